From an optimization exercise on the open Yosys and OpenROAD flow, aimed at small area; shortcuts taken in it are not production practice.
Where RTL was checked, it was by simulation tests only, not by an equivalence proof against the original.
The runs stand in the order in which they began. Some may have run side by side, so a run need not build on the results above it, and the first need not be the original design.
Not every run is shown, and edits may drop behaviour that the tests do not exercise.
No functional check of the RTL was part of runs 6 to 11, 14 and 15. No driver is modelled on the clock port, so clocking that relies on it looks cheaper here than on a real chip.

==> design/flow/design.v <==
module fix2float #(
    parameter INT_BITS  = 4,     
    parameter FRAC_BITS = 30     
) (
    input  wire [INT_BITS+FRAC_BITS:0] fixed_i,
    output reg  [31:0] float_o
);
    parameter TOTAL_BITS = INT_BITS + FRAC_BITS + 1;     
    reg                  sign;       
    reg [7:0]            exp;        
    reg [22:0]           mant;       
    reg [TOTAL_BITS-2:0] abs_fixed;  
    reg [TOTAL_BITS-2:0] norm_mant;  
    integer lead_zero;  
    integer i;
    integer msb;        
    always @(*) begin
        i         = 0;
        abs_fixed = 0;
        lead_zero = 0;
        msb       = 0;
        exp       = 8'd0;
        norm_mant = 0;
        mant      = 23'd0;
        sign = fixed_i[TOTAL_BITS-1];      
        if (fixed_i[TOTAL_BITS-2:0] == 0) begin
            float_o = {sign, 31'b0};   
        end else begin
            abs_fixed = sign ? -fixed_i[TOTAL_BITS-2:0] : fixed_i[TOTAL_BITS-2:0];   
            for (i = 1; i <= TOTAL_BITS-2; i = i + 1) begin
                if (abs_fixed[i] == 1'b1)
                    msb = i;
            end
            lead_zero = (msb != 0) ? TOTAL_BITS-2 - msb : 0;
            exp = 127 + msb - FRAC_BITS;     
            norm_mant = abs_fixed << (lead_zero + 1'b1);     
            mant = norm_mant[TOTAL_BITS-2:TOTAL_BITS-24];    
            float_o = {sign, exp, mant};  
        end
    end
endmodule
`timescale 1ns/1ps
module cic_filter (
    input                       clk         , 
    input                       rstn        , 
    input       signed [4:0]    dat_in      ,
    output  reg signed [34:0]   dat_out     ,
    output  reg                 clk_vld_out            
);
reg     signed  [34:0]  section_out1    ; 
reg     signed  [34:0]  section_out2    ;
reg     signed  [34:0]  section_out3    ;
reg     signed  [34:0]  section_out4    ;
reg     signed  [34:0]  section_out5    ;
reg     signed  [34:0]  section_out5_r  ;
reg     signed  [34:0]  section_out5_2r ;
reg     signed  [34:0]  section_out6_r  ;
reg     signed  [34:0]  section_out7_r  ;
reg     signed  [34:0]  section_out8_r  ;
reg     signed  [34:0]  section_out9_r  ;
wire    signed  [34:0]  section_out6    ;
wire    signed  [34:0]  section_out7    ;
wire    signed  [34:0]  section_out8    ;
wire    signed  [34:0]  section_out9    ;
wire    signed  [34:0]  section_out10   ;
reg     [5:0]   cur_cnt         ;
wire            phase_1         ;
always @(posedge clk or negedge rstn)
begin
    if (!rstn)
    begin
        section_out1 <= 35'd0;
        section_out2 <= 35'd0;
        section_out3 <= 35'd0;
        section_out4 <= 35'd0;
        section_out5 <= 35'd0;
    end
    else
    begin
        section_out1 <= dat_in       + section_out1;
        section_out2 <= section_out1 + section_out2;
        section_out3 <= section_out2 + section_out3;
        section_out4 <= section_out3 + section_out4;
        section_out5 <= section_out4 + section_out5;
    end
end
always @(posedge clk or negedge rstn)
begin
    if (!rstn)
        cur_cnt <= 6'd0;
    else 
        cur_cnt <= cur_cnt + 6'd1;
end
assign  phase_1 = (cur_cnt == 6'd1);
assign section_out6  = section_out5_r - section_out5_2r;
assign section_out7  = section_out6   - section_out6_r ;
assign section_out8  = section_out7   - section_out7_r ;
assign section_out9  = section_out8   - section_out8_r ;
assign section_out10 = section_out9   - section_out9_r ;
always @(posedge clk or negedge rstn)
begin
    if (!rstn)
    begin
        section_out5_r  <= 35'd0;
        section_out5_2r <= 35'd0;
        section_out6_r  <= 35'd0;
        section_out7_r  <= 35'd0;
        section_out8_r  <= 35'd0;
        section_out9_r  <= 35'd0;
    end
    else if (phase_1)
    begin
        section_out5_r  <= section_out5;
        section_out5_2r <= section_out5_r;
        section_out6_r  <= section_out6;
        section_out7_r  <= section_out7;
        section_out8_r  <= section_out8;
        section_out9_r  <= section_out9;
    end
end 
always @(posedge clk or negedge rstn)
begin
    if (!rstn)
        dat_out <= 35'd0;
    else if (phase_1)
        dat_out <= section_out10;
end 
always @(posedge clk or negedge rstn)
begin
    if (!rstn)
        clk_vld_out <= 1'b0;
    else
        clk_vld_out <= phase_1;
end 
endmodule  
`timescale 1ns/1ps
module cic_comp_filter (
    input                       clk         ,
    input                       rstn        ,
    input                       clk_vld_in  ,
    input       signed  [34:0]  dat_in      ,
    output  reg                 clk_vld_out ,
    output  reg signed  [34:0]  dat_out
);
    reg     signed  [34:0]      dat_r[13:0]    ;
    wire    signed  [64:0]      dat2[7:0]      ;
    wire    signed  [64:0]      dat3           ;
    wire    signed  [34:0]      dat4           ;
    reg                         cnt            ;
    wire                        clk_vld_out_pre;
    always @(posedge clk or negedge rstn) begin
        if (!rstn) begin
            dat_r[0]    <= 35'd0;
            dat_r[1]    <= 35'd0;
            dat_r[2]    <= 35'd0;
            dat_r[3]    <= 35'd0;
            dat_r[4]    <= 35'd0;
            dat_r[5]    <= 35'd0;
            dat_r[6]    <= 35'd0;
            dat_r[7]    <= 35'd0;
            dat_r[8]    <= 35'd0;
            dat_r[9]    <= 35'd0;
            dat_r[10]   <= 35'd0;
            dat_r[11]   <= 35'd0;
            dat_r[12]   <= 35'd0;
            dat_r[13]   <= 35'd0;
        end
        else if (clk_vld_in) begin
            dat_r[0]    <= dat_in   ;
            dat_r[1]    <= dat_r[0] ;
            dat_r[2]    <= dat_r[1] ;
            dat_r[3]    <= dat_r[2] ;
            dat_r[4]    <= dat_r[3] ;
            dat_r[5]    <= dat_r[4] ;
            dat_r[6]    <= dat_r[5] ;
            dat_r[7]    <= dat_r[6] ;
            dat_r[8]    <= dat_r[7] ;
            dat_r[9]    <= dat_r[8] ;
            dat_r[10]   <= dat_r[9] ;
            dat_r[11]   <= dat_r[10];
            dat_r[12]   <= dat_r[11];
            dat_r[13]   <= dat_r[12];
        end
    end
    always @(posedge clk or negedge rstn) begin
        if (!rstn)
            cnt <= 1'b0;
        else if (clk_vld_in)
            cnt <= ~cnt;
    end
    assign clk_vld_out_pre = clk_vld_in & cnt;
    wire signed [34:0] x[0:7];
    assign x[0] = dat_in   + dat_r[13];
    assign x[1] = dat_r[0] + dat_r[12];
    assign x[2] = dat_r[1] + dat_r[11];
    assign x[3] = dat_r[2] + dat_r[10];
    assign x[4] = dat_r[3] + dat_r[9];
    assign x[5] = dat_r[4] + dat_r[8];
    assign x[6] = dat_r[5] + dat_r[7];
    assign x[7] = dat_r[6];
    assign dat2[0] = {{8{x[0][34]}}, x[0], 22'b0}
                   + {{9{x[0][34]}}, x[0], 21'b0}
                   + {{13{x[0][34]}}, x[0], 17'b0}
                   - {{19{x[0][34]}}, x[0], 11'b0}
                   + {{21{x[0][34]}}, x[0], 9'b0}
                   + {{25{x[0][34]}}, x[0], 5'b0}
                   + {{29{x[0][34]}}, x[0], 1'b0};
    assign dat2[1] = {{10{x[1][34]}}, x[1], 20'b0}
                   + {{15{x[1][34]}}, x[1], 15'b0}
                   + {{18{x[1][34]}}, x[1], 12'b0}
                   + {{19{x[1][34]}}, x[1], 11'b0}
                   + {{21{x[1][34]}}, x[1], 9'b0}
                   + {{22{x[1][34]}}, x[1], 8'b0}
                   + {{24{x[1][34]}}, x[1], 6'b0}
                   - {{27{x[1][34]}}, x[1], 3'b0}
                   + {{29{x[1][34]}}, x[1], 1'b0};
    assign dat2[2] = {{5{x[2][34]}}, x[2], 25'b0}
                   + {{10{x[2][34]}}, x[2], 20'b0}
                   + {{13{x[2][34]}}, x[2], 17'b0}
                   + {{14{x[2][34]}}, x[2], 16'b0}
                   + {{17{x[2][34]}}, x[2], 13'b0}
                   + {{18{x[2][34]}}, x[2], 12'b0}
                   - {{21{x[2][34]}}, x[2], 9'b0}
                   + {{23{x[2][34]}}, x[2], 7'b0}
                   + {{29{x[2][34]}}, x[2], 1'b0};
    assign dat2[3] = {{7{x[3][34]}}, x[3], 23'b0}
                   + {{12{x[3][34]}}, x[3], 18'b0}
                   - {{16{x[3][34]}}, x[3], 14'b0}
                   + {{17{x[3][34]}}, x[3], 13'b0}
                   - {{20{x[3][34]}}, x[3], 10'b0}
                   + {{22{x[3][34]}}, x[3], 8'b0}
                   + {{26{x[3][34]}}, x[3], 4'b0}
                   + {{29{x[3][34]}}, x[3], 1'b0}
                   + {x[3]};
    assign dat2[4] = {{4{x[4][34]}}, x[4], 26'b0}
                   + {{5{x[4][34]}}, x[4], 25'b0}
                   + {{6{x[4][34]}}, x[4], 24'b0}
                   - {{10{x[4][34]}}, x[4], 20'b0}
                   + {{13{x[4][34]}}, x[4], 17'b0}
                   + {{17{x[4][34]}}, x[4], 13'b0}
                   + {{19{x[4][34]}}, x[4], 11'b0}
                   + {{21{x[4][34]}}, x[4], 9'b0}
                   - {{24{x[4][34]}}, x[4], 6'b0}
                   + {{29{x[4][34]}}, x[4], 1'b0}
                   + {x[4]};
    assign dat2[5] = {{5{x[5][34]}}, x[5], 25'b0}
                   + {{6{x[5][34]}}, x[5], 24'b0}
                   + {{9{x[5][34]}}, x[5], 21'b0}
                   + {{11{x[5][34]}}, x[5], 19'b0}
                   + {{12{x[5][34]}}, x[5], 18'b0}
                   + {{20{x[5][34]}}, x[5], 10'b0}
                   + {{23{x[5][34]}}, x[5], 7'b0}
                   + {{25{x[5][34]}}, x[5], 5'b0}
                   + {{26{x[5][34]}}, x[5], 4'b0}
                   + {x[5]};
    assign dat2[6] = {{2{x[6][34]}}, x[6], 28'b0}
                   + {{4{x[6][34]}}, x[6], 26'b0}
                   + {{6{x[6][34]}}, x[6], 24'b0}
                   + {{8{x[6][34]}}, x[6], 22'b0}
                   - {{12{x[6][34]}}, x[6], 18'b0}
                   + {{13{x[6][34]}}, x[6], 17'b0}
                   - {{16{x[6][34]}}, x[6], 14'b0}
                   + {{18{x[6][34]}}, x[6], 12'b0}
                   + {{19{x[6][34]}}, x[6], 11'b0}
                   + {{20{x[6][34]}}, x[6], 10'b0}
                   - {{23{x[6][34]}}, x[6], 7'b0}
                   + {{24{x[6][34]}}, x[6], 6'b0}
                   - {{29{x[6][34]}}, x[6], 1'b0};
    assign dat2[7] = {{1{x[7][34]}}, x[7], 29'b0}
                   + {{4{x[7][34]}}, x[7], 26'b0}
                   + {{6{x[7][34]}}, x[7], 24'b0}
                   + {{7{x[7][34]}}, x[7], 23'b0}
                   - {{10{x[7][34]}}, x[7], 20'b0}
                   + {{14{x[7][34]}}, x[7], 16'b0}
                   - {{17{x[7][34]}}, x[7], 13'b0}
                   + {{20{x[7][34]}}, x[7], 10'b0}
                   + {{25{x[7][34]}}, x[7], 5'b0}
                   + {{26{x[7][34]}}, x[7], 4'b0}
                   - {{29{x[7][34]}}, x[7], 1'b0};
    assign dat3 = - dat2[0]
                  - dat2[1]
                  + dat2[2]
                  + dat2[3]
                  - dat2[4]
                  - dat2[5]
                  + dat2[6]
                  + dat2[7];
    assign dat4 = dat3 >>> 30;
    always @(posedge clk or negedge rstn) begin
        if (!rstn)
            dat_out <= 35'd0;
        else if (clk_vld_out_pre)
            dat_out <= dat4;
    end
    always @(posedge clk or negedge rstn) begin
        if (!rstn)
            clk_vld_out <= 1'b0;
        else
            clk_vld_out <= clk_vld_out_pre;
    end
endmodule
`timescale 1ns/1ps
module hb1_filter (
    input                       clk         ,
    input                       rstn        ,
    input                       clk_vld_in  ,
    input       signed  [34:0]  dat_in      ,
    output  reg                 clk_vld_out ,
    output  reg signed  [34:0]  dat_out
);
    reg     signed  [34:0]      dat0_r[3:0]     ;
    reg     signed  [34:0]      dat1_r[1:0]     ;
    wire    signed  [64:0]      dat2[2:0]       ;
    wire    signed  [64:0]      dat3            ;
    wire    signed  [34:0]      dat4            ;
    reg                         cnt             ;
    wire                        clk_vld_out_0   ;
    wire                        clk_vld_out_1   ;
    always @(posedge clk or negedge rstn) begin
        if (!rstn)
        begin
            dat1_r[0]    <= 35'd0;
            dat1_r[1]    <= 35'd0;
        end
        else if (clk_vld_out_1)
        begin
            dat1_r[0]    <= dat_in      ;
            dat1_r[1]    <= dat1_r[0]   ;
        end
    end
    always @(posedge clk or negedge rstn) begin
        if (!rstn)
        begin
            dat0_r[0]    <= 35'd0;
            dat0_r[1]    <= 35'd0;
            dat0_r[2]    <= 35'd0;
            dat0_r[3]    <= 35'd0;
        end
        else if (clk_vld_out_0)
        begin
            dat0_r[0]    <= dat_in      ;
            dat0_r[1]    <= dat0_r[0]   ;
            dat0_r[2]    <= dat0_r[1]   ;
            dat0_r[3]    <= dat0_r[2]   ;
        end
    end
    always @(posedge clk or negedge rstn) begin
        if (!rstn)
            cnt <= 1'b0;
        else if (clk_vld_in)
            cnt <= ~cnt;
    end
    assign clk_vld_out_0 = clk_vld_in & (~cnt);
    assign clk_vld_out_1 = clk_vld_in & cnt;
    wire signed [34:0] x[0:2];
    assign x[0] = dat0_r[0] + dat0_r[3];
    assign x[1] = dat0_r[1] + dat0_r[2];
    assign x[2] = dat1_r[1];
    assign dat2[0] = {{5{x[0][34]}}, x[0], 25'b0}
                   + {{6{x[0][34]}}, x[0], 24'b0}
                   + {{8{x[0][34]}}, x[0], 22'b0}
                   - {{12{x[0][34]}}, x[0], 18'b0}
                   + {{14{x[0][34]}}, x[0], 16'b0}
                   + {{16{x[0][34]}}, x[0], 14'b0}
                   + {{17{x[0][34]}}, x[0], 13'b0}
                   + {{19{x[0][34]}}, x[0], 11'b0}
                   + {{20{x[0][34]}}, x[0], 10'b0}
                   + {{22{x[0][34]}}, x[0], 8'b0}
                   + {{25{x[0][34]}}, x[0], 5'b0}
                   + {{26{x[0][34]}}, x[0], 4'b0}
                   + {{29{x[0][34]}}, x[0], 1'b0};
    assign dat2[1] = {{2{x[1][34]}}, x[1], 28'b0}
                   + {{5{x[1][34]}}, x[1], 25'b0}
                   + {{6{x[1][34]}}, x[1], 24'b0}
                   - {{9{x[1][34]}}, x[1], 21'b0}
                   + {{13{x[1][34]}}, x[1], 17'b0}
                   + {{16{x[1][34]}}, x[1], 14'b0}
                   + {{23{x[1][34]}}, x[1], 7'b0}
                   + {{27{x[1][34]}}, x[1], 3'b0}
                   + {{28{x[1][34]}}, x[1], 2'b0};
    assign dat2[2] = {{1{x[2][34]}}, x[2], 29'b0};
    assign dat3 = -dat2[0] +dat2[1] +dat2[2];
    assign dat4 = dat3 >>> 30;
    always @(posedge clk or negedge rstn) begin
        if (!rstn)
            dat_out <= 35'd0;
        else if (clk_vld_out_1)
            dat_out <= dat4;
    end
    always @(posedge clk or negedge rstn) begin
        if (!rstn)
            clk_vld_out <= 1'b0;
        else
            clk_vld_out <= clk_vld_out_1;
    end
endmodule
`timescale 1ns/1ps
module hb2_filter (
    input                       clk         ,
    input                       rstn        ,
    input                       clk_vld_in  ,
    input       signed  [34:0]  dat_in      ,
    output  reg                 clk_vld_out ,
    output  reg signed  [34:0]  dat_out
);
    reg     signed  [34:0]      dat0_r[37:0]    ;
    reg     signed  [34:0]      dat1_r[18:0]    ;
    wire    signed  [64:0]      dat2[19:0]      ;
    wire    signed  [64:0]      dat3            ;
    wire    signed  [34:0]      dat4            ;
    reg                         cnt             ;
    wire                        clk_vld_out_0   ;
    wire                        clk_vld_out_1   ;
    genvar                      ii              ;
    always @(posedge clk or negedge rstn) begin
        if (!rstn)
            dat1_r[0]    <= 35'd0;
        else if (clk_vld_out_1)
            dat1_r[0]    <= dat_in;
    end
    generate
    for (ii=1;ii<=18;ii=ii+1)
    always @(posedge clk or negedge rstn) begin
        if (!rstn)
            dat1_r[ii]  <= 35'd0;
        else if (clk_vld_out_1)
            dat1_r[ii]  <= dat1_r[ii-1];
    end
    endgenerate
    always @(posedge clk or negedge rstn) begin
        if (!rstn)
            dat0_r[0]    <= 35'd0;
        else if (clk_vld_out_0)
            dat0_r[0]    <= dat_in;
    end
    generate
    for (ii=1;ii<=37;ii=ii+1)
    always @(posedge clk or negedge rstn) begin
        if (!rstn)
            dat0_r[ii]  <= 35'd0;
        else if (clk_vld_out_0)
            dat0_r[ii]  <= dat0_r[ii-1];
    end
    endgenerate
    always @(posedge clk or negedge rstn) begin
        if (!rstn)
            cnt <= 1'b0;
        else if (clk_vld_in)
            cnt <= ~cnt;
    end
    assign clk_vld_out_0 = clk_vld_in & (~cnt);
    assign clk_vld_out_1 = clk_vld_in & cnt;
    wire signed [34:0] x[0:19];
    assign x[0]  =  dat0_r[0]  + dat0_r[37];
    assign x[1]  =  dat0_r[1]  + dat0_r[36];
    assign x[2]  =  dat0_r[2]  + dat0_r[35];
    assign x[3]  =  dat0_r[3]  + dat0_r[34];
    assign x[4]  =  dat0_r[4]  + dat0_r[33];
    assign x[5]  =  dat0_r[5]  + dat0_r[32];
    assign x[6]  =  dat0_r[6]  + dat0_r[31];
    assign x[7]  =  dat0_r[7]  + dat0_r[30];
    assign x[8]  =  dat0_r[8]  + dat0_r[29];
    assign x[9]  =  dat0_r[9]  + dat0_r[28];
    assign x[10] =  dat0_r[10] + dat0_r[27];
    assign x[11] =  dat0_r[11] + dat0_r[26];
    assign x[12] =  dat0_r[12] + dat0_r[25];
    assign x[13] =  dat0_r[13] + dat0_r[24];
    assign x[14] =  dat0_r[14] + dat0_r[23];
    assign x[15] =  dat0_r[15] + dat0_r[22];
    assign x[16] =  dat0_r[16] + dat0_r[21];
    assign x[17] =  dat0_r[17] + dat0_r[20];
    assign x[18] =  dat0_r[18] + dat0_r[19];
    assign x[19] =  dat1_r[18];
    assign dat2[0] = {{18{x[0][34]}}, x[0], 12'b0}
                   - {{22{x[0][34]}}, x[0], 8'b0}
                   + {{25{x[0][34]}}, x[0], 5'b0}
                   - {{29{x[0][34]}}, x[0], 1'b0};
    assign dat2[1] = {{16{x[1][34]}}, x[1], 14'b0}
                   - {{23{x[1][34]}}, x[1], 7'b0}
                   + {{25{x[1][34]}}, x[1], 5'b0}
                   + {{26{x[1][34]}}, x[1], 4'b0}
                   + {x[1]};
    assign dat2[2] = {{15{x[2][34]}}, x[2], 15'b0}
                   + {{16{x[2][34]}}, x[2], 14'b0}
                   - {{20{x[2][34]}}, x[2], 10'b0}
                   + {{22{x[2][34]}}, x[2], 8'b0}
                   + {{23{x[2][34]}}, x[2], 7'b0}
                   + {{25{x[2][34]}}, x[2], 5'b0}
                   + {{27{x[2][34]}}, x[2], 3'b0}
                   + {x[2]};
    assign dat2[3] = {{13{x[3][34]}}, x[3], 17'b0}
                   - {{16{x[3][34]}}, x[3], 14'b0}
                   + {{18{x[3][34]}}, x[3], 12'b0}
                   + {{21{x[3][34]}}, x[3], 9'b0}
                   - {{24{x[3][34]}}, x[3], 6'b0}
                   + {{26{x[3][34]}}, x[3], 4'b0}
                   + {{27{x[3][34]}}, x[3], 3'b0}
                   + {{29{x[3][34]}}, x[3], 1'b0}
                   + {x[3]};
    assign dat2[4] = {{12{x[4][34]}}, x[4], 18'b0}
                   - {{17{x[4][34]}}, x[4], 13'b0}
                   + {{18{x[4][34]}}, x[4], 12'b0}
                   - {{22{x[4][34]}}, x[4], 8'b0}
                   + {{25{x[4][34]}}, x[4], 5'b0}
                   - {{28{x[4][34]}}, x[4], 2'b0};
    assign dat2[5] = {{11{x[5][34]}}, x[5], 19'b0}
                   - {{15{x[5][34]}}, x[5], 15'b0}
                   + {{16{x[5][34]}}, x[5], 14'b0}
                   - {{21{x[5][34]}}, x[5], 9'b0}
                   + {{25{x[5][34]}}, x[5], 5'b0}
                   + {{28{x[5][34]}}, x[5], 2'b0}
                   + {x[5]};
    assign dat2[6] = {{10{x[6][34]}}, x[6], 20'b0}
                   - {{13{x[6][34]}}, x[6], 17'b0}
                   + {{17{x[6][34]}}, x[6], 13'b0}
                   + {{19{x[6][34]}}, x[6], 11'b0}
                   + {{22{x[6][34]}}, x[6], 8'b0}
                   + {{23{x[6][34]}}, x[6], 7'b0}
                   + {{29{x[6][34]}}, x[6], 1'b0}
                   + {x[6]};
    assign dat2[7] = {{10{x[7][34]}}, x[7], 20'b0}
                   + {{11{x[7][34]}}, x[7], 19'b0}
                   + {{16{x[7][34]}}, x[7], 14'b0}
                   + {{17{x[7][34]}}, x[7], 13'b0}
                   + {{19{x[7][34]}}, x[7], 11'b0}
                   + {{22{x[7][34]}}, x[7], 8'b0}
                   + {{25{x[7][34]}}, x[7], 5'b0}
                   + {{26{x[7][34]}}, x[7], 4'b0}
                   + {{27{x[7][34]}}, x[7], 3'b0}
                   - {x[7]};
    assign dat2[8] = {{9{x[8][34]}}, x[8], 21'b0}
                   + {{11{x[8][34]}}, x[8], 19'b0}
                   + {{18{x[8][34]}}, x[8], 12'b0}
                   - {{22{x[8][34]}}, x[8], 8'b0}
                   + {{25{x[8][34]}}, x[8], 5'b0}
                   + {{27{x[8][34]}}, x[8], 3'b0}
                   + {x[8]};
    assign dat2[9] = {{8{x[9][34]}}, x[9], 22'b0}
                   - {{14{x[9][34]}}, x[9], 16'b0}
                   + {{18{x[9][34]}}, x[9], 12'b0}
                   + {{19{x[9][34]}}, x[9], 11'b0}
                   + {{24{x[9][34]}}, x[9], 6'b0}
                   + {{26{x[9][34]}}, x[9], 4'b0}
                   + {{27{x[9][34]}}, x[9], 3'b0}
                   + {x[9]};
    assign dat2[10] = {{8{x[10][34]}}, x[10], 22'b0}
                    + {{9{x[10][34]}}, x[10], 21'b0}
                    + {{19{x[10][34]}}, x[10], 11'b0}
                    + {{20{x[10][34]}}, x[10], 10'b0}
                    + {{27{x[10][34]}}, x[10], 3'b0}
                    - {x[10]};
    assign dat2[11] = {{7{x[11][34]}}, x[11], 23'b0}
                    + {{10{x[11][34]}}, x[11], 20'b0}
                    - {{13{x[11][34]}}, x[11], 17'b0}
                    + {{16{x[11][34]}}, x[11], 14'b0}
                    - {{20{x[11][34]}}, x[11], 10'b0}
                    + {{23{x[11][34]}}, x[11], 7'b0}
                    + {{24{x[11][34]}}, x[11], 6'b0}
                    + {{26{x[11][34]}}, x[11], 4'b0}
                    + {{27{x[11][34]}}, x[11], 3'b0}
                    + {{29{x[11][34]}}, x[11], 1'b0};
    assign dat2[12] = {{7{x[12][34]}}, x[12], 23'b0}
                    + {{8{x[12][34]}}, x[12], 22'b0}
                    + {{10{x[12][34]}}, x[12], 20'b0}
                    - {{13{x[12][34]}}, x[12], 17'b0}
                    + {{16{x[12][34]}}, x[12], 14'b0}
                    + {{18{x[12][34]}}, x[12], 12'b0}
                    + {{19{x[12][34]}}, x[12], 11'b0}
                    + {{25{x[12][34]}}, x[12], 5'b0}
                    + {{27{x[12][34]}}, x[12], 3'b0}
                    + {x[12]};
    assign dat2[13] = {{6{x[13][34]}}, x[13], 24'b0}
                    + {{9{x[13][34]}}, x[13], 21'b0}
                    + {{11{x[13][34]}}, x[13], 19'b0}
                    - {{15{x[13][34]}}, x[13], 15'b0}
                    + {{17{x[13][34]}}, x[13], 13'b0}
                    + {{19{x[13][34]}}, x[13], 11'b0}
                    + {{20{x[13][34]}}, x[13], 10'b0}
                    + {{22{x[13][34]}}, x[13], 8'b0}
                    + {{23{x[13][34]}}, x[13], 7'b0}
                    - {{26{x[13][34]}}, x[13], 4'b0}
                    + {{28{x[13][34]}}, x[13], 2'b0};
    assign dat2[14] = {{6{x[14][34]}}, x[14], 24'b0}
                    + {{7{x[14][34]}}, x[14], 23'b0}
                    + {{9{x[14][34]}}, x[14], 21'b0}
                    + {{11{x[14][34]}}, x[14], 19'b0}
                    - {{14{x[14][34]}}, x[14], 16'b0}
                    + {{16{x[14][34]}}, x[14], 14'b0}
                    + {{18{x[14][34]}}, x[14], 12'b0}
                    - {{23{x[14][34]}}, x[14], 7'b0};
    assign dat2[15] = {{5{x[15][34]}}, x[15], 25'b0}
                    + {{8{x[15][34]}}, x[15], 22'b0}
                    + {{9{x[15][34]}}, x[15], 21'b0}
                    + {{11{x[15][34]}}, x[15], 19'b0}
                    + {{15{x[15][34]}}, x[15], 15'b0}
                    + {{16{x[15][34]}}, x[15], 14'b0}
                    - {{21{x[15][34]}}, x[15], 9'b0}
                    + {{27{x[15][34]}}, x[15], 3'b0}
                    + {{29{x[15][34]}}, x[15], 1'b0}
                    + {x[15]};
    assign dat2[16] = {{4{x[16][34]}}, x[16], 26'b0}
                    - {{7{x[16][34]}}, x[16], 23'b0}
                    + {{9{x[16][34]}}, x[16], 21'b0}
                    + {{10{x[16][34]}}, x[16], 20'b0}
                    + {{12{x[16][34]}}, x[16], 18'b0}
                    - {{15{x[16][34]}}, x[16], 15'b0}
                    + {{20{x[16][34]}}, x[16], 10'b0}
                    + {{22{x[16][34]}}, x[16], 8'b0}
                    + {{24{x[16][34]}}, x[16], 6'b0};
    assign dat2[17] = {{4{x[17][34]}}, x[17], 26'b0}
                    + {{5{x[17][34]}}, x[17], 25'b0}
                    + {{7{x[17][34]}}, x[17], 23'b0}
                    + {{10{x[17][34]}}, x[17], 20'b0}
                    - {{14{x[17][34]}}, x[17], 16'b0}
                    + {{15{x[17][34]}}, x[17], 15'b0}
                    - {{18{x[17][34]}}, x[17], 12'b0}
                    + {{20{x[17][34]}}, x[17], 10'b0}
                    + {{21{x[17][34]}}, x[17], 9'b0}
                    + {{23{x[17][34]}}, x[17], 7'b0}
                    + {{25{x[17][34]}}, x[17], 5'b0}
                    + {{26{x[17][34]}}, x[17], 4'b0}
                    + {{28{x[17][34]}}, x[17], 2'b0}
                    + {x[17]};
    assign dat2[18] = {{2{x[18][34]}}, x[18], 28'b0}
                    + {{4{x[18][34]}}, x[18], 26'b0}
                    + {{8{x[18][34]}}, x[18], 22'b0}
                    + {{11{x[18][34]}}, x[18], 19'b0}
                    + {{13{x[18][34]}}, x[18], 17'b0}
                    + {{14{x[18][34]}}, x[18], 16'b0}
                    + {{16{x[18][34]}}, x[18], 14'b0}
                    + {{20{x[18][34]}}, x[18], 10'b0}
                    + {{23{x[18][34]}}, x[18], 7'b0}
                    - {{27{x[18][34]}}, x[18], 3'b0}
                    + {{29{x[18][34]}}, x[18], 1'b0}
                    + {x[18]};
    assign dat2[19] = {{1{x[19][34]}}, x[19], 29'b0};
    assign dat3 = dat2[0]
                - dat2[1]
                + dat2[2]
                - dat2[3]
                + dat2[4]
                - dat2[5]
                + dat2[6]
                - dat2[7]
                + dat2[8]
                - dat2[9]
                + dat2[10]
                - dat2[11]
                + dat2[12]
                - dat2[13]
                + dat2[14]
                - dat2[15]
                + dat2[16]
                - dat2[17]
                + dat2[18]
                + dat2[19];
    assign dat4 = dat3 >>> 30;
    always @(posedge clk or negedge rstn) begin
        if (!rstn)
            dat_out <= 35'd0;
        else if (clk_vld_out_1)
            dat_out <= dat4;
    end
    always @(posedge clk or negedge rstn) begin
        if (!rstn)
            clk_vld_out <= 1'b0;
        else
            clk_vld_out <= clk_vld_out_1;
    end
endmodule
`timescale 1ns/1ps
module adc_top (
    input  wire                clk,
    input  wire                rstn,
    input  wire signed [4:0]   dat_in,
    output wire                clk_vld_out,
    output wire signed [31:0]  dat_out
);
    wire signed [34:0] cic_dat_out;
    wire signed        cic_clk_vld_out;
    cic_filter u_cic_filter (
        .clk         ( clk             ),
        .rstn        ( rstn            ),
        .dat_in      ( dat_in          ),
        .dat_out     ( cic_dat_out     ),
        .clk_vld_out ( cic_clk_vld_out )
    );
    wire signed        comp_clk_vld_out;
    wire signed [34:0] comp_dat_out;
    cic_comp_filter u_cic_comp_filter (
        .clk         ( clk              ) ,
        .rstn        ( rstn             ) ,
        .clk_vld_in  ( cic_clk_vld_out  ) ,
        .dat_in      ( cic_dat_out      ) ,
        .clk_vld_out ( comp_clk_vld_out ) ,
        .dat_out     ( comp_dat_out     )
    );
    wire                 hb1_clk_vld_out;
    wire signed  [34:0]  hb1_dat_out;
    hb1_filter u_hb1_filter (
        .clk         ( clk              ) ,
        .rstn        ( rstn             ) ,
        .clk_vld_in  ( comp_clk_vld_out ) ,
        .dat_in      ( comp_dat_out     ) ,
        .clk_vld_out ( hb1_clk_vld_out  ) ,
        .dat_out     ( hb1_dat_out      )
    );
    wire signed  [34:0]  hb2_dat_out;
    hb2_filter u_hb2_filter (
        .clk         ( clk             ) ,
        .rstn        ( rstn            ) ,
        .clk_vld_in  ( hb1_clk_vld_out ) ,
        .dat_in      ( hb1_dat_out     ) ,
        .clk_vld_out ( clk_vld_out     ) ,
        .dat_out     ( hb2_dat_out     )
    );
    fix2float u_fix2float (
    .fixed_i ( hb2_dat_out ),
    .float_o ( dat_out     )
);
endmodule
==> design/flow/run.sh <==
#!/bin/bash
# synth_recipe.tcl (not shown) runs the flow's synth.tcl, then flattens the netlist and writes it again
# the make line also repeats each setting of config.mk as NAME=value (left out here)
make -C /OpenROAD-flow-scripts/flow DESIGN_CONFIG=/design/flow/config.mk WORK_HOME=/design/flow/orfs CLKGATE_MAP_FILE= SYNTH_SCRIPT=/design/flow/synth_recipe.tcl finish
==> design/flow/config.mk <==
export PLATFORM = sky130hd
export DESIGN_NAME = adc_top
export DESIGN_NICKNAME = adc_top
export VERILOG_FILES = /design/flow/design.v
export SDC_FILE = /design/flow/constraint.sdc
export NUM_CORES = 8
export LEC_CHECK = 0
export CAP_MARGIN = 20
export CORE_MARGIN = 2
export CORE_UTILIZATION = 40
export SLEW_MARGIN = 20
==> design/flow/constraint.sdc <==
create_clock -name core_clock -period 30.0 [get_ports {clk}]
set_input_delay 6.0000 -clock core_clock [delete_from_list [all_inputs] [get_ports {clk}]]
set_output_delay 6.0000 -clock core_clock [all_outputs]
set_load 0.01 [all_outputs]
==> flow_metrics.tcl, run 1 <==
set metrics [dict create \
    outcome "timing/DRC/antenna clean" \
    final_net_count 60500 \
    syn_avg_cell_area_um2 9.92 \
    synth_nets 59700 \
    cts.path.max_buffers 5 \
    core_area_um2 1150000 \
    row_count 394 \
    slowest_stage "a2111oi_1" \
    numPortBuffers 39 \
    die_area_um2 1160000 \
    drv_slew 0 \
    required_ns 30.95 \
    final-hold-violation-count 0 \
    hp-class "reg -> reg" \
    yosys_most_used_dff "dfrtp_1" \
    vias 329000 \
    path_max_fanout 6 \
    cp-start-kind "flip-flop" \
    ys.warnings.count 10 \
    layout_min_cycle_time_ns 20.80 \
    cts_made_buffers 399 \
    avgRoutedWirePerCell_um 28.1 \
    postCtsHoldBufs 0 \
    h-tree-depth 5 \
    max_cap_viol_count 0 \
    area_delta_synth_final_pct 8.97 \
    drt-initial-drc-count 34100 \
    drc_errors 0 \
    clock-sinks 3233 \
    cp_common_cell "fa_1" \
    cts-resized-gates 0 \
    period_share_pct 69.3 \
    antenna_found_initial 80 \
    finalSetupViolCount 0 \
    yosys.area.top_type "fa_1" \
    grt_first_pass_wirelength_mm 2530 \
    yosysSeqAreaShare_pct 17.5 \
    synth-edff-count 0 \
    dr.pass1.iters 7 \
    fmaxAchievable_mhz 48.1 \
    postRouteAntennaNets 0 \
    slew-limit-headroom_pct 13.1 \
    synthTopCellsByArea "fa_1 40%, dfrtp_1 18%, ha_1 11%, inv_1 8.8%, nand2_1 6.2%" \
    initial_core_util_pct 40.1 \
    ys_ff_latch 3233 \
    avgViaCountPerCell 5.24 \
    cts-root-buf "clkbuf_16" \
    path_clk_slew_ns 0.06 \
    cp-end-kind "flip-flop" \
    hpwl_mm 1500 \
    gr-total-overflow 0 \
    skew_ns 0.129 \
    grt_pass1_vias 338000 \
    cts_tree "done" \
    tightest_slew_ns 1.30 \
    routed_wl_mm 1760 \
    layout-drive-gt1-share_pct 5.89 \
    crit_type "reg -> reg" \
    dieHeight_mm 1.08 \
    insertion_delay_ns 1.16 \
    async_flop_share_pct 100 \
    synth_cells 46500 \
    cts_setup_buffers 0 \
    crit_arrival_ns 21.75 \
    post_synth_num_cell_types 114 \
    gp_congestion 1.03 \
    ios 40 \
    synth_top_area_share_pct 39.8 \
    grt_setup_unrepaired "no" \
    crit_path_max_incr_delay_ns 0.89 \
    grt_max_degree 237 \
    grt.total_usage_pct 30.7 \
    fin_tns_setup_ns 0 \
    chipWidth_mm 1.08 \
    syn_area_um2 461000 \
]
[worst max-delay path: cells and delay by family, from the launching register on]
kind            cells  cell delay [ns]
compound gates     29             8.49
xor+xnor            3             0.77
fa+ha+maj          18             8.33
buf+inv             4             0.59
flops               1             0.42
simple gates       13             2.05
[worst paths after layout]
check                                                       startpoint                                          to  slack (ns)  cells after the start
worst max-delay path            u_hb2_filter.dat0_r[35][1]$_DFFE_PN0P_        u_hb2_filter.dat_out[33]$_DFFE_PN0P_        9.20                     67
worst min-delay path             u_hb2_filter.dat1_r[2][9]$_DFFE_PN0P_       u_hb2_filter.dat1_r[3][9]$_DFFE_PN0P_        0.38                      2
worst max register to register  u_hb2_filter.dat0_r[35][1]$_DFFE_PN0P_        u_hb2_filter.dat_out[33]$_DFFE_PN0P_        9.20                     67
worst min register to register   u_hb2_filter.dat1_r[2][9]$_DFFE_PN0P_       u_hb2_filter.dat1_r[3][9]$_DFFE_PN0P_        0.38                      2
max in group asynchronous                                         rstn  u_cic_comp_filter.dat_r[6][10]$_DFFE_PN0P_       19.75                      7
min in group asynchronous                                         rstn        u_hb2_filter.dat_out[33]$_DFFE_PN0P_        4.81                      1
[registers in the layout, indices dropped and copies added, names as in the netlist, 70 cells and up]
signal / count
u_hb1_filter.dat0_r: 140
u_hb1_filter.dat1_r: 70
u_cic_comp_filter.dat_r: 490
u_hb2_filter.dat1_r: 665
u_hb2_filter.dat0_r: 1330
[layer usage]
layer | up-vias | share of wire, % | global-route usage, %
met5 | - | 0.013 | 0
met1 | 170000 | 43 | 43.6
met3 | 2275 | 11 | 9.56
li1 | 143000 | - | -
met2 | 13500 | 41 | 43.9
met4 | 20 | 4.8 | 11.3
[through the flow]
stage	setup slack (ns)	util [%]	instances	cell area [um^2]	hold WS (ns)
after floorplan	12.88	-	46500	461000	0.437
after global placement	9.03	42.5	62100	489000	0.446
after detailed placement	9.48	42.5	62100	489000	0.448
after CTS	9.47	43.7	62800	502000	0.369
after global routing	8.33	43.7	62800	503000	0.413
final	9.20	43.7	62900	503000	0.379
[synthesized netlist by cell type, types with 29 or more instances]
cell	number
dfrtp_1	3233
ha_1	4049
nor2b_1	258
a21boi_0	72
a41o_1	29
inv_1	10800
o2111ai_1	49
and3_1	171
nor2_1	1037
or2_2	120
a31oi_1	164
o21ai_0	1170
nor3_1	333
a211o_1	51
xor2_1	760
o21a_1	285
a21oi_1	1445
xnor2_1	1447
nand4_1	88
o31ai_1	83
a41oi_1	36
nand3_1	314
or3_1	113
o31a_1	41
o22ai_1	34
a31o_2	32
nand2_1	7588
and2_1	94
a21o_1	752
clkbuf_1	671
a211oi_1	122
a2111oi_0	33
o21bai_1	314
mux2_2	539
mux2i_1	48
nor4_1	41
o41ai_1	37
fa_1	9178
nand2b_1	319
o211ai_1	79
[cells in the final DEF, fill, tap and decap left out, types with 330 or more instances in the layout]
cell type | Yosys | routed
nand2_1 | 7588 | 7584
a21oi_1 | 1445 | 1440
clkbuf_16 | 0 | 400
o21ai_0 | 1170 | 1165
dfrtp_1 | 3233 | 3224
mux2_2 | 539 | 539
ha_1 | 4049 | 4049
a21o_1 | 752 | 752
inv_1 | 10800 | 10800
nor2_1 | 1037 | 1028
fa_1 | 9178 | 9178
nor3_1 | 333 | 330
buf_4 | 4 | 1013
xor2_1 | 760 | 684
xnor2_1 | 1447 | 1255
[cell families after synthesis]
family | after synthesis | share of synthesized area, %
AOI/OAI and AO/OA | 5100 | 7.03
xor gates and xnor gates | 2212 | 4.21
adders and majority gates | 13200 | 50.8
buffers and inverters | 11500 | 9.38
DFF | 3233 | 17.5
muxes | 590 | 1.43
and+or+nand+nor | 10600 | 9.59
[cell type report]
class | instances | area, um^2
clock buffer | 545 | 11400
sequential | 3233 | 80900
multi-input combinational | 31800 | 340000
fill | 112000 | 648000
antenna | 44 | 110
clock inverter | 177 | 2330
tap | 15200 | 19100
timing repair buffer | 1075 | 8470
inverter | 10800 | 40500
Power of run 1 is not shown: the default activity estimate is doubtful for this run.
==> run 2: changes to the inputs <==
==> design/flow/design.v (replaced) <==
`timescale 1ns/1ps
module fix2float (
    input               clk,
    input       [5:0]   ph,
    input               start,
    input               din,
    input               sign,
    output      [31:0]  float_o
);
    reg        rd;
    reg        any;
    reg [22:0] sr;
    reg [22:0] mant;
    reg [7:0]  expo;
    reg        sg;
    wire act  = start && (ph != 6'd0);
    wire st   = start && (ph == 6'd1);
    wire anye = st ? 1'b0 : any;
    wire ab   = rd ^ (sign & anye);
    always @(posedge clk) begin
        rd  <= din;
        any <= anye | rd;
        sr  <= {act & ab, sr[22:1]};
        if (st) begin
            mant <= 23'd0;
            expo <= 8'd0;
            sg   <= sign;
        end
        if (act && ab) begin
            mant <= sr;
            expo <= 8'd96 + {2'd0, ph};
        end
    end
    assign float_o = {sg, expo, mant};
endmodule
`timescale 1ns/1ps
module cic_filter (
    input                   clk,
    input                   rstn,
    input  signed [4:0]     dat_in,
    input         [5:0]     ph,
    input                   cap,
    input                   rend,
    input                   pass,
    input                   clr,
    output                  y
);
    reg signed [34:0] s1, s2, s3, s4, a5;
    reg        [34:0] c;         
    reg        [4:0]  chi;       
    reg               rep;       
    wire [34:0] n1, n2, n3, n4, n5;
    rca #(35) r1 (.a(s1), .b({{30{dat_in[4]}}, dat_in}), .ci(1'b0), .s(n1));
    rca #(35) r2 (.a(s2), .b(s1), .ci(1'b0), .s(n2));
    rca #(35) r3 (.a(s3), .b(s2), .ci(1'b0), .s(n3));
    rca #(35) r4 (.a(s4), .b(s3), .ci(1'b0), .s(n4));
    rca #(35) r5 (.a(a5 & {35{~cap}}), .b(s4), .ci(1'b0), .s(n5));
    always @(posedge clk or negedge rstn) begin
        if (!rstn) begin
            s1 <= 35'd0; s2 <= 35'd0; s3 <= 35'd0; s4 <= 35'd0; a5 <= 35'd0;
        end else begin
            s1 <= n1; s2 <= n2; s3 <= n3; s4 <= n4; a5 <= n5;
        end
    end
    always @(posedge clk) begin
        if (cap) begin
            c   <= a5;
            chi <= c[34:30];
        end
        if (rend)
            rep <= 1'b0;
        else if (cap)
            rep <= 1'b1;
    end
    wire d0 = (rep && ph >= 6'd30) ? chi[ph - 6'd30] : c[ph];
    reg  [34:0] l1, l2, l3, l4;
    reg  [3:0]  bc;
    wire        first = (ph == 6'd0);
    wire [3:0]  cin = first ? 4'b1111 : bc;
    wire        a1 = d0;
    wire        p1 = l1[0], p2 = l2[0], p3 = l3[0], p4 = l4[0];
    wire        d1 = a1 ^ ~p1 ^ cin[0];
    wire        d2 = d1 ^ ~p2 ^ cin[1];
    wire        d3 = d2 ^ ~p3 ^ cin[2];
    wire        d4 = d3 ^ ~p4 ^ cin[3];
    always @(posedge clk) begin
        bc[0] <= (a1 & ~p1) | (a1 & cin[0]) | (~p1 & cin[0]);
        bc[1] <= (d1 & ~p2) | (d1 & cin[1]) | (~p2 & cin[1]);
        bc[2] <= (d2 & ~p3) | (d2 & cin[2]) | (~p3 & cin[2]);
        bc[3] <= (d3 & ~p4) | (d3 & cin[3]) | (~p4 & cin[3]);
        l1 <= {~clr & (pass ? a1 : p1), l1[34:1]};
        l2 <= {~clr & (pass ? d1 : p2), l2[34:1]};
        l3 <= {~clr & (pass ? d2 : p3), l3[34:1]};
        l4 <= {~clr & (pass ? d3 : p4), l4[34:1]};
    end
    assign y = d4;
endmodule
`timescale 1ns/1ps
module cic_comp_filter (
    input               clk,
    input       [5:0]   ph,
    input               clr,
    input               pB,
    input               pA,
    input               pQ,
    input               ystr,
    input       [13:0]  cl,
    input       [2:0]   hl_e,
    input       [1:0]   hl_o,
    output              str
);
    wire sgn = (ph == 6'd34);
    wire rb  = (ph == 6'd0);
    reg a1, b1, a2, b2, a3, b3, a4, b4;
    always @* begin
        a1 = 1'b0; b1 = 1'b0; a2 = 1'b0; b2 = 1'b0;
        a3 = 1'b0; b3 = 1'b0; a4 = 1'b0; b4 = 1'b0;
        if (pB) begin
            a1 = ystr;   b1 = cl[13];
            a2 = cl[0];  b2 = cl[12];
            a3 = cl[1];  b3 = cl[11];
            a4 = cl[2];  b4 = cl[10];
        end
        if (pA) begin
            a1 = cl[4];  b1 = cl[10];
            a2 = cl[5];  b2 = cl[9];
            a3 = cl[6];  b3 = cl[8];
            a4 = cl[7];
        end
        if (pQ) begin
            a1 = str;     b1 = hl_e[2];
            a2 = hl_e[0]; b2 = hl_e[1];
            a3 = hl_o[1];
        end
    end
    reg  [3:0] cy;
    wire [3:0] ci = rb ? 4'd0 : cy;
    wire s1 = a1 ^ b1 ^ ci[0];
    wire s2 = a2 ^ b2 ^ ci[1];
    wire s3 = a3 ^ b3 ^ ci[2];
    wire s4 = a4 ^ b4 ^ ci[3];
    always @(posedge clk) begin
        cy[0] <= (a1 & b1) | (a1 & ci[0]) | (b1 & ci[0]);
        cy[1] <= (a2 & b2) | (a2 & ci[1]) | (b2 & ci[1]);
        cy[2] <= (a3 & b3) | (a3 & ci[2]) | (b3 & ci[2]);
        cy[3] <= (a4 & b4) | (a4 & ci[3]) | (b4 & ci[3]);
    end
    reg [32:0] x12;
    always @* begin
        x12 = 33'd0;
        if (pB) begin
            case ({sgn, s1, s2})
                3'b000: x12 = 33'sd0;
                3'b001: x12 = -33'sd1088314;
                3'b010: x12 = -33'sd6421026;
                3'b011: x12 = -33'sd7509340;
                3'b100: x12 = 33'sd0;
                3'b101: x12 = 33'sd1088314;
                3'b110: x12 = 33'sd6421026;
                3'b111: x12 = 33'sd7509340;
            endcase
        end
        if (pA) begin
            case ({sgn, s1, s2})
                3'b000: x12 = 33'sd0;
                3'b001: x12 = -33'sd53216433;
                3'b010: x12 = -33'sd116533699;
                3'b011: x12 = -33'sd169750132;
                3'b100: x12 = 33'sd0;
                3'b101: x12 = 33'sd53216431;
                3'b110: x12 = 33'sd116533697;
                3'b111: x12 = 33'sd169750128;
            endcase
        end
        if (pQ) begin
            case ({sgn, s1, s2})
                3'b000: x12 = 33'sd0;
                3'b001: x12 = 33'sd316817548;
                3'b010: x12 = -33'sd54357298;
                3'b011: x12 = 33'sd262460250;
                3'b100: x12 = 33'sd0;
                3'b101: x12 = -33'sd316817548;
                3'b110: x12 = 33'sd54357298;
                3'b111: x12 = -33'sd262460250;
            endcase
        end
    end
    reg [32:0] x34;
    always @* begin
        x34 = 33'd0;
        if (pB) begin
            case ({sgn, s3, s4})
                3'b000: x34 = 33'sd0;
                3'b001: x34 = 33'sd8641811;
                3'b010: x34 = 33'sd34811522;
                3'b011: x34 = 33'sd43453333;
                3'b100: x34 = 33'sd0;
                3'b101: x34 = -33'sd8641809;
                3'b110: x34 = -33'sd34811522;
                3'b111: x34 = -33'sd43453331;
            endcase
        end
        if (pA) begin
            case ({sgn, s3, s4})
                3'b000: x34 = 33'sd0;
                3'b001: x34 = 33'sd628155438;
                3'b010: x34 = 33'sd356375486;
                3'b011: x34 = 33'sd984530924;
                3'b100: x34 = 33'sd0;
                3'b101: x34 = -33'sd628155438;
                3'b110: x34 = -33'sd356375486;
                3'b111: x34 = -33'sd984530924;
            endcase
        end
        if (pQ) begin
            case ({sgn, s3, s4})
                3'b000: x34 = 33'sd0;
                3'b001: x34 = 33'sd0;
                3'b010: x34 = 33'sd536870912;
                3'b011: x34 = 33'sd536870912;
                3'b100: x34 = 33'sd0;
                3'b101: x34 = 33'sd0;
                3'b110: x34 = -33'sd536870912;
                3'b111: x34 = -33'sd536870912;
            endcase
        end
    end
    wire first = pB | pQ;
    reg  signed [31:0] acc;
    reg         [34:0] lr;
    reg         [29:0] hr;
    reg         [4:0]  dly;
    reg                pfirst;
    wire               lb = ~first & lr[0];
    wire        [32:0] ae = rb ? 33'd0 : {acc[31], acc};
    wire        [32:0] sum;
    wire [32:0] cs_s, cs_k;
    csa #(33) c0 (.a(ae), .b(x12), .c(x34), .s(cs_s), .k(cs_k));
    rca #(33) ra (.a(cs_s), .b(cs_k), .ci(lb), .s(sum));
    wire        [29:0] hn;
    rca #(30) rh (.a(hr & {30{~pfirst}}), .b(acc[29:0]), .ci(1'b0), .s(hn));
    always @(posedge clk) begin
        acc <= sum[32:1];
        lr  <= {sum[0], lr[34:1]};
        dly <= {sum[0], dly[4:1]};
        if (rb)
            hr <= hn;
        if (sgn)
            pfirst <= first;
    end
    assign str = (ph < 6'd5) ? dly[0] : hr[ph - 6'd5];
endmodule
`timescale 1ns/1ps
module hb1_filter (
    input           clk,
    input           clr,
    input           ystr,
    input           shift_c,
    input           str,
    input           shift_e,
    input           shift_o,
    output [13:0]   cl,
    output [2:0]    hl_e,
    output [1:0]    hl_o
);
    wire [13:0] lco;
    genvar g_lc;
    generate for (g_lc = 0; g_lc < 14; g_lc = g_lc + 1) begin : gl_lc
        reg [34:0] r;
        wire nb;
        if (g_lc == 0) begin : h
            assign nb = shift_c ? ystr : r[0];
        end else begin : t
            assign nb = shift_c ? lco[g_lc-1] : r[0];
        end
        always @(posedge clk)
            r <= {~clr & nb, r[34:1]};
        assign lco[g_lc] = r[0];
    end endgenerate
    wire [2:0] leo;
    genvar g_le;
    generate for (g_le = 0; g_le < 3; g_le = g_le + 1) begin : gl_le
        reg [34:0] r;
        wire nb;
        if (g_le == 0) begin : h
            assign nb = shift_e ? str : r[0];
        end else begin : t
            assign nb = shift_e ? leo[g_le-1] : r[0];
        end
        always @(posedge clk)
            r <= {~clr & nb, r[34:1]};
        assign leo[g_le] = r[0];
    end endgenerate
    wire [1:0] loo;
    genvar g_lo;
    generate for (g_lo = 0; g_lo < 2; g_lo = g_lo + 1) begin : gl_lo
        reg [34:0] r;
        wire nb;
        if (g_lo == 0) begin : h
            assign nb = shift_o ? str : r[0];
        end else begin : t
            assign nb = shift_o ? loo[g_lo-1] : r[0];
        end
        always @(posedge clk)
            r <= {~clr & nb, r[34:1]};
        assign loo[g_lo] = r[0];
    end endgenerate
    assign cl   = lco;
    assign hl_e = leo;
    assign hl_o = loo;
endmodule
`timescale 1ns/1ps
module hb2_filter (
    input           clk,
    input           rstn,
    input   [5:0]   ph,
    input           clr,
    input           v_evt,
    input           w_evt,
    input           din,
    output          str,
    output          sign
);
    wire sgn = (ph == 6'd34);
    wire rb  = (ph == 6'd0);
    wire [36:0] leo;
    genvar g_le;
    generate for (g_le = 0; g_le < 37; g_le = g_le + 1) begin : gl_le
        reg [34:0] r;
        wire nb;
        if (g_le == 0) begin : h
            assign nb = v_evt ? din : r[0];
        end else begin : t
            assign nb = v_evt ? leo[g_le-1] : r[0];
        end
        always @(posedge clk)
            r <= {~clr & nb, r[34:1]};
        assign leo[g_le] = r[0];
    end endgenerate
    wire [17:0] loo;
    genvar g_lo;
    generate for (g_lo = 0; g_lo < 18; g_lo = g_lo + 1) begin : gl_lo
        reg [34:0] r;
        wire nb;
        if (g_lo == 0) begin : h
            assign nb = w_evt ? din : r[0];
        end else begin : t
            assign nb = w_evt ? loo[g_lo-1] : r[0];
        end
        always @(posedge clk)
            r <= {~clr & nb, r[34:1]};
        assign loo[g_lo] = r[0];
    end endgenerate
    reg [3:0] p;
    reg       f;
    wire go = ~clr & (((p != 4'd6) && (p != 4'd9)) || ((p == 4'd6) && w_evt) || ((p == 4'd9) && v_evt));
    always @(posedge clk or negedge rstn) begin
        if (!rstn) begin
            p <= 4'd7;
            f <= 1'b1;
        end else if (sgn && go) begin
            p <= (p == 4'd9) ? 4'd0 : p + 4'd1;
            f <= (p == 4'd9);
        end
    end
    reg a1, b1, a2, b2;
    always @* begin
        a1 = 1'b0; b1 = 1'b0; a2 = 1'b0; b2 = 1'b0;
        if (go) begin
            case (p)
                4'd9: begin a1 = din; b1 = leo[36]; end
                default: begin a1 = leo[p]; b1 = leo[35 - p]; end
            endcase
            case (p)
                4'd6: begin a2 = loo[17]; b2 = 1'b0; end
                4'd7: begin a2 = leo[15]; b2 = leo[20]; end
                4'd8: begin a2 = leo[16]; b2 = leo[19]; end
                4'd9: begin a2 = leo[17]; b2 = leo[18]; end
                default: begin a2 = leo[9 + p]; b2 = leo[26 - p]; end
            endcase
        end
    end
    reg  [1:0] cy;
    wire [1:0] ci = rb ? 2'd0 : cy;
    wire s1 = a1 ^ b1 ^ ci[0];
    wire s2 = a2 ^ b2 ^ ci[1];
    always @(posedge clk) begin
        cy[0] <= (a1 & b1) | (a1 & ci[0]) | (b1 & ci[0]);
        cy[1] <= (a2 & b2) | (a2 & ci[1]) | (b2 & ci[1]);
    end
    reg [31:0] k1;
    always @* begin
        k1 = 32'sd0;
        if (go)
        case (p)
            4'd0: k1 = sgn ? 32'sd16303 : -32'sd16305;
            4'd1: k1 = sgn ? -32'sd48551 : 32'sd48553;
            4'd2: k1 = sgn ? 32'sd119257 : -32'sd119259;
            4'd3: k1 = sgn ? -32'sd257820 : 32'sd257820;
            4'd4: k1 = sgn ? 32'sd507427 : -32'sd507429;
            4'd5: k1 = sgn ? -32'sd928129 : 32'sd928131;
            4'd6: k1 = sgn ? 32'sd1599801 : -32'sd1599799;
            4'd7: k1 = sgn ? -32'sd2625319 : 32'sd2625321;
            4'd8: k1 = sgn ? 32'sd4134999 : -32'sd4135001;
            4'd9: k1 = sgn ? -32'sd3870 : 32'sd3870;
            default: k1 = 32'sd0;
        endcase
    end
    wire [31:0] x1 = s1 ? k1 : 32'd0;
    reg [31:0] k2;
    always @* begin
        k2 = 32'sd0;
        if (go)
        case (p)
            4'd0: k2 = sgn ? -32'sd6294537 : 32'sd6294535;
            4'd1: k2 = sgn ? 32'sd9321690 : -32'sd9321690;
            4'd2: k2 = sgn ? -32'sd13522983 : 32'sd13522985;
            4'd3: k2 = sgn ? 32'sd19377524 : -32'sd19377524;
            4'd4: k2 = sgn ? -32'sd27742080 : 32'sd27742080;
            4'd5: k2 = sgn ? 32'sd40418825 : -32'sd40418827;
            4'd6: k2 = sgn ? -32'sd536870912 : 32'sd536870912;
            4'd7: k2 = sgn ? -32'sd62096704 : 32'sd62096704;
            4'd8: k2 = sgn ? 32'sd110065331 : -32'sd110065333;
            4'd9: k2 = sgn ? -32'sd340477049 : 32'sd340477051;
            default: k2 = 32'sd0;
        endcase
    end
    wire [31:0] x2 = s2 ? k2 : 32'd0;
    wire first = go & f;
    reg  signed [30:0] acc;
    reg         [34:0] lr;
    reg         [29:0] hr;
    reg         [4:0]  dly;
    reg                pfirst;
    wire               lb = ~first & lr[0];
    wire        [31:0] ae = rb ? 32'd0 : {acc[30], acc};
    wire        [31:0] sum;
    wire [31:0] ta_s, ta_k;
    csa #(32) c0 (.a(ae), .b(x1), .c(x2), .s(ta_s), .k(ta_k));
    rca #(32) ra (.a(ta_s), .b(ta_k), .ci(lb), .s(sum));
    wire        [29:0] hn;
    rca #(30) rh (.a(hr & {30{~pfirst}}), .b(acc[29:0]), .ci(1'b0), .s(hn));
    always @(posedge clk) begin
        acc <= sum[31:1];
        lr  <= {sum[0], lr[34:1]};
        dly <= {sum[0], dly[4:1]};
        if (rb)
            hr <= hn;
        if (sgn)
            pfirst <= first;
    end
    assign str  = (ph < 6'd5) ? dly[0] : hr[ph - 6'd5];
    assign sign = hr[29];
endmodule
`timescale 1ns/1ps
module adc_top (
    input  wire                clk,
    input  wire                rstn,
    input  wire signed [4:0]   dat_in,
    output wire                clk_vld_out,
    output wire signed [31:0]  dat_out
);
    reg  [8:0] cnt;       
    reg  [5:0] ph;        
    reg        clr;       
    reg        vld;
    always @(posedge clk or negedge rstn) begin
        if (!rstn) begin
            cnt <= 9'd0;
            ph  <= 6'd0;
            clr <= 1'b1;
            vld <= 1'b0;
        end else begin
            cnt <= cnt + 9'd1;
            ph  <= (ph == 6'd34) ? 6'd0 : ph + 6'd1;
            if (ph == 6'd34)
                clr <= 1'b0;
            vld <= (cnt == 9'd452);
        end
    end
    wire rend = (ph == 6'd34);         
    wire cap  = (cnt[5:0] == 6'd1);    
    reg       cpend;
    reg [2:0] ckk;
    reg       e0v, e1v, e2v, e3v, e4v;
    reg [2:0] e0k, e1k, e2k, e3k, e4k;
    always @(posedge clk or negedge rstn) begin
        if (!rstn) begin
            cpend <= 1'b0; ckk <= 3'd0;
            e0v <= 1'b0; e1v <= 1'b0; e2v <= 1'b0; e3v <= 1'b0; e4v <= 1'b0;
            e0k <= 3'd0; e1k <= 3'd0; e2k <= 3'd0; e3k <= 3'd0; e4k <= 3'd0;
        end else if (rend) begin
            e0v <= cpend | cap;
            e0k <= cap ? cnt[8:6] : ckk;
            cpend <= 1'b0;
            e1v <= e0v; e1k <= e0k;
            e2v <= e1v; e2k <= e1k;
            e3v <= e2v; e3k <= e2k;
            e4v <= e3v; e4k <= e3k;
        end else if (cap) begin
            cpend <= 1'b1;
            ckk   <= cnt[8:6];
        end
    end
    wire ystr;                  
    wire e1str;                 
    wire e2str;                 
    wire e2sign;
    cic_filter u_cic (
        .clk(clk), .rstn(rstn), .dat_in(dat_in), .ph(ph), .cap(cap),
        .rend(rend), .pass(e0v), .clr(clr), .y(ystr)
    );
    wire [13:0] cl;             
    wire [2:0]  hl_e;           
    wire [1:0]  hl_o;           
    cic_comp_filter u_comp (
        .clk(clk), .ph(ph), .clr(clr),
        .pB(e0v & ~e0k[0]), .pA(e1v & ~e1k[0]), .pQ(e2v & (e2k[1:0] == 2'd0)),
        .ystr(ystr), .cl(cl), .hl_e(hl_e), .hl_o(hl_o), .str(e1str)
    );
    hb1_filter u_hb1 (
        .clk(clk), .clr(clr), .ystr(ystr), .shift_c(e0v),
        .str(e1str), .shift_e(e2v & (e2k[1:0] == 2'd0)), .shift_o(e2v & (e2k[1:0] == 2'd2)),
        .cl(cl), .hl_e(hl_e), .hl_o(hl_o)
    );
    hb2_filter u_hb2 (
        .clk(clk), .rstn(rstn), .ph(ph), .clr(clr),
        .v_evt(e3v & (e3k == 3'd0)), .w_evt(e3v & (e3k == 3'd4)),
        .din(e1str), .str(e2str), .sign(e2sign)
    );
    fix2float u_fix2float (
        .clk(clk), .ph(ph), .start(e4v & (e4k == 3'd0)),
        .din(e2str), .sign(e2sign), .float_o(dat_out)
    );
    assign clk_vld_out = vld;
endmodule
module rca #(parameter W = 35) (
    input  [W-1:0] a,
    input  [W-1:0] b,
    input          ci,
    output [W-1:0] s
);
    wire [W:0] c;
    assign c[0] = ci;
    genvar i;
    generate for (i = 0; i < W; i = i + 1) begin : g
        assign s[i]   = a[i] ^ b[i] ^ c[i];
        assign c[i+1] = (a[i] & b[i]) | (a[i] & c[i]) | (b[i] & c[i]);
    end endgenerate
endmodule
module csa #(parameter W = 35) (
    input  [W-1:0] a,
    input  [W-1:0] b,
    input  [W-1:0] c,
    output [W-1:0] s,
    output [W-1:0] k
);
    assign s = a ^ b ^ c;
    assign k = {(a[W-2:0] & b[W-2:0]) | (a[W-2:0] & c[W-2:0]) | (b[W-2:0] & c[W-2:0]), 1'b0};
endmodule
==> run 2 against run 1 <==
  * Register-to-register slack improved by 1.4 ns
  * Design area fell by 81%
  * Synthesized cell count fell by 89%
==> flow_metrics.tcl, run 2 <==
set metrics [dict create \
    synthTopCellsByCount "2899 x dfxtp_1, 355 x fa_1, 272 x nand2_1" \
    multi_input_area_um2 14400 \
    clock-sinks 3253 \
    path_clk_slew_ns 0.06 \
    gr-total-overflow 0 \
    grt_max_degree 110 \
    cts_made_buffers 318 \
    postRouteAntennaNets 0 \
    cts-root-buf "clkbuf_16" \
    yosysSeqAreaShare_pct 81.4 \
    syn_avg_cell_area_um2 16.5 \
    final_net_count 5689 \
    outcome "timing/DRC/antenna clean" \
    grt_setup_unrepaired "no" \
    synth-edff-count 133 \
    slowest_stage "fa_1" \
    ys.warnings.count 6 \
    postCtsHoldBufs 0 \
    reg2reg_to "u_comp.acc[30]$_DFF_P_" \
    tightest_slew_ns 1.01 \
    top_register "u_hb2.gl_le.r" \
    grt_pass1_vias 35400 \
    final_common_cell "dfxtp_1" \
    grt_first_pass_wirelength_mm 195 \
    initial_core_util_pct 40.2 \
    most-common-layout-cells "2899 x dfxtp_1, 355 x fa_1, 334 x clkbuf_16, 272 x nand2_1, 216 x dfrtp_1" \
    post_synth_num_cell_types 70 \
    ys_ff_latch 3253 \
    layout_min_cycle_time_ns 20.02 \
    h-tree-depth 5 \
    synth_cells 5018 \
    fin_tns_setup_ns 0 \
    gp_congestion 0.833 \
    drt-initial-drc-count 1826 \
    antenna_found_initial 7 \
    reg_top3 "u_hb2.gl_le.r x1295, u_hb2.gl_lo.r x630, u_hb1.gl_lc.r x490" \
    seqCellArea_um2 67600 \
    period_share_pct 66.7 \
    max_cap_viol_count 0 \
    reg2reg_from "ph[0]$_DFF_PN0_" \
    final-hold-violation-count 0 \
    synth_top_area_share_pct 69.9 \
    ios 40 \
    area_delta_synth_final_pct 17.0 \
    chipWidth_um 460 \
    pre_cts_ws_ns 8.92 \
    drv_slew 0 \
    syn_area_um2 83000 \
    required_ns 30.81 \
    rrSetupSlack_ns 10.62 \
    drc_errors 0 \
    skew_ns 0.0773 \
    cts_setup_buffers 0 \
    cp-end-kind "flip-flop" \
    hold_ws_ns 0.256 \
    dieHeight_um 460 \
    cp-start-kind "input port" \
    synth_most_common_cell "dfxtp_1" \
    reg2reg_depth 53 \
    crit_path_max_incr_delay_ns 0.45 \
    avgViaCountPerCell 4.18 \
    nFillCells 17500 \
    hold_start "u_hb2.gl_le[26].r[24]$_DFF_P_" \
    row_count 167 \
    timing.final.ws_setup_ns 9.98 \
    finalSetupViolCount 0 \
    yosys.area.top_type "dfxtp_1" \
    vias 34400 \
    fmaxAchievable_mhz 50.0 \
    avgRoutedWirePerCell_um 14.5 \
    min_path_cells 0 \
    hp-class "reg -> reg" \
    crit_type "in -> reg" \
    layout-drive-gt1-share_pct 10.9 \
    synthTopCellsByArea "dfxtp_1 70%, fa_1 8.6%, dfrtp_1 6.5%, edfxtp_1 4.8%, nand2_1 1.2%" \
    insertion_delay_ns 0.93 \
    largest_reg_flops 1295 \
    yosys_most_used_dff "dfxtp_1" \
    hpwl_mm 73.2 \
    holdPathEnd "u_hb2.gl_le[26].r[23]$_DFF_P_" \
    slew-limit-headroom_pct 32.4 \
    die_area_um2 211000 \
    synth_nets 5414 \
    cts_tree "done" \
    crit_arrival_ns 20.83 \
    core_area_um2 207000 \
    dr.pass1.iters 5 \
    async_flop_share_pct 6.79 \
    grt.total_usage_pct 11.7 \
    cts.path.max_buffers 4 \
    cp_common_cell "fa_1" \
    cts-resized-gates 0 \
    numPortBuffers 39 \
    routed_wl_mm 120 \
    path_max_fanout 1 \
]
## run 2: cell count changes in the layout (fill, tap and decap cells not counted), sizes merged, moves of 2899 or more
cell / change
fa: -8823
dfxtp: +2899
inv: -10600
dfrtp: -3017
nand2: -7321
ha: -4015
## run 2: worst max path at each step
stage | start | cells past startpoint | slack, ns | end
floorplan | dat_in[0] | 38 | 9.79 | u_cic.s1[34]$_DFF_PN0_
global placement | dat_in[0] | 39 | 8.98 | u_cic.s1[34]$_DFF_PN0_
detailed placement | dat_in[0] | 39 | 8.92 | u_cic.s1[34]$_DFF_PN0_
CTS | dat_in[0] | 39 | 9.91 | u_cic.s1[34]$_DFF_PN0_
global route | dat_in[0] | 39 | 9.35 | u_cic.s1[34]$_DFF_PN0_
finish | dat_in[0] | 39 | 9.98 | u_cic.s1[34]$_DFF_PN0_
## run 2: layout make-up
type                       count  share of cell area (%)
sequential                  3253                    69.6
multi-input combinational   1478                    14.8
clock buffer                 452                    9.74
tap                         2704                    3.48
clock inverter                99                    1.07
inverter                     171                   0.661
timing repair buffer          71                   0.650
antenna                        6                  0.0155
## run 2: per-stage QoR
| step | instance area [um^2] | instances | utilization [%] |
|---|---|---|---|
| 3_5_place_dp | 86600 | 7677 | 41.9 |
| 3_3_place_gp | 86600 | 7677 | 41.9 |
| 2_1_floorplan | 83000 | 5018 | - |
| 6_report | 97100 | 8234 | 47.0 |
| 4_1_cts | 97100 | 8228 | 47.0 |
| 5_1_grt | 97100 | 8230 | 47.0 |
## run 2: cell families (layout without fill, tap and decap cells)
| logic type | after synthesis | after routing | share of synthesized area (%) |
|---|---|---|---|
| AOI/OAI and AO/OA | 297 | 297 | 2.18 |
| xor gates and xnor gates | 36 | 36 | 0.412 |
| adders and majority gates | 389 | 389 | 9.07 |
| buffers and inverters | 287 | 793 | 1.35 |
| DFF | 3253 | 3253 | 81.4 |
| muxes | 94 | 94 | 1.74 |
| other | 0 | 6 | 0 |
| and+or+nand+nor | 662 | 662 | 3.84 |
## run 2: per-layer routing
| metal | vias to the layer above | part of all wire, % | global-route usage (%) |
|---|---|---|---|
| met1 | 17000 | 51 | 17.3 |
| li1 | 16600 | - | - |
| met4 | 0 | 3.3 | 4.79 |
| met2 | 597 | 41 | 16.5 |
| met5 | - | 0 | 0 |
| met3 | 306 | 4.4 | 2.59 |
## run 2: critical path: cells and delay by family
family,cells,cell delay [ns]
buffers and inverters,3,0.52
XOR/XNOR,2,0.29
adder cells (fa/ha/maj),34,14.02
Power of run 2 is not shown: the default activity estimate is doubtful for this run.
==> run 3: changes to the inputs <==
--- a/design/flow/config.mk
+++ b/design/flow/config.mk
@@ -8,4 +8,6 @@
 export CAP_MARGIN = 20
 export CORE_MARGIN = 2
 export CORE_UTILIZATION = 40
+export CTS_BUF_LIST = sky130_fd_sc_hd__clkbuf_8
+export CTS_CLUSTER_SIZE = 24
 export SLEW_MARGIN = 20
==> run 3 against run 2 <==
  * Critical path depth unchanged
  * Still clean
  * Clock skew up 0.047 ns
  * Hold slack worse by 0.0089 ns
  * Count of clock-buffer cells in the layout up 134
  * Synthesized cell count unchanged
  * First-iteration DRC count down 3.2%
  * Via count up 2.3%
  * Sequential cell count unchanged
  * Fmax up 0.92%
  * Routed wire length up 0.91%
  * Register-to-register slack worse by 0.03 ns
  * Non-clock buffer count up 1
==> flow_metrics.tcl, run 3 <==
set metrics [dict create \
    antenna_found_initial 13 \
    cts-root-buf "clkbuf_8" \
    outcome "timing/DRC/antenna clean" \
    reg_top3 "u_hb2.gl_le.r x1295, u_hb2.gl_lo.r x630, u_hb1.gl_lc.r x490" \
    grt_max_degree 110 \
    postCtsHoldBufs 0 \
    clock-sinks 3253 \
    largest_reg_flops 1295 \
    reg2reg_from "ph[0]$_DFF_PN0_" \
    drv_slew 0 \
    final-hold-violation-count 0 \
    crit_start "dat_in[0]" \
    synthTopCellsByCount "2899 x dfxtp_1, 355 x fa_1, 272 x nand2_1" \
    place_inst 7677 \
    synth_most_common_cell "dfxtp_1" \
    post_synth_num_cell_types 70 \
    synth-edff-count 133 \
    layout_min_cycle_time_ns 19.84 \
    hp-class "reg -> reg" \
    layout-drive-gt1-share_pct 13.1 \
    core_area_um2 207000 \
    max_cap_viol_count 0 \
    path_buf_inv 3 \
    initial_core_util_pct 40.2 \
    numPortBuffers 39 \
    fmaxAchievable_mhz 50.4 \
    cts_made_buffers 473 \
    routed_wl_mm 121 \
    reg2reg_to "u_comp.acc[30]$_DFF_P_" \
    cts_setup_buffers 0 \
    period_share_pct 66.1 \
    finalSetupViolCount 0 \
    reg2reg_depth 53 \
    grt.total_usage_pct 11.8 \
    gr-total-overflow 0 \
    row_count 167 \
    slowest_stage "fa_1" \
    h-tree-depth 5 \
    required_ns 30.99 \
    crit_path_max_incr_delay_ns 0.44 \
    gp_congestion 0.833 \
    synthTopCellsByArea "dfxtp_1 70%, fa_1 8.6%, dfrtp_1 6.5%, edfxtp_1 4.8%, nand2_1 1.2%" \
    insertion_delay_ns 1.10 \
    most-common-layout-cells "2899 x dfxtp_1, 586 x clkbuf_8, 355 x fa_1, 329 x inv_1, 272 x nand2_1" \
    top_register "u_hb2.gl_le.r" \
    cp_common_cell "fa_1" \
    cts_tree "done" \
    avgRoutedWirePerCell_um 14.2 \
    cp-endpoint "u_cic.s1[34]$_DFF_PN0_" \
    yosys.area.top_type "dfxtp_1" \
    cp-end-kind "flip-flop" \
    slew-limit-headroom_pct 30.0 \
    skew_ns 0.125 \
    rrSetupSlack_ns 10.59 \
    die_area_um2 211000 \
    path_clk_slew_ns 0.06 \
    stdcell_count 8501 \
    crit_arrival_ns 20.82 \
    dieHeight_um 460 \
    syn_avg_cell_area_um2 16.5 \
    ios 40 \
    chipWidth_um 460 \
    fin_tns_setup_ns 0 \
    cp-start-kind "input port" \
    avgViaCountPerCell 4.14 \
    yosys_most_used_dff "dfxtp_1" \
    tightest_slew_ns 1.05 \
    syn_area_um2 83000 \
    async_flop_share_pct 6.79 \
    hpwl_mm 73.2 \
    drc_errors 0 \
    cp.depth 39 \
    vias 35200 \
    nFillCells 17800 \
    crit_family "adder cells" \
    final_net_count 5845 \
    ys.warnings.count 6 \
    path_max_fanout 1 \
    crit_type "in -> reg" \
    cts-resized-gates 0 \
    grt_setup_unrepaired "no" \
    dr.pass1.iters 5 \
    drt-initial-drc-count 1768 \
    cts.path.max_buffers 4 \
    synth_nets 5414 \
    ys_ff_latch 3253 \
    synth_top_area_share_pct 69.9 \
    area_delta_synth_final_pct 15.7 \
    final_common_cell "dfxtp_1" \
    synth_cells 5018 \
    grt_first_pass_wirelength_mm 197 \
    yosysSeqAreaShare_pct 81.4 \
    grt_pass1_vias 36800 \
    postRouteAntennaNets 0 \
]
==> run 3: layout make-up <==
class | count | area (um^2) | area share [%]
tap | 2704 | 3380 | 3.52
clock inverter | 233 | 1320 | 1.37
multi-input combinational | 1478 | 14400 | 15.0
timing repair buffer | 72 | 658 | 0.686
antenna | 4 | 10.0 | 0.0104
inverter | 171 | 642 | 0.669
sequential | 3253 | 67600 | 70.4
clock buffer | 586 | 8070 | 8.40
==> run 3: routing by layer <==
metal  vias to the layer above  share of wire, %  track usage [%]
met2                       766                41             16.4
met1                     17200                50             17.1
li1                      16900                 -                -
met5                         -                 0                0
met3                       281               5.5             3.41
met4                         0               2.9             5.09
==> run 3: worst reg2reg max path: cells and delay by family (launching register included) <==
kind | cells | cell delay, ns
adder cells (fa/ha/maj) | 38 | 15.74
AO/OA/AOI/OAI | 7 | 1.48
buffers and inverters | 5 | 0.96
flip-flops | 1 | 0.60
AND/OR/NAND/NOR | 3 | 0.52
==> run 3: kinds of logic (layout without fill, tap and decap cells) <==
logic type                 after synthesis  after routing  synth area share, %
AOI/OAI and AO/OA                      297            297                 2.18
xor gates and xnor gates                36             36                0.412
adders and majority gates              389            389                 9.07
buffers and inverters                  287           1062                 1.35
DFF                                   3253           3253                 81.4
muxes                                   94             94                 1.74
other                                    0              4                    0
and+or+nand+nor                        662            662                 3.84
==> run 3: worst min-delay path by stage <==
stage | cells after the start | startpoint | endpoint | slack [ns]
after CTS | 0 | u_hb2.gl_lo[16].r[8]$_DFF_P_ | u_hb2.gl_lo[16].r[7]$_DFF_P_ | 0.25
after detailed placement | 0 | u_hb1.gl_le[1].r[1]$_DFF_P_ | u_hb1.gl_le[1].r[0]$_DFF_P_ | 0.31
after global placement | 0 | u_hb2.gl_le[10].r[19]$_DFF_P_ | u_hb2.gl_le[10].r[18]$_DFF_P_ | 0.31
final | 0 | u_hb2.gl_lo[16].r[8]$_DFF_P_ | u_hb2.gl_lo[16].r[7]$_DFF_P_ | 0.25
after global routing | 0 | u_hb2.gl_le[23].r[21]$_DFF_P_ | u_hb2.gl_le[23].r[20]$_DFF_P_ | 0.26
after floorplan | 0 | u_cic.l1[1]$_DFF_P_ | u_cic.l1[0]$_DFF_P_ | 0.31
==> run 3: metrics by stage <==
stage / area, um^2 / hold slack, ns / util [%] / worst slack, ns
2_1_floorplan: 83000 / 0.310 / - / 9.79
3_3_place_gp: 86600 / 0.310 / 41.9 / 8.98
3_5_place_dp: 86600 / 0.312 / 41.9 / 8.92
4_1_cts: 96000 / 0.246 / 46.4 / 10.15
5_1_grt: 96000 / 0.255 / 46.5 / 9.58
6_report: 96000 / 0.247 / 46.5 / 10.16
Power of run 3 is not shown: the default activity estimate is doubtful for this run.
==> run 4: changes to the inputs <==
--- a/design/flow/config.mk
+++ b/design/flow/config.mk
@@ -8,6 +8,6 @@
 export CAP_MARGIN = 20
 export CORE_MARGIN = 2
 export CORE_UTILIZATION = 40
-export CTS_BUF_LIST = sky130_fd_sc_hd__clkbuf_8
-export CTS_CLUSTER_SIZE = 24
+export CTS_CLUSTER_DIAMETER = 120
+export CTS_CLUSTER_SIZE = 28
 export SLEW_MARGIN = 20
==> run 4 against run 3 <==
  * Still clean on timing, DRC and antenna
  * Worst setup slack got worse by 0.31 ns
  * Sequential cell count did not move
  * Hold slack improved by 0.038 ns
  * Fmax fell by 1.5%
==> flow_metrics.tcl, run 4 <==
set metrics [dict create \
    die_area_um2 211000 \
    cts.path.max_buffers 3 \
    wl_met1_mm 59.4 \
    cp_common_cell "fa_1" \
    layout_min_cycle_time_ns 20.15 \
    cts_setup_buffers 0 \
    cp-end-kind "flip-flop" \
    yosys.area.top_type "dfxtp_1" \
    path_max_fanout 1 \
    cts_made_buffers 134 \
    crit_path_max_incr_delay_ns 0.45 \
    max_cap_viol_count 0 \
    post_synth_num_cell_types 70 \
    grt_max_degree 110 \
    finalSetupViolCount 0 \
    skew_ns 0.0605 \
    yosysSeqAreaShare_pct 81.4 \
    synthTopCellsByArea "dfxtp_1 70%, fa_1 8.6%, dfrtp_1 6.5%, edfxtp_1 4.8%, nand2_1 1.2%" \
    period_share_pct 67.2 \
    vias 32900 \
    postRouteAntennaNets 0 \
    synth_nets 5414 \
    row_count 167 \
    wl_met3_mm 4.57 \
    path_buf_inv 3 \
    synth_top_area_share_pct 69.9 \
    crit_family "adder cells" \
    initial_core_util_pct 40.2 \
    area_delta_synth_final_pct 8.92 \
    avgViaCountPerCell 4.19 \
    nFillCells 18100 \
    drc_errors 0 \
    hold_ws_ns 0.285 \
    layout-drive-gt1-share_pct 5.00 \
    synth-edff-count 133 \
    clock-sinks 3253 \
    synth_cells 5018 \
    tightest_slew_ns 1.03 \
    async_flop_share_pct 6.79 \
    drt-initial-drc-count 1897 \
    final_util_pct 43.7 \
    grt_pass1_vias 33100 \
    insertion_delay_ns 0.83 \
    gr-total-overflow 0 \
    drv_slew 0 \
    syn_area_um2 83000 \
    chipWidth_um 460 \
    hp-class "reg -> reg" \
    ys.warnings.count 6 \
    slew-limit-headroom_pct 31.0 \
    gp_congestion 0.833 \
    largest_reg_flops 1295 \
    core_area_um2 207000 \
    antenna_found_initial 14 \
    cts-root-buf "clkbuf_16" \
    syn_avg_cell_area_um2 16.5 \
    final-hold-violation-count 0 \
    met2_length_mm 47.0 \
    numPortBuffers 39 \
    grt_first_pass_wirelength_mm 185 \
    routed_wl_mm 114 \
    fmaxAchievable_mhz 49.6 \
    cp-start-kind "input port" \
    hpwl_mm 73.2 \
    most-common-layout-cells "2899 x dfxtp_1, 355 x fa_1, 272 x nand2_1, 216 x dfrtp_1, 169 x inv_1" \
    final_common_cell "dfxtp_1" \
    grt_setup_unrepaired "no" \
    postCtsHoldBufs 0 \
    avgRoutedWirePerCell_um 14.5 \
    top_register "u_hb2.gl_le.r" \
    fin_tns_setup_ns 0 \
    slowest_stage "fa_1" \
    ys_ff_latch 3253 \
    outcome "timing/DRC/antenna clean" \
    grt.total_usage_pct 11.1 \
    final_net_count 5506 \
    synthTopCellsByCount "2899 x dfxtp_1, 355 x fa_1, 272 x nand2_1" \
    required_ns 30.69 \
    cts-resized-gates 0 \
    ios 40 \
    crit_arrival_ns 20.84 \
    highest_layer "met4" \
    synth_most_common_cell "dfxtp_1" \
    yosys_most_used_dff "dfxtp_1" \
    dieHeight_um 460 \
    path_clk_slew_ns 0.09 \
    crit_type "in -> reg" \
    cts_tree "done" \
    dr.pass1.iters 5 \
    h-tree-depth 4 \
    reg_top3 "u_hb2.gl_le.r x1295, u_hb2.gl_lo.r x630, u_hb1.gl_lc.r x490" \
]
## run 4: worst paths after layout
| check | startpoint | to | slack (ns) | cells past startpoint |
|---|---|---|---|---|
| min in group asynchronous | rstn | u_cic.s1[22]$_DFF_PN0_ | 5.24 | 1 |
| hold / removal | u_hb1.gl_lo[0].r[21]$_DFF_P_ | u_hb1.gl_lo[0].r[20]$_DFF_P_ | 0.28 | 0 |
| setup reg to reg | ph[0]$_DFF_PN0_ | u_comp.acc[30]$_DFF_P_ | 10.64 | 53 |
| max in group asynchronous | rstn | u_hb2.p[0]$_DFFE_PN1P_ | 23.33 | 3 |
| hold reg to reg | u_hb1.gl_lo[0].r[21]$_DFF_P_ | u_hb1.gl_lo[0].r[20]$_DFF_P_ | 0.28 | 0 |
| setup / recovery | dat_in[0] | u_cic.s1[34]$_DFF_PN0_ | 9.85 | 39 |
## run 4: final cells by class
class / instances / area [um^2] / share of cell area, %
multi-input combinational: 1478 / 14400 / 15.9
tap: 2704 / 3380 / 3.74
clock inverter: 13 / 228 / 0.252
timing repair buffer: 72 / 658 / 0.728
antenna: 3 / 7.51 / 0.00830
inverter: 171 / 642 / 0.710
sequential: 3253 / 67600 / 74.7
clock buffer: 168 / 3550 / 3.93
## run 4: through the flow
stage / std cells / setup slack (ns) / area [um^2]
after floorplan: 5018 / 9.79 / 83000
after global placement: 7677 / 8.98 / 86600
after detailed placement: 7677 / 8.92 / 86600
after CTS: 7858 / 9.77 / 90400
after global routing: 7861 / 9.22 / 90400
final: 7862 / 9.85 / 90400
## run 4: routing by layer
layer | up-vias | GRT usage (%)
met1 | 16300 | 17.1
met5 | - | 0
li1 | 16000 | -
met2 | 470 | 15.7
met3 | 174 | 2.13
met4 | 0 | 3.56
## run 4: cells by family after synthesis
group	after synthesis	share of synthesized area [%]
mux	94	1.74
buf+inv	287	1.35
fa+ha+maj	389	9.07
xor+xnor	36	0.412
compound gates	297	2.18
flops	3253	81.4
simple gates	662	3.84
Power of run 4 is not shown: the default activity estimate is doubtful for this run.
==> run 5: changes to the inputs <==
--- a/design/flow/config.mk
+++ b/design/flow/config.mk
@@ -7,7 +7,7 @@
 export LEC_CHECK = 0
 export CAP_MARGIN = 20
 export CORE_MARGIN = 2
-export CORE_UTILIZATION = 40
-export CTS_CLUSTER_DIAMETER = 120
-export CTS_CLUSTER_SIZE = 28
+export CORE_UTILIZATION = 60
+export CTS_CLUSTER_DIAMETER = 100
+export CTS_CLUSTER_SIZE = 30
 export SLEW_MARGIN = 20
==> run 5 against run 4 <==
  * Design area is 1.7% lower
  * Global-route usage is 5.7 points higher
  * Routed wire length is 0.92% higher
==> flow_metrics.tcl, run 5 <==
set metrics [dict create \
    outcome "timing/DRC/antenna clean" \
    crit_type "in -> reg" \
    cts_tree "done" \
    yosys.area.top_type "dfxtp_1" \
    routed_wl_mm 115 \
    async_flop_share_pct 6.79 \
    cp-end-kind "flip-flop" \
    clock-sinks 3253 \
    hpwl_mm 75.2 \
    tightest_slew_ns 1.05 \
    synth_top_family_by_area "adder cells" \
    grt_pass1_vias 32100 \
    drt-initial-drc-count 1807 \
    synth_compound_area_share_pct 2.18 \
    hp-class "reg -> reg" \
    vias 32600 \
    crit_arrival_ns 20.82 \
    period_share_pct 67.2 \
    fin_tns_setup_ns 0 \
    fmaxAchievable_mhz 49.6 \
    cts-resized-gates 0 \
    drc_errors 0 \
    numPortBuffers 39 \
    post_synth_num_cell_types 70 \
    h-tree-depth 3 \
    skew_ns 0.0477 \
    reg_top3 "u_hb2.gl_le.r x1295, u_hb2.gl_lo.r x630, u_hb1.gl_lc.r x490" \
    most-common-layout-cells "2899 x dfxtp_1, 355 x fa_1, 272 x nand2_1, 216 x dfrtp_1, 169 x inv_1" \
    avgViaCountPerCell 4.69 \
    cts_setup_buffers 0 \
    cts-root-buf "clkbuf_16" \
    avgRoutedWirePerCell_um 16.6 \
    cts.path.max_buffers 3 \
    drv_slew 0 \
    grt_first_pass_wirelength_mm 183 \
    gr-total-overflow 0 \
    ys.warnings.count 6 \
    dieHeight_um 376 \
    cp_common_cell "fa_1" \
    max_cap_viol_count 0 \
    final-hold-violation-count 0 \
    die_area_um2 141000 \
    area_delta_synth_final_pct 7.04 \
    synth_mux_area_share_pct 1.74 \
    insertion_delay_ns 0.78 \
    crit_path_max_incr_delay_ns 0.45 \
    synth-xor-area-share_pct 0.412 \
    synth_most_common_cell "dfxtp_1" \
    gp_congestion 0.864 \
    ios 40 \
    top_register "u_hb2.gl_le.r" \
    yosys.area_share.adder_pct 9.07 \
    yosysSeqAreaShare_pct 81.4 \
    syn_area_um2 83000 \
    layout-drive-gt1-share_pct 4.67 \
    synthSimpleGateAreaFrac_pct 3.84 \
    nFillCells 9945 \
    synth-edff-count 133 \
    final_net_count 5492 \
    dr.pass1.iters 5 \
    yosys_most_used_dff "dfxtp_1" \
    grt.total_usage_pct 16.8 \
    synth_top_area_share_pct 69.9 \
    row_count 136 \
    grt_max_degree 83 \
    chipWidth_um 376 \
    ys_ff_latch 3253 \
    core_area_um2 137000 \
    synth_cells 5018 \
    synthTopCellsByArea "dfxtp_1 70%, fa_1 8.6%, dfrtp_1 6.5%, edfxtp_1 4.8%, nand2_1 1.2%" \
    largest_reg_flops 1295 \
    cp-start-kind "input port" \
    synthTopCellsByCount "2899 x dfxtp_1, 355 x fa_1, 272 x nand2_1" \
    postRouteAntennaNets 0 \
    initial_core_util_pct 60.4 \
    syn_avg_cell_area_um2 16.5 \
    path_max_fanout 1 \
    final_common_cell "dfxtp_1" \
    postCtsHoldBufs 0 \
    path_clk_slew_ns 0.10 \
    cts_made_buffers 120 \
    antenna_found_initial 5 \
    slew-limit-headroom_pct 30.1 \
    finalSetupViolCount 0 \
    grt_setup_unrepaired "no" \
    required_ns 30.67 \
    synth_nets 5414 \
    layout_min_cycle_time_ns 20.15 \
    slowest_stage "fa_1" \
]
-- run 5: cell counts after synthesis --
No cell type changed its count.
-- run 5: area by class of cell --
class,instances,area [um^2],share of cell area [%]
Multi-Input combinational cell,1478,14400,16.2
Tap cell,1794,2240,2.53
Clock buffer,155,3140,3.54
Inverter,171,642,0.722
Sequential cell,3253,67600,76.1
Clock inverter,12,231,0.261
Timing Repair Buffer,72,641,0.721
Antenna cell,4,10.0,0.0113
-- run 5: metal layers --
layer / global-route usage, % / vias up / share of wire [%]
met5: 0 / - / 0
met4: 4.99 / 0 / 2.3
met3: 3.35 / 145 / 5.2
met2: 23.3 / 496 / 40
met1: 26.8 / 16000 / 52
li1: - / 15900 / -
-- run 5: worst paths after layout --
kind | startpoint | to | slack, ns | depth (start not counted)
hold reg to reg | u_hb2.gl_lo[16].r[33]$_DFF_P_ | u_hb2.gl_lo[16].r[32]$_DFF_P_ | 0.31 | 0
min in group asynchronous | rstn | cnt[1]$_DFF_PN0_ | 5.22 | 1
max in group asynchronous | rstn | u_cic.s2[24]$_DFF_PN0_ | 22.53 | 3
setup / recovery | dat_in[0] | u_cic.s1[34]$_DFF_PN0_ | 9.85 | 39
setup reg to reg | ph[0]$_DFF_PN0_ | u_comp.acc[31]$_DFF_P_ | 10.87 | 57
hold / removal | u_hb2.gl_lo[16].r[33]$_DFF_P_ | u_hb2.gl_lo[16].r[32]$_DFF_P_ | 0.31 | 0
-- run 5: cells by family (layout without fill, tap and decap cells) --
group,count (synthesis),count (layout)
muxes,94,94
buffers and inverters,287,410
xor gates and xnor gates,36,36
adders and majority gates,389,389
DFF,3253,3253
AOI/OAI and AO/OA,297,297
other,0,4
and+or+nand+nor,662,662
-- run 5: worst max-delay path, delay by kind of cell --
family	cells	cell delay, ns
xor gates and xnor gates	2	0.29
adders and majority gates	34	13.98
buffers and inverters	3	0.54
-- run 5: stage by stage --
| step | util, % | instance area [um^2] | setup slack, ns | hold WS [ns] | cells |
|---|---|---|---|---|---|
| 2_1_floorplan | - | 83000 | 9.79 | 0.310 | 5018 |
| 3_3_place_gp | 62.2 | 85400 | 8.89 | 0.309 | 6768 |
| 3_5_place_dp | 62.2 | 85500 | 8.85 | 0.312 | 6768 |
| 4_1_cts | 64.7 | 88800 | 9.71 | 0.295 | 6935 |
| 5_1_grt | 64.7 | 88800 | 9.32 | 0.307 | 6935 |
| 6_report | 64.7 | 88800 | 9.85 | 0.311 | 6939 |
Power of run 5 is not shown: the default activity estimate is doubtful for this run.
==> run 6: changes to the inputs <==
--- a/design/flow/design.v
+++ b/design/flow/design.v
@@ -238,13 +238,12 @@
     csa #(33) c0 (.a(ae), .b(x12), .c(x34), .s(cs_s), .k(cs_k));
     rca #(33) ra (.a(cs_s), .b(cs_k), .ci(lb), .s(sum));
     wire        [29:0] hn;
-    rca #(30) rh (.a(hr & {30{~pfirst}}), .b(acc[29:0]), .ci(1'b0), .s(hn));
+    rca #(30) rh (.a(hr & {30{~(rb & pfirst)}}), .b(acc[29:0] & {30{rb}}), .ci(1'b0), .s(hn));
     always @(posedge clk) begin
         acc <= sum[32:1];
         lr  <= {sum[0], lr[34:1]};
         dly <= {sum[0], dly[4:1]};
-        if (rb)
-            hr <= hn;
+        hr <= hn;
         if (sgn)
             pfirst <= first;
     end
@@ -439,13 +438,12 @@
     csa #(32) c0 (.a(ae), .b(x1), .c(x2), .s(ta_s), .k(ta_k));
     rca #(32) ra (.a(ta_s), .b(ta_k), .ci(lb), .s(sum));
     wire        [29:0] hn;
-    rca #(30) rh (.a(hr & {30{~pfirst}}), .b(acc[29:0]), .ci(1'b0), .s(hn));
+    rca #(30) rh (.a(hr & {30{~(rb & pfirst)}}), .b(acc[29:0] & {30{rb}}), .ci(1'b0), .s(hn));
     always @(posedge clk) begin
         acc <= sum[31:1];
         lr  <= {sum[0], lr[34:1]};
         dly <= {sum[0], dly[4:1]};
-        if (rb)
-            hr <= hn;
+        hr <= hn;
         if (sgn)
             pfirst <= first;
     end
@@ -482,21 +480,23 @@
     wire cap  = (cnt[5:0] == 6'd1);    
     reg       cpend;
     reg [2:0] ckk;
-    reg       e0v, e1v, e2v, e3v, e4v;
-    reg [2:0] e0k, e1k, e2k, e3k, e4k;
+    reg       e0v, e1e, e2e, e3v, e3w, e4v;
+    reg [2:0] e0k;
+    reg [1:0] e1k, e2k;
     always @(posedge clk or negedge rstn) begin
         if (!rstn) begin
             cpend <= 1'b0; ckk <= 3'd0;
-            e0v <= 1'b0; e1v <= 1'b0; e2v <= 1'b0; e3v <= 1'b0; e4v <= 1'b0;
-            e0k <= 3'd0; e1k <= 3'd0; e2k <= 3'd0; e3k <= 3'd0; e4k <= 3'd0;
+            e0v <= 1'b0; e1e <= 1'b0; e2e <= 1'b0; e3v <= 1'b0; e3w <= 1'b0; e4v <= 1'b0;
+            e0k <= 3'd0; e1k <= 2'd0; e2k <= 2'd0;
         end else if (rend) begin
             e0v <= cpend | cap;
             e0k <= cap ? cnt[8:6] : ckk;
             cpend <= 1'b0;
-            e1v <= e0v; e1k <= e0k;
-            e2v <= e1v; e2k <= e1k;
-            e3v <= e2v; e3k <= e2k;
-            e4v <= e3v; e4k <= e3k;
+            e1e <= e0v & ~e0k[0]; e1k <= e0k[2:1];
+            e2e <= e1e;           e2k <= e1k;
+            e3v <= e2e & (e2k == 2'd0);
+            e3w <= e2e & (e2k == 2'd2);
+            e4v <= e3v;
         end else if (cap) begin
             cpend <= 1'b1;
             ckk   <= cnt[8:6];
@@ -515,21 +515,21 @@
     wire [1:0]  hl_o;           
     cic_comp_filter u_comp (
         .clk(clk), .ph(ph), .clr(clr),
-        .pB(e0v & ~e0k[0]), .pA(e1v & ~e1k[0]), .pQ(e2v & (e2k[1:0] == 2'd0)),
+        .pB(e0v & ~e0k[0]), .pA(e1e), .pQ(e2e & ~e2k[0]),
         .ystr(ystr), .cl(cl), .hl_e(hl_e), .hl_o(hl_o), .str(e1str)
     );
     hb1_filter u_hb1 (
         .clk(clk), .clr(clr), .ystr(ystr), .shift_c(e0v),
-        .str(e1str), .shift_e(e2v & (e2k[1:0] == 2'd0)), .shift_o(e2v & (e2k[1:0] == 2'd2)),
+        .str(e1str), .shift_e(e2e & ~e2k[0]), .shift_o(e2e & e2k[0]),
         .cl(cl), .hl_e(hl_e), .hl_o(hl_o)
     );
     hb2_filter u_hb2 (
         .clk(clk), .rstn(rstn), .ph(ph), .clr(clr),
-        .v_evt(e3v & (e3k == 3'd0)), .w_evt(e3v & (e3k == 3'd4)),
+        .v_evt(e3v), .w_evt(e3w),
         .din(e1str), .str(e2str), .sign(e2sign)
     );
     fix2float u_fix2float (
-        .clk(clk), .ph(ph), .start(e4v & (e4k == 3'd0)),
+        .clk(clk), .ph(ph), .start(e4v),
         .din(e2str), .sign(e2sign), .float_o(dat_out)
     );
     assign clk_vld_out = vld;
--- a/design/flow/config.mk
+++ b/design/flow/config.mk
@@ -8,6 +8,7 @@
 export CAP_MARGIN = 20
 export CORE_MARGIN = 2
 export CORE_UTILIZATION = 60
-export CTS_CLUSTER_DIAMETER = 100
-export CTS_CLUSTER_SIZE = 30
+export CTS_CLUSTER_DIAMETER = 60
+export CTS_CLUSTER_SIZE = 34
+export PLACE_DENSITY = 0.75
 export SLEW_MARGIN = 20
==> run 6 against run 5 <==
  * Clock skew decreased by 0.0014 ns
  * Critical path depth unchanged
  * Register-to-register slack got worse by 1.0 ns
  * Hold slack got worse by 0.0094 ns
  * Sequential share of layout area decreased by 1.7 points
  * Sequential cell count decreased by 7
==> flow_metrics.tcl, run 6 <==
set metrics [dict create \
    crit_family "adder cells" \
    crit_arrival_ns 21.10 \
    path_max_fanout 1 \
    cp-start-kind "input port" \
    period_share_pct 68.1 \
    cts_tree "done" \
    h-tree-depth 4 \
    pre_cts_ws_ns 8.59 \
    core_area_um2 137000 \
    layout-drive-gt1-share_pct 6.36 \
    yosys.area.top_type "dfxtp_1" \
    initial_core_util_pct 60.3 \
    avgRoutedWirePerCell_um 16.9 \
    synthTopCellsByCount "2959 x dfxtp_1, 355 x fa_1, 241 x and2_1" \
    top_register "u_hb2.gl_le.r" \
    final_net_count 5478 \
    synthTopCellsByArea "dfxtp_1 72%, fa_1 8.6%, dfrtp_1 6.3%, edfxtp_1 2.7%, and2_1 1.8%" \
    yosysSeqAreaShare_pct 80.9 \
    stdcell_count 6972 \
    layout_min_cycle_time_ns 20.42 \
    use_met2_pct 26.4 \
    use_met1_pct 25.7 \
    dieHeight_um 375 \
    slew-limit-headroom_pct 29.7 \
    timing.final.ws_setup_ns 9.58 \
    place_inst 6734 \
    numPortBuffers 39 \
    top_usage_layer "met2" \
    placed_cell_area_um2 85000 \
    reg_top3 "u_hb2.gl_le.r x1295, u_hb2.gl_lo.r x630, u_hb1.gl_lc.r x490" \
    syn_area_um2 82600 \
    vias 32500 \
    post_synth_num_cell_types 74 \
    drt-initial-drc-count 2214 \
    ys.warnings.count 6 \
    final_common_cell "dfxtp_1" \
    cp_common_cell "fa_1" \
    finalSetupViolCount 0 \
    path_clk_slew_ns 0.12 \
    die_area_um2 141000 \
    drc_errors 0 \
    ios 40 \
    crit_type "in -> reg" \
    routed_wl_mm 118 \
    path_buf_inv 3 \
    fin_tns_setup_ns 0 \
    grt_first_pass_wirelength_mm 191 \
    cts-resized-gates 0 \
    outcome "timing/DRC/antenna clean" \
    synth_cells 4987 \
    rrSetupSlack_ns 9.86 \
    gp_congestion 0.867 \
    required_ns 30.68 \
    synth_top_area_share_pct 71.7 \
    most-common-layout-cells "2959 x dfxtp_1, 355 x fa_1, 241 x and2_1, 208 x dfrtp_1, 162 x inv_1" \
    hp-class "reg -> reg" \
    grt.total_usage_pct 17.4 \
    clock-sinks 3246 \
    cts_made_buffers 140 \
    gr-total-overflow 0 \
    async_flop_share_pct 6.59 \
    fmaxAchievable_mhz 49.0 \
    dr.pass1.iters 6 \
    cts-root-buf "clkbuf_16" \
    drv_slew 0 \
    ys_ff_latch 3246 \
    yosys_most_used_dff "dfxtp_1" \
    cts.path.max_buffers 3 \
    hpwl_mm 72.2 \
    stdcell_area_um2 89900 \
    insertion_delay_ns 0.81 \
    max_cap_viol_count 0 \
    slowest_stage "fa_1" \
    largest_reg_flops 1295 \
    grt_pass1_vias 34100 \
    synth_most_common_cell "dfxtp_1" \
    postCtsHoldBufs 0 \
    tightest_slew_ns 1.05 \
    grt_setup_unrepaired "no" \
    skew_ns 0.0463 \
    nFillCells 9188 \
    crit_path_max_incr_delay_ns 0.45 \
    final-hold-violation-count 0 \
    syn_avg_cell_area_um2 16.6 \
    chipWidth_um 375 \
    cts_setup_buffers 0 \
    postRouteAntennaNets 0 \
    synth_nets 5383 \
    row_count 136 \
    grt_max_degree 84 \
    area_delta_synth_final_pct 8.81 \
    synth-edff-count 73 \
    cp-end-kind "flip-flop" \
    avgViaCountPerCell 4.67 \
    gr-usage-met3_pct 3.08 \
    antenna_found_initial 3 \
]
==> run 6: final timing paths <==
kind | from | end | cells past startpoint
worst max-delay path | dat_in[0] | u_cic.s1[34]$_DFF_PN0_ | 39
worst min-delay path | u_comp.lr[26]$_DFF_P_ | u_comp.lr[25]$_DFF_P_ | 0
worst max register to register | ph[0]$_DFF_PN0_ | u_comp.acc[30]$_DFF_P_ | 56
worst min register to register | u_comp.lr[26]$_DFF_P_ | u_comp.lr[25]$_DFF_P_ | 0
max in group asynchronous | rstn | u_cic.s1[2]$_DFF_PN0_ | 3
min in group asynchronous | rstn | vld$_DFF_PN0_ | 1
==> run 6: cells by family (layout without fill, tap and decap cells) <==
logic type / count (synthesis) / count (layout) / share of synthesized area, %
DFF: 3246 / 3246 / 80.9
AOI/OAI and AO/OA: 243 / 243 / 1.84
muxes: 145 / 145 / 2.45
adders and majority gates: 389 / 389 / 9.12
and+or+nand+nor: 652 / 652 / 4.03
xor gates and xnor gates: 32 / 32 / 0.362
buffers and inverters: 280 / 470 / 1.34
other: 0 / 1 / 0
==> run 6: metrics by stage <==
stage / util [%] / hold slack [ns]
after global placement: 62.0 / 0.310
after global routing: 65.6 / 0.306
after floorplan: - / 0.310
after detailed placement: 62.0 / 0.312
final: 65.6 / 0.302
after CTS: 65.6 / 0.300
==> run 6: worst register-to-register path: cells and delay by family, from the launching register on <==
| kind | cells | cell delay (ns) |
|---|---|---|
| simple gates | 3 | 0.40 |
| fa+ha+maj | 39 | 16.31 |
| compound gates | 8 | 1.45 |
| flops | 1 | 0.75 |
| buf+inv | 6 | 1.13 |
==> run 6: routing by layer <==
layer | share of wire, % | vias up
met2 | 44 | 477
met4 | 2.8 | 2
li1 | - | 15900
met1 | 49 | 16000
met5 | 0.011 | -
met3 | 3.8 | 189
==> run 6: cell type report <==
cell class	count	area (um^2)	share of cell area, %
flip-flops and latches	3246	66800	74.3
clock inverters	76	1180	1.31
clock buffers	161	3710	4.13
repair buffers	69	616	0.685
well taps	1794	2240	2.50
diodes	1	2.50	0.00278
multi-input cells	1461	14700	16.4
inverters	164	616	0.685
Power of run 6 is not shown: the default activity estimate is doubtful for this run.
==> run 7: changes to the inputs <==
--- a/design/flow/config.mk
+++ b/design/flow/config.mk
@@ -8,7 +8,6 @@
 export CAP_MARGIN = 20
 export CORE_MARGIN = 2
 export CORE_UTILIZATION = 60
-export CTS_CLUSTER_DIAMETER = 60
-export CTS_CLUSTER_SIZE = 34
-export PLACE_DENSITY = 0.75
+export CTS_CLUSTER_DIAMETER = 100
+export CTS_CLUSTER_SIZE = 30
 export SLEW_MARGIN = 20
==> run 7 against run 6 <==
  * Critical endpoint unchanged
  * Cell count down 1.2%
  * Utilization fell by 1.2 points
  * Critical path depth unchanged
  * Clock skew fell by 0.0092 ns
  * Register-to-register slack better by 0.21 ns
  * Worst setup slack improved by 0.21 ns
==> flow_metrics.tcl, run 7 <==
set metrics [dict create \
    outcome "timing/DRC/antenna clean" \
    dieHeight_um 375 \
    gp_congestion 0.860 \
    yosys.area_share.adder_pct 9.12 \
    numPortBuffers 39 \
    syn_area_um2 82600 \
    max_cap_viol_count 0 \
    core_area_um2 137000 \
    dr.pass1.iters 5 \
    cts.path.max_buffers 3 \
    grt_first_pass_wirelength_mm 182 \
    cts_setup_buffers 0 \
    cts_made_buffers 118 \
    ios 40 \
    crit_path_max_incr_delay_ns 0.48 \
    cp-end-kind "flip-flop" \
    hp-class "reg -> reg" \
    layout-drive-gt1-share_pct 4.63 \
    yosys.area.top_type "dfxtp_1" \
    clock-sinks 3246 \
    hpwl_mm 70.8 \
    synth_mux_area_share_pct 2.45 \
    synth_compound_area_share_pct 1.84 \
    post_synth_num_cell_types 74 \
    final_common_cell "dfxtp_1" \
    slowest_stage "fa_1" \
    yosysSeqAreaShare_pct 80.9 \
    cts-root-buf "clkbuf_16" \
    initial_core_util_pct 60.3 \
    synth_top_family_by_area "adder cells" \
    crit_type "in -> reg" \
    multi_input_area_um2 14700 \
    chipWidth_um 375 \
    die_area_um2 141000 \
    layout_min_cycle_time_ns 20.21 \
    area_delta_synth_final_pct 6.85 \
    cp_common_cell "fa_1" \
    synthSimpleGateAreaFrac_pct 4.03 \
    syn_avg_cell_area_um2 16.6 \
    drc_errors 0 \
    synth-xor-area-share_pct 0.362 \
    final-hold-violation-count 0 \
    synth_top_area_share_pct 71.7 \
    gr-total-overflow 0 \
    required_ns 30.67 \
    synth_nets 5383 \
    final_net_count 5454 \
    synth_cells 4987 \
    fin_tns_setup_ns 0 \
    yosys_most_used_dff "dfxtp_1" \
    slew-limit-headroom_pct 33.3 \
    postRouteAntennaNets 0 \
    path_clk_slew_ns 0.10 \
    postCtsHoldBufs 0 \
    ys.warnings.count 6 \
    grt_max_degree 112 \
    avgViaCountPerCell 4.68 \
    row_count 136 \
    h-tree-depth 3 \
    cts-resized-gates 0 \
    grt.total_usage_pct 16.5 \
    top_register "u_hb2.gl_le.r" \
    synth_most_common_cell "dfxtp_1" \
    grt_setup_unrepaired "no" \
    drt-initial-drc-count 1879 \
    finalSetupViolCount 0 \
    fmaxAchievable_mhz 49.5 \
    period_share_pct 67.4 \
    crit_arrival_ns 20.88 \
    antenna_found_initial 5 \
    cp-start-kind "input port" \
    skew_ns 0.0371 \
    drv_slew 0 \
    async_flop_share_pct 6.59 \
    seqCellArea_um2 66800 \
    routed_wl_mm 111 \
    cts_tree "done" \
    avgRoutedWirePerCell_um 16.1 \
    synthTopCellsByArea "dfxtp_1 72%, fa_1 8.6%, dfrtp_1 6.3%, edfxtp_1 2.7%, and2_1 1.8%" \
    synthTopCellsByCount "2959 x dfxtp_1, 355 x fa_1, 241 x and2_1" \
    tightest_slew_ns 0.999 \
    grt_pass1_vias 32500 \
    insertion_delay_ns 0.79 \
    nFillCells 9821 \
    most-common-layout-cells "2959 x dfxtp_1, 355 x fa_1, 241 x and2_1, 208 x dfrtp_1, 162 x inv_1" \
    ys_ff_latch 3246 \
    vias 32200 \
    synth-edff-count 73 \
    reg_top3 "u_hb2.gl_le.r x1295, u_hb2.gl_lo.r x630, u_hb1.gl_lc.r x490" \
    largest_reg_flops 1295 \
    path_max_fanout 1 \
]
[run 7: cells by family after synthesis]
| kind of cell | Yosys count |
|---|---|
| mux | 145 |
| buf+inv | 280 |
| xor+xnor | 32 |
| simple gates | 652 |
| fa+ha+maj | 389 |
| compound gates | 243 |
| flops | 3246 |
[run 7: final timing paths]
path	from	to	slack [ns]	depth (start not counted)
worst max-delay path	dat_in[0]	u_cic.s1[34]$_DFF_PN0_	9.79	39
worst min-delay path	u_hb2.gl_le[22].r[26]$_DFF_P_	u_hb2.gl_le[22].r[25]$_DFF_P_	0.31	0
worst max register to register	ph[0]$_DFF_PN0_	u_comp.acc[30]$_DFF_P_	10.07	56
worst min register to register	u_hb2.gl_le[22].r[26]$_DFF_P_	u_hb2.gl_le[22].r[25]$_DFF_P_	0.31	0
max in group asynchronous	rstn	u_cic.s1[8]$_DFF_PN0_	23.79	2
min in group asynchronous	rstn	u_cic.a5[30]$_DFF_PN0_	5.05	1
[run 7: final cells by class]
type,instances,area share [%]
Antenna cell,2,0.00567
Clock buffer,146,3.52
Clock inverter,9,0.169
Inverter,164,0.698
Multi-Input combinational cell,1461,16.7
Sequential cell,3246,75.7
Tap cell,1794,2.54
Timing Repair Buffer,67,0.703
[run 7: critical path, delay by kind of cell]
kind / cells / cell delay (ns)
xor+xnor: 2 / 0.31
fa+ha+maj: 34 / 14.03
buf+inv: 3 / 0.54
[run 7: stage by stage]
step	utilization [%]	hold WS, ns	instance area [um^2]	setup slack [ns]	std cells
floorplan	-	0.310	82600	9.79	4987
global placement	62.0	0.310	85000	9.13	6731
detailed placement	62.0	0.312	85000	8.83	6731
CTS	64.4	0.301	88200	9.70	6886
global route	64.4	0.314	88200	9.13	6887
finish	64.4	0.309	88200	9.79	6889
[run 7: per-layer routing]
metal  share of wire, %  track usage, %  routed length (um)  vias up
li1                   -               -                   -    15800
met2                 40            22.4               44100      404
met3                3.6            2.83                4050      166
met4                2.4            4.33                2700        2
met1                 54            27.1               60300    15900
met5             0.0099               0                  11        -
Power of run 7 is not shown: the default activity estimate is doubtful for this run.
==> run 8: changes to the inputs <==
--- a/design/flow/config.mk
+++ b/design/flow/config.mk
@@ -7,7 +7,8 @@
 export LEC_CHECK = 0
 export CAP_MARGIN = 20
 export CORE_MARGIN = 2
-export CORE_UTILIZATION = 60
+export CORE_UTILIZATION = 65
 export CTS_CLUSTER_DIAMETER = 100
 export CTS_CLUSTER_SIZE = 30
+export PLACE_DENSITY = 0.85
 export SLEW_MARGIN = 20
==> run 8 against run 7 <==
  * Clock skew increased by 0.038 ns
  * Critical endpoint unchanged
  * Sequential cell count unchanged
  * Via count grew 4.0%
==> flow_metrics.tcl, run 8 <==
set metrics [dict create \
    cts_made_buffers 119 \
    vias 33500 \
    syn_avg_cell_area_um2 16.6 \
    layout-drive-gt1-share_pct 4.55 \
    cts.path.max_buffers 3 \
    most-common-layout-cells "2959 x dfxtp_1, 355 x fa_1, 241 x and2_1, 208 x dfrtp_1, 162 x inv_1" \
    drc_errors 0 \
    syn_area_um2 82600 \
    insertion_delay_ns 0.82 \
    use_met1_pct 29.9 \
    initial_core_util_pct 65.6 \
    path_buf_inv 3 \
    post_synth_num_cell_types 74 \
    avgViaCountPerCell 4.97 \
    grt_setup_unrepaired "no" \
    postRouteAntennaNets 0 \
    final_net_count 5454 \
    drt-initial-drc-count 2548 \
    max_cap_viol_count 0 \
    synth_cells 4987 \
    outcome "timing/DRC/antenna clean" \
    hold_start "u_hb1.gl_lc[4].r[32]$_DFF_P_" \
    synthTopCellsByArea "dfxtp_1 72%, fa_1 8.6%, dfrtp_1 6.3%, edfxtp_1 2.7%, and2_1 1.8%" \
    crit_arrival_ns 21.03 \
    dieHeight_um 360 \
    core_area_um2 126000 \
    gp_congestion 0.884 \
    cts_setup_buffers 0 \
    finalSetupViolCount 0 \
    tightest_slew_ns 1.12 \
    antenna_found_initial 7 \
    nFillCells 7657 \
    crit_start "dat_in[0]" \
    yosys_most_used_dff "dfxtp_1" \
    synthTopCellsByCount "2959 x dfxtp_1, 355 x fa_1, 241 x and2_1" \
    synth_most_common_cell "dfxtp_1" \
    crit_family "adder cells" \
    die_area_um2 130000 \
    use_met2_pct 33.4 \
    cp_common_cell "fa_1" \
    dr.pass1.iters 8 \
    h-tree-depth 3 \
    cp-end-kind "flip-flop" \
    postCtsHoldBufs 0 \
    reg2reg_from "ph[1]$_DFF_PN0_" \
    async_flop_share_pct 6.59 \
    layout_min_cycle_time_ns 20.34 \
    cts_tree "done" \
    hpwl_mm 81.6 \
    hp-class "reg -> reg" \
    largest_reg_flops 1295 \
    grt.total_usage_pct 21.0 \
    synth_nets 5383 \
    path_max_fanout 1 \
    clock-sinks 3246 \
    top_register "u_hb2.gl_le.r" \
    skew_ns 0.0755 \
    synth_top_area_share_pct 71.7 \
    cts-resized-gates 0 \
    chipWidth_um 360 \
    ys_ff_latch 3246 \
    ios 40 \
    final-hold-violation-count 0 \
    grt_first_pass_wirelength_mm 209 \
    reg_top3 "u_hb2.gl_le.r x1295, u_hb2.gl_lo.r x630, u_hb1.gl_lc.r x490" \
    gr-total-overflow 0 \
    slowest_stage "fa_1" \
    drv_slew 0 \
    cts-root-buf "clkbuf_16" \
    top_usage_layer "met2" \
    final_common_cell "dfxtp_1" \
    synth-edff-count 73 \
    avgRoutedWirePerCell_um 19.6 \
    fmaxAchievable_mhz 49.2 \
    grt_pass1_vias 36200 \
    path_clk_slew_ns 0.11 \
    cp-start-kind "input port" \
    yosys.area.top_type "dfxtp_1" \
    area_delta_synth_final_pct 6.64 \
    slew-limit-headroom_pct 24.8 \
    fin_tns_setup_ns 0 \
    period_share_pct 67.8 \
    required_ns 30.69 \
    grt_max_degree 76 \
    row_count 130 \
    gr-usage-met3_pct 3.43 \
    yosysSeqAreaShare_pct 80.9 \
    ys.warnings.count 6 \
    crit_type "in -> reg" \
    routed_wl_mm 132 \
    numPortBuffers 39 \
    crit_path_max_incr_delay_ns 0.46 \
]
## run 8: cell counts after synthesis
Identical to the previous run, type by type.
## run 8: path summary, 6_finish.rpt
| kind | slack (ns) | endpoint | depth (start not counted) |
|---|---|---|---|
| max reg2reg | 10.39 | u_comp.acc[30]$_DFF_P_ | 53 |
| min in group asynchronous | 5.16 | u_hb2.p[3]$_DFFE_PN0P_ | 1 |
| max | 9.66 | u_cic.s1[34]$_DFF_PN0_ | 39 |
| max in group asynchronous | 22.54 | e3v$_DFFE_PN0P_ | 3 |
| min reg2reg | 0.28 | u_hb1.gl_lc[4].r[31]$_DFF_P_ | 0 |
| min | 0.28 | u_hb1.gl_lc[4].r[31]$_DFF_P_ | 0 |
## run 8: area by class of cell
class	count	area [um^2]	area share, %
Inverter	164	616	0.699
Multi-Input combinational cell	1461	14700	16.7
Sequential cell	3246	66800	75.8
Clock buffer	150	3090	3.51
Clock inverter	9	209	0.237
Antenna cell	1	2.50	0.00284
Timing Repair Buffer	66	593	0.673
Tap cell	1650	2060	2.34
## run 8: cells by family after synthesis
| family | synth area share, % |
|---|---|
| compound gates | 1.84 |
| xor+xnor | 0.362 |
| fa+ha+maj | 9.12 |
| buf+inv | 1.34 |
| flops | 80.9 |
| mux | 2.45 |
| simple gates | 4.03 |
## run 8: metrics by stage
step                hold slack (ns)  instance area (um^2)  util (%)  setup WS, ns  instances
global placement              0.310                 84800      67.3          8.91       6587
CTS                           0.287                 88100      70.0          9.54       6746
floorplan                     0.310                 82600         -          9.79       4987
global route                  0.288                 88100      70.0          9.07       6746
finish                        0.282                 88100      70.0          9.66       6747
detailed placement            0.312                 84800      67.3          8.73       6587
## run 8: layer usage
layer	routed length, um	vias up
met5	0	-
li1	-	15800
met1	60300	16800
met3	6320	248
met4	3860	0
met2	61700	743
## run 8: worst register-to-register path: cells and delay by family, from the launching register on
family                     cells  cell delay (ns)
buffers and inverters          4             0.36
and+or+nand+nor                4             0.85
AOI/OAI and AO/OA              5             0.86
muxes                          2             0.78
DFF                            1             0.87
adders and majority gates     38            15.78
Power of run 8 is not shown: the default activity estimate is doubtful for this run.
==> run 9: changes to the inputs <==
--- a/design/flow/config.mk
+++ b/design/flow/config.mk
@@ -8,7 +8,7 @@
 export CAP_MARGIN = 20
 export CORE_MARGIN = 2
 export CORE_UTILIZATION = 65
-export CTS_CLUSTER_DIAMETER = 100
-export CTS_CLUSTER_SIZE = 30
-export PLACE_DENSITY = 0.85
+export CTS_CLUSTER_DIAMETER = 80
+export CTS_CLUSTER_SIZE = 34
+export PLACE_DENSITY = 0.8
 export SLEW_MARGIN = 20
==> run 9 against run 8 <==
  * Clock skew is 0.017 ns lower
  * Still clean on timing, DRC and antenna
  * Worst setup slack better by 0.030 ns
  * Utilization increased by 0.17 points
  * Global-route usage is 1.0 points lower
  * Area after synthesis did not move
  * Routed wire length decreased by 4.7%
  * First-iteration DRC count fell by 13%
  * Cell count about the same
  * Die area unchanged
  * Via count down 1.9%
  * Count of clock-buffer cells in the layout shrank 16
==> flow_metrics.tcl, run 9 <==
set metrics [dict create \
    outcome "timing/DRC/antenna clean" \
    crit_path_max_incr_delay_ns 0.46 \
    post_synth_num_cell_types 74 \
    final_util_pct 70.1 \
    required_ns 30.65 \
    hold_ws_ns 0.288 \
    grt_first_pass_wirelength_mm 200 \
    slew-limit-headroom_pct 28.9 \
    ios 40 \
    synth_cells 4987 \
    synth-edff-count 73 \
    fmaxAchievable_mhz 49.2 \
    ys_ff_latch 3246 \
    yosys_most_used_dff "dfxtp_1" \
    final-hold-violation-count 0 \
    die_area_um2 130000 \
    syn_avg_cell_area_um2 16.6 \
    multi_input_area_um2 14700 \
    synth_most_common_cell "dfxtp_1" \
    grt_setup_unrepaired "no" \
    seqCellArea_um2 66800 \
    core_area_um2 126000 \
    ys.warnings.count 6 \
    drt-initial-drc-count 2218 \
    most-common-layout-cells "2959 x dfxtp_1, 355 x fa_1, 241 x and2_1, 208 x dfrtp_1, 162 x inv_1" \
    gr-total-overflow 0 \
    row_count 130 \
    cp-end-kind "flip-flop" \
    layout-drive-gt1-share_pct 4.88 \
    cts_tree "done" \
    slowest_stage "fa_1" \
    cp_common_cell "fa_1" \
    hpwl_mm 77.3 \
    crit_arrival_ns 20.96 \
    cts_setup_buffers 0 \
    dieHeight_um 360 \
    yosysSeqAreaShare_pct 80.9 \
    vias 32900 \
    top_register "u_hb2.gl_le.r" \
    chipWidth_um 360 \
    grt_pass1_vias 35100 \
    layout_min_cycle_time_ns 20.31 \
    yosys.area.top_type "dfxtp_1" \
    period_share_pct 67.7 \
    numPortBuffers 39 \
    hp-class "reg -> reg" \
    nFillCells 7858 \
    largest_reg_flops 1295 \
    final_net_count 5450 \
    insertion_delay_ns 0.79 \
    synthTopCellsByArea "dfxtp_1 72%, fa_1 8.6%, dfrtp_1 6.3%, edfxtp_1 2.7%, and2_1 1.8%" \
    tightest_slew_ns 1.06 \
    area_delta_synth_final_pct 6.90 \
    cp-start-kind "input port" \
    fin_tns_setup_ns 0 \
    crit_type "in -> reg" \
    cts-root-buf "clkbuf_16" \
    avgRoutedWirePerCell_um 18.7 \
    synthTopCellsByCount "2959 x dfxtp_1, 355 x fa_1, 241 x and2_1" \
    reg_top3 "u_hb2.gl_le.r x1295, u_hb2.gl_lo.r x630, u_hb1.gl_lc.r x490" \
    grt.total_usage_pct 20.0 \
    cts.path.max_buffers 3 \
    skew_ns 0.0584 \
    synth_nets 5383 \
    routed_wl_mm 126 \
    async_flop_share_pct 6.59 \
    clock-sinks 3246 \
    antenna_found_initial 9 \
    syn_area_um2 82600 \
    h-tree-depth 3 \
    final_common_cell "dfxtp_1" \
    cts_made_buffers 113 \
    max_cap_viol_count 0 \
    grt_max_degree 79 \
    avgViaCountPerCell 4.87 \
    drv_slew 0 \
    synth_top_area_share_pct 71.7 \
    gp_congestion 0.845 \
    cts-resized-gates 0 \
    finalSetupViolCount 0 \
    path_clk_slew_ns 0.12 \
    initial_core_util_pct 65.6 \
    drc_errors 0 \
    dr.pass1.iters 6 \
    path_max_fanout 1 \
    postCtsHoldBufs 0 \
    postRouteAntennaNets 0 \
]
[run 9: per-stage QoR]
stage / std cells / worst slack (ns) / area, um^2
floorplan: 4987 / 9.79 / 82600
global placement: 6589 / 8.91 / 84800
detailed placement: 6589 / 8.84 / 84800
CTS: 6749 / 9.57 / 88300
global route: 6749 / 9.13 / 88300
finish: 6750 / 9.69 / 88300
[run 9: cell families after synthesis]
kind of cell,count (synthesis),synth area share [%]
simple gates,652,4.03
buf+inv,280,1.34
fa+ha+maj,389,9.12
mux,145,2.45
compound gates,243,1.84
xor+xnor,32,0.362
flops,3246,80.9
[run 9: cell type report]
class / count / share of cell area [%]
multi-input combinational: 1461 / 16.6
tap: 1650 / 2.34
sequential: 3246 / 75.7
clock inverter: 26 / 0.578
timing repair buffer: 68 / 0.689
clock buffer: 134 / 3.39
inverter: 164 / 0.697
antenna: 1 / 0.00283
[run 9: critical path, delay by kind of cell]
kind	cells	cell delay [ns]
xor+xnor	2	0.30
fa+ha+maj	34	14.10
buf+inv	3	0.53
[run 9: layer usage]
| layer | vias up | track usage, % | part of all wire, % |
|---|---|---|---|
| met5 | - | 0 | 0 |
| met4 | 0 | 5.25 | 2.1 |
| met3 | 158 | 3.63 | 4.9 |
| met2 | 565 | 31.3 | 46 |
| met1 | 16400 | 29.3 | 47 |
| li1 | 15800 | - | - |
[run 9: final timing paths]
path	from	end	slack, ns	cells after the start
setup / recovery	dat_in[0]	u_cic.s1[34]$_DFF_PN0_	9.69	39
hold / removal	u_hb1.gl_lc[9].r[1]$_DFF_P_	u_hb1.gl_lc[9].r[0]$_DFF_P_	0.29	0
setup reg to reg	ph[1]$_DFF_PN0_	u_comp.acc[30]$_DFF_P_	10.49	53
hold reg to reg	u_hb1.gl_lc[9].r[1]$_DFF_P_	u_hb1.gl_lc[9].r[0]$_DFF_P_	0.29	0
max in group asynchronous	rstn	e3v$_DFFE_PN0P_	22.56	3
min in group asynchronous	rstn	u_hb2.p[3]$_DFFE_PN0P_	5.22	1
Power of run 9 is not shown: the default activity estimate is doubtful for this run.
==> run 10: changes to the inputs <==
--- a/design/flow/design.v
+++ b/design/flow/design.v
@@ -116,16 +116,16 @@
         a1 = 1'b0; b1 = 1'b0; a2 = 1'b0; b2 = 1'b0;
         a3 = 1'b0; b3 = 1'b0; a4 = 1'b0; b4 = 1'b0;
         if (pB) begin
-            a1 = ystr;   b1 = cl[13];
-            a2 = cl[0];  b2 = cl[12];
-            a3 = cl[1];  b3 = cl[11];
-            a4 = cl[2];  b4 = cl[10];
+            a1 = ystr;   b1 = cl[13];     
+            a2 = cl[0];  b2 = cl[12];     
+            a3 = cl[5];  b3 = cl[7];      
+            a4 = cl[6];                   
         end
         if (pA) begin
-            a1 = cl[4];  b1 = cl[10];
-            a2 = cl[5];  b2 = cl[9];
-            a3 = cl[6];  b3 = cl[8];
-            a4 = cl[7];
+            a1 = cl[2];  b1 = cl[12];     
+            a2 = cl[3];  b2 = cl[11];     
+            a3 = cl[4];  b3 = cl[10];     
+            a4 = cl[5];  b4 = cl[9];      
         end
         if (pQ) begin
             a1 = str;     b1 = hl_e[2];
@@ -145,102 +145,102 @@
         cy[2] <= (a3 & b3) | (a3 & ci[2]) | (b3 & ci[2]);
         cy[3] <= (a4 & b4) | (a4 & ci[3]) | (b4 & ci[3]);
     end
-    reg [32:0] x12;
+    reg [31:0] x12;
     always @* begin
-        x12 = 33'd0;
+        x12 = 32'd0;
         if (pB) begin
-            case ({sgn, s1, s2})
-                3'b000: x12 = 33'sd0;
-                3'b001: x12 = -33'sd1088314;
-                3'b010: x12 = -33'sd6421026;
-                3'b011: x12 = -33'sd7509340;
-                3'b100: x12 = 33'sd0;
-                3'b101: x12 = 33'sd1088314;
-                3'b110: x12 = 33'sd6421026;
-                3'b111: x12 = 33'sd7509340;
+            case ({sgn, s1, s4})
+                3'b000: x12 = 32'sd0;
+                3'b001: x12 = 32'sd628155438;
+                3'b010: x12 = -32'sd6421026;
+                3'b011: x12 = 32'sd621734412;
+                3'b100: x12 = 32'sd0;
+                3'b101: x12 = -32'sd628155438;
+                3'b110: x12 = 32'sd6421026;
+                3'b111: x12 = -32'sd621734412;
             endcase
         end
         if (pA) begin
-            case ({sgn, s1, s2})
-                3'b000: x12 = 33'sd0;
-                3'b001: x12 = -33'sd53216433;
-                3'b010: x12 = -33'sd116533699;
-                3'b011: x12 = -33'sd169750132;
-                3'b100: x12 = 33'sd0;
-                3'b101: x12 = 33'sd53216431;
-                3'b110: x12 = 33'sd116533697;
-                3'b111: x12 = 33'sd169750128;
+            case ({sgn, s1, s4})
+                3'b000: x12 = 32'sd0;
+                3'b001: x12 = -32'sd53216433;
+                3'b010: x12 = 32'sd34811522;
+                3'b011: x12 = -32'sd18404911;
+                3'b100: x12 = 32'sd0;
+                3'b101: x12 = 32'sd53216431;
+                3'b110: x12 = -32'sd34811522;
+                3'b111: x12 = 32'sd18404909;
             endcase
         end
         if (pQ) begin
-            case ({sgn, s1, s2})
-                3'b000: x12 = 33'sd0;
-                3'b001: x12 = 33'sd316817548;
-                3'b010: x12 = -33'sd54357298;
-                3'b011: x12 = 33'sd262460250;
-                3'b100: x12 = 33'sd0;
-                3'b101: x12 = -33'sd316817548;
-                3'b110: x12 = 33'sd54357298;
-                3'b111: x12 = -33'sd262460250;
+            case ({sgn, s1, s4})
+                3'b000: x12 = 32'sd0;
+                3'b001: x12 = 32'sd0;
+                3'b010: x12 = -32'sd54357298;
+                3'b011: x12 = -32'sd54357298;
+                3'b100: x12 = 32'sd0;
+                3'b101: x12 = 32'sd0;
+                3'b110: x12 = 32'sd54357298;
+                3'b111: x12 = 32'sd54357298;
             endcase
         end
     end
-    reg [32:0] x34;
+    reg [31:0] x34;
     always @* begin
-        x34 = 33'd0;
+        x34 = 32'd0;
         if (pB) begin
-            case ({sgn, s3, s4})
-                3'b000: x34 = 33'sd0;
-                3'b001: x34 = 33'sd8641811;
-                3'b010: x34 = 33'sd34811522;
-                3'b011: x34 = 33'sd43453333;
-                3'b100: x34 = 33'sd0;
-                3'b101: x34 = -33'sd8641809;
-                3'b110: x34 = -33'sd34811522;
-                3'b111: x34 = -33'sd43453331;
+            case ({sgn, s2, s3})
+                3'b000: x34 = 32'sd0;
+                3'b001: x34 = 32'sd356375486;
+                3'b010: x34 = -32'sd1088314;
+                3'b011: x34 = 32'sd355287172;
+                3'b100: x34 = 32'sd0;
+                3'b101: x34 = -32'sd356375486;
+                3'b110: x34 = 32'sd1088314;
+                3'b111: x34 = -32'sd355287172;
             endcase
         end
         if (pA) begin
-            case ({sgn, s3, s4})
-                3'b000: x34 = 33'sd0;
-                3'b001: x34 = 33'sd628155438;
-                3'b010: x34 = 33'sd356375486;
-                3'b011: x34 = 33'sd984530924;
-                3'b100: x34 = 33'sd0;
-                3'b101: x34 = -33'sd628155438;
-                3'b110: x34 = -33'sd356375486;
-                3'b111: x34 = -33'sd984530924;
+            case ({sgn, s2, s3})
+                3'b000: x34 = 32'sd0;
+                3'b001: x34 = -32'sd116533699;
+                3'b010: x34 = 32'sd8641811;
+                3'b011: x34 = -32'sd107891888;
+                3'b100: x34 = 32'sd0;
+                3'b101: x34 = 32'sd116533697;
+                3'b110: x34 = -32'sd8641809;
+                3'b111: x34 = 32'sd107891888;
             endcase
         end
         if (pQ) begin
-            case ({sgn, s3, s4})
-                3'b000: x34 = 33'sd0;
-                3'b001: x34 = 33'sd0;
-                3'b010: x34 = 33'sd536870912;
-                3'b011: x34 = 33'sd536870912;
-                3'b100: x34 = 33'sd0;
-                3'b101: x34 = 33'sd0;
-                3'b110: x34 = -33'sd536870912;
-                3'b111: x34 = -33'sd536870912;
+            case ({sgn, s2, s3})
+                3'b000: x34 = 32'sd0;
+                3'b001: x34 = 32'sd536870912;
+                3'b010: x34 = 32'sd316817548;
+                3'b011: x34 = 32'sd853688460;
+                3'b100: x34 = 32'sd0;
+                3'b101: x34 = -32'sd536870912;
+                3'b110: x34 = -32'sd316817548;
+                3'b111: x34 = -32'sd853688460;
             endcase
         end
     end
     wire first = pB | pQ;
-    reg  signed [31:0] acc;
+    reg  signed [30:0] acc;
     reg         [34:0] lr;
     reg         [29:0] hr;
     reg         [4:0]  dly;
     reg                pfirst;
     wire               lb = ~first & lr[0];
-    wire        [32:0] ae = rb ? 33'd0 : {acc[31], acc};
-    wire        [32:0] sum;
-    wire [32:0] cs_s, cs_k;
-    csa #(33) c0 (.a(ae), .b(x12), .c(x34), .s(cs_s), .k(cs_k));
-    rca #(33) ra (.a(cs_s), .b(cs_k), .ci(lb), .s(sum));
+    wire        [31:0] ae = rb ? 32'd0 : {acc[30], acc};
+    wire        [31:0] sum;
+    wire [31:0] cs_s, cs_k;
+    csa #(32) c0 (.a(ae), .b(x12), .c(x34), .s(cs_s), .k(cs_k));
+    rca #(32) ra (.a(cs_s), .b(cs_k), .ci(lb), .s(sum));
     wire        [29:0] hn;
     rca #(30) rh (.a(hr & {30{~(rb & pfirst)}}), .b(acc[29:0] & {30{rb}}), .ci(1'b0), .s(hn));
     always @(posedge clk) begin
-        acc <= sum[32:1];
+        acc <= sum[31:1];
         lr  <= {sum[0], lr[34:1]};
         dly <= {sum[0], dly[4:1]};
         hr <= hn;
==> design/flow/config.mk (replaced) <==
export PLATFORM = sky130hd
export DESIGN_NAME = adc_top
export DESIGN_NICKNAME = adc_top
export VERILOG_FILES = /design/flow/design.v
export SDC_FILE = /design/flow/constraint.sdc
export NUM_CORES = 8
export LEC_CHECK = 0
export CAP_MARGIN = 0
export CORE_MARGIN = 2
export CORE_UTILIZATION = 60
export CTS_CLUSTER_DIAMETER = 100
export CTS_CLUSTER_SIZE = 30
export SLEW_MARGIN = 0
==> run 10 against run 9 <==
  * The layout now fails its checks (antenna rules)
  * Cell count up 1.1%
  * Area after synthesis down 0.62%
  * Sequential share of layout area up 0.38 points
  * Register-to-register slack better by 0.59 ns
  * Clock skew down 0.0038 ns
  * Sequential cell count down 1
  * Global-route usage down 3.8 points
  * First-iteration DRC count down 18%
  * Highest routed layer unchanged
==> flow_metrics.tcl, run 10 <==
set metrics [dict create \
    finalSetupViolCount 0 \
    gp_congestion 0.893 \
    h-tree-depth 3 \
    synth_top_area_share_pct 72.1 \
    ys_ff_latch 3245 \
    crit_family "adder cells" \
    fin_tns_setup_ns 0 \
    grt_max_degree 90 \
    crit_path_max_incr_delay_ns 0.45 \
    ys.warnings.count 6 \
    die_area_um2 140000 \
    rrSetupSlack_ns 11.08 \
    syn_area_um2 82100 \
    antenna_found_initial 4 \
    synthTopCellsByCount "2958 x dfxtp_1, 353 x fa_1, 209 x dfrtp_1" \
    postRouteAntennaNets 1 \
    path_buf_inv 3 \
    placed_cell_area_um2 84500 \
    synth_cells 4928 \
    crit_type "in -> reg" \
    grt_pass1_vias 32000 \
    post_synth_num_cell_types 64 \
    cts_tree "done" \
    area_delta_synth_final_pct 6.99 \
    numPortBuffers 39 \
    grt_setup_unrepaired "no" \
    stdcell_count 6824 \
    hold_ws_ns 0.311 \
    place_inst 6662 \
    gr-total-overflow 0 \
    outcome "complete, but fails checks" \
    drt-initial-drc-count 1813 \
    chipWidth_um 374 \
    synth-edff-count 73 \
    dr.pass1.iters 6 \
    hpwl_mm 69.9 \
    drv_slew 0 \
    hp-class "reg -> reg" \
    postCtsHoldBufs 0 \
    reg2reg_depth 52 \
    final-hold-violation-count 0 \
    grt_first_pass_wirelength_mm 179 \
    crit_start "dat_in[0]" \
    synthTopCellsByArea "dfxtp_1 72%, fa_1 8.6%, dfrtp_1 6.4%, edfxtp_1 2.7%, and2_1 1.2%" \
    required_ns 30.65 \
    period_share_pct 67.4 \
    violations "antenna rules" \
    stdcell_area_um2 87800 \
    initial_core_util_pct 60.5 \
    cts-root-buf "clkbuf_16" \
    path_clk_slew_ns 0.11 \
    max_cap_viol_count 0 \
    yosys_most_used_dff "dfxtp_1" \
    cts_setup_buffers 0 \
    layout-drive-gt1-share_pct 4.49 \
    layout_min_cycle_time_ns 20.21 \
    synth_most_common_cell "dfxtp_1" \
    largest_reg_flops 1295 \
    slew-limit-headroom_pct 31.6 \
    most-common-layout-cells "2958 x dfxtp_1, 353 x fa_1, 207 x dfrtp_1, 189 x nand2_1, 158 x and2_1" \
    row_count 135 \
    top_usage_layer "met1" \
    slowest_stage "fa_1" \
    cts-resized-gates 0 \
    cp-endpoint "u_cic.s1[34]$_DFF_PN0_" \
    reg2reg_from "ph[1]$_DFF_PN0_" \
    cp_common_cell "fa_1" \
    cts_made_buffers 119 \
    avgRoutedWirePerCell_um 16.2 \
    crit_arrival_ns 20.87 \
    gr-usage-met3_pct 2.56 \
    synth_nets 5322 \
    cp-start-kind "input port" \
    reg2reg_to "u_comp.acc[30]$_DFF_P_" \
    cp-end-kind "flip-flop" \
    cts.path.max_buffers 3 \
    use_met2_pct 22.5 \
    syn_avg_cell_area_um2 16.7 \
    skew_ns 0.0546 \
    reg_top3 "u_hb2.gl_le.r x1295, u_hb2.gl_lo.r x630, u_hb1.gl_lc.r x490" \
    yosysSeqAreaShare_pct 81.3 \
    yosys.area.top_type "dfxtp_1" \
    insertion_delay_ns 0.78 \
    final_net_count 5396 \
    drc_errors 0 \
    async_flop_share_pct 6.59 \
    ios 40 \
    routed_wl_mm 110 \
    path_max_fanout 1 \
    core_area_um2 136000 \
    clock-sinks 3245 \
    final_common_cell "dfxtp_1" \
    tightest_slew_ns 1.01 \
    dieHeight_um 374 \
    cp.depth 39 \
    grt.total_usage_pct 16.2 \
    avgViaCountPerCell 4.72 \
    vias 32200 \
    fmaxAchievable_mhz 49.5 \
    top_register "u_hb2.gl_le.r" \
    use_met1_pct 26.5 \
]
-- run 10: cell count changes after synthesis, moves of 12 or more --
cell | previous run | this run
a21oi_1 | 75 | 87
and2_1 | 241 | 158
and3_1 | 10 | 71
inv_1 | 162 | 100
nand2_1 | 143 | 190
nor2_1 | 159 | 133
o21ai_0 | 59 | 30
o21ai_1 | 1 | 43
-- run 10: kinds of logic after synthesis --
logic type	count (synthesis)	share of synthesized area, %
simple gates	635	3.82
flops	3245	81.3
compound gates	265	1.91
buf+inv	218	1.04
xor+xnor	33	0.352
mux	145	2.40
fa+ha+maj	387	9.13
-- run 10: worst min path at each step --
stage	start	end	slack (ns)	depth (start not counted)
floorplan	u_cic.l1[1]$_DFF_P_	u_cic.l1[0]$_DFF_P_	0.31	0
global placement	u_cic.l1[14]$_DFF_P_	u_cic.l1[13]$_DFF_P_	0.31	0
detailed placement	u_cic.l3[1]$_DFF_P_	u_cic.l3[0]$_DFF_P_	0.31	0
CTS	u_hb2.gl_lo[2].r[1]$_DFF_P_	u_hb2.gl_lo[2].r[0]$_DFF_P_	0.30	0
global route	u_hb2.gl_le[32].r[32]$_DFF_P_	u_hb2.gl_le[32].r[31]$_DFF_P_	0.31	0
finish	u_hb1.gl_lc[11].r[28]$_DFF_P_	u_hb1.gl_lc[11].r[27]$_DFF_P_	0.31	0
-- run 10: layout make-up --
cell class,count,area (um^2)
flip-flops and latches,3245,66800
multi-input cells,1465,14500
fillers,9796,47800
repair buffers,69,616
clock inverters,12,210
inverters,102,383
well taps,1781,2230
diodes,7,17.5
clock buffers,143,3100
-- run 10: routing by layer --
layer  wire length, um  vias to the layer above
li1                  -                    15700
met1             59500                    15900
met2             44300                      435
met3              4190                      145
met4              2190                        0
met5                 0                        -
-- run 10: through the flow --
| stage | util [%] | worst slack (ns) |
|---|---|---|
| finish | 64.7 | 9.79 |
| global route | 64.7 | 9.29 |
| CTS | 64.7 | 9.64 |
| detailed placement | 62.3 | 8.83 |
| global placement | 62.3 | 8.84 |
| floorplan | - | 9.79 |
Power of run 10 is not shown: the default activity estimate is doubtful for this run.
==> run 11: changes to the inputs <==
--- a/design/flow/config.mk
+++ b/design/flow/config.mk
@@ -5,9 +5,9 @@
 export SDC_FILE = /design/flow/constraint.sdc
 export NUM_CORES = 8
 export LEC_CHECK = 0
-export CAP_MARGIN = 0
+export CAP_MARGIN = 20
 export CORE_MARGIN = 2
 export CORE_UTILIZATION = 60
 export CTS_CLUSTER_DIAMETER = 100
 export CTS_CLUSTER_SIZE = 30
-export SLEW_MARGIN = 0
+export SLEW_MARGIN = 20
==> run 11 against run 10 <==
  * Still fails the layout checks on antenna rules
  * Synthesized cell count did not move
  * Design area did not move
  * Via count did not move
  * Cell count did not move
  * Critical path type unchanged
==> flow_metrics.tcl, run 11 <==
set metrics [dict create \
    yosys.area.top_type "dfxtp_1" \
    reg2reg_depth 52 \
    final_net_count 5396 \
    drc_errors 0 \
    ys.warnings.count 6 \
    cts_tree "done" \
    yosys_most_used_dff "dfxtp_1" \
    clock-sinks 3245 \
    insertion_delay_ns 0.78 \
    gp_congestion 0.893 \
    antenna_found_initial 4 \
    yosysSeqAreaShare_pct 81.3 \
    cp-start-kind "input port" \
    synth_most_common_cell "dfxtp_1" \
    numPortBuffers 39 \
    crit_type "in -> reg" \
    placed_cell_area_um2 84500 \
    hp-class "reg -> reg" \
    path_max_fanout 1 \
    cts_made_buffers 119 \
    post_synth_num_cell_types 64 \
    async_flop_share_pct 6.59 \
    syn_avg_cell_area_um2 16.7 \
    drv_slew 0 \
    synth_cells 4928 \
    final_common_cell "dfxtp_1" \
    timing.final.ws_setup_ns 9.79 \
    stdcell_area_um2 87800 \
    fin_tns_setup_ns 0 \
    dieHeight_um 374 \
    area_delta_synth_final_pct 6.99 \
    finalSetupViolCount 0 \
    most-common-layout-cells "2958 x dfxtp_1, 353 x fa_1, 207 x dfrtp_1, 189 x nand2_1, 158 x and2_1" \
    cts-root-buf "clkbuf_16" \
    synth_nets 5322 \
    cp_common_cell "fa_1" \
    max_cap_viol_count 0 \
    stdcell_count 6824 \
    outcome "complete, but fails checks" \
    postCtsHoldBufs 0 \
    grt_max_degree 90 \
    die_area_um2 140000 \
    row_count 135 \
    grt_setup_unrepaired "no" \
    crit_arrival_ns 20.87 \
    reg_top3 "u_hb2.gl_le.r x1295, u_hb2.gl_lo.r x630, u_hb1.gl_lc.r x490" \
    ys_ff_latch 3245 \
    chipWidth_um 374 \
    cp-end-kind "flip-flop" \
    routed_wl_mm 110 \
    hpwl_mm 69.9 \
    synthTopCellsByArea "dfxtp_1 72%, fa_1 8.6%, dfrtp_1 6.4%, edfxtp_1 2.7%, and2_1 1.2%" \
    core_area_um2 136000 \
    layout-drive-gt1-share_pct 4.49 \
    synth-edff-count 73 \
    pre_cts_ws_ns 8.83 \
    postRouteAntennaNets 1 \
    grt_pass1_vias 32000 \
    grt_first_pass_wirelength_mm 179 \
    dr.pass1.iters 6 \
    vias 32200 \
    ios 40 \
    final-hold-violation-count 0 \
    place_inst 6662 \
    violations "antenna rules" \
    top_register "u_hb2.gl_le.r" \
    crit_family "adder cells" \
    largest_reg_flops 1295 \
    initial_core_util_pct 60.5 \
    cts.path.max_buffers 3 \
    skew_ns 0.0546 \
    avgRoutedWirePerCell_um 16.2 \
    drt-initial-drc-count 1813 \
    cts-resized-gates 0 \
    nFillCells 9796 \
    fmaxAchievable_mhz 49.5 \
    min_path_cells 0 \
    path_clk_slew_ns 0.11 \
    tightest_slew_ns 1.01 \
    slowest_stage "fa_1" \
    layout_min_cycle_time_ns 20.21 \
    period_share_pct 67.4 \
    cts_setup_buffers 0 \
    grt.total_usage_pct 16.2 \
    required_ns 30.65 \
    syn_area_um2 82100 \
    cp.depth 39 \
    gr-total-overflow 0 \
    crit_path_max_incr_delay_ns 0.45 \
    slew-limit-headroom_pct 31.6 \
    synth_top_area_share_pct 72.1 \
    avgViaCountPerCell 4.72 \
    path_buf_inv 3 \
    synthTopCellsByCount "2958 x dfxtp_1, 353 x fa_1, 209 x dfrtp_1" \
    h-tree-depth 3 \
]
[run 11: kinds of logic after synthesis]
| kind of cell | Yosys count | synth area share [%] |
|---|---|---|
| AND/OR/NAND/NOR | 635 | 3.82 |
| AO/OA/AOI/OAI | 265 | 1.91 |
| multiplexers | 145 | 2.40 |
| XOR/XNOR | 33 | 0.352 |
| adder cells (fa/ha/maj) | 387 | 9.13 |
| flip-flops | 3245 | 81.3 |
| buffers and inverters | 218 | 1.04 |
[run 11: final timing paths]
kind	startpoint	end	slack, ns
worst max-delay path	dat_in[0]	u_cic.s1[34]$_DFF_PN0_	9.79
worst min-delay path	u_hb1.gl_lc[11].r[28]$_DFF_P_	u_hb1.gl_lc[11].r[27]$_DFF_P_	0.31
worst max register to register	ph[1]$_DFF_PN0_	u_comp.acc[30]$_DFF_P_	11.08
worst min register to register	u_hb1.gl_lc[11].r[28]$_DFF_P_	u_hb1.gl_lc[11].r[27]$_DFF_P_	0.31
max in group asynchronous	rstn	e3v$_DFFE_PN0P_	22.58
min in group asynchronous	rstn	u_cic.s2[33]$_DFF_PN0_	5.24
[run 11: final cells by class]
| type | count | area [um^2] | area share (%) |
|---|---|---|---|
| Timing Repair Buffer | 69 | 616 | 0.701 |
| Inverter | 102 | 383 | 0.436 |
| Tap cell | 1781 | 2230 | 2.54 |
| Sequential cell | 3245 | 66800 | 76.0 |
| Multi-Input combinational cell | 1465 | 14500 | 16.5 |
| Antenna cell | 7 | 17.5 | 0.0199 |
| Clock buffer | 143 | 3100 | 3.53 |
| Clock inverter | 12 | 210 | 0.239 |
[run 11: per-layer routing]
layer	track usage (%)	wire, um	vias up
met3	2.56	4190	145
met2	22.5	44300	435
li1	-	-	15700
met4	4.31	2190	0
met5	0	0	-
met1	26.5	59500	15900
[run 11: per-stage QoR]
stage | utilization [%] | hold slack (ns)
floorplan | - | 0.310
global placement | 62.3 | 0.309
detailed placement | 62.3 | 0.312
CTS | 64.7 | 0.305
global route | 64.7 | 0.313
finish | 64.7 | 0.311
Power of run 11 is not shown: the default activity estimate is doubtful for this run.
==> run 12: changes to the inputs <==
--- a/design/flow/design.v
+++ b/design/flow/design.v
@@ -83,15 +83,17 @@
     wire        d2 = d1 ^ ~p2 ^ cin[1];
     wire        d3 = d2 ^ ~p3 ^ cin[2];
     wire        d4 = d3 ^ ~p4 ^ cin[3];
+    wire        take = pass & ~clr;
+    wire        keep = ~(pass | clr);
     always @(posedge clk) begin
         bc[0] <= (a1 & ~p1) | (a1 & cin[0]) | (~p1 & cin[0]);
         bc[1] <= (d1 & ~p2) | (d1 & cin[1]) | (~p2 & cin[1]);
         bc[2] <= (d2 & ~p3) | (d2 & cin[2]) | (~p3 & cin[2]);
         bc[3] <= (d3 & ~p4) | (d3 & cin[3]) | (~p4 & cin[3]);
-        l1 <= {~clr & (pass ? a1 : p1), l1[34:1]};
-        l2 <= {~clr & (pass ? d1 : p2), l2[34:1]};
-        l3 <= {~clr & (pass ? d2 : p3), l3[34:1]};
-        l4 <= {~clr & (pass ? d3 : p4), l4[34:1]};
+        l1 <= {(take & a1) | (keep & p1), l1[34:1]};
+        l2 <= {(take & d1) | (keep & p2), l2[34:1]};
+        l3 <= {(take & d2) | (keep & p3), l3[34:1]};
+        l4 <= {(take & d3) | (keep & p4), l4[34:1]};
     end
     assign y = d4;
 endmodule
@@ -263,45 +265,51 @@
     output [1:0]    hl_o
 );
     wire [13:0] lco;
+    wire lc_take = shift_c & ~clr;
+    wire lc_keep = ~(shift_c | clr);
     genvar g_lc;
     generate for (g_lc = 0; g_lc < 14; g_lc = g_lc + 1) begin : gl_lc
         reg [34:0] r;
-        wire nb;
+        wire pv;
         if (g_lc == 0) begin : h
-            assign nb = shift_c ? ystr : r[0];
+            assign pv = ystr;
         end else begin : t
-            assign nb = shift_c ? lco[g_lc-1] : r[0];
+            assign pv = lco[g_lc-1];
         end
         always @(posedge clk)
-            r <= {~clr & nb, r[34:1]};
+            r <= {(lc_take & pv) | (lc_keep & r[0]), r[34:1]};
         assign lco[g_lc] = r[0];
     end endgenerate
     wire [2:0] leo;
+    wire le_take = shift_e & ~clr;
+    wire le_keep = ~(shift_e | clr);
     genvar g_le;
     generate for (g_le = 0; g_le < 3; g_le = g_le + 1) begin : gl_le
         reg [34:0] r;
-        wire nb;
+        wire pv;
         if (g_le == 0) begin : h
-            assign nb = shift_e ? str : r[0];
+            assign pv = str;
         end else begin : t
-            assign nb = shift_e ? leo[g_le-1] : r[0];
+            assign pv = leo[g_le-1];
         end
         always @(posedge clk)
-            r <= {~clr & nb, r[34:1]};
+            r <= {(le_take & pv) | (le_keep & r[0]), r[34:1]};
         assign leo[g_le] = r[0];
     end endgenerate
     wire [1:0] loo;
+    wire lo_take = shift_o & ~clr;
+    wire lo_keep = ~(shift_o | clr);
     genvar g_lo;
     generate for (g_lo = 0; g_lo < 2; g_lo = g_lo + 1) begin : gl_lo
         reg [34:0] r;
-        wire nb;
+        wire pv;
         if (g_lo == 0) begin : h
-            assign nb = shift_o ? str : r[0];
+            assign pv = str;
         end else begin : t
-            assign nb = shift_o ? loo[g_lo-1] : r[0];
+            assign pv = loo[g_lo-1];
         end
         always @(posedge clk)
-            r <= {~clr & nb, r[34:1]};
+            r <= {(lo_take & pv) | (lo_keep & r[0]), r[34:1]};
         assign loo[g_lo] = r[0];
     end endgenerate
     assign cl   = lco;
@@ -323,31 +331,35 @@
     wire sgn = (ph == 6'd34);
     wire rb  = (ph == 6'd0);
     wire [36:0] leo;
+    wire le_take = v_evt & ~clr;
+    wire le_keep = ~(v_evt | clr);
     genvar g_le;
     generate for (g_le = 0; g_le < 37; g_le = g_le + 1) begin : gl_le
         reg [34:0] r;
-        wire nb;
+        wire pv;
         if (g_le == 0) begin : h
-            assign nb = v_evt ? din : r[0];
+            assign pv = din;
         end else begin : t
-            assign nb = v_evt ? leo[g_le-1] : r[0];
+            assign pv = leo[g_le-1];
         end
         always @(posedge clk)
-            r <= {~clr & nb, r[34:1]};
+            r <= {(le_take & pv) | (le_keep & r[0]), r[34:1]};
         assign leo[g_le] = r[0];
     end endgenerate
     wire [17:0] loo;
+    wire lo_take = w_evt & ~clr;
+    wire lo_keep = ~(w_evt | clr);
     genvar g_lo;
     generate for (g_lo = 0; g_lo < 18; g_lo = g_lo + 1) begin : gl_lo
         reg [34:0] r;
-        wire nb;
+        wire pv;
         if (g_lo == 0) begin : h
-            assign nb = w_evt ? din : r[0];
+            assign pv = din;
         end else begin : t
-            assign nb = w_evt ? loo[g_lo-1] : r[0];
+            assign pv = loo[g_lo-1];
         end
         always @(posedge clk)
-            r <= {~clr & nb, r[34:1]};
+            r <= {(lo_take & pv) | (lo_keep & r[0]), r[34:1]};
         assign loo[g_lo] = r[0];
     end endgenerate
     reg [3:0] p;
--- a/design/flow/config.mk
+++ b/design/flow/config.mk
@@ -7,7 +7,7 @@
 export LEC_CHECK = 0
 export CAP_MARGIN = 20
 export CORE_MARGIN = 2
-export CORE_UTILIZATION = 60
+export CORE_UTILIZATION = 55
 export CTS_CLUSTER_DIAMETER = 100
 export CTS_CLUSTER_SIZE = 30
 export SLEW_MARGIN = 20
==> run 12 against run 11 <==
  * The run now finishes clean
  * Utilization is 5.2 points lower
  * Design area grew 0.38%
  * Area after synthesis is 0.19% higher
  * Synthesized cell count up 0.32%
==> flow_metrics.tcl, run 12 <==
set metrics [dict create \
    outcome "timing/DRC/antenna clean" \
    gr-usage-met3_pct 2.81 \
    most-common-layout-cells "2958 x dfxtp_1, 353 x fa_1, 210 x and2_1, 207 x dfrtp_1, 191 x nand2_1" \
    reg2reg_depth 51 \
    yosys.area.top_type "dfxtp_1" \
    numPortBuffers 39 \
    slew-limit-headroom_pct 27.6 \
    syn_area_um2 82200 \
    post_synth_num_cell_types 74 \
    reg_top3 "u_hb2.gl_le.r x1295, u_hb2.gl_lo.r x630, u_hb1.gl_lc.r x490" \
    cp-start-kind "input port" \
    grt_setup_unrepaired "no" \
    path_max_fanout 1 \
    area_delta_synth_final_pct 7.19 \
    avgViaCountPerCell 4.59 \
    gr-total-overflow 0 \
    largest_reg_flops 1295 \
    antenna_found_initial 2 \
    postRouteAntennaNets 0 \
    synth_cells 4944 \
    cts-root-buf "clkbuf_16" \
    synthTopCellsByCount "2958 x dfxtp_1, 353 x fa_1, 210 x and2_1" \
    crit_arrival_ns 21.64 \
    synthTopCellsByArea "dfxtp_1 72%, fa_1 8.6%, dfrtp_1 6.4%, edfxtp_1 2.7%, and2_1 1.6%" \
    die_area_um2 153000 \
    cts_tree "done" \
    drv_slew 0 \
    chipWidth_um 391 \
    cts_made_buffers 118 \
    synth_nets 5338 \
    synth_top_area_share_pct 72.0 \
    skew_ns 0.0617 \
    yosysSeqAreaShare_pct 81.2 \
    grt_pass1_vias 32000 \
    ios 40 \
    hp-class "reg -> reg" \
    min_path_cells 0 \
    diodes 0 \
    fin_tns_setup_ns 0 \
    final-hold-violation-count 0 \
    layout_min_cycle_time_ns 20.96 \
    clock-sinks 3245 \
    vias 32100 \
    postCtsHoldBufs 0 \
    row_count 141 \
    path_clk_slew_ns 0.11 \
    grt_first_pass_wirelength_mm 180 \
    ys_ff_latch 3245 \
    cp-end-kind "flip-flop" \
    grt_max_degree 95 \
    gp_congestion 0.842 \
    final_net_count 5411 \
    synth_most_common_cell "dfxtp_1" \
    hpwl_mm 70.7 \
    drt-initial-drc-count 1659 \
    dieHeight_um 391 \
    finalSetupViolCount 0 \
    use_met2_pct 21.0 \
    final_common_cell "dfxtp_1" \
    cts_setup_buffers 0 \
    crit_path_max_incr_delay_ns 0.51 \
    syn_avg_cell_area_um2 16.6 \
    h-tree-depth 3 \
    required_ns 30.68 \
    tightest_slew_ns 1.07 \
    max_cap_viol_count 0 \
    synth-edff-count 73 \
    cts-resized-gates 0 \
    ys.warnings.count 6 \
    fmaxAchievable_mhz 47.7 \
    grt.total_usage_pct 15.1 \
    drc_errors 0 \
    top_usage_layer "met1" \
    slowest_stage "fa_1" \
    yosys_most_used_dff "dfxtp_1" \
    crit_type "in -> reg" \
    avgRoutedWirePerCell_um 15.9 \
    stdcell_count 6985 \
    use_met1_pct 24.3 \
    cts.path.max_buffers 3 \
    initial_core_util_pct 55.6 \
    period_share_pct 69.9 \
    routed_wl_mm 111 \
    dr.pass1.iters 6 \
    core_area_um2 148000 \
    cp_common_cell "fa_1" \
    async_flop_share_pct 6.59 \
    insertion_delay_ns 0.79 \
    hold_ws_ns 0.300 \
    final_util_pct 59.6 \
    top_register "u_hb2.gl_le.r" \
    layout-drive-gt1-share_pct 4.57 \
    place_inst 6827 \
]
run 12: final timing paths:
path                                      startpoint                     end  slack [ns]
worst max-delay path                       dat_in[0]  u_cic.s1[34]$_DFF_PN0_        9.04
worst min register to register  u_cic.l4[24]$_DFF_P_    u_cic.l4[23]$_DFF_P_        0.30
worst max register to register       ph[1]$_DFF_PN0_  u_comp.acc[30]$_DFF_P_       10.50
worst min-delay path            u_cic.l4[24]$_DFF_P_    u_cic.l4[23]$_DFF_P_        0.30
min in group asynchronous                       rstn           vld$_DFF_PN0_        5.24
max in group asynchronous                       rstn         ph[1]$_DFF_PN0_       23.19
run 12: logic make-up after synthesis:
kind of cell             after synthesis  share of synthesized area, %
XOR/XNOR                              33                         0.361
adder cells (fa/ha/maj)              387                          9.11
AND/OR/NAND/NOR                      643                          3.86
buffers and inverters                220                          1.03
flip-flops                          3245                          81.2
multiplexers                         153                          2.44
AO/OA/AOI/OAI                        263                          2.00
run 12: cell type report:
type,count,area (um^2)
clock buffers,148,3090
clock inverters,10,199
fillers,11100,59900
inverters,105,394
multi-input cells,1479,14700
flip-flops and latches,3245,66800
well taps,1930,2410
repair buffers,68,621
run 12: through the flow:
step / cell area (um^2) / setup slack [ns]
global placement: 84800 / 8.08
global route: 88100 / 8.45
floorplan: 82200 / 8.97
detailed placement: 84900 / 8.04
finish: 88100 / 9.04
CTS: 88100 / 8.95
run 12: worst max-delay path: cells and delay by family:
family,cells,cell delay (ns)
buf+inv,3,0.54
xor+xnor,2,0.28
fa+ha+maj,34,14.84
run 12: routing by layer:
| metal | vias to the layer above | wire length, um |
|---|---|---|
| met2 | 434 | 44700 |
| met4 | 0 | 2470 |
| li1 | 15700 | - |
| met3 | 161 | 4830 |
| met1 | 15800 | 59100 |
| met5 | - | 0 |
Power of run 12 is not shown: the default activity estimate is doubtful for this run.
==> run 13: changes to the inputs <==
--- a/design/flow/config.mk
+++ b/design/flow/config.mk
@@ -7,7 +7,7 @@
 export LEC_CHECK = 0
 export CAP_MARGIN = 20
 export CORE_MARGIN = 2
-export CORE_UTILIZATION = 55
+export CORE_UTILIZATION = 60
 export CTS_CLUSTER_DIAMETER = 100
 export CTS_CLUSTER_SIZE = 30
 export SLEW_MARGIN = 20
==> run 13 against run 12 <==
  * Utilization increased by 5.2 points
  * Sequential cell count unchanged
  * Global-route usage increased by 1.4 points
  * Fmax decreased by 0.32%
  * Non-clock buffer count increased by 1
  * Die area decreased by 8.2%
  * Via count increased by 0.12%
  * Hold slack got worse by 0.0034 ns
  * Critical path type unchanged
  * Highest routed layer unchanged
  * Count of clock-buffer cells in the layout decreased by 4
  * Register-to-register slack improved by 0.07 ns
  * Synthesized cell count unchanged
  * Routed wire length increased by 0.44%
==> flow_metrics.tcl, run 13 <==
set metrics [dict create \
    async_flop_share_pct 6.59 \
    core_area_um2 136000 \
    cp-start-kind "input port" \
    yosysSeqAreaShare_pct 81.2 \
    h-tree-depth 3 \
    dr.pass1.iters 5 \
    min_path_cells 0 \
    syn_area_um2 82200 \
    cts-root-buf "clkbuf_16" \
    row_count 135 \
    hp-class "reg -> reg" \
    numPortBuffers 39 \
    outcome "timing/DRC/antenna clean" \
    gp_congestion 0.853 \
    layout_min_cycle_time_ns 21.03 \
    routed_wl_mm 112 \
    seqCellArea_um2 66800 \
    clock-sinks 3245 \
    final-hold-violation-count 0 \
    yosys_most_used_dff "dfxtp_1" \
    tightest_slew_ns 1.11 \
    fmaxAchievable_mhz 47.6 \
    synthSimpleGateAreaFrac_pct 3.86 \
    most-common-layout-cells "2958 x dfxtp_1, 353 x fa_1, 210 x and2_1, 207 x dfrtp_1, 191 x nand2_1" \
    cts-resized-gates 0 \
    cts_tree "done" \
    area_delta_synth_final_pct 6.93 \
    ios 40 \
    cts_setup_buffers 0 \
    synthTopCellsByArea "dfxtp_1 72%, fa_1 8.6%, dfrtp_1 6.4%, edfxtp_1 2.7%, and2_1 1.6%" \
    die_area_um2 140000 \
    finalSetupViolCount 0 \
    final_net_count 5413 \
    yosys.area_share.adder_pct 9.11 \
    slew-limit-headroom_pct 25.7 \
    crit_path_max_incr_delay_ns 0.52 \
    top_register "u_hb2.gl_le.r" \
    cts.path.max_buffers 3 \
    insertion_delay_ns 0.77 \
    synth_most_common_cell "dfxtp_1" \
    drc_errors 0 \
    crit_type "in -> reg" \
    synth-xor-area-share_pct 0.361 \
    avgViaCountPerCell 4.70 \
    grt_setup_unrepaired "no" \
    cp-end-kind "flip-flop" \
    yosys.area.top_type "dfxtp_1" \
    drt-initial-drc-count 1750 \
    synth-edff-count 73 \
    max_cap_viol_count 0 \
    dieHeight_um 374 \
    postCtsHoldBufs 0 \
    reg_top3 "u_hb2.gl_le.r x1295, u_hb2.gl_lo.r x630, u_hb1.gl_lc.r x490" \
    ys.warnings.count 6 \
    ys_ff_latch 3245 \
    hpwl_mm 71.4 \
    avgRoutedWirePerCell_um 16.3 \
    grt_pass1_vias 32400 \
    postRouteAntennaNets 0 \
    reg2reg_depth 51 \
    skew_ns 0.0400 \
    initial_core_util_pct 60.6 \
    antenna_found_initial 1 \
    synth_top_family_by_area "adder cells" \
    gr-total-overflow 0 \
    synthTopCellsByCount "2958 x dfxtp_1, 353 x fa_1, 210 x and2_1" \
    final_common_cell "dfxtp_1" \
    required_ns 30.67 \
    period_share_pct 70.1 \
    syn_avg_cell_area_um2 16.6 \
    nFillCells 9743 \
    cp_common_cell "fa_1" \
    fin_tns_setup_ns 0 \
    grt_max_degree 100 \
    synth_mux_area_share_pct 2.44 \
    path_clk_slew_ns 0.11 \
    synth_top_area_share_pct 72.0 \
    slowest_stage "fa_1" \
    grt.total_usage_pct 16.5 \
    largest_reg_flops 1295 \
    vias 32100 \
    path_max_fanout 1 \
    cts_made_buffers 119 \
    synth_compound_area_share_pct 2.00 \
    synth_nets 5338 \
    drv_slew 0 \
    post_synth_num_cell_types 74 \
    synth_cells 4944 \
    layout-drive-gt1-share_pct 4.57 \
    multi_input_area_um2 14600 \
    crit_arrival_ns 21.69 \
    chipWidth_um 374 \
    grt_first_pass_wirelength_mm 181 \
]
## run 13: cell counts after synthesis
No cell type changed its count.
## run 13: cell type report
cell class                 instances  area share (%)
clock buffer                     144            3.49
timing repair buffer              69           0.714
tap                             1781            2.53
clock inverter                    11           0.212
sequential                      3245            75.9
inverter                         105           0.448
multi-input combinational       1479            16.7
antenna                            1         0.00285
## run 13: layer usage
metal	vias to the layer above	GRT usage [%]	wire length, um
met5	-	0	0
met4	0	3.93	2440
met3	148	2.90	4350
met2	422	23.2	45200
met1	15800	26.7	59600
li1	15700	-	-
## run 13: path summary, 6_finish.rpt
check / start / end / slack, ns
setup / recovery: dat_in[0] / u_cic.s1[34]$_DFF_PN0_ / 8.97
hold / removal: u_hb2.gl_le[33].r[1]$_DFF_P_ / u_hb2.gl_le[33].r[0]$_DFF_P_ / 0.30
setup reg to reg: ph[1]$_DFF_PN0_ / u_comp.acc[30]$_DFF_P_ / 10.57
hold reg to reg: u_hb2.gl_le[33].r[1]$_DFF_P_ / u_hb2.gl_le[33].r[0]$_DFF_P_ / 0.30
max in group asynchronous: rstn / ph[1]$_DFF_PN0_ / 23.33
min in group asynchronous: rstn / u_cic.s1[34]$_DFF_PN0_ / 5.30
## run 13: cell families after synthesis
family / after synthesis
adders and majority gates: 387
DFF: 3245
xor gates and xnor gates: 33
and+or+nand+nor: 643
muxes: 153
buffers and inverters: 220
AOI/OAI and AO/OA: 263
## run 13: critical path: cells and delay by family
| family | cells | cell delay (ns) |
|---|---|---|
| xor gates and xnor gates | 2 | 0.28 |
| buffers and inverters | 3 | 0.53 |
| adders and majority gates | 34 | 14.89 |
## run 13: through the flow
step / util [%] / hold WS, ns / cell area (um^2) / setup slack, ns / instances
after global routing: 64.7 / 0.316 / 87900 / 8.41 / 6834
after global placement: 62.3 / 0.309 / 84600 / 8.01 / 6678
after floorplan: - / 0.310 / 82200 / 8.97 / 4944
after CTS: 64.7 / 0.298 / 87900 / 8.84 / 6834
after detailed placement: 62.3 / 0.312 / 84700 / 8.00 / 6679
final: 64.8 / 0.297 / 87900 / 8.97 / 6835
Power of run 13 is not shown: the default activity estimate is doubtful for this run.
==> run 14: changes to the inputs <==
--- a/design/flow/design.v
+++ b/design/flow/design.v
@@ -16,7 +16,7 @@
     wire act  = start && (ph != 6'd0);
     wire st   = start && (ph == 6'd1);
     wire anye = st ? 1'b0 : any;
-    wire ab   = rd ^ (sign & anye);
+    wire ab   = rd ^ (sg & anye);       
     always @(posedge clk) begin
         rd  <= din;
         any <= anye | rd;
@@ -105,6 +105,7 @@
     input               pB,
     input               pA,
     input               pQ,
+    input               orot,
     input               ystr,
     input       [13:0]  cl,
     input       [2:0]   hl_e,
@@ -232,7 +233,6 @@
     reg         [34:0] lr;
     reg         [29:0] hr;
     reg         [4:0]  dly;
-    reg                pfirst;
     wire               lb = ~first & lr[0];
     wire        [31:0] ae = rb ? 32'd0 : {acc[30], acc};
     wire        [31:0] sum;
@@ -240,16 +240,15 @@
     csa #(32) c0 (.a(ae), .b(x12), .c(x34), .s(cs_s), .k(cs_k));
     rca #(32) ra (.a(cs_s), .b(cs_k), .ci(lb), .s(sum));
     wire        [29:0] hn;
-    rca #(30) rh (.a(hr & {30{~(rb & pfirst)}}), .b(acc[29:0] & {30{rb}}), .ci(1'b0), .s(hn));
+    rca #(30) rh (.a(hr), .b(acc[29:0] & {30{rb}}), .ci(1'b0), .s(hn));
+    wire               hsh = (orot | clr) & (ph >= 6'd5);
     always @(posedge clk) begin
         acc <= sum[31:1];
         lr  <= {sum[0], lr[34:1]};
         dly <= {sum[0], dly[4:1]};
-        hr <= hn;
-        if (sgn)
-            pfirst <= first;
+        hr <= hsh ? {1'b0, hr[29:1]} : hn;
     end
-    assign str = (ph < 6'd5) ? dly[0] : hr[ph - 6'd5];
+    assign str = (ph < 6'd5) ? dly[0] : hr[0];
 endmodule
 `timescale 1ns/1ps
 module hb1_filter (
@@ -324,6 +323,7 @@
     input           clr,
     input           v_evt,
     input           w_evt,
+    input           orot,
     input           din,
     output          str,
     output          sign
@@ -442,7 +442,6 @@
     reg         [34:0] lr;
     reg         [29:0] hr;
     reg         [4:0]  dly;
-    reg                pfirst;
     wire               lb = ~first & lr[0];
     wire        [31:0] ae = rb ? 32'd0 : {acc[30], acc};
     wire        [31:0] sum;
@@ -450,16 +449,15 @@
     csa #(32) c0 (.a(ae), .b(x1), .c(x2), .s(ta_s), .k(ta_k));
     rca #(32) ra (.a(ta_s), .b(ta_k), .ci(lb), .s(sum));
     wire        [29:0] hn;
-    rca #(30) rh (.a(hr & {30{~(rb & pfirst)}}), .b(acc[29:0] & {30{rb}}), .ci(1'b0), .s(hn));
+    rca #(30) rh (.a(hr), .b(acc[29:0] & {30{rb}}), .ci(1'b0), .s(hn));
+    wire               hsh = (orot | clr) & (ph >= 6'd5);
     always @(posedge clk) begin
         acc <= sum[31:1];
         lr  <= {sum[0], lr[34:1]};
         dly <= {sum[0], dly[4:1]};
-        hr <= hn;
-        if (sgn)
-            pfirst <= first;
+        hr <= hsh ? {1'b0, hr[29:1]} : hn;
     end
-    assign str  = (ph < 6'd5) ? dly[0] : hr[ph - 6'd5];
+    assign str  = (ph < 6'd5) ? dly[0] : hr[0];
     assign sign = hr[29];
 endmodule
 `timescale 1ns/1ps
@@ -527,7 +525,7 @@
     wire [1:0]  hl_o;           
     cic_comp_filter u_comp (
         .clk(clk), .ph(ph), .clr(clr),
-        .pB(e0v & ~e0k[0]), .pA(e1e), .pQ(e2e & ~e2k[0]),
+        .pB(e0v & ~e0k[0]), .pA(e1e), .pQ(e2e & ~e2k[0]), .orot(e2e | e3v | e3w),
         .ystr(ystr), .cl(cl), .hl_e(hl_e), .hl_o(hl_o), .str(e1str)
     );
     hb1_filter u_hb1 (
@@ -537,7 +535,7 @@
     );
     hb2_filter u_hb2 (
         .clk(clk), .rstn(rstn), .ph(ph), .clr(clr),
-        .v_evt(e3v), .w_evt(e3w),
+        .v_evt(e3v), .w_evt(e3w), .orot(e4v),
         .din(e1str), .str(e2str), .sign(e2sign)
     );
     fix2float u_fix2float (
--- a/design/flow/config.mk
+++ b/design/flow/config.mk
@@ -8,6 +8,6 @@
 export CAP_MARGIN = 20
 export CORE_MARGIN = 2
 export CORE_UTILIZATION = 60
-export CTS_CLUSTER_DIAMETER = 100
-export CTS_CLUSTER_SIZE = 30
+export CTS_CLUSTER_DIAMETER = 90
+export CTS_CLUSTER_SIZE = 32
 export SLEW_MARGIN = 20
==> run 14 against run 13 <==
  * Fmax grew 4.1%
  * Still clean
  * Critical path depth unchanged
  * Worst setup slack better by 0.82 ns
  * Area after synthesis down 0.45%
  * Die area shrank 0.45%
  * Cell count fell by 0.97%
  * Routed wire length decreased by 3.9%
  * Highest routed layer unchanged
  * Critical endpoint unchanged
  * Clock skew down 0.0023 ns
  * Utilization fell by 0.19 points
==> flow_metrics.tcl, run 14 <==
set metrics [dict create \
    outcome "timing/DRC/antenna clean" \
    dr.pass1.iters 5 \
    final_net_count 5346 \
    postRouteAntennaNets 0 \
    initial_core_util_pct 60.4 \
    post_synth_num_cell_types 68 \
    min_path_cells 0 \
    avgViaCountPerCell 4.69 \
    row_count 135 \
    syn_avg_cell_area_um2 16.8 \
    reg2reg_depth 48 \
    vias 31700 \
    period_share_pct 67.3 \
    die_area_um2 139000 \
    grt_pass1_vias 31700 \
    synthTopCellsByArea "dfxtp_1 72%, fa_1 8.6%, dfrtp_1 6.4%, edfxtp_1 2.6%, mux2i_1 1.0%" \
    cts-root-buf "clkbuf_16" \
    rrSetupSlack_ns 10.66 \
    antenna_found_initial 6 \
    crit_path_max_incr_delay_ns 0.47 \
    hpwl_mm 68.3 \
    cts.path.max_buffers 3 \
    async_flop_share_pct 6.60 \
    final-hold-violation-count 0 \
    cts_made_buffers 113 \
    finalSetupViolCount 0 \
    tightest_slew_ns 0.993 \
    synth-edff-count 71 \
    crit_type "in -> reg" \
    drt-initial-drc-count 2017 \
    cp-end-kind "flip-flop" \
    fin_tns_setup_ns 0 \
    slew-limit-headroom_pct 33.3 \
    syn_area_um2 81900 \
    synth_nets 5280 \
    skew_ns 0.0378 \
    postCtsHoldBufs 0 \
    area_delta_synth_final_pct 6.84 \
    path_clk_slew_ns 0.11 \
    layout_min_cycle_time_ns 20.20 \
    ys_ff_latch 3243 \
    cts-resized-gates 0 \
    yosys_most_used_dff "dfxtp_1" \
    top_register "u_hb2.gl_le.r" \
    largest_reg_flops 1295 \
    numPortBuffers 39 \
    clock-sinks 3243 \
    gr-total-overflow 0 \
    layout-drive-gt1-share_pct 5.16 \
    drc_errors 0 \
    drv_slew 0 \
    most-common-layout-cells "2958 x dfxtp_1, 353 x fa_1, 208 x dfrtp_1, 184 x nand2_1, 135 x nor2_1" \
    grt_max_degree 87 \
    ys.warnings.count 6 \
    required_ns 30.67 \
    insertion_delay_ns 0.78 \
    nFillCells 9833 \
    core_area_um2 135000 \
    slowest_stage "fa_1" \
    synth_most_common_cell "dfxtp_1" \
    cts_tree "done" \
    h-tree-depth 3 \
    cp-start-kind "input port" \
    path_max_fanout 1 \
    grt.total_usage_pct 15.9 \
    max_cap_viol_count 0 \
    fmaxAchievable_mhz 49.5 \
    synth_cells 4887 \
    cts_setup_buffers 0 \
    yosys.area.top_type "dfxtp_1" \
    routed_wl_mm 107 \
    grt_first_pass_wirelength_mm 176 \
    yosysSeqAreaShare_pct 81.5 \
    reg_top3 "u_hb2.gl_le.r x1295, u_hb2.gl_lo.r x630, u_hb1.gl_lc.r x490" \
    synthTopCellsByCount "2958 x dfxtp_1, 353 x fa_1, 209 x dfrtp_1" \
    hp-class "reg -> reg" \
    ios 40 \
    final_common_cell "dfxtp_1" \
    crit_arrival_ns 20.88 \
    chipWidth_um 373 \
    grt_setup_unrepaired "no" \
    gp_congestion 0.891 \
    dieHeight_um 373 \
    avgRoutedWirePerCell_um 15.8 \
    cp_common_cell "fa_1" \
    synth_top_area_share_pct 72.3 \
]
run 14: path summary, 6_finish.rpt:
path | from | endpoint
worst max-delay path | dat_in[0] | u_cic.s1[34]$_DFF_PN0_
worst min-delay path | u_hb1.gl_lc[8].r[18]$_DFF_P_ | u_hb1.gl_lc[8].r[17]$_DFF_P_
worst max register to register | ph[0]$_DFF_PN0_ | u_comp.acc[30]$_DFF_P_
worst min register to register | u_hb1.gl_lc[8].r[18]$_DFF_P_ | u_hb1.gl_lc[8].r[17]$_DFF_P_
max in group asynchronous | rstn | u_cic.a5[20]$_DFF_PN0_
min in group asynchronous | rstn | vld$_DFF_PN0_
run 14: worst max-delay path: cells and delay by family:
kind       cells  cell delay [ns]
xor+xnor       2             0.30
buf+inv        3             0.53
fa+ha+maj     34            14.02
run 14: area by class of cell:
class,count,area [um^2],share of cell area (%)
Sequential cell,3243,66700,76.3
Multi-Input combinational cell,1430,14300,16.4
Clock buffer,133,2950,3.37
Tap cell,1781,2230,2.55
Timing Repair Buffer,66,601,0.687
Inverter,99,372,0.425
Clock inverter,14,278,0.318
Antenna cell,3,7.51,0.00858
run 14: cell families (layout without fill, tap and decap cells):
logic type      count (synthesis)  count (layout)  share of synthesized area (%)
flops                        3243            3243                           81.5
simple gates                  567             567                           3.33
fa+ha+maj                     386             386                           9.14
compound gates                269             269                           1.94
buf+inv                       214             312                           1.07
mux                           176             176                           2.70
xor+xnor                       32              32                          0.342
other cells                     0               3                              0
run 14: layer usage:
| layer | vias up | wire [um] | GRT usage, % |
|---|---|---|---|
| li1 | 15600 | - | - |
| met1 | 15500 | 58200 | 26.4 |
| met2 | 436 | 42100 | 21.7 |
| met3 | 142 | 4710 | 2.89 |
| met5 | - | 0 | 0 |
| met4 | 0 | 2230 | 3.73 |
run 14: metrics by stage:
step                worst slack [ns]  util [%]  area, um^2  hold WS, ns  cells
floorplan                       9.79         -       81900        0.310   4887
global placement                8.92      62.2       84200        0.310   6617
detailed placement              8.85      62.2       84200        0.312   6617
CTS                             9.70      64.5       87400        0.307   6764
global route                    9.18      64.6       87500        0.311   6766
finish                          9.80      64.6       87500        0.314   6769
Power of run 14 is not shown: the default activity estimate is doubtful for this run.
==> run 15: changes to the inputs <==
--- a/design/flow/config.mk
+++ b/design/flow/config.mk
@@ -8,6 +8,6 @@
 export CAP_MARGIN = 20
 export CORE_MARGIN = 2
 export CORE_UTILIZATION = 60
-export CTS_CLUSTER_DIAMETER = 90
-export CTS_CLUSTER_SIZE = 32
+export CTS_CLUSTER_DIAMETER = 100
+export CTS_CLUSTER_SIZE = 30
 export SLEW_MARGIN = 20
==> run 15 against run 14 <==
  * Register-to-register slack barely moved
  * Cell count rose by 0.13%
  * Count of clock-buffer cells in the layout increased by 13
  * Still clean
  * Design area up 0.11%
  * Clock skew rose by 0.025 ns
  * Via count up 0.35%
  * Die area stayed put
  * Worst setup slack improved by 0.013 ns
  * Sequential share of layout area fell by 0.086 points
  * Area after synthesis stayed put
  * First-iteration DRC count fell by 0.94%
  * Highest routed layer unchanged
==> flow_metrics.tcl, run 15 <==
set metrics [dict create \
    grt_first_pass_wirelength_mm 175 \
    largest_reg_flops 1295 \
    finalSetupViolCount 0 \
    syn_avg_cell_area_um2 16.8 \
    crit_arrival_ns 20.88 \
    drc_errors 0 \
    clock-sinks 3243 \
    path_max_fanout 1 \
    avgViaCountPerCell 4.70 \
    final_common_cell "dfxtp_1" \
    postCtsHoldBufs 0 \
    seqCellArea_um2 66700 \
    path_buf_inv 3 \
    cts_tree "done" \
    timing.final.ws_setup_ns 9.81 \
    fmaxAchievable_mhz 49.5 \
    cp-end-kind "flip-flop" \
    cts-resized-gates 0 \
    final-hold-violation-count 0 \
    numPortBuffers 39 \
    slew-limit-headroom_pct 34.6 \
    initial_core_util_pct 60.4 \
    die_area_um2 139000 \
    hpwl_mm 68.3 \
    pre_cts_ws_ns 8.85 \
    dr.pass1.iters 6 \
    yosys_most_used_dff "dfxtp_1" \
    multi_input_area_um2 14300 \
    ys_ff_latch 3243 \
    synthTopCellsByArea "dfxtp_1 72%, fa_1 8.6%, dfrtp_1 6.4%, edfxtp_1 2.6%, mux2i_1 1.0%" \
    postRouteAntennaNets 0 \
    async_flop_share_pct 6.60 \
    yosysSeqAreaShare_pct 81.5 \
    cts_setup_buffers 0 \
    path_clk_slew_ns 0.11 \
    dieHeight_um 373 \
    core_area_um2 135000 \
    cp-start-kind "input port" \
    synth_top_area_share_pct 72.3 \
    reg_top3 "u_hb2.gl_le.r x1295, u_hb2.gl_lo.r x630, u_hb1.gl_lc.r x490" \
    h-tree-depth 3 \
    antenna_found_initial 5 \
    avgRoutedWirePerCell_um 15.8 \
    slowest_stage "fa_1" \
    final_net_count 5352 \
    tightest_slew_ns 0.982 \
    row_count 135 \
    grt_setup_unrepaired "no" \
    cts-root-buf "clkbuf_16" \
    period_share_pct 67.3 \
    crit_type "in -> reg" \
    synthTopCellsByCount "2958 x dfxtp_1, 353 x fa_1, 209 x dfrtp_1" \
    ios 40 \
    required_ns 30.69 \
    grt_max_degree 87 \
    nFillCells 9849 \
    top_register "u_hb2.gl_le.r" \
    layout_min_cycle_time_ns 20.19 \
    hold_ws_ns 0.292 \
    drt-initial-drc-count 1998 \
    outcome "timing/DRC/antenna clean" \
    chipWidth_um 373 \
    cts_made_buffers 119 \
    max_cap_viol_count 0 \
    yosys.area.top_type "dfxtp_1" \
    cts.path.max_buffers 3 \
    gp_congestion 0.891 \
    synth-edff-count 71 \
    grt.total_usage_pct 15.9 \
    gr-total-overflow 0 \
    skew_ns 0.0624 \
    ys.warnings.count 6 \
    layout-drive-gt1-share_pct 5.19 \
    post_synth_num_cell_types 68 \
    routed_wl_mm 107 \
    synth_cells 4887 \
    most-common-layout-cells "2958 x dfxtp_1, 353 x fa_1, 208 x dfrtp_1, 184 x nand2_1, 135 x nor2_1" \
    crit_family "adder cells" \
    synth_nets 5280 \
    syn_area_um2 81900 \
    cp_common_cell "fa_1" \
    vias 31800 \
    drv_slew 0 \
    fin_tns_setup_ns 0 \
    crit_path_max_incr_delay_ns 0.47 \
    final_util_pct 64.6 \
    hp-class "reg -> reg" \
    grt_pass1_vias 31800 \
    insertion_delay_ns 0.78 \
    area_delta_synth_final_pct 6.96 \
    synth_most_common_cell "dfxtp_1" \
]
## run 15: cell counts after synthesis
No cell type changed its count.
## run 15: path summary, 6_finish.rpt
kind / startpoint / to / slack (ns) / cells after the start
setup / recovery: dat_in[0] / u_cic.s1[34]$_DFF_PN0_ / 9.81 / 39
hold / removal: u_hb1.gl_le[1].r[33]$_DFF_P_ / u_hb1.gl_le[1].r[32]$_DFF_P_ / 0.29 / 0
setup reg to reg: ph[0]$_DFF_PN0_ / u_comp.acc[30]$_DFF_P_ / 10.65 / 48
hold reg to reg: u_hb1.gl_le[1].r[33]$_DFF_P_ / u_hb1.gl_le[1].r[32]$_DFF_P_ / 0.29 / 0
max in group asynchronous: rstn / u_cic.a5[17]$_DFF_PN0_ / 22.66 / 3
min in group asynchronous: rstn / vld$_DFF_PN0_ / 5.17 / 1
## run 15: logic make-up after synthesis
group / Yosys count / share of synthesized area [%]
fa+ha+maj: 386 / 9.14
mux: 176 / 2.70
xor+xnor: 32 / 0.342
compound gates: 269 / 1.94
flops: 3243 / 81.5
simple gates: 567 / 3.33
buf+inv: 214 / 1.07
## run 15: worst reg2reg max path: cells and delay by family, from the launching register on
kind                     cells  cell delay [ns]
XOR/XNOR                     2             0.31
flip-flops                   1             0.86
multiplexers                 3             1.44
adder cells (fa/ha/maj)     37            15.67
AND/OR/NAND/NOR              2             0.15
buffers and inverters        1             0.18
AO/OA/AOI/OAI                3             0.66
## run 15: stage by stage
step | area (um^2) | cells
floorplan | 81900 | 4887
global placement | 84200 | 6617
detailed placement | 84200 | 6617
CTS | 87500 | 6773
global route | 87600 | 6775
finish | 87600 | 6778
## run 15: final cells by class
cell class	count	share of cell area, %
sequential	3243	76.2
multi-input combinational	1430	16.4
clock buffer	146	3.57
tap	1781	2.54
timing repair buffer	66	0.686
inverter	99	0.424
clock inverter	10	0.229
antenna	3	0.00857
## run 15: layer usage
metal	track usage (%)	vias up	wire length, um
met1	26.3	15600	58500
met5	0	-	0
li1	-	15600	-
met4	3.91	0	2380
met2	21.6	428	41600
met3	2.93	165	4420
Power of run 15 is not shown: the default activity estimate is doubtful for this run.
==> run 16: changes to the inputs <==
--- a/design/flow/design.v
+++ b/design/flow/design.v
@@ -45,7 +45,9 @@
     input                   clr,
     output                  y
 );
-    reg signed [34:0] s1, s2, s3, s4, a5;
+    reg signed [34:0] s1, s2, s3, s4;
+    reg        [34:0] a5;        
+    reg               f0;        
     reg        [34:0] c;         
     reg        [4:0]  chi;       
     reg               rep;       
@@ -54,15 +56,18 @@
     rca #(35) r2 (.a(s2), .b(s1), .ci(1'b0), .s(n2));
     rca #(35) r3 (.a(s3), .b(s2), .ci(1'b0), .s(n3));
     rca #(35) r4 (.a(s4), .b(s3), .ci(1'b0), .s(n4));
-    rca #(35) r5 (.a(a5 & {35{~cap}}), .b(s4), .ci(1'b0), .s(n5));
+    rca #(35) r5 (.a(a5 & {35{~(cap | f0)}}), .b(s4), .ci(1'b0), .s(n5));
     always @(posedge clk or negedge rstn) begin
         if (!rstn) begin
-            s1 <= 35'd0; s2 <= 35'd0; s3 <= 35'd0; s4 <= 35'd0; a5 <= 35'd0;
+            s1 <= 35'd0; s2 <= 35'd0; s3 <= 35'd0; s4 <= 35'd0;
+            f0 <= 1'b1;
         end else begin
-            s1 <= n1; s2 <= n2; s3 <= n3; s4 <= n4; a5 <= n5;
+            s1 <= n1; s2 <= n2; s3 <= n3; s4 <= n4;
+            f0 <= 1'b0;
         end
     end
     always @(posedge clk) begin
+        a5 <= n5;
         if (cap) begin
             c   <= a5;
             chi <= c[34:30];
--- a/design/flow/config.mk
+++ b/design/flow/config.mk
@@ -8,6 +8,6 @@
 export CAP_MARGIN = 20
 export CORE_MARGIN = 2
 export CORE_UTILIZATION = 60
-export CTS_CLUSTER_DIAMETER = 100
-export CTS_CLUSTER_SIZE = 30
+export CTS_CLUSTER_DIAMETER = 90
+export CTS_CLUSTER_SIZE = 32
 export SLEW_MARGIN = 20
==> run 16 against run 15 <==
  * Still clean
  * Critical path depth unchanged
  * Sequential share of layout area grew 0.092 points
  * Clock skew fell by 0.010 ns
  * Routed wire length shrank 0.36%
  * Count of clock-buffer cells in the layout shrank 10
  * Worst setup slack lost 0.017 ns
  * Area after synthesis about the same
  * Hold slack improved by 0.023 ns
  * Fmax hardly changed
  * Non-clock buffer count did not move
  * Cell count shrank 0.44%
==> flow_metrics.tcl, run 16 <==
set metrics [dict create \
    outcome "timing/DRC/antenna clean" \
    cp-start-kind "input port" \
    h-tree-depth 3 \
    place_inst 6599 \
    drv_slew 0 \
    grt_max_degree 69 \
    avgRoutedWirePerCell_um 15.8 \
    reg2reg_depth 51 \
    cts-root-buf "clkbuf_16" \
    synthTopCellsByArea "dfxtp_1 73%, fa_1 8.6%, dfrtp_1 5.3%, edfxtp_1 2.6%, mux2i_1 0.95%" \
    synth-edff-count 71 \
    dr.pass1.iters 5 \
    fin_tns_setup_ns 0 \
    final_net_count 5326 \
    area_delta_synth_final_pct 6.62 \
    most-common-layout-cells "2993 x dfxtp_1, 353 x fa_1, 173 x dfrtp_1, 154 x nand2_1, 142 x nor2_1" \
    tightest_slew_ns 0.969 \
    crit_arrival_ns 20.87 \
    rrSetupSlack_ns 10.88 \
    fmaxAchievable_mhz 49.5 \
    routed_wl_mm 107 \
    synth_cells 4870 \
    synth_nets 5263 \
    cp-end-kind "flip-flop" \
    yosys_most_used_dff "dfxtp_1" \
    async_flop_share_pct 5.55 \
    crit_type "in -> reg" \
    placed_cell_area_um2 84100 \
    max_cap_viol_count 0 \
    grt_first_pass_wirelength_mm 175 \
    multi_input_area_um2 14400 \
    required_ns 30.66 \
    vias 31500 \
    row_count 135 \
    path_max_fanout 1 \
    syn_area_um2 81800 \
    ys_ff_latch 3244 \
    grt_setup_unrepaired "no" \
    gr-total-overflow 0 \
    core_area_um2 135000 \
    synth_most_common_cell "dfxtp_1" \
    grt_pass1_vias 31600 \
    crit_path_max_incr_delay_ns 0.47 \
    grt.total_usage_pct 15.8 \
    hpwl_mm 68.0 \
    slew-limit-headroom_pct 34.7 \
    synthTopCellsByCount "2993 x dfxtp_1, 353 x fa_1, 174 x dfrtp_1" \
    post_synth_num_cell_types 72 \
    hp-class "reg -> reg" \
    antenna_found_initial 3 \
    drc_errors 0 \
    drt-initial-drc-count 1772 \
    path_clk_slew_ns 0.11 \
    insertion_delay_ns 0.77 \
    final_common_cell "dfxtp_1" \
    skew_ns 0.0522 \
    crit_start "dat_in[0]" \
    cts.path.max_buffers 3 \
    clock-sinks 3244 \
    cts_made_buffers 112 \
    reg2reg_from "ph[2]$_DFF_PN0_" \
    finalSetupViolCount 0 \
    stdcell_count 6748 \
    postCtsHoldBufs 0 \
    die_area_um2 139000 \
    synth_top_area_share_pct 73.2 \
    layout_min_cycle_time_ns 20.21 \
    dieHeight_um 373 \
    syn_avg_cell_area_um2 16.8 \
    initial_core_util_pct 60.4 \
    ys.warnings.count 6 \
    cp_common_cell "fa_1" \
    cts_setup_buffers 0 \
    cts-resized-gates 0 \
    avgViaCountPerCell 4.67 \
    ios 40 \
    yosys.area.top_type "dfxtp_1" \
    layout-drive-gt1-share_pct 5.74 \
    gp_congestion 0.892 \
    numPortBuffers 39 \
    top_register "u_hb2.gl_le.r" \
    nFillCells 9734 \
    stdcell_area_um2 87300 \
    postRouteAntennaNets 0 \
    period_share_pct 67.4 \
    seqCellArea_um2 66600 \
    slowest_stage "fa_1" \
    cts_tree "done" \
    yosysSeqAreaShare_pct 81.3 \
    reg2reg_to "u_comp.acc[30]$_DFF_P_" \
    reg_top3 "u_hb2.gl_le.r x1295, u_hb2.gl_lo.r x630, u_hb1.gl_lc.r x490" \
    cp-endpoint "u_cic.s1[34]$_DFF_PN0_" \
    largest_reg_flops 1295 \
    final-hold-violation-count 0 \
    chipWidth_um 373 \
]
run 16: cell count changes in the layout (fill, tap and decap cells not counted), sizes merged, moves of 7 or more:
cell    delta
nand2     -29
dfxtp     +35
clkbuf    -10
a21oi     -15
nand3      +8
nor2       +7
dfrtp     -35
run 16: logic make-up after synthesis:
kind of cell    synth area share [%]
flops                           81.3
simple gates                    3.26
fa+ha+maj                       9.14
compound gates                  2.00
buf+inv                         1.16
mux                             2.76
xor+xnor                       0.352
other cells                  0.00458
run 16: through the flow:
step	utilization (%)	hold WS, ns	setup WS, ns
2_1_floorplan	-	0.310	9.79
3_3_place_gp	62.1	0.310	8.92
3_5_place_dp	62.1	0.312	8.86
4_1_cts	64.4	0.311	9.70
5_1_grt	64.4	0.322	9.17
6_report	64.4	0.315	9.79
run 16: metal layers:
| metal | vias to the layer above | share of wire (%) | GRT usage (%) |
|---|---|---|---|
| met5 | - | 0 | 0 |
| met4 | 0 | 2.3 | 3.89 |
| met3 | 160 | 3.3 | 2.48 |
| met2 | 389 | 40 | 22.2 |
| met1 | 15400 | 54 | 25.8 |
| li1 | 15500 | - | - |
run 16: how the worst min path moves through the flow:
stage | startpoint | end | slack [ns] | cells past startpoint
2_1_floorplan | u_cic.l1[1]$_DFF_P_ | u_cic.l1[0]$_DFF_P_ | 0.31 | 0
3_3_place_gp | u_hb2.gl_le[32].r[3]$_DFF_P_ | u_hb2.gl_le[32].r[2]$_DFF_P_ | 0.31 | 0
3_5_place_dp | u_hb1.gl_lc[11].r[34]$_DFF_P_ | u_hb1.gl_lc[11].r[33]$_DFF_P_ | 0.31 | 0
4_1_cts | u_hb2.gl_le[20].r[16]$_DFF_P_ | u_hb2.gl_le[20].r[15]$_DFF_P_ | 0.31 | 0
5_1_grt | u_hb2.gl_lo[15].r[27]$_DFF_P_ | u_hb2.gl_lo[15].r[26]$_DFF_P_ | 0.32 | 0
6_report | u_hb1.gl_le[0].r[26]$_DFF_P_ | u_hb1.gl_le[0].r[25]$_DFF_P_ | 0.32 | 0
run 16: worst max-delay path, delay by kind of cell:
family	cells	cell delay [ns]
adder cells (fa/ha/maj)	34	14.00
XOR/XNOR	2	0.29
buffers and inverters	3	0.54
run 16: layout make-up:
type	instances	share of cell area [%]
Sequential cell	3244	76.3
Inverter	103	0.443
Antenna cell	2	0.00574
Multi-Input combinational cell	1406	16.5
Clock buffer	136	3.33
Clock inverter	10	0.215
Tap cell	1781	2.55
Timing Repair Buffer	66	0.693
Power of run 16 is not shown: the default activity estimate is doubtful for this run.
==> run 17: changes to the inputs <==
--- a/design/flow/config.mk
+++ b/design/flow/config.mk
@@ -5,6 +5,7 @@
 export SDC_FILE = /design/flow/constraint.sdc
 export NUM_CORES = 8
 export LEC_CHECK = 0
+export ABC_AREA = 1
 export CAP_MARGIN = 20
 export CORE_MARGIN = 2
 export CORE_UTILIZATION = 60
==> run 17 against run 16 <==
  * Critical path depth decreased by 1
  * Via count increased by 3.3%
  * Area after synthesis decreased by 0.32%
  * Register-to-register slack got worse by 0.36 ns
  * Design area decreased by 0.16%
  * Global-route usage decreased by 0.19 points
  * Sequential cell count unchanged
  * First-iteration DRC count decreased by 5.0%
  * Hold slack got worse by 0.035 ns
  * Routed wire length decreased by 0.84%
  * Still clean on timing, DRC and antenna
  * Worst setup slack improved by 0.18 ns
  * Non-clock buffer count decreased by 6
==> flow_metrics.tcl, run 17 <==
set metrics [dict create \
    outcome "timing/DRC/antenna clean" \
    dieHeight_um 373 \
    ios 40 \
    drt-initial-drc-count 1683 \
    synth_mux_area_share_pct 0.463 \
    cts_setup_buffers 0 \
    synthTopCellsByCount "2993 x dfxtp_1, 427 x inv_1, 422 x nand2_1" \
    reg2reg_depth 53 \
    reg_top3 "u_hb2.gl_le.r x1295, u_hb2.gl_lo.r x630, u_hb1.gl_lc.r x490" \
    layout_min_cycle_time_ns 20.02 \
    cts_made_buffers 113 \
    stdcell_area_um2 87100 \
    syn_area_um2 81600 \
    grt_setup_unrepaired "no" \
    dr.pass1.iters 5 \
    slew-limit-headroom_pct 30.7 \
    final-hold-violation-count 0 \
    avgRoutedWirePerCell_um 14.7 \
    avgViaCountPerCell 4.53 \
    top_register "u_hb2.gl_le.r" \
    final_common_cell "dfxtp_1" \
    path_clk_slew_ns 0.12 \
    cts_tree "done" \
    cp-end-kind "flip-flop" \
    skew_ns 0.0796 \
    synth-xor-area-share_pct 0.301 \
    placed_cell_area_um2 84000 \
    crit_arrival_ns 20.67 \
    fin_tns_setup_ns 0 \
    syn_avg_cell_area_um2 15.5 \
    post_synth_num_cell_types 52 \
    slowest_stage "fa_1" \
    largest_reg_flops 1295 \
    postCtsHoldBufs 0 \
    crit_type "in -> reg" \
    final_net_count 5761 \
    required_ns 30.65 \
    h-tree-depth 3 \
    drc_errors 0 \
    clock-sinks 3244 \
    row_count 135 \
    synth-edff-count 71 \
    synth_most_common_cell "dfxtp_1" \
    drv_slew 0 \
    nFillCells 10000 \
    ys_ff_latch 3244 \
    hold_ws_ns 0.281 \
    yosys.area.top_type "dfxtp_1" \
    numPortBuffers 39 \
    grt_first_pass_wirelength_mm 174 \
    most-common-layout-cells "2993 x dfxtp_1, 427 x inv_1, 421 x nand2_1, 353 x fa_1, 222 x nor2_1" \
    yosysSeqAreaShare_pct 81.6 \
    cp-start-kind "input port" \
    fmaxAchievable_mhz 49.9 \
    chipWidth_um 373 \
    cts-resized-gates 0 \
    gp_congestion 0.835 \
    layout-drive-gt1-share_pct 4.41 \
    area_delta_synth_final_pct 6.80 \
    core_area_um2 135000 \
    min_path_cells 0 \
    hpwl_mm 68.5 \
    ys.warnings.count 6 \
    async_flop_share_pct 5.55 \
    cp_common_cell "fa_1" \
    synth_compound_area_share_pct 2.13 \
    grt.total_usage_pct 15.7 \
    synth_top_family_by_area "adder cells" \
    synth_cells 5279 \
    cts.path.max_buffers 3 \
    tightest_slew_ns 1.03 \
    yosys_most_used_dff "dfxtp_1" \
    grt_pass1_vias 32900 \
    max_cap_viol_count 0 \
    finalSetupViolCount 0 \
    gr-total-overflow 0 \
    initial_core_util_pct 60.4 \
    period_share_pct 66.7 \
    die_area_um2 139000 \
    cts-root-buf "clkbuf_16" \
    hp-class "reg -> reg" \
    insertion_delay_ns 0.78 \
    routed_wl_mm 106 \
    synth_top_area_share_pct 73.4 \
    synthTopCellsByArea "dfxtp_1 73%, fa_1 8.7%, dfrtp_1 5.3%, edfxtp_1 2.6%, inv_1 2.0%" \
    grt_max_degree 115 \
    synth_nets 5672 \
    yosys.area_share.adder_pct 9.17 \
    postRouteAntennaNets 0 \
    crit_path_max_incr_delay_ns 0.46 \
    path_max_fanout 1 \
    synthSimpleGateAreaFrac_pct 3.81 \
    vias 32600 \
    antenna_found_initial 6 \
]
run 17: cell count changes after synthesis, moves of 27 or more:
cell | before | now
and2_1 | 99 | 0
nor2_1 | 145 | 223
mux4_2 | 34 | 0
o22ai_1 | 4 | 74
mux2i_1 | 78 | 4
inv_1 | 102 | 427
nand3_1 | 32 | 71
a21oi_1 | 76 | 49
mux2_2 | 63 | 30
and3_1 | 67 | 1
nand2_1 | 155 | 422
run 17: cell families after synthesis:
group / count (synthesis)
buf+inv: 525
compound gates: 293
mux: 34
simple gates: 768
fa+ha+maj: 386
xor+xnor: 28
flops: 3244
other cells: 1
run 17: stage by stage:
stage	utilization, %	std cells	setup WS (ns)
2_1_floorplan	-	5279	9.92
3_3_place_gp	62.1	7033	9.07
3_5_place_dp	62.1	7033	9.01
4_1_cts	64.5	7178	9.82
5_1_grt	64.5	7179	9.28
6_report	64.5	7182	9.98
run 17: routing by layer:
| metal | part of all wire [%] | wire length (um) | vias to the layer above | global-route usage (%) |
|---|---|---|---|---|
| li1 | - | - | 16300 | - |
| met1 | 54 | 57400 | 15700 | 25.2 |
| met2 | 40 | 42000 | 345 | 22.1 |
| met3 | 3.6 | 3800 | 146 | 2.66 |
| met4 | 2.3 | 2400 | 0 | 3.87 |
| met5 | 0 | 0 | - | 0 |
run 17: path summary, 6_finish.rpt:
path	end	slack, ns	from
max	u_cic.s1[34]$_DFF_PN0_	9.98	dat_in[0]
min	u_hb1.gl_lc[9].r[5]$_DFF_P_	0.28	u_hb1.gl_lc[9].r[6]$_DFF_P_
max reg2reg	u_comp.acc[30]$_DFF_P_	10.52	ph[0]$_DFF_PN0_
min reg2reg	u_hb1.gl_lc[9].r[5]$_DFF_P_	0.28	u_hb1.gl_lc[9].r[6]$_DFF_P_
max in group asynchronous	u_cic.s3[1]$_DFF_PN0_	23.04	rstn
min in group asynchronous	vld$_DFF_PN0_	5.34	rstn
run 17: cell type report:
cell class / count / area, um^2 / share of cell area, %
repair buffers: 60 / 554 / 0.636
clock buffers: 131 / 2900 / 3.33
inverters: 439 / 1650 / 1.89
well taps: 1781 / 2230 / 2.56
diodes: 3 / 7.51 / 0.00862
clock inverters: 14 / 236 / 0.271
multi-input cells: 1510 / 13000 / 14.9
flip-flops and latches: 3244 / 66600 / 76.4
run 17: worst max-delay path, delay by kind of cell:
family	cells	cell delay, ns
fa+ha+maj	34	13.97
buf+inv	3	0.55
xor+xnor	1	0.14
Power of run 17 is not shown: the default activity estimate is doubtful for this run.
==> run 18: changes to the inputs <==
--- a/design/flow/config.mk
+++ b/design/flow/config.mk
@@ -11,4 +11,6 @@
 export CORE_UTILIZATION = 60
 export CTS_CLUSTER_DIAMETER = 90
 export CTS_CLUSTER_SIZE = 32
+export GPL_ROUTABILITY_DRIVEN = 0
+export GPL_TIMING_DRIVEN = 0
 export SLEW_MARGIN = 20
==> run 18 against run 17 <==
  * Global-route usage is essentially flat
  * Die area is the same
  * Via count rose by 2.4%
  * Sequential cell count stayed put
  * Routed wire length up 0.41%
  * First-iteration DRC count increased by 31%
  * Fmax decreased by 0.83%
  * Largest cell class unchanged
==> flow_metrics.tcl, run 18 <==
set metrics [dict create \
    cts-root-buf "clkbuf_16" \
    dieHeight_um 373 \
    yosys_most_used_dff "dfxtp_1" \
    outcome "timing/DRC/antenna clean" \
    synthTopCellsByArea "dfxtp_1 73%, fa_1 8.7%, dfrtp_1 5.3%, edfxtp_1 2.6%, inv_1 2.0%" \
    post_synth_num_cell_types 52 \
    chipWidth_um 373 \
    cts_tree "done" \
    grt_max_degree 70 \
    grt_pass1_vias 33000 \
    drt-initial-drc-count 2204 \
    syn_area_um2 81600 \
    path_max_fanout 1 \
    ys_ff_latch 3244 \
    synth_most_common_cell "dfxtp_1" \
    top_register "u_hb2.gl_le.r" \
    grt_setup_unrepaired "no" \
    crit_arrival_ns 20.86 \
    synthTopCellsByCount "2993 x dfxtp_1, 427 x inv_1, 422 x nand2_1" \
    initial_core_util_pct 60.4 \
    most-common-layout-cells "2993 x dfxtp_1, 426 x inv_1, 421 x nand2_1, 353 x fa_1, 223 x nor2_1" \
    synth_top_area_share_pct 73.4 \
    reg_top3 "u_hb2.gl_le.r x1295, u_hb2.gl_lo.r x630, u_hb1.gl_lc.r x490" \
    tightest_slew_ns 0.810 \
    yosys.area.top_type "dfxtp_1" \
    slowest_stage "fa_1" \
    avgViaCountPerCell 4.60 \
    antenna_found_initial 5 \
    grt.total_usage_pct 15.6 \
    postCtsHoldBufs 0 \
    pre_cts_ws_ns 8.88 \
    required_ns 30.67 \
    avgRoutedWirePerCell_um 14.6 \
    yosysSeqAreaShare_pct 81.6 \
    path_clk_slew_ns 0.12 \
    cp-end-kind "flip-flop" \
    timing.final.ws_setup_ns 9.81 \
    core_area_um2 135000 \
    routed_wl_mm 106 \
    area_delta_synth_final_pct 7.19 \
    die_area_um2 139000 \
    row_count 135 \
    insertion_delay_ns 0.77 \
    cp_common_cell "fa_1" \
    synth_nets 5672 \
    grt_first_pass_wirelength_mm 173 \
    final-hold-violation-count 0 \
    ios 40 \
    crit_path_max_incr_delay_ns 0.45 \
    synth_cells 5279 \
    cp-start-kind "input port" \
    numPortBuffers 39 \
    finalSetupViolCount 0 \
    h-tree-depth 3 \
    cts.path.max_buffers 3 \
    layout_min_cycle_time_ns 20.19 \
    clock-sinks 3244 \
    hold_ws_ns 0.300 \
    layout-drive-gt1-share_pct 4.59 \
    cts_setup_buffers 0 \
    final_common_cell "dfxtp_1" \
    ys.warnings.count 6 \
    crit_type "in -> reg" \
    final_net_count 5830 \
    period_share_pct 67.3 \
    max_cap_viol_count 0 \
    drv_slew 0 \
    cts_made_buffers 112 \
    fmaxAchievable_mhz 49.5 \
    skew_ns 0.0655 \
    dr.pass1.iters 6 \
    gr-total-overflow 0 \
    cts-resized-gates 0 \
    hpwl_mm 71.0 \
    drc_errors 0 \
    hp-class "reg -> reg" \
    async_flop_share_pct 5.55 \
    synth-edff-count 71 \
    largest_reg_flops 1295 \
    syn_avg_cell_area_um2 15.5 \
    slew-limit-headroom_pct 45.5 \
    postRouteAntennaNets 0 \
    fin_tns_setup_ns 0 \
    vias 33300 \
]
## run 18: layout make-up
| type | count | area, um^2 |
|---|---|---|
| clock buffers | 130 | 2930 |
| inverters | 439 | 1650 |
| fillers | 10000 | 47700 |
| multi-input cells | 1510 | 13000 |
| well taps | 1781 | 2230 |
| diodes | 4 | 10.0 |
| repair buffers | 44 | 514 |
| clock inverters | 10 | 175 |
| flip-flops and latches | 3244 | 66600 |
| plain buffers | 86 | 410 |
## run 18: critical path, delay by kind of cell
kind	cells	cell delay [ns]
fa+ha+maj	34	14.16
buf+inv	3	0.55
xor+xnor	1	0.13
## run 18: worst paths after layout
check	start	endpoint	slack, ns	depth (start not counted)
min in group asynchronous	rstn	vld$_DFF_PN0_	5.19	1
worst max register to register	ph[0]$_DFF_PN0_	u_comp.acc[30]$_DFF_P_	10.23	55
max in group asynchronous	rstn	u_cic.s1[3]$_DFF_PN0_	23.73	3
worst max-delay path	dat_in[0]	u_cic.s1[34]$_DFF_PN0_	9.81	38
worst min register to register	u_hb1.gl_lc[6].r[23]$_DFF_P_	u_hb1.gl_lc[6].r[22]$_DFF_P_	0.30	0
worst min-delay path	u_hb1.gl_lc[6].r[23]$_DFF_P_	u_hb1.gl_lc[6].r[22]$_DFF_P_	0.30	0
## run 18: metrics by stage
stage               util, %  area [um^2]  std cells
CTS                    64.7        87400       7244
global placement       62.3        84200       7099
finish                 64.7        87400       7248
floorplan                 -        81600       5279
detailed placement     62.4        84300       7104
global route           64.7        87400       7244
## run 18: cell families after synthesis
group,Yosys count,share of synthesized area (%)
and+or+nand+nor,768,3.81
AOI/OAI and AO/OA,293,2.13
buffers and inverters,525,2.52
other,1,0.00460
xor gates and xnor gates,28,0.301
DFF,3244,81.6
adders and majority gates,386,9.17
muxes,34,0.463
## run 18: per-layer routing
layer | up-vias | global-route usage (%) | wire length [um]
li1 | 16500 | - | -
met1 | 16000 | 24.7 | 55700
met2 | 689 | 21.8 | 42000
met3 | 227 | 2.96 | 5000
met4 | 0 | 4.78 | 3320
met5 | - | 0 | 0
Power of run 18 is not shown: the default activity estimate is doubtful for this run.
==> run 19: changes to the inputs <==
--- a/design/flow/design.v
+++ b/design/flow/design.v
@@ -493,28 +493,21 @@
     end
     wire rend = (ph == 6'd34);         
     wire cap  = (cnt[5:0] == 6'd1);    
-    reg       cpend;
-    reg [2:0] ckk;
     reg       e0v, e1e, e2e, e3v, e3w, e4v;
     reg [2:0] e0k;
     reg [1:0] e1k, e2k;
     always @(posedge clk or negedge rstn) begin
         if (!rstn) begin
-            cpend <= 1'b0; ckk <= 3'd0;
             e0v <= 1'b0; e1e <= 1'b0; e2e <= 1'b0; e3v <= 1'b0; e3w <= 1'b0; e4v <= 1'b0;
             e0k <= 3'd0; e1k <= 2'd0; e2k <= 2'd0;
         end else if (rend) begin
-            e0v <= cpend | cap;
-            e0k <= cap ? cnt[8:6] : ckk;
-            cpend <= 1'b0;
+            e0v <= (cnt[5:0] != 6'd0) && (cnt[5:0] <= 6'd35);
+            e0k <= cnt[8:6];
             e1e <= e0v & ~e0k[0]; e1k <= e0k[2:1];
             e2e <= e1e;           e2k <= e1k;
             e3v <= e2e & (e2k == 2'd0);
             e3w <= e2e & (e2k == 2'd2);
             e4v <= e3v;
-        end else if (cap) begin
-            cpend <= 1'b1;
-            ckk   <= cnt[8:6];
         end
     end
     wire ystr;                  
--- a/design/flow/config.mk
+++ b/design/flow/config.mk
@@ -11,6 +11,4 @@
 export CORE_UTILIZATION = 60
 export CTS_CLUSTER_DIAMETER = 90
 export CTS_CLUSTER_SIZE = 32
-export GPL_ROUTABILITY_DRIVEN = 0
-export GPL_TIMING_DRIVEN = 0
 export SLEW_MARGIN = 20
==> run 19 against run 18 <==
  * Routed wire length is 2.8% higher
  * Critical path depth unchanged
  * Clock skew is 0.028 ns lower
  * Sequential share of layout area increased by 0.29 points
  * Worst setup slack better by 0.12 ns
  * Synthesized cell count fell by 0.13%
  * Non-clock buffer count fell by 73
  * Highest routed layer unchanged
==> flow_metrics.tcl, run 19 <==
set metrics [dict create \
    cp-start-kind "input port" \
    reg2reg_depth 53 \
    clock-sinks 3240 \
    yosysSeqAreaShare_pct 81.6 \
    required_ns 30.65 \
    synthTopCellsByArea "dfxtp_1 74%, fa_1 8.7%, dfrtp_1 5.2%, edfxtp_1 2.6%, inv_1 2.0%" \
    holdPathEnd "u_hb2.gl_le[21].r[30]$_DFF_P_" \
    yosys_most_used_dff "dfxtp_1" \
    largest_reg_flops 1295 \
    hold_start "u_hb2.gl_le[21].r[31]$_DFF_P_" \
    layout_min_cycle_time_ns 20.07 \
    finalSetupViolCount 0 \
    die_area_um2 139000 \
    numPortBuffers 39 \
    tightest_slew_ns 1.11 \
    slew-limit-headroom_pct 25.9 \
    core_area_um2 135000 \
    cp-end-kind "flip-flop" \
    vias 32700 \
    path_clk_slew_ns 0.11 \
    grt_max_degree 117 \
    hp-class "reg -> reg" \
    row_count 135 \
    place_inst 7032 \
    final-hold-violation-count 0 \
    cts_made_buffers 113 \
    async_flop_share_pct 5.43 \
    cts_tree "done" \
    avgViaCountPerCell 4.55 \
    routed_wl_mm 109 \
    cts.path.max_buffers 3 \
    cts-resized-gates 0 \
    nFillCells 9863 \
    layout-drive-gt1-share_pct 4.32 \
    gr-total-overflow 0 \
    syn_avg_cell_area_um2 15.4 \
    fin_tns_setup_ns 0 \
    min_path_cells 0 \
    reg_top3 "u_hb2.gl_le.r x1295, u_hb2.gl_lo.r x630, u_hb1.gl_lc.r x490" \
    most-common-layout-cells "2993 x dfxtp_1, 430 x inv_1, 426 x nand2_1, 353 x fa_1, 226 x nor2_1" \
    yosys.area.top_type "dfxtp_1" \
    reg2reg_from "ph[0]$_DFF_PN0_" \
    post_synth_num_cell_types 52 \
    period_share_pct 66.9 \
    top_register "u_hb2.gl_le.r" \
    gp_congestion 0.856 \
    ios 40 \
    synth_cells 5272 \
    h-tree-depth 3 \
    postCtsHoldBufs 0 \
    grt_pass1_vias 32600 \
    synth_nets 5665 \
    cts-root-buf "clkbuf_16" \
    initial_core_util_pct 60.2 \
    ys.warnings.count 6 \
    rrSetupSlack_ns 10.59 \
    insertion_delay_ns 0.77 \
    cp_common_cell "fa_1" \
    max_cap_viol_count 0 \
    path_max_fanout 1 \
    crit_type "in -> reg" \
    grt_first_pass_wirelength_mm 177 \
    ys_ff_latch 3240 \
    skew_ns 0.0370 \
    crit_arrival_ns 20.72 \
    synth_top_area_share_pct 73.6 \
    stdcell_count 7181 \
    reg2reg_to "u_comp.acc[30]$_DFF_P_" \
    outcome "timing/DRC/antenna clean" \
    final_common_cell "dfxtp_1" \
    synth-edff-count 71 \
    drv_slew 0 \
    hpwl_mm 70.7 \
    antenna_found_initial 6 \
    crit_path_max_incr_delay_ns 0.44 \
    area_delta_synth_final_pct 6.85 \
    postRouteAntennaNets 0 \
    cts_setup_buffers 0 \
    fmaxAchievable_mhz 49.8 \
    dieHeight_um 372 \
    dr.pass1.iters 5 \
    synth_most_common_cell "dfxtp_1" \
    drc_errors 0 \
    slowest_stage "fa_1" \
    avgRoutedWirePerCell_um 15.2 \
    chipWidth_um 372 \
    final_net_count 5759 \
    synthTopCellsByCount "2993 x dfxtp_1, 430 x inv_1, 427 x nand2_1" \
    syn_area_um2 81400 \
    drt-initial-drc-count 1720 \
    grt_setup_unrepaired "no" \
    grt.total_usage_pct 16.3 \
]
## run 19: cell types whose count changed after synthesis, sizes merged, moves of 4 or more
cell   delta
nor2      +6
o22ai     +5
mux2i     -4
dfrtp     -4
nand3     -5
nand2     +4
nor3      +4
buf       -7
inv       +5
## run 19: per-stage QoR
stage	setup WS (ns)	util (%)	area, um^2	hold slack (ns)
3_3_place_gp	9.12	62.0	83800	0.310
2_1_floorplan	9.92	-	81400	0.310
5_1_grt	9.40	64.4	87000	0.303
6_report	9.93	64.4	87000	0.309
3_5_place_dp	8.99	62.0	83800	0.312
4_1_cts	9.83	64.4	87000	0.299
## run 19: critical path: cells and delay by family
family / cells / cell delay (ns)
adder cells (fa/ha/maj): 34 / 14.02
XOR/XNOR: 1 / 0.13
buffers and inverters: 3 / 0.53
## run 19: layout make-up
| class | instances | area [um^2] | area share (%) |
|---|---|---|---|
| multi-input combinational | 1509 | 12900 | 14.9 |
| clock buffer | 133 | 2920 | 3.36 |
| tap | 1781 | 2230 | 2.56 |
| timing repair buffer | 57 | 526 | 0.604 |
| clock inverter | 14 | 244 | 0.281 |
| sequential | 3240 | 66500 | 76.4 |
| inverter | 445 | 1670 | 1.92 |
| antenna | 2 | 5.00 | 0.00575 |
## run 19: cells by family (layout without fill, tap and decap cells)
group / after synthesis / in the layout / synth area share (%)
buffers and inverters: 523 / 649 / 2.52
DFF: 3240 / 3240 / 81.6
muxes: 29 / 29 / 0.401
AOI/OAI and AO/OA: 289 / 289 / 2.09
adders and majority gates: 386 / 386 / 9.19
xor gates and xnor gates: 27 / 27 / 0.291
other: 1 / 3 / 0.00461
and+or+nand+nor: 777 / 777 / 3.86
## run 19: worst max path at each step
stage                     slack, ns                     end  cells after the start       from
after global placement         9.12  u_cic.s1[34]$_DFF_PN0_                     38  dat_in[0]
after CTS                      9.83  u_cic.s1[34]$_DFF_PN0_                     38  dat_in[0]
after floorplan                9.92  u_cic.s1[34]$_DFF_PN0_                     37  dat_in[0]
final                          9.93  u_cic.s1[34]$_DFF_PN0_                     38  dat_in[0]
after detailed placement       8.99  u_cic.s1[34]$_DFF_PN0_                     38  dat_in[0]
after global routing           9.40  u_cic.s1[34]$_DFF_PN0_                     38  dat_in[0]
## run 19: layer usage
metal | part of all wire [%] | up-vias | routed length [um] | GRT usage [%]
met5 | 0 | - | 0 | 0
li1 | - | 16300 | - | -
met3 | 3.4 | 165 | 3700 | 2.79
met4 | 3.1 | 0 | 3350 | 5.29
met2 | 42 | 354 | 45900 | 23.9
met1 | 51 | 15800 | 56000 | 24.8
Power of run 19 is not shown: the default activity estimate is doubtful for this run.
==> run 20: changes to the inputs <==
==> design/flow/flow/run.sh (new file) <==
#!/bin/bash
# The standard layout (standard.sh, unchanged synthesis and steps) with two
# changes: the port buffers are buf_1 cells, and clock tree synthesis inserts
# no dummy loads.  Each tool's output goes to standard.log.
set -euo pipefail
export BUFFER_PORTS_ARGS="-buffer_cell sky130_fd_sc_hd__buf_1"
export CTS_ARGS="-sink_clustering_enable -repair_clock_nets -sink_clustering_size 32 -sink_clustering_max_diameter 90 -dont_use_dummy_load"
bash standard.sh > standard.log 2>&1
==> design/flow/standard.sh (new file) <==
#!/bin/bash
# synth_recipe.tcl (not shown) runs the flow's synth.tcl, then flattens the netlist and writes it again
# the make line also repeats each setting of config.mk as NAME=value (left out here)
make -C /OpenROAD-flow-scripts/flow DESIGN_CONFIG=/design/flow/config.mk WORK_HOME=/design/flow/orfs CLKGATE_MAP_FILE= SYNTH_SCRIPT=/design/flow/synth_recipe.tcl "${@:-finish}"
removed: design/flow/run.sh
==> run 20 against run 19 <==
  * Die area stayed put
  * Still clean on timing, DRC and antenna
  * Fmax is 1.8% higher
  * Register-to-register slack worse by 0.20 ns
  * Count of clock-buffer cells in the layout is 21 lower
  * Utilization is 0.44 points lower
==> flow_metrics.tcl, run 20 <==
set metrics [dict create \
    dieHeight_um 372 \
    min_path_cells 0 \
    insertion_delay_ns 0.75 \
    gr-total-overflow 0 \
    reg2reg_depth 53 \
    rrSetupSlack_ns 10.39 \
    initial_core_util_pct 60.2 \
    largest_reg_flops 1295 \
    postCtsHoldBufs 0 \
    reg2reg_from "ph[0]$_DFF_PN0_" \
    grt_setup_unrepaired "no" \
    crit_arrival_ns 20.32 \
    avgRoutedWirePerCell_um 15.2 \
    synth_most_common_cell "dfxtp_1" \
    top_register "u_hb2.gl_le.r" \
    hpwl_mm 70.7 \
    ys_ff_latch 3240 \
    yosys_most_used_dff "dfxtp_1" \
    final_common_cell "dfxtp_1" \
    antenna_found_initial 3 \
    fmaxAchievable_mhz 50.7 \
    clock-sinks 3240 \
    routed_wl_mm 109 \
    synth_top_area_share_pct 73.6 \
    cts-resized-gates 0 \
    chipWidth_um 372 \
    hp-class "reg -> reg" \
    max_cap_viol_count 0 \
    cts-root-buf "clkbuf_16" \
    tightest_slew_ns 0.997 \
    seqCellArea_um2 66500 \
    drc_errors 0 \
    synth_nets 5665 \
    fin_tns_setup_ns 0 \
    skew_ns 0.0841 \
    drt-initial-drc-count 1728 \
    multi_input_area_um2 12900 \
    yosys.area.top_type "dfxtp_1" \
    drv_slew 0 \
    crit_type "in -> reg" \
    path_buf_inv 3 \
    cts_tree "done" \
    cts_setup_buffers 0 \
    most-common-layout-cells "2993 x dfxtp_1, 429 x inv_1, 426 x nand2_1, 353 x fa_1, 226 x nor2_1" \
    grt.total_usage_pct 16.2 \
    slew-limit-headroom_pct 33.2 \
    row_count 135 \
    layout-drive-gt1-share_pct 4.03 \
    grt_max_degree 92 \
    final_util_pct 63.9 \
    avgViaCountPerCell 4.55 \
    dr.pass1.iters 5 \
    crit_path_max_incr_delay_ns 0.44 \
    cts_made_buffers 112 \
    reg_top3 "u_hb2.gl_le.r x1295, u_hb2.gl_lo.r x630, u_hb1.gl_lc.r x490" \
    cp-end-kind "flip-flop" \
    finalSetupViolCount 0 \
    syn_avg_cell_area_um2 15.4 \
    postRouteAntennaNets 0 \
    post_synth_num_cell_types 52 \
    layout_min_cycle_time_ns 19.71 \
    yosysSeqAreaShare_pct 81.6 \
    synth-edff-count 71 \
    pre_cts_ws_ns 9.29 \
    timing.final.ws_setup_ns 10.29 \
    gp_congestion 0.843 \
    synthTopCellsByArea "dfxtp_1 74%, fa_1 8.7%, dfrtp_1 5.2%, edfxtp_1 2.6%, inv_1 2.0%" \
    area_delta_synth_final_pct 6.12 \
    grt_first_pass_wirelength_mm 176 \
    cp-start-kind "input port" \
    required_ns 30.61 \
    synthTopCellsByCount "2993 x dfxtp_1, 430 x inv_1, 427 x nand2_1" \
    reg2reg_to "u_comp.acc[30]$_DFF_P_" \
    async_flop_share_pct 5.43 \
    slowest_stage "fa_1" \
    synth_cells 5272 \
    ios 40 \
    vias 32500 \
    cp_common_cell "fa_1" \
    final_net_count 5757 \
    final-hold-violation-count 0 \
    hold_start "u_hb2.gl_le[18].r[22]$_DFF_P_" \
    outcome "timing/DRC/antenna clean" \
    cts.path.max_buffers 3 \
    hold_ws_ns 0.279 \
    h-tree-depth 3 \
    numPortBuffers 39 \
    holdPathEnd "u_hb2.gl_le[18].r[21]$_DFF_P_" \
    nFillCells 9988 \
    grt_pass1_vias 32400 \
    path_clk_slew_ns 0.11 \
    path_max_fanout 1 \
    core_area_um2 135000 \
    syn_area_um2 81400 \
    ys.warnings.count 6 \
    period_share_pct 65.7 \
    crit_family "adder cells" \
    die_area_um2 139000 \
]
-- run 20: worst max path at each step --
stage | from | to | slack (ns) | cells after the start
after floorplan | dat_in[0] | u_cic.s1[34]$_DFF_PN0_ | 9.92 | 37
after detailed placement | dat_in[0] | u_cic.s1[34]$_DFF_PN0_ | 9.29 | 38
after global placement | dat_in[0] | u_cic.s1[34]$_DFF_PN0_ | 9.46 | 38
final | dat_in[0] | u_cic.s1[34]$_DFF_PN0_ | 10.29 | 38
after CTS | dat_in[0] | u_cic.s1[34]$_DFF_PN0_ | 10.11 | 38
after global routing | ph[0]$_DFF_PN0_ | u_comp.acc[30]$_DFF_P_ | 9.55 | 53
-- run 20: routing by layer --
| layer | vias up | part of all wire, % | global-route usage (%) |
|---|---|---|---|
| met3 | 174 | 4.3 | 2.52 |
| met1 | 15700 | 51 | 24.9 |
| met5 | - | 0.012 | 0 |
| met2 | 334 | 42 | 23.6 |
| met4 | 2 | 2.9 | 5.34 |
| li1 | 16300 | - | - |
-- run 20: cell type report --
type | count | share of cell area [%]
Tap cell | 1781 | 2.58
Antenna cell | 1 | 0.00290
Sequential cell | 3240 | 76.9
Timing Repair Buffer | 56 | 0.337
Clock buffer | 112 | 3.24
Multi-Input combinational cell | 1509 | 15.0
Inverter | 445 | 1.93
-- run 20: logic make-up after synthesis --
group           share of synthesized area, %
mux                                    0.401
fa+ha+maj                               9.19
xor+xnor                               0.291
buf+inv                                 2.52
compound gates                          2.09
other cells                          0.00461
flops                                   81.6
simple gates                            3.86
-- run 20: stage by stage --
step / instances / instance area [um^2]
after CTS: 7143 / 86400
after global placement: 7031 / 83600
after detailed placement: 7031 / 83600
after floorplan: 5272 / 81400
final: 7144 / 86400
after global routing: 7143 / 86400
-- run 20: worst reg2reg max path, delay by kind of cell (launching register included) --
kind / cells / cell delay (ns)
flops: 1 / 0.85
simple gates: 4 / 0.98
xor+xnor: 2 / 0.35
compound gates: 2 / 0.21
buf+inv: 7 / 1.30
fa+ha+maj: 38 / 15.88
Power of run 20 is not shown: the default activity estimate is doubtful for this run.
==> run 21: changes to the inputs <==
==> design/flow/flow/run.sh (replaced) <==
#!/bin/bash
# The standard layout (standard.sh, unchanged synthesis and steps) with two
# changes: the port buffers are buf_1 cells, and clock tree synthesis inserts
# no dummy loads.  Each tool's output goes to standard.log.
set -euo pipefail
export BUFFER_PORTS_ARGS="-buffer_cell sky130_fd_sc_hd__buf_1"
export CTS_ARGS="-sink_clustering_enable -repair_clock_nets -sink_clustering_size 33 -sink_clustering_max_diameter 110 -dont_use_dummy_load"
bash standard.sh > standard.log 2>&1
==> run 21 against run 20 <==
  * Hold slack got worse by 0.0029 ns
  * Register-to-register slack improved by 0.04 ns
  * Sequential cell count unchanged
  * Highest routed layer is now met4
  * Critical path depth unchanged
  * Non-clock buffer count unchanged
  * Count of clock-buffer cells in the layout decreased by 4
  * Critical path type unchanged
  * Sequential share of layout area increased by 0.087 points
  * Utilization decreased by 0.072 points
  * Synthesized cell count unchanged
  * Worst setup slack got worse by 0.011 ns
  * Still clean
==> flow_metrics.tcl, run 21 <==
set metrics [dict create \
    grt_pass1_vias 32400 \
    hpwl_mm 70.7 \
    synth_mux_area_share_pct 0.401 \
    max_cap_viol_count 0 \
    required_ns 30.60 \
    met2_length_mm 45.4 \
    postCtsHoldBufs 0 \
    cts_setup_buffers 0 \
    antenna_found_initial 3 \
    synthTopCellsByArea "dfxtp_1 74%, fa_1 8.7%, dfrtp_1 5.2%, edfxtp_1 2.6%, inv_1 2.0%" \
    cts_tree "done" \
    min_path_cells 0 \
    most-common-layout-cells "2993 x dfxtp_1, 429 x inv_1, 426 x nand2_1, 353 x fa_1, 226 x nor2_1" \
    outcome "timing/DRC/antenna clean" \
    grt_first_pass_wirelength_mm 176 \
    post_synth_num_cell_types 52 \
    reg2reg_depth 53 \
    path_clk_slew_ns 0.11 \
    top_register "u_hb2.gl_le.r" \
    clock-sinks 3240 \
    synth-edff-count 71 \
    cp-start-kind "input port" \
    area_delta_synth_final_pct 6.00 \
    drc_errors 0 \
    synth_compound_area_share_pct 2.09 \
    yosysSeqAreaShare_pct 81.6 \
    avgViaCountPerCell 4.56 \
    syn_area_um2 81400 \
    dr.pass1.iters 5 \
    yosys.area_share.adder_pct 9.19 \
    chipWidth_um 372 \
    synth_most_common_cell "dfxtp_1" \
    numPortBuffers 39 \
    yosys_most_used_dff "dfxtp_1" \
    timing.final.ws_setup_ns 10.28 \
    slew-limit-headroom_pct 31.3 \
    fin_tns_setup_ns 0 \
    crit_type "in -> reg" \
    synth_top_area_share_pct 73.6 \
    synthSimpleGateAreaFrac_pct 3.86 \
    fmaxAchievable_mhz 50.7 \
    die_area_um2 139000 \
    ys.warnings.count 6 \
    pre_cts_ws_ns 9.29 \
    path_max_fanout 1 \
    wl_met1_mm 56.1 \
    final_net_count 5753 \
    largest_reg_flops 1295 \
    insertion_delay_ns 0.76 \
    cts-resized-gates 0 \
    hold_ws_ns 0.276 \
    drv_slew 0 \
    wl_met3_mm 3.93 \
    gr-total-overflow 0 \
    finalSetupViolCount 0 \
    highest_layer "met4" \
    layout_min_cycle_time_ns 19.72 \
    async_flop_share_pct 5.43 \
    hp-class "reg -> reg" \
    drt-initial-drc-count 1673 \
    reg2reg_from "ph[0]$_DFF_PN0_" \
    cts_made_buffers 108 \
    postRouteAntennaNets 0 \
    gp_congestion 0.843 \
    vias 32600 \
    synth_nets 5665 \
    core_area_um2 135000 \
    cp-end-kind "flip-flop" \
    routed_wl_mm 109 \
    synth_cells 5272 \
    reg2reg_to "u_comp.acc[30]$_DFF_P_" \
    synth_top_family_by_area "adder cells" \
    hold_start "u_cic.l4[32]$_DFF_P_" \
    cp_common_cell "fa_1" \
    grt_setup_unrepaired "no" \
    h-tree-depth 3 \
    cts.path.max_buffers 3 \
    grt_max_degree 92 \
    ys_ff_latch 3240 \
    slowest_stage "fa_1" \
    tightest_slew_ns 1.03 \
    ios 40 \
    dieHeight_um 372 \
    syn_avg_cell_area_um2 15.4 \
    row_count 135 \
    skew_ns 0.0699 \
    holdPathEnd "u_cic.l4[31]$_DFF_P_" \
    avgRoutedWirePerCell_um 15.2 \
    crit_path_max_incr_delay_ns 0.44 \
    yosys.area.top_type "dfxtp_1" \
    final-hold-violation-count 0 \
    final_common_cell "dfxtp_1" \
    rrSetupSlack_ns 10.43 \
    synthTopCellsByCount "2993 x dfxtp_1, 430 x inv_1, 427 x nand2_1" \
    reg_top3 "u_hb2.gl_le.r x1295, u_hb2.gl_lo.r x630, u_hb1.gl_lc.r x490" \
    period_share_pct 65.7 \
    layout-drive-gt1-share_pct 3.96 \
    initial_core_util_pct 60.2 \
    grt.total_usage_pct 16.2 \
    synth-xor-area-share_pct 0.291 \
    cts-root-buf "clkbuf_16" \
    crit_arrival_ns 20.32 \
]
-- run 21: cell counts after synthesis --
Identical to the previous run, type by type.
-- run 21: worst max-delay path by stage --
stage / start / end / depth (start not counted)
5_1_grt: ph[0]$_DFF_PN0_ / u_comp.acc[30]$_DFF_P_ / 53
2_1_floorplan: dat_in[0] / u_cic.s1[34]$_DFF_PN0_ / 37
4_1_cts: dat_in[0] / u_cic.s1[34]$_DFF_PN0_ / 38
6_report: dat_in[0] / u_cic.s1[34]$_DFF_PN0_ / 38
3_5_place_dp: dat_in[0] / u_cic.s1[34]$_DFF_PN0_ / 38
3_3_place_gp: dat_in[0] / u_cic.s1[34]$_DFF_PN0_ / 38
-- run 21: cells by family (layout without fill, tap and decap cells) --
kind of cell | count (synthesis) | after routing
compound gates | 289 | 289
xor+xnor | 27 | 27
fa+ha+maj | 386 | 386
buf+inv | 523 | 609
flops | 3240 | 3240
mux | 29 | 29
other cells | 1 | 3
simple gates | 777 | 777
-- run 21: cell type report --
cell class / instances / area (um^2)
Antenna cell: 2 / 5.00
Clock buffer: 108 / 2700
Fill cell: 9988 / 48800
Inverter: 445 / 1670
Multi-Input combinational cell: 1509 / 12900
Sequential cell: 3240 / 66500
Tap cell: 1781 / 2230
Timing Repair Buffer: 56 / 292
-- run 21: worst max-delay path, delay by kind of cell --
kind | cells | cell delay, ns
fa+ha+maj | 34 | 14.00
xor+xnor | 1 | 0.13
buf+inv | 3 | 0.19
-- run 21: per-layer routing --
| layer | track usage (%) | up-vias |
|---|---|---|
| met1 | 24.9 | 15800 |
| met2 | 23.8 | 361 |
| met5 | 0 | - |
| li1 | - | 16300 |
| met4 | 4.80 | 0 |
| met3 | 2.73 | 173 |
-- run 21: metrics by stage --
stage | utilization, % | cells | instance area, um^2
after floorplan | - | 5272 | 81400
final | 63.9 | 7141 | 86300
after global routing | 63.9 | 7139 | 86300
after detailed placement | 61.9 | 7031 | 83600
after global placement | 61.9 | 7031 | 83600
after CTS | 63.9 | 7139 | 86300
Power of run 21 is not shown: the default activity estimate is doubtful for this run.
==> run 22: changes to the inputs <==
==> design/flow/flow/run.sh (replaced) <==
#!/bin/bash
# The standard layout (standard.sh, unchanged synthesis and steps) with two
# changes: the port buffers are buf_1 cells, and clock tree synthesis inserts
# no dummy loads.  Each tool's output goes to standard.log.
set -euo pipefail
export BUFFER_PORTS_ARGS="-buffer_cell sky130_fd_sc_hd__buf_1"
export CTS_ARGS="-sink_clustering_enable -repair_clock_nets -sink_clustering_size 34 -sink_clustering_max_diameter 90 -dont_use_dummy_load"
bash standard.sh > standard.log 2>&1
--- a/design/flow/config.mk
+++ b/design/flow/config.mk
@@ -8,7 +8,7 @@
 export ABC_AREA = 1
 export CAP_MARGIN = 20
 export CORE_MARGIN = 2
-export CORE_UTILIZATION = 60
+export CORE_UTILIZATION = 50
 export CTS_CLUSTER_DIAMETER = 90
 export CTS_CLUSTER_SIZE = 32
 export SLEW_MARGIN = 20
==> run 22 against run 21 <==
  * Highest routed layer unchanged
  * Non-clock buffer count is 2 higher
  * Still clean on timing, DRC and antenna
  * Critical path depth unchanged
  * Count of clock-buffer cells in the layout increased by 4
  * Synthesized cell count unchanged
  * Sequential cell count is the same
  * Area after synthesis is the same
==> flow_metrics.tcl, run 22 <==
set metrics [dict create \
    outcome "timing/DRC/antenna clean" \
    layout-drive-gt1-share_pct 4.08 \
    synth_top_area_share_pct 73.6 \
    insertion_delay_ns 0.80 \
    gp_congestion 0.834 \
    cp-start-kind "input port" \
    placed_cell_area_um2 84100 \
    grt_max_degree 157 \
    cts-root-buf "clkbuf_16" \
    path_clk_slew_ns 0.12 \
    drv_slew 0 \
    cts.path.max_buffers 3 \
    rrSetupSlack_ns 10.46 \
    dr.pass1.iters 7 \
    synthTopCellsByCount "2993 x dfxtp_1, 430 x inv_1, 427 x nand2_1" \
    core_area_um2 162000 \
    final-hold-violation-count 0 \
    cts_setup_buffers 0 \
    grt.total_usage_pct 13.4 \
    numPortBuffers 39 \
    synthTopCellsByArea "dfxtp_1 74%, fa_1 8.7%, dfrtp_1 5.2%, edfxtp_1 2.6%, inv_1 2.0%" \
    area_delta_synth_final_pct 6.76 \
    gr-total-overflow 0 \
    routed_wl_mm 110 \
    period_share_pct 65.7 \
    grt_pass1_vias 32600 \
    die_area_um2 166000 \
    slew-limit-headroom_pct 31.4 \
    reg_top3 "u_hb2.gl_le.r x1295, u_hb2.gl_lo.r x630, u_hb1.gl_lc.r x490" \
    crit_arrival_ns 20.33 \
    syn_avg_cell_area_um2 15.4 \
    max_cap_viol_count 0 \
    drc_errors 0 \
    final_common_cell "dfxtp_1" \
    holdPathEnd "u_hb1.gl_lc[11].r[28]$_DFF_P_" \
    final_net_count 5759 \
    yosysSeqAreaShare_pct 81.6 \
    reg2reg_to "u_comp.acc[30]$_DFF_P_" \
    synth_nets 5665 \
    top_register "u_hb2.gl_le.r" \
    syn_area_um2 81400 \
    vias 32600 \
    slowest_stage "fa_1" \
    cp_common_cell "fa_1" \
    fmaxAchievable_mhz 50.8 \
    chipWidth_um 407 \
    avgViaCountPerCell 4.32 \
    h-tree-depth 3 \
    grt_setup_unrepaired "no" \
    postRouteAntennaNets 0 \
    cts-resized-gates 0 \
    crit_path_max_incr_delay_ns 0.45 \
    avgRoutedWirePerCell_um 14.5 \
    synth_most_common_cell "dfxtp_1" \
    skew_ns 0.0977 \
    synth-edff-count 71 \
    most-common-layout-cells "2993 x dfxtp_1, 429 x inv_1, 425 x nand2_1, 353 x fa_1, 226 x nor2_1" \
    drt-initial-drc-count 1568 \
    seqCellArea_um2 66500 \
    row_count 148 \
    postCtsHoldBufs 0 \
    yosys.area.top_type "dfxtp_1" \
    post_synth_num_cell_types 52 \
    dieHeight_um 407 \
    required_ns 30.64 \
    tightest_slew_ns 1.03 \
    grt_first_pass_wirelength_mm 177 \
    min_path_cells 0 \
    nFillCells 13400 \
    crit_type "in -> reg" \
    layout_min_cycle_time_ns 19.70 \
    hpwl_mm 71.5 \
    ios 40 \
    stdcell_area_um2 86900 \
    cts_made_buffers 112 \
    hold_start "u_hb1.gl_lc[11].r[29]$_DFF_P_" \
    fin_tns_setup_ns 0 \
    path_max_fanout 1 \
    initial_core_util_pct 50.2 \
    cts_tree "done" \
    ys.warnings.count 6 \
    async_flop_share_pct 5.43 \
    reg2reg_depth 53 \
    cp-end-kind "flip-flop" \
    largest_reg_flops 1295 \
    finalSetupViolCount 0 \
    hp-class "reg -> reg" \
    antenna_found_initial 4 \
    synth_cells 5272 \
    ys_ff_latch 3240 \
    yosys_most_used_dff "dfxtp_1" \
    reg2reg_from "ph[0]$_DFF_PN0_" \
    clock-sinks 3240 \
    multi_input_area_um2 12900 \
]
run 22: cell count changes in the layout (fill, tap and decap cells not counted), sizes merged:
cell and delta:
diode +1, buf +2, clkbuf +4
run 22: final cells by class:
type / count / share of cell area [%]
diodes: 3 / 0.00864
clock buffers: 112 / 3.23
inverters: 445 / 1.92
multi-input cells: 1509 / 14.9
flip-flops and latches: 3240 / 76.5
well taps: 2175 / 3.13
repair buffers: 58 / 0.361
run 22: cells by family (layout without fill, tap and decap cells):
logic type      count (synthesis)  after routing  synth area share, %
flops                        3240           3240                 81.6
simple gates                  777            777                 3.86
buf+inv                       523            615                 2.52
fa+ha+maj                     386            386                 9.19
compound gates                289            289                 2.09
mux                            29             29                0.401
xor+xnor                       27             27                0.291
other cells                     1              4              0.00461
run 22: worst max-delay path, delay by kind of cell:
kind | cells | cell delay (ns)
fa+ha+maj | 34 | 13.98
buf+inv | 3 | 0.19
xor+xnor | 1 | 0.13
run 22: how the worst max path moves through the flow:
| stage | from | slack, ns | endpoint | depth (start not counted) |
|---|---|---|---|---|
| after floorplan | dat_in[0] | 9.92 | u_cic.s1[34]$_DFF_PN0_ | 37 |
| after detailed placement | dat_in[0] | 9.30 | u_cic.s1[34]$_DFF_PN0_ | 38 |
| after global routing | ph[0]$_DFF_PN0_ | 9.54 | u_comp.acc[30]$_DFF_P_ | 53 |
| after CTS | dat_in[0] | 10.16 | u_cic.s1[34]$_DFF_PN0_ | 38 |
| final | dat_in[0] | 10.30 | u_cic.s1[34]$_DFF_PN0_ | 38 |
| after global placement | dat_in[0] | 9.47 | u_cic.s1[34]$_DFF_PN0_ | 38 |
run 22: metrics by stage:
step	instances	hold slack [ns]	util (%)	worst slack (ns)
finish	7542	0.267	53.6	10.30
detailed placement	7426	0.312	51.8	9.30
floorplan	5272	0.310	-	9.92
global placement	7426	0.309	51.8	9.47
global route	7539	0.256	53.6	9.54
CTS	7538	0.239	53.6	10.16
run 22: per-layer routing:
layer	routed length [um]	vias to the layer above	track usage (%)
li1	-	16300	-
met1	58900	15800	21.0
met2	44700	330	19.3
met3	3240	172	2.08
met4	2880	0	3.68
met5	0	-	0
Power of run 22 is not shown: the default activity estimate is doubtful for this run.
==> run 23: changes to the inputs <==
==> design/flow/flow/run.sh (replaced) <==
#!/bin/bash
# The standard layout (standard.sh, unchanged synthesis and steps) with two
# changes: the port buffers are buf_1 cells, and clock tree synthesis inserts
# no dummy loads.  Each tool's output goes to standard.log.
set -euo pipefail
export BUFFER_PORTS_ARGS="-buffer_cell sky130_fd_sc_hd__buf_1"
export CTS_ARGS="-sink_clustering_enable -repair_clock_nets -sink_clustering_size 34 -sink_clustering_max_diameter 90 -dont_use_dummy_load -buf_list {sky130_fd_sc_hd__clkbuf_8 sky130_fd_sc_hd__clkbuf_16} -sink_clustering_buffer sky130_fd_sc_hd__clkbuf_16"
bash standard.sh > standard.log 2>&1
--- a/design/flow/config.mk
+++ b/design/flow/config.mk
@@ -8,7 +8,7 @@
 export ABC_AREA = 1
 export CAP_MARGIN = 20
 export CORE_MARGIN = 2
-export CORE_UTILIZATION = 50
+export CORE_UTILIZATION = 60
 export CTS_CLUSTER_DIAMETER = 90
 export CTS_CLUSTER_SIZE = 32
 export SLEW_MARGIN = 20
==> run 23 against run 22 <==
  * Cell count fell by 5.3%
  * Synthesized cell count did not move
  * Fmax barely moved
  * Design area fell by 0.73%
  * First-iteration DRC count rose by 12%
  * Global-route usage rose by 2.8 points
  * Sequential cell count did not move
  * Sequential share of layout area rose by 0.56 points
  * Clock skew barely moved
  * Critical endpoint unchanged
==> flow_metrics.tcl, run 23 <==
set metrics [dict create \
    nFillCells 9992 \
    clock-sinks 3240 \
    hold_start "u_hb2.gl_le[16].r[29]$_DFF_P_" \
    post_synth_num_cell_types 52 \
    grt_setup_unrepaired "no" \
    gp_congestion 0.843 \
    placed_cell_area_um2 83600 \
    chipWidth_um 372 \
    h-tree-depth 3 \
    grt_pass1_vias 32500 \
    layout-drive-gt1-share_pct 3.94 \
    grt_max_degree 92 \
    yosysSeqAreaShare_pct 81.6 \
    crit_path_max_incr_delay_ns 0.44 \
    final_net_count 5752 \
    cts-root-buf "clkbuf_16" \
    vias 32500 \
    use_met2_pct 23.7 \
    cp-end-kind "flip-flop" \
    postRouteAntennaNets 0 \
    path_clk_slew_ns 0.11 \
    reg_top3 "u_hb2.gl_le.r x1295, u_hb2.gl_lo.r x630, u_hb1.gl_lc.r x490" \
    numPortBuffers 39 \
    yosys.area.top_type "dfxtp_1" \
    synth_nets 5665 \
    crit_start "dat_in[0]" \
    crit_family "adder cells" \
    dr.pass1.iters 5 \
    area_delta_synth_final_pct 5.97 \
    core_area_um2 135000 \
    top_usage_layer "met1" \
    synth-edff-count 71 \
    fmaxAchievable_mhz 50.7 \
    reg2reg_to "u_comp.acc[30]$_DFF_P_" \
    row_count 135 \
    most-common-layout-cells "2993 x dfxtp_1, 429 x inv_1, 426 x nand2_1, 353 x fa_1, 226 x nor2_1" \
    cts.path.max_buffers 3 \
    path_buf_inv 3 \
    use_met1_pct 24.9 \
    crit_type "in -> reg" \
    ys.warnings.count 6 \
    reg2reg_from "ph[0]$_DFF_PN0_" \
    tightest_slew_ns 1.02 \
    slowest_stage "fa_1" \
    async_flop_share_pct 5.43 \
    synth_top_area_share_pct 73.6 \
    cts_tree "done" \
    cts_made_buffers 107 \
    cp-start-kind "input port" \
    stdcell_area_um2 86300 \
    gr-total-overflow 0 \
    initial_core_util_pct 60.2 \
    slew-limit-headroom_pct 31.6 \
    reg2reg_depth 53 \
    yosys_most_used_dff "dfxtp_1" \
    crit_arrival_ns 20.32 \
    min_path_cells 0 \
    cts-resized-gates 0 \
    synth_most_common_cell "dfxtp_1" \
    antenna_found_initial 3 \
    fin_tns_setup_ns 0 \
    layout_min_cycle_time_ns 19.71 \
    rrSetupSlack_ns 10.39 \
    required_ns 30.61 \
    grt.total_usage_pct 16.2 \
    hpwl_mm 70.7 \
    insertion_delay_ns 0.77 \
    grt_first_pass_wirelength_mm 176 \
    synthTopCellsByCount "2993 x dfxtp_1, 430 x inv_1, 427 x nand2_1" \
    path_max_fanout 1 \
    finalSetupViolCount 0 \
    synthTopCellsByArea "dfxtp_1 74%, fa_1 8.7%, dfrtp_1 5.2%, edfxtp_1 2.6%, inv_1 2.0%" \
    avgViaCountPerCell 4.55 \
    outcome "timing/DRC/antenna clean" \
    drv_slew 0 \
    syn_avg_cell_area_um2 15.4 \
    routed_wl_mm 109 \
    period_share_pct 65.7 \
    drt-initial-drc-count 1751 \
    final-hold-violation-count 0 \
    gr-usage-met3_pct 2.51 \
    dieHeight_um 372 \
    synth_cells 5272 \
    hp-class "reg -> reg" \
    cp_common_cell "fa_1" \
    die_area_um2 139000 \
    final_common_cell "dfxtp_1" \
    drc_errors 0 \
    avgRoutedWirePerCell_um 15.2 \
    postCtsHoldBufs 0 \
    holdPathEnd "u_hb2.gl_le[16].r[28]$_DFF_P_" \
    cts_setup_buffers 0 \
    largest_reg_flops 1295 \
    syn_area_um2 81400 \
    ys_ff_latch 3240 \
    max_cap_viol_count 0 \
    ios 40 \
    top_register "u_hb2.gl_le.r" \
    skew_ns 0.0980 \
]
run 23: layout make-up:
type / instances / area, um^2 / share of cell area (%)
Sequential cell: 3240 / 66500 / 77.0
Multi-Input combinational cell: 1509 / 12900 / 15.0
Clock buffer: 107 / 2680 / 3.10
Inverter: 445 / 1670 / 1.94
Timing Repair Buffer: 56 / 292 / 0.338
Antenna cell: 3 / 7.51 / 0.00870
Tap cell: 1781 / 2230 / 2.58
run 23: cell families after synthesis:
logic type	after synthesis	synth area share, %
DFF	3240	81.6
buffers and inverters	523	2.52
and+or+nand+nor	777	3.86
muxes	29	0.401
adders and majority gates	386	9.19
AOI/OAI and AO/OA	289	2.09
other	1	0.00461
xor gates and xnor gates	27	0.291
run 23: how the worst max path moves through the flow:
stage,endpoint,cells past startpoint
5_1_grt,u_comp.acc[30]$_DFF_P_,53
4_1_cts,u_cic.s1[34]$_DFF_PN0_,38
3_3_place_gp,u_cic.s1[34]$_DFF_PN0_,38
3_5_place_dp,u_cic.s1[34]$_DFF_PN0_,38
2_1_floorplan,u_cic.s1[34]$_DFF_PN0_,37
6_report,u_cic.s1[34]$_DFF_PN0_,38
run 23: layer usage:
metal,wire (um),vias up,share of wire [%]
met3,4430,145,4.1
met4,2710,0,2.5
met1,56100,15700,52
met2,45300,361,42
met5,0,-,0
li1,-,16300,-
run 23: stage by stage:
step	cells	utilization, %	hold slack, ns	setup slack [ns]
after floorplan	5272	-	0.310	9.92
after global placement	7031	61.9	0.309	9.46
after detailed placement	7031	61.9	0.312	9.29
after CTS	7138	63.8	0.245	10.12
after global routing	7138	63.8	0.264	9.55
final	7141	63.8	0.263	10.29
Power of run 23 is not shown: the default activity estimate is doubtful for this run.
==> run 24: changes to the inputs <==
==> design/flow/flow/run.sh (replaced) <==
#!/bin/bash
# The standard layout (standard.sh, unchanged synthesis and steps) with two
# changes: the port buffers are buf_1 cells, and clock tree synthesis inserts
# no dummy loads.  Each tool's output goes to standard.log.
set -euo pipefail
export BUFFER_PORTS_ARGS="-buffer_cell sky130_fd_sc_hd__buf_1"
export CTS_ARGS="-sink_clustering_enable -repair_clock_nets -sink_clustering_size 34 -sink_clustering_max_diameter 90 -dont_use_dummy_load"
bash standard.sh > standard.log 2>&1
==> run 24 against run 23 <==
  * Clock skew is the same
  * Routed wire length is the same
  * Non-clock buffer count is the same
  * Area after synthesis is the same
  * Cell count is the same
  * Worst setup slack is the same
  * Sequential cell count is the same
==> flow_metrics.tcl, run 24 <==
set metrics [dict create \
    outcome "timing/DRC/antenna clean" \
    async_flop_share_pct 5.43 \
    ios 40 \
    cp_common_cell "fa_1" \
    top_register "u_hb2.gl_le.r" \
    cts-resized-gates 0 \
    grt_pass1_vias 32500 \
    synth_most_common_cell "dfxtp_1" \
    synthTopCellsByArea "dfxtp_1 74%, fa_1 8.7%, dfrtp_1 5.2%, edfxtp_1 2.6%, inv_1 2.0%" \
    grt_max_degree 92 \
    drt-initial-drc-count 1751 \
    ys_ff_latch 3240 \
    core_area_um2 135000 \
    layout-drive-gt1-share_pct 3.94 \
    required_ns 30.61 \
    yosys_most_used_dff "dfxtp_1" \
    postCtsHoldBufs 0 \
    crit_arrival_ns 20.32 \
    cts_tree "done" \
    cts-root-buf "clkbuf_16" \
    nFillCells 9992 \
    path_clk_slew_ns 0.11 \
    h-tree-depth 3 \
    vias 32500 \
    crit_type "in -> reg" \
    max_cap_viol_count 0 \
    yosysSeqAreaShare_pct 81.6 \
    largest_reg_flops 1295 \
    skew_ns 0.0980 \
    syn_area_um2 81400 \
    antenna_found_initial 3 \
    layout_min_cycle_time_ns 19.71 \
    cts.path.max_buffers 3 \
    numPortBuffers 39 \
    fmaxAchievable_mhz 50.7 \
    synth-edff-count 71 \
    grt_setup_unrepaired "no" \
    synthTopCellsByCount "2993 x dfxtp_1, 430 x inv_1, 427 x nand2_1" \
    insertion_delay_ns 0.77 \
    slew-limit-headroom_pct 31.6 \
    ys.warnings.count 6 \
    avgViaCountPerCell 4.55 \
    placed_cell_area_um2 83600 \
    syn_avg_cell_area_um2 15.4 \
    die_area_um2 139000 \
    finalSetupViolCount 0 \
    hold_ws_ns 0.263 \
    hp-class "reg -> reg" \
    most-common-layout-cells "2993 x dfxtp_1, 429 x inv_1, 426 x nand2_1, 353 x fa_1, 226 x nor2_1" \
    synth_nets 5665 \
    post_synth_num_cell_types 52 \
    area_delta_synth_final_pct 5.97 \
    seqCellArea_um2 66500 \
    stdcell_count 7141 \
    synth_top_area_share_pct 73.6 \
    final-hold-violation-count 0 \
    row_count 135 \
    cts_setup_buffers 0 \
    multi_input_area_um2 12900 \
    stdcell_area_um2 86300 \
    drv_slew 0 \
    cp-end-kind "flip-flop" \
    place_inst 7031 \
    final_common_cell "dfxtp_1" \
    clock-sinks 3240 \
    period_share_pct 65.7 \
    drc_errors 0 \
    tightest_slew_ns 1.02 \
    avgRoutedWirePerCell_um 15.2 \
    hpwl_mm 70.7 \
    path_max_fanout 1 \
    crit_path_max_incr_delay_ns 0.44 \
    postRouteAntennaNets 0 \
    gp_congestion 0.843 \
    grt_first_pass_wirelength_mm 176 \
    gr-total-overflow 0 \
    dr.pass1.iters 5 \
    fin_tns_setup_ns 0 \
    chipWidth_um 372 \
    cts_made_buffers 107 \
    yosys.area.top_type "dfxtp_1" \
    synth_cells 5272 \
    final_net_count 5752 \
    routed_wl_mm 109 \
    grt.total_usage_pct 16.2 \
    initial_core_util_pct 60.2 \
    dieHeight_um 372 \
    reg_top3 "u_hb2.gl_le.r x1295, u_hb2.gl_lo.r x630, u_hb1.gl_lc.r x490" \
    cp-start-kind "input port" \
    slowest_stage "fa_1" \
]
[run 24: cell counts in the layout (fill, tap and decap cells not counted)]
Identical to the previous run, type by type.
[run 24: final timing paths]
check	startpoint	endpoint	slack (ns)	cells past startpoint
setup / recovery	dat_in[0]	u_cic.s1[34]$_DFF_PN0_	10.29	38
hold / removal	u_hb2.gl_le[16].r[29]$_DFF_P_	u_hb2.gl_le[16].r[28]$_DFF_P_	0.26	0
setup reg to reg	ph[0]$_DFF_PN0_	u_comp.acc[30]$_DFF_P_	10.39	53
hold reg to reg	u_hb2.gl_le[16].r[29]$_DFF_P_	u_hb2.gl_le[16].r[28]$_DFF_P_	0.26	0
max in group asynchronous	rstn	u_cic.s3[0]$_DFF_PN0_	22.44	3
min in group asynchronous	rstn	e1k[1]$_DFFE_PN0P_	5.36	1
[run 24: cell type report]
type                       instances  area share (%)
timing repair buffer              56           0.338
sequential                      3240            77.0
tap                             1781            2.58
antenna                            3         0.00870
multi-input combinational       1509            15.0
clock buffer                     107            3.10
inverter                         445            1.94
[run 24: per-stage QoR]
step                util, %  worst slack [ns]
finish                 63.8             10.29
detailed placement     61.9              9.29
global route           63.8              9.55
CTS                    63.8             10.12
global placement       61.9              9.46
floorplan                 -              9.92
[run 24: cells by family (layout without fill, tap and decap cells)]
family | Yosys count | in the layout | synth area share (%)
AOI/OAI and AO/OA | 289 | 289 | 2.09
xor gates and xnor gates | 27 | 27 | 0.291
adders and majority gates | 386 | 386 | 9.19
buffers and inverters | 523 | 608 | 2.52
DFF | 3240 | 3240 | 81.6
muxes | 29 | 29 | 0.401
other | 1 | 4 | 0.00461
and+or+nand+nor | 777 | 777 | 3.86
[run 24: metal layers]
| layer | part of all wire (%) | vias up | GRT usage (%) |
|---|---|---|---|
| met5 | 0 | - | 0 |
| met4 | 2.5 | 0 | 5.04 |
| met3 | 4.1 | 145 | 2.51 |
| met2 | 42 | 361 | 23.7 |
| met1 | 52 | 15700 | 24.9 |
| li1 | - | 16300 | - |
[run 24: critical path, delay by kind of cell]
| kind | cells | cell delay, ns |
|---|---|---|
| buffers and inverters | 3 | 0.19 |
| adders and majority gates | 34 | 13.99 |
| xor gates and xnor gates | 1 | 0.13 |
Power of run 24 is not shown: the default activity estimate is doubtful for this run.
==> run 25: changes to the inputs <==
--- a/design/flow/design.v
+++ b/design/flow/design.v
@@ -2,35 +2,42 @@
 module fix2float (
     input               clk,
     input       [5:0]   ph,
-    input               start,
+    input               rd1,
+    input               rd2,
+    input               clrw,
     input               din,
     input               sign,
     output      [31:0]  float_o
 );
     reg        rd;
     reg        any;
-    reg [22:0] sr;
-    reg [22:0] mant;
-    reg [7:0]  expo;
     reg        sg;
-    wire act  = start && (ph != 6'd0);
-    wire st   = start && (ph == 6'd1);
+    reg        nz;
+    reg [5:0]  msb;
+    reg [22:0] mant;
+    wire act  = (rd1 | rd2) && (ph != 6'd0);       
+    wire st   = (rd1 | rd2) && (ph == 6'd1);
     wire anye = st ? 1'b0 : any;
-    wire ab   = rd ^ (sg & anye);       
+    wire ab   = rd ^ (sg & anye);                 
+    wire [5:0] i  = ph - 6'd1;
+    wire [5:0] d  = msb - i;                     
+    wire       inw = rd2 && act && (msb > i) && (d <= 6'd23);
     always @(posedge clk) begin
         rd  <= din;
         any <= anye | rd;
-        sr  <= {act & ab, sr[22:1]};
-        if (st) begin
-            mant <= 23'd0;
-            expo <= 8'd0;
-            sg   <= sign;
-        end
-        if (act && ab) begin
-            mant <= sr;
-            expo <= 8'd96 + {2'd0, ph};
+        if (rd1 && st) begin
+            sg  <= sign;
+            nz  <= 1'b0;
+            msb <= 6'd0;
+        end
+        if (rd1 && act && ab) begin
+            nz  <= 1'b1;
+            msb <= i;
         end
+        if (inw || clrw)
+            mant <= {inw & ab, mant[22:1]};
     end
+    wire [7:0] expo = nz ? 8'd97 + {2'd0, msb} : 8'd0;
     assign float_o = {sg, expo, mant};
 endmodule
 `timescale 1ns/1ps
@@ -329,6 +336,7 @@
     input           v_evt,
     input           w_evt,
     input           orot,
+    input           orot2,
     input           din,
     output          str,
     output          sign
@@ -369,14 +377,26 @@
     end endgenerate
     reg [3:0] p;
     reg       f;
-    wire go = ~clr & (((p != 4'd6) && (p != 4'd9)) || ((p == 4'd6) && w_evt) || ((p == 4'd9) && v_evt));
+    wire idle = (p == 4'd10);
+    wire go = ~clr & ~idle & (((p != 4'd6) && (p != 4'd9)) || ((p == 4'd6) && w_evt) || ((p == 4'd9) && v_evt));
+    reg [3:0] pn;
+    always @* begin
+        case (p)
+            4'd4:  pn = 4'd6;
+            4'd6:  pn = 4'd5;
+            4'd5:  pn = 4'd7;
+            4'd9:  pn = 4'd10;
+            4'd10: pn = 4'd0;
+            default: pn = p + 4'd1;
+        endcase
+    end
     always @(posedge clk or negedge rstn) begin
         if (!rstn) begin
             p <= 4'd7;
             f <= 1'b1;
-        end else if (sgn && go) begin
-            p <= (p == 4'd9) ? 4'd0 : p + 4'd1;
-            f <= (p == 4'd9);
+        end else if (sgn && (go || (idle && ~clr))) begin
+            p <= pn;
+            f <= idle;
         end
     end
     reg a1, b1, a2, b2;
@@ -455,12 +475,12 @@
     rca #(32) ra (.a(ta_s), .b(ta_k), .ci(lb), .s(sum));
     wire        [29:0] hn;
     rca #(30) rh (.a(hr), .b(acc[29:0] & {30{rb}}), .ci(1'b0), .s(hn));
-    wire               hsh = (orot | clr) & (ph >= 6'd5);
+    wire               hsh = (orot | orot2 | clr) & (ph >= 6'd5);
     always @(posedge clk) begin
         acc <= sum[31:1];
         lr  <= {sum[0], lr[34:1]};
         dly <= {sum[0], dly[4:1]};
-        hr <= hsh ? {1'b0, hr[29:1]} : hn;
+        hr <= hsh ? {orot & hr[0], hr[29:1]} : hn;
     end
     assign str  = (ph < 6'd5) ? dly[0] : hr[0];
     assign sign = hr[29];
@@ -493,12 +513,12 @@
     end
     wire rend = (ph == 6'd34);         
     wire cap  = (cnt[5:0] == 6'd1);    
-    reg       e0v, e1e, e2e, e3v, e3w, e4v;
+    reg       e0v, e1e, e2e, e3v, e3w, e4v, e5v;
     reg [2:0] e0k;
     reg [1:0] e1k, e2k;
     always @(posedge clk or negedge rstn) begin
         if (!rstn) begin
-            e0v <= 1'b0; e1e <= 1'b0; e2e <= 1'b0; e3v <= 1'b0; e3w <= 1'b0; e4v <= 1'b0;
+            e0v <= 1'b0; e1e <= 1'b0; e2e <= 1'b0; e3v <= 1'b0; e3w <= 1'b0; e4v <= 1'b0; e5v <= 1'b0;
             e0k <= 3'd0; e1k <= 2'd0; e2k <= 2'd0;
         end else if (rend) begin
             e0v <= (cnt[5:0] != 6'd0) && (cnt[5:0] <= 6'd35);
@@ -508,6 +528,7 @@
             e3v <= e2e & (e2k == 2'd0);
             e3w <= e2e & (e2k == 2'd2);
             e4v <= e3v;
+            e5v <= e4v;
         end
     end
     wire ystr;                  
@@ -533,11 +554,11 @@
     );
     hb2_filter u_hb2 (
         .clk(clk), .rstn(rstn), .ph(ph), .clr(clr),
-        .v_evt(e3v), .w_evt(e3w), .orot(e4v),
+        .v_evt(e3v), .w_evt(e3w), .orot(e4v), .orot2(e5v),
         .din(e1str), .str(e2str), .sign(e2sign)
     );
     fix2float u_fix2float (
-        .clk(clk), .ph(ph), .start(e4v),
+        .clk(clk), .ph(ph), .rd1(e4v), .rd2(e5v), .clrw(cnt[8:5] == 4'd0),
         .din(e2str), .sign(e2sign), .float_o(dat_out)
     );
     assign clk_vld_out = vld;
==> run 25 against run 24 <==
  * Hold slack got worse by 0.029 ns
  * Utilization decreased by 0.063 points
  * Die area about the same
  * Non-clock buffer count increased by 1
  * First-iteration DRC count increased by 2.8%
  * Count of clock-buffer cells in the layout decreased by 1
  * Routed wire length decreased by 5.0%
  * Fmax about the same
  * Clock skew increased by 0.020 ns
  * Largest cell class unchanged
  * Area after synthesis about the same
  * Critical path depth unchanged
  * Still clean
  * Critical path type unchanged
==> flow_metrics.tcl, run 25 <==
set metrics [dict create \
    outcome "timing/DRC/antenna clean" \
    drc_errors 0 \
    hp-class "reg -> reg" \
    routed_wl_mm 103 \
    numPortBuffers 39 \
    insertion_delay_ns 0.77 \
    yosys.area.top_type "dfxtp_1" \
    antenna_found_initial 2 \
    synth-edff-count 70 \
    grt_setup_unrepaired "no" \
    die_area_um2 139000 \
    cts_tree "done" \
    nFillCells 10100 \
    ios 40 \
    crit_arrival_ns 20.30 \
    final_common_cell "dfxtp_1" \
    slowest_stage "fa_1" \
    multi_input_area_um2 13400 \
    area_delta_synth_final_pct 5.85 \
    yosysSeqAreaShare_pct 81.1 \
    h-tree-depth 3 \
    core_area_um2 135000 \
    crit_path_max_incr_delay_ns 0.45 \
    post_synth_num_cell_types 55 \
    crit_family "adder cells" \
    fmaxAchievable_mhz 50.8 \
    fin_tns_setup_ns 0 \
    final-hold-violation-count 0 \
    skew_ns 0.118 \
    row_count 135 \
    path_clk_slew_ns 0.12 \
    grt_first_pass_wirelength_mm 169 \
    avgViaCountPerCell 4.55 \
    synthTopCellsByArea "dfxtp_1 73%, fa_1 8.7%, dfrtp_1 5.3%, edfxtp_1 2.6%, nand2_1 2.4%" \
    final_net_count 5834 \
    syn_avg_cell_area_um2 15.2 \
    initial_core_util_pct 60.3 \
    cts.path.max_buffers 3 \
    top_register "u_hb2.gl_le.r" \
    ys.warnings.count 6 \
    layout-drive-gt1-share_pct 3.54 \
    postCtsHoldBufs 0 \
    cp-start-kind "input port" \
    synthTopCellsByCount "2971 x dfxtp_1, 528 x nand2_1, 414 x inv_1" \
    dieHeight_um 372 \
    grt.total_usage_pct 15.3 \
    seqCellArea_um2 66000 \
    most-common-layout-cells "2971 x dfxtp_1, 527 x nand2_1, 413 x inv_1, 354 x fa_1, 200 x nor2_1" \
    avgRoutedWirePerCell_um 14.3 \
    max_cap_viol_count 0 \
    chipWidth_um 372 \
    synth_top_area_share_pct 73.1 \
    grt_max_degree 69 \
    cp-end-kind "flip-flop" \
    cts_made_buffers 106 \
    path_buf_inv 3 \
    vias 32800 \
    drt-initial-drc-count 1800 \
    gp_congestion 0.861 \
    hpwl_mm 66.7 \
    cts-resized-gates 0 \
    slew-limit-headroom_pct 33.4 \
    postRouteAntennaNets 0 \
    cts_setup_buffers 0 \
    syn_area_um2 81400 \
    yosys_most_used_dff "dfxtp_1" \
    clock-sinks 3218 \
    gr-total-overflow 0 \
    drv_slew 0 \
    ys_ff_latch 3218 \
    dr.pass1.iters 5 \
    layout_min_cycle_time_ns 19.70 \
    crit_type "in -> reg" \
    period_share_pct 65.7 \
    path_max_fanout 1 \
    largest_reg_flops 1295 \
    cp_common_cell "fa_1" \
    required_ns 30.60 \
    synth_cells 5349 \
    reg_top3 "u_hb2.gl_le.r x1295, u_hb2.gl_lo.r x630, u_hb1.gl_lc.r x490" \
    tightest_slew_ns 0.988 \
    grt_pass1_vias 32300 \
    synth_most_common_cell "dfxtp_1" \
    cts-root-buf "clkbuf_16" \
    async_flop_share_pct 5.50 \
    finalSetupViolCount 0 \
    synth_nets 5752 \
]
-- run 25: cell families after synthesis --
family	after synthesis	share of synthesized area, %
AND/OR/NAND/NOR	865	4.34
multiplexers	2	0.0261
flip-flops	3218	81.1
AO/OA/AOI/OAI	318	2.31
other	1	0.00461
XOR/XNOR	37	0.398
adder cells (fa/ha/maj)	396	9.35
buffers and inverters	512	2.49
-- run 25: worst register-to-register path, delay by kind of cell (launching register included) --
kind	cells	cell delay (ns)
buf+inv	5	1.00
xor+xnor	2	0.32
simple gates	5	0.42
flops	1	0.93
compound gates	4	0.62
fa+ha+maj	38	16.10
-- run 25: cell type report --
type	count	area share, %
Multi-Input combinational cell	1619	15.5
Sequential cell	3218	76.6
Tap cell	1781	2.59
Clock buffer	106	3.08
Inverter	429	1.87
Antenna cell	5	0.0145
Timing Repair Buffer	57	0.332
-- run 25: worst paths after layout --
path	cells after the start	startpoint	endpoint	slack, ns
worst max-delay path	38	dat_in[0]	u_cic.s1[34]$_DFF_PN0_	10.30
worst min-delay path	0	u_hb2.gl_le[17].r[31]$_DFF_P_	u_hb2.gl_le[17].r[30]$_DFF_P_	0.23
worst max register to register	54	ph[0]$_DFF_PN0_	u_comp.acc[30]$_DFF_P_	10.58
worst min register to register	0	u_hb2.gl_le[17].r[31]$_DFF_P_	u_hb2.gl_le[17].r[30]$_DFF_P_	0.23
max in group asynchronous	3	rstn	e3w$_DFFE_PN0P_	22.51
min in group asynchronous	1	rstn	u_cic.s1[33]$_DFF_PN0_	5.36
-- run 25: through the flow --
stage / worst slack (ns) / area (um^2) / hold WS, ns / instances / utilization, %
after floorplan: 9.92 / 81400 / 0.310 / 5349 / -
after global placement: 9.33 / 83500 / 0.310 / 7104 / 61.8
after detailed placement: 9.38 / 83500 / 0.312 / 7104 / 61.8
after CTS: 10.15 / 86200 / 0.220 / 7210 / 63.8
after global routing: 9.58 / 86200 / 0.222 / 7210 / 63.8
final: 10.30 / 86200 / 0.234 / 7215 / 63.8
-- run 25: per-layer routing --
layer	up-vias	global-route usage (%)	share of wire, %
met4	0	4.03	2.4
li1	16500	-	-
met1	15900	24.0	54
met3	151	2.46	3.1
met5	-	0	0
met2	299	22.2	41
Power of run 25 is not shown: the default activity estimate is doubtful for this run.

-- port drivers added, routing unchanged --
In the flow no input, the clock included, has a driving cell. The finished layouts below were timed again as built, in two steps.
Step 1 assumes that a clkbuf_16 drives the clock port and a buf_2 every other input.
Step 2 adds t to the input delays and takes it off the output delays; t is the mean of the earliest and latest rising clock arrival at the registers after step 1. Input paths then give back, and output paths get back, about the clock's delay inside the block.
Slacks: ideal / step 1 / step 2; pairs: ideal / step 1.
run | shift t [ns] | setup slack, ns | worst setup path at the end | worst data-port slew with drivers (ns)
run 1 | 1.236 | 9.201 / 9.201 / 9.201 | register to register | 0.09
run 2 | 0.972 | 9.981 / 10.045 / 9.073 | input to register | 0.08
run 3 | 1.119 | 10.164 / 10.224 / 9.104 | input to register | 0.07
run 4 | 0.889 | 9.852 / 9.915 / 9.025 | input to register | 0.08
run 5 | 0.829 | 9.855 / 9.908 / 9.079 | input to register | 0.07
run 6 | 0.855 | 9.580 / 9.613 / 8.758 | input to register | 0.08
run 7 | 0.837 | 9.791 / 9.842 / 9.005 | input to register | 0.13
run 8 | 0.839 | 9.662 / 9.711 / 8.872 | input to register | 0.13
run 9 | 0.829 | 9.692 / 9.735 / 8.906 | input to register | 0.08
run 10 | 0.825 | 9.788 / 9.840 / 9.015 | input to register | 0.05
run 11 | 0.825 | 9.788 / 9.840 / 9.015 | input to register | 0.05
run 12 | 0.831 | 9.042 / 9.096 / 8.266 | input to register | 0.06
run 13 | 0.823 | 8.975 / 9.026 / 8.204 | input to register | 0.07
run 14 | 0.832 | 9.798 / 9.843 / 9.011 | input to register | 0.08
run 15 | 0.825 | 9.811 / 9.857 / 9.032 | input to register | 0.08
run 16 | 0.817 | 9.794 / 9.845 / 9.028 | input to register | 0.07
run 17 | 0.807 | 9.978 / 10.024 / 9.217 | input to register | 0.05
run 18 | 0.817 | 9.810 / 9.868 / 9.052 | input to register | 0.06
run 19 | 0.822 | 9.931 / 9.978 / 9.156 | input to register | 0.05
run 20 | 0.790 | 10.290 / 10.347 / 9.557 | input to register | 0.03
run 21 | 0.787 | 10.279 / 10.335 / 9.548 | input to register | 0.03
run 22 | 0.812 | 10.305 / 10.365 / 9.552 | input to register | 0.05
run 23 | 0.793 | 10.289 / 10.345 / 9.552 | input to register | 0.03
run 24 | 0.793 | 10.289 / 10.345 / 9.552 | input to register | 0.03
run 25 | 0.786 | 10.301 / 10.353 / 9.567 | input to register | 0.03
For run 3, which loses most, drivers alone change the setup slack by +0.060 ns; drivers and shift together by -1.060 ns.
